From an optimization exercise on the open Yosys and OpenROAD flow, aimed at small area; shortcuts taken in it are not production practice.
At most, simulation tests tie the RTL to the original design; equivalence was not proved.
The runs stand in the order in which they began. Some may have run side by side, so a run need not build on the results above it, and the first need not be the original design.
Some runs may be left out. An edit can pass the tests and still lose a function that they never use.
Only the layout flow was run in run 12; the RTL was not checked for function there.
Power figures rest on the tool's default switching activity, not on a simulated workload.

$ cat run.sh
#!/bin/bash
# synth_recipe.tcl (not shown) runs the flow's synth.tcl, then flattens the netlist and writes it again
# the make line also repeats each setting of config.mk as NAME=value (left out here)
make -C /OpenROAD-flow-scripts/flow DESIGN_CONFIG=/design/flow/config.mk WORK_HOME=/design/flow/orfs CLKGATE_MAP_FILE= SYNTH_SCRIPT=/design/flow/synth_recipe.tcl finish
$ cat config.mk
export PLATFORM = sky130hd
export DESIGN_NAME = dp_mod
export DESIGN_NICKNAME = dp_mod
export VERILOG_FILES = /design/flow/design.v
export SDC_FILE = /design/flow/constraint.sdc
export NUM_CORES = 4
export LEC_CHECK = 0
export ABC_AREA = 1
export CAP_MARGIN = 20
export CORE_MARGIN = 2
export CORE_UTILIZATION = 25
export PLACE_DENSITY = 0.35
export SLEW_MARGIN = 20
export SYNTH_MEMORY_MAX_BITS = 131072
$ cat constraint.sdc
create_clock -name core_clock -period 12.0 [get_ports {clk}]
set_input_delay 2.4000 -clock core_clock [delete_from_list [all_inputs] [get_ports {clk}]]
set_output_delay 2.4000 -clock core_clock [all_outputs]
set_load 0.01 [all_outputs]
$ cat design.v
module dds_mod_dds (
	input clk,
	input ic_rst,			 
	input ic_rh1,			 
	input ic_rh2,			 
	input [23:0] id_inc,	 
	input [23:0] id_frec,	 
	output signed [15:0] od_sin_wave
);
logic [23:0] acc;
logic [14:0] x_ph;			 
logic [14:0] z0, z;		 
logic [15:0] sin_r;
wire ac1, ac2, ac3, ac4, ac5, ac6, ac7, ac8, ac9, ac10, ac11, ac12, ac13, ac14, ac15, ac16;
wire ac17, ac18, ac19, ac20, ac21, ac22, ac23, ac24, ac25, ac26, ac27, ac28, ac29, ac30, ac31, ac32;
wire ac33, ac34, ac35, ac36, ac37, ac38, ac39, ac40, ac41, ac42, ac43, ac44, ac45, ac46, ac47, ac48;
wire ac49, ac50, ac51, ac52, ac53, ac54, ac55, ac56, ac57, ac58, ac59, ac60, ac61, ac62, ac63, ac64;
wire ac65, ac66, ac67, ac68, ac69, ac70, ac71, ac72, ac73, ac74, ac75, ac76, ac77, ac78, ac79, ac80;
wire ac81, ac82, ac83, ac84, ac85, ac86, ac87, ac88, ac89, ac90, ac91, ac92, ac93, ac94, ac95, ac96;
assign ac1 = acc[0] ^ id_inc[0];
assign ac2 = acc[0] & id_inc[0];
assign ac3 = acc[1] ^ id_inc[1] ^ id_frec[1];
assign ac4 = (acc[1] & id_inc[1]) | (acc[1] & id_frec[1]) | (id_inc[1] & id_frec[1]);
assign ac5 = acc[2] ^ id_inc[2] ^ id_frec[2];
assign ac6 = (acc[2] & id_inc[2]) | (acc[2] & id_frec[2]) | (id_inc[2] & id_frec[2]);
assign ac7 = acc[3] ^ id_inc[3] ^ id_frec[3];
assign ac8 = (acc[3] & id_inc[3]) | (acc[3] & id_frec[3]) | (id_inc[3] & id_frec[3]);
assign ac9 = acc[4] ^ id_inc[4] ^ id_frec[4];
assign ac10 = (acc[4] & id_inc[4]) | (acc[4] & id_frec[4]) | (id_inc[4] & id_frec[4]);
assign ac11 = acc[5] ^ id_inc[5] ^ id_frec[5];
assign ac12 = (acc[5] & id_inc[5]) | (acc[5] & id_frec[5]) | (id_inc[5] & id_frec[5]);
assign ac13 = acc[6] ^ id_inc[6] ^ id_frec[6];
assign ac14 = (acc[6] & id_inc[6]) | (acc[6] & id_frec[6]) | (id_inc[6] & id_frec[6]);
assign ac15 = acc[7] ^ id_inc[7] ^ id_frec[7];
assign ac16 = (acc[7] & id_inc[7]) | (acc[7] & id_frec[7]) | (id_inc[7] & id_frec[7]);
assign ac17 = acc[8] ^ id_inc[8] ^ id_frec[8];
assign ac18 = (acc[8] & id_inc[8]) | (acc[8] & id_frec[8]) | (id_inc[8] & id_frec[8]);
assign ac19 = acc[9] ^ id_inc[9] ^ id_frec[9];
assign ac20 = (acc[9] & id_inc[9]) | (acc[9] & id_frec[9]) | (id_inc[9] & id_frec[9]);
assign ac21 = acc[10] ^ id_inc[10] ^ id_frec[10];
assign ac22 = (acc[10] & id_inc[10]) | (acc[10] & id_frec[10]) | (id_inc[10] & id_frec[10]);
assign ac23 = acc[11] ^ id_inc[11] ^ id_frec[11];
assign ac24 = (acc[11] & id_inc[11]) | (acc[11] & id_frec[11]) | (id_inc[11] & id_frec[11]);
assign ac25 = acc[12] ^ id_inc[12] ^ id_frec[12];
assign ac26 = (acc[12] & id_inc[12]) | (acc[12] & id_frec[12]) | (id_inc[12] & id_frec[12]);
assign ac27 = acc[13] ^ id_inc[13] ^ id_frec[13];
assign ac28 = (acc[13] & id_inc[13]) | (acc[13] & id_frec[13]) | (id_inc[13] & id_frec[13]);
assign ac29 = acc[14] ^ id_inc[14] ^ id_frec[14];
assign ac30 = (acc[14] & id_inc[14]) | (acc[14] & id_frec[14]) | (id_inc[14] & id_frec[14]);
assign ac31 = acc[15] ^ id_inc[15] ^ id_frec[15];
assign ac32 = (acc[15] & id_inc[15]) | (acc[15] & id_frec[15]) | (id_inc[15] & id_frec[15]);
assign ac33 = acc[16] ^ id_inc[16] ^ id_frec[16];
assign ac34 = (acc[16] & id_inc[16]) | (acc[16] & id_frec[16]) | (id_inc[16] & id_frec[16]);
assign ac35 = acc[17] ^ id_inc[17] ^ id_frec[17];
assign ac36 = (acc[17] & id_inc[17]) | (acc[17] & id_frec[17]) | (id_inc[17] & id_frec[17]);
assign ac37 = acc[18] ^ id_inc[18] ^ id_frec[18];
assign ac38 = (acc[18] & id_inc[18]) | (acc[18] & id_frec[18]) | (id_inc[18] & id_frec[18]);
assign ac39 = acc[19] ^ id_inc[19] ^ id_frec[19];
assign ac40 = (acc[19] & id_inc[19]) | (acc[19] & id_frec[19]) | (id_inc[19] & id_frec[19]);
assign ac41 = acc[20] ^ id_inc[20] ^ id_frec[20];
assign ac42 = (acc[20] & id_inc[20]) | (acc[20] & id_frec[20]) | (id_inc[20] & id_frec[20]);
assign ac43 = acc[21] ^ id_inc[21] ^ id_frec[21];
assign ac44 = (acc[21] & id_inc[21]) | (acc[21] & id_frec[21]) | (id_inc[21] & id_frec[21]);
assign ac45 = acc[22] ^ id_inc[22] ^ id_frec[22];
assign ac46 = (acc[22] & id_inc[22]) | (acc[22] & id_frec[22]) | (id_inc[22] & id_frec[22]);
assign ac47 = acc[23] ^ id_inc[23] ^ id_frec[23];
assign ac48 = (acc[23] & id_inc[23]) | (acc[23] & id_frec[23]) | (id_inc[23] & id_frec[23]);
assign ac49 = ac1 ^ id_frec[0];
assign ac50 = ac1 & id_frec[0];
assign ac51 = ac2 ^ ac3 ^ ac50;
assign ac52 = (ac2 & ac3) | (ac2 & ac50) | (ac3 & ac50);
assign ac53 = ac4 ^ ac5 ^ ac52;
assign ac54 = (ac4 & ac5) | (ac4 & ac52) | (ac5 & ac52);
assign ac55 = ac6 ^ ac7 ^ ac54;
assign ac56 = (ac6 & ac7) | (ac6 & ac54) | (ac7 & ac54);
assign ac57 = ac8 ^ ac9 ^ ac56;
assign ac58 = (ac8 & ac9) | (ac8 & ac56) | (ac9 & ac56);
assign ac59 = ac10 ^ ac11 ^ ac58;
assign ac60 = (ac10 & ac11) | (ac10 & ac58) | (ac11 & ac58);
assign ac61 = ac12 ^ ac13 ^ ac60;
assign ac62 = (ac12 & ac13) | (ac12 & ac60) | (ac13 & ac60);
assign ac63 = ac14 ^ ac15 ^ ac62;
assign ac64 = (ac14 & ac15) | (ac14 & ac62) | (ac15 & ac62);
assign ac65 = ac16 ^ ac17 ^ ac64;
assign ac66 = (ac16 & ac17) | (ac16 & ac64) | (ac17 & ac64);
assign ac67 = ac18 ^ ac19 ^ ac66;
assign ac68 = (ac18 & ac19) | (ac18 & ac66) | (ac19 & ac66);
assign ac69 = ac20 ^ ac21 ^ ac68;
assign ac70 = (ac20 & ac21) | (ac20 & ac68) | (ac21 & ac68);
assign ac71 = ac22 ^ ac23 ^ ac70;
assign ac72 = (ac22 & ac23) | (ac22 & ac70) | (ac23 & ac70);
assign ac73 = ac24 ^ ac25 ^ ac72;
assign ac74 = (ac24 & ac25) | (ac24 & ac72) | (ac25 & ac72);
assign ac75 = ac26 ^ ac27 ^ ac74;
assign ac76 = (ac26 & ac27) | (ac26 & ac74) | (ac27 & ac74);
assign ac77 = ac28 ^ ac29 ^ ac76;
assign ac78 = (ac28 & ac29) | (ac28 & ac76) | (ac29 & ac76);
assign ac79 = ac30 ^ ac31 ^ ac78;
assign ac80 = (ac30 & ac31) | (ac30 & ac78) | (ac31 & ac78);
assign ac81 = ac32 ^ ac33 ^ ac80;
assign ac82 = (ac32 & ac33) | (ac32 & ac80) | (ac33 & ac80);
assign ac83 = ac34 ^ ac35 ^ ac82;
assign ac84 = (ac34 & ac35) | (ac34 & ac82) | (ac35 & ac82);
assign ac85 = ac36 ^ ac37 ^ ac84;
assign ac86 = (ac36 & ac37) | (ac36 & ac84) | (ac37 & ac84);
assign ac87 = ac38 ^ ac39 ^ ac86;
assign ac88 = (ac38 & ac39) | (ac38 & ac86) | (ac39 & ac86);
assign ac89 = ac40 ^ ac41 ^ ac88;
assign ac90 = (ac40 & ac41) | (ac40 & ac88) | (ac41 & ac88);
assign ac91 = ac42 ^ ac43 ^ ac90;
assign ac92 = (ac42 & ac43) | (ac42 & ac90) | (ac43 & ac90);
assign ac93 = ac44 ^ ac45 ^ ac92;
assign ac94 = (ac44 & ac45) | (ac44 & ac92) | (ac45 & ac92);
assign ac95 = ac46 ^ ac47 ^ ac94;
assign ac96 = (ac46 & ac47) | (ac46 & ac94) | (ac47 & ac94);
wire [23:0] acc_n = {ac95, ac93, ac91, ac89, ac87, ac85, ac83, ac81, ac79, ac77, ac75, ac73, ac71, ac69, ac67, ac65, ac63, ac61, ac59, ac57, ac55, ac53, ac51, ac49};
wire [14:0] y;
wire z_s = z[14];
wire [12:0] z_a = z[12:0] ^ {13{z[13]}};
dds_mod_dds_sine rom (.a(z_a), .y(y));
wire [15:0] yx = {1'b0, y} ^ {16{z_s}};
wire ng1, ng2, ng3, ng4, ng5, ng6, ng7, ng8, ng9, ng10, ng11, ng12, ng13, ng14, ng15, ng16;
wire ng17, ng18, ng19, ng20, ng21, ng22, ng23, ng24, ng25, ng26, ng27, ng28, ng29, ng30, ng31, ng32;
assign ng1 = yx[0] ^ z_s;
assign ng2 = yx[0] & z_s;
assign ng3 = yx[1] ^ ng2;
assign ng4 = yx[1] & ng2;
assign ng5 = yx[2] ^ ng4;
assign ng6 = yx[2] & ng4;
assign ng7 = yx[3] ^ ng6;
assign ng8 = yx[3] & ng6;
assign ng9 = yx[4] ^ ng8;
assign ng10 = yx[4] & ng8;
assign ng11 = yx[5] ^ ng10;
assign ng12 = yx[5] & ng10;
assign ng13 = yx[6] ^ ng12;
assign ng14 = yx[6] & ng12;
assign ng15 = yx[7] ^ ng14;
assign ng16 = yx[7] & ng14;
assign ng17 = yx[8] ^ ng16;
assign ng18 = yx[8] & ng16;
assign ng19 = yx[9] ^ ng18;
assign ng20 = yx[9] & ng18;
assign ng21 = yx[10] ^ ng20;
assign ng22 = yx[10] & ng20;
assign ng23 = yx[11] ^ ng22;
assign ng24 = yx[11] & ng22;
assign ng25 = yx[12] ^ ng24;
assign ng26 = yx[12] & ng24;
assign ng27 = yx[13] ^ ng26;
assign ng28 = yx[13] & ng26;
assign ng29 = yx[14] ^ ng28;
assign ng30 = yx[14] & ng28;
assign ng31 = yx[15] ^ ng30;
assign ng32 = yx[15] & ng30;
wire [15:0] sv = {ng31, ng29, ng27, ng25, ng23, ng21, ng19, ng17, ng15, ng13, ng11, ng9, ng7, ng5, ng3, ng1};
wire hold = ic_rh1 | ic_rh2;
always_ff @(posedge clk) begin
	acc <= (ic_rst | ic_rh1) ? 24'd0 : acc_n;
	x_ph <= acc[23:9];
	z0 <= hold ? 15'd0 : x_ph;
	z <= z0;
	sin_r <= hold ? 16'd0 : sv;
end
assign od_sin_wave = sin_r;
endmodule
module dds_mod_dds_sine (
  input  [12:0] a,
  output [14:0] y
);
wire [6:0] j = a[12:6];
wire [5:0] m = a[5:0];
wire [4:0] w = m[4:0] ^ {5{~m[5]}};
reg [22:0] ta;
reg [12:0] tb;
reg [4:0] tc;
reg [8:0] tt;
always @* begin
  case(j)
    7'd0: ta = 23'd698;
    7'd1: ta = 23'd103624;
    7'd2: ta = 23'd206568;
    7'd3: ta = 23'd309449;
    7'd4: ta = 23'd412304;
    7'd5: ta = 23'd515087;
    7'd6: ta = 23'd617798;
    7'd7: ta = 23'd720452;
    7'd8: ta = 23'd822921;
    7'd9: ta = 23'd925326;
    7'd10: ta = 23'd1027550;
    7'd11: ta = 23'd1129649;
    7'd12: ta = 23'd1231557;
    7'd13: ta = 23'd1333312;
    7'd14: ta = 23'd1434839;
    7'd15: ta = 23'd1536150;
    7'd16: ta = 23'd1637227;
    7'd17: ta = 23'd1738076;
    7'd18: ta = 23'd1838659;
    7'd19: ta = 23'd1938947;
    7'd20: ta = 23'd2038967;
    7'd21: ta = 23'd2138670;
    7'd22: ta = 23'd2238049;
    7'd23: ta = 23'd2337142;
    7'd24: ta = 23'd2435689;
    7'd25: ta = 23'd2534159;
    7'd26: ta = 23'd2632043;
    7'd27: ta = 23'd2729599;
    7'd28: ta = 23'd2826719;
    7'd29: ta = 23'd2923434;
    7'd30: ta = 23'd3019699;
    7'd31: ta = 23'd3115529;
    7'd32: ta = 23'd3210852;
    7'd33: ta = 23'd3305712;
    7'd34: ta = 23'd3400074;
    7'd35: ta = 23'd3493939;
    7'd36: ta = 23'd3587276;
    7'd37: ta = 23'd3680044;
    7'd38: ta = 23'd3772307;
    7'd39: ta = 23'd3863934;
    7'd40: ta = 23'd3955018;
    7'd41: ta = 23'd4045493;
    7'd42: ta = 23'd4135385;
    7'd43: ta = 23'd4224636;
    7'd44: ta = 23'd4313265;
    7'd45: ta = 23'd4401196;
    7'd46: ta = 23'd4488517;
    7'd47: ta = 23'd4575157;
    7'd48: ta = 23'd4661097;
    7'd49: ta = 23'd4746302;
    7'd50: ta = 23'd4830840;
    7'd51: ta = 23'd4914647;
    7'd52: ta = 23'd4997682;
    7'd53: ta = 23'd5080043;
    7'd54: ta = 23'd5161550;
    7'd55: ta = 23'd5242300;
    7'd56: ta = 23'd5322282;
    7'd57: ta = 23'd5401436;
    7'd58: ta = 23'd5479818;
    7'd59: ta = 23'd5557325;
    7'd60: ta = 23'd5634018;
    7'd61: ta = 23'd5709870;
    7'd62: ta = 23'd5784854;
    7'd63: ta = 23'd5858970;
    7'd64: ta = 23'd5932197;
    7'd65: ta = 23'd6004539;
    7'd66: ta = 23'd6075963;
    7'd67: ta = 23'd6146488;
    7'd68: ta = 23'd6216081;
    7'd69: ta = 23'd6284736;
    7'd70: ta = 23'd6352434;
    7'd71: ta = 23'd6419206;
    7'd72: ta = 23'd6484987;
    7'd73: ta = 23'd6549797;
    7'd74: ta = 23'd6613619;
    7'd75: ta = 23'd6676434;
    7'd76: ta = 23'd6738277;
    7'd77: ta = 23'd6799119;
    7'd78: ta = 23'd6858870;
    7'd79: ta = 23'd6917603;
    7'd80: ta = 23'd6975330;
    7'd81: ta = 23'd7031985;
    7'd82: ta = 23'd7087583;
    7'd83: ta = 23'd7142118;
    7'd84: ta = 23'd7195569;
    7'd85: ta = 23'd7247942;
    7'd86: ta = 23'd7299233;
    7'd87: ta = 23'd7349466;
    7'd88: ta = 23'd7398493;
    7'd89: ta = 23'd7446446;
    7'd90: ta = 23'd7493285;
    7'd91: ta = 23'd7538995;
    7'd92: ta = 23'd7583594;
    7'd93: ta = 23'd7627011;
    7'd94: ta = 23'd7669296;
    7'd95: ta = 23'd7710427;
    7'd96: ta = 23'd7750391;
    7'd97: ta = 23'd7789186;
    7'd98: ta = 23'd7826816;
    7'd99: ta = 23'd7863267;
    7'd100: ta = 23'd7898539;
    7'd101: ta = 23'd7932614;
    7'd102: ta = 23'd7965516;
    7'd103: ta = 23'd7997173;
    7'd104: ta = 23'd8027650;
    7'd105: ta = 23'd8056927;
    7'd106: ta = 23'd8084991;
    7'd107: ta = 23'd8111793;
    7'd108: ta = 23'd8137435;
    7'd109: ta = 23'd8161820;
    7'd110: ta = 23'd8184977;
    7'd111: ta = 23'd8206898;
    7'd112: ta = 23'd8227605;
    7'd113: ta = 23'd8247073;
    7'd114: ta = 23'd8265267;
    7'd115: ta = 23'd8282238;
    7'd116: ta = 23'd8297959;
    7'd117: ta = 23'd8312448;
    7'd118: ta = 23'd8325635;
    7'd119: ta = 23'd8337612;
    7'd120: ta = 23'd8348335;
    7'd121: ta = 23'd8357775;
    7'd122: ta = 23'd8365952;
    7'd123: ta = 23'd8372900;
    7'd124: ta = 23'd8378587;
    7'd125: ta = 23'd8382983;
    7'd126: ta = 23'd8386154;
    7'd127: ta = 23'd8388029;
    default: ta = 23'd0;
  endcase
end
always @* begin
  case(j)
    7'd0: tb = 13'd6432;
    7'd1: tb = 13'd6433;
    7'd2: tb = 13'd6429;
    7'd3: tb = 13'd6428;
    7'd4: tb = 13'd6424;
    7'd5: tb = 13'd6419;
    7'd6: tb = 13'd6413;
    7'd7: tb = 13'd6401;
    7'd8: tb = 13'd6396;
    7'd9: tb = 13'd6388;
    7'd10: tb = 13'd6381;
    7'd11: tb = 13'd6369;
    7'd12: tb = 13'd6358;
    7'd13: tb = 13'd6344;
    7'd14: tb = 13'd6331;
    7'd15: tb = 13'd6318;
    7'd16: tb = 13'd6302;
    7'd17: tb = 13'd6286;
    7'd18: tb = 13'd6268;
    7'd19: tb = 13'd6251;
    7'd20: tb = 13'd6231;
    7'd21: tb = 13'd6211;
    7'd22: tb = 13'd6190;
    7'd23: tb = 13'd6162;
    7'd24: tb = 13'd6139;
    7'd25: tb = 13'd6115;
    7'd26: tb = 13'd6097;
    7'd27: tb = 13'd6070;
    7'd28: tb = 13'd6044;
    7'd29: tb = 13'd6017;
    7'd30: tb = 13'd5988;
    7'd31: tb = 13'd5958;
    7'd32: tb = 13'd5929;
    7'd33: tb = 13'd5899;
    7'd34: tb = 13'd5867;
    7'd35: tb = 13'd5833;
    7'd36: tb = 13'd5797;
    7'd37: tb = 13'd5764;
    7'd38: tb = 13'd5726;
    7'd39: tb = 13'd5693;
    7'd40: tb = 13'd5656;
    7'd41: tb = 13'd5618;
    7'd42: tb = 13'd5579;
    7'd43: tb = 13'd5539;
    7'd44: tb = 13'd5497;
    7'd45: tb = 13'd5459;
    7'd46: tb = 13'd5415;
    7'd47: tb = 13'd5371;
    7'd48: tb = 13'd5327;
    7'd49: tb = 13'd5285;
    7'd50: tb = 13'd5238;
    7'd51: tb = 13'd5191;
    7'd52: tb = 13'd5147;
    7'd53: tb = 13'd5092;
    7'd54: tb = 13'd5047;
    7'd55: tb = 13'd4998;
    7'd56: tb = 13'd4947;
    7'd57: tb = 13'd4898;
    7'd58: tb = 13'd4843;
    7'd59: tb = 13'd4793;
    7'd60: tb = 13'd4741;
    7'd61: tb = 13'd4686;
    7'd62: tb = 13'd4632;
    7'd63: tb = 13'd4577;
    7'd64: tb = 13'd4521;
    7'd65: tb = 13'd4465;
    7'd66: tb = 13'd4408;
    7'd67: tb = 13'd4350;
    7'd68: tb = 13'd4291;
    7'd69: tb = 13'd4232;
    7'd70: tb = 13'd4173;
    7'd71: tb = 13'd4106;
    7'd72: tb = 13'd4051;
    7'd73: tb = 13'd3990;
    7'd74: tb = 13'd3927;
    7'd75: tb = 13'd3866;
    7'd76: tb = 13'd3801;
    7'd77: tb = 13'd3733;
    7'd78: tb = 13'd3672;
    7'd79: tb = 13'd3609;
    7'd80: tb = 13'd3541;
    7'd81: tb = 13'd3474;
    7'd82: tb = 13'd3409;
    7'd83: tb = 13'd3341;
    7'd84: tb = 13'd3272;
    7'd85: tb = 13'd3205;
    7'd86: tb = 13'd3136;
    7'd87: tb = 13'd3062;
    7'd88: tb = 13'd2996;
    7'd89: tb = 13'd2928;
    7'd90: tb = 13'd2856;
    7'd91: tb = 13'd2785;
    7'd92: tb = 13'd2712;
    7'd93: tb = 13'd2642;
    7'd94: tb = 13'd2571;
    7'd95: tb = 13'd2498;
    7'd96: tb = 13'd2426;
    7'd97: tb = 13'd2353;
    7'd98: tb = 13'd2279;
    7'd99: tb = 13'd2204;
    7'd100: tb = 13'd2130;
    7'd101: tb = 13'd2056;
    7'd102: tb = 13'd1978;
    7'd103: tb = 13'd1905;
    7'd104: tb = 13'd1830;
    7'd105: tb = 13'd1754;
    7'd106: tb = 13'd1677;
    7'd107: tb = 13'd1603;
    7'd108: tb = 13'd1525;
    7'd109: tb = 13'd1449;
    7'd110: tb = 13'd1372;
    7'd111: tb = 13'd1295;
    7'd112: tb = 13'd1217;
    7'd113: tb = 13'd1138;
    7'd114: tb = 13'd1061;
    7'd115: tb = 13'd983;
    7'd116: tb = 13'd905;
    7'd117: tb = 13'd825;
    7'd118: tb = 13'd750;
    7'd119: tb = 13'd670;
    7'd120: tb = 13'd589;
    7'd121: tb = 13'd513;
    7'd122: tb = 13'd435;
    7'd123: tb = 13'd355;
    7'd124: tb = 13'd275;
    7'd125: tb = 13'd198;
    7'd126: tb = 13'd116;
    7'd127: tb = 13'd33;
    default: tb = 13'd0;
  endcase
end
always @* begin
  case(j)
    7'd0: tc = 5'd0;
    7'd1: tc = 5'd0;
    7'd2: tc = 5'd0;
    7'd3: tc = 5'd0;
    7'd4: tc = 5'd0;
    7'd5: tc = 5'd1;
    7'd6: tc = 5'd1;
    7'd7: tc = 5'd0;
    7'd8: tc = 5'd0;
    7'd9: tc = 5'd0;
    7'd10: tc = 5'd2;
    7'd11: tc = 5'd0;
    7'd12: tc = 5'd0;
    7'd13: tc = 5'd0;
    7'd14: tc = 5'd0;
    7'd15: tc = 5'd4;
    7'd16: tc = 5'd0;
    7'd17: tc = 5'd2;
    7'd18: tc = 5'd4;
    7'd19: tc = 5'd3;
    7'd20: tc = 5'd5;
    7'd21: tc = 5'd5;
    7'd22: tc = 5'd5;
    7'd23: tc = 5'd2;
    7'd24: tc = 5'd2;
    7'd25: tc = 5'd2;
    7'd26: tc = 5'd6;
    7'd27: tc = 5'd6;
    7'd28: tc = 5'd4;
    7'd29: tc = 5'd6;
    7'd30: tc = 5'd3;
    7'd31: tc = 5'd5;
    7'd32: tc = 5'd6;
    7'd33: tc = 5'd4;
    7'd34: tc = 5'd5;
    7'd35: tc = 5'd6;
    7'd36: tc = 5'd5;
    7'd37: tc = 5'd5;
    7'd38: tc = 5'd5;
    7'd39: tc = 5'd6;
    7'd40: tc = 5'd9;
    7'd41: tc = 5'd6;
    7'd42: tc = 5'd10;
    7'd43: tc = 5'd10;
    7'd44: tc = 5'd7;
    7'd45: tc = 5'd6;
    7'd46: tc = 5'd8;
    7'd47: tc = 5'd9;
    7'd48: tc = 5'd8;
    7'd49: tc = 5'd7;
    7'd50: tc = 5'd7;
    7'd51: tc = 5'd8;
    7'd52: tc = 5'd8;
    7'd53: tc = 5'd8;
    7'd54: tc = 5'd11;
    7'd55: tc = 5'd10;
    7'd56: tc = 5'd9;
    7'd57: tc = 5'd11;
    7'd58: tc = 5'd9;
    7'd59: tc = 5'd9;
    7'd60: tc = 5'd11;
    7'd61: tc = 5'd12;
    7'd62: tc = 5'd10;
    7'd63: tc = 5'd13;
    7'd64: tc = 5'd12;
    7'd65: tc = 5'd13;
    7'd66: tc = 5'd13;
    7'd67: tc = 5'd14;
    7'd68: tc = 5'd13;
    7'd69: tc = 5'd11;
    7'd70: tc = 5'd12;
    7'd71: tc = 5'd11;
    7'd72: tc = 5'd13;
    7'd73: tc = 5'd12;
    7'd74: tc = 5'd14;
    7'd75: tc = 5'd13;
    7'd76: tc = 5'd16;
    7'd77: tc = 5'd12;
    7'd78: tc = 5'd15;
    7'd79: tc = 5'd14;
    7'd80: tc = 5'd13;
    7'd81: tc = 5'd13;
    7'd82: tc = 5'd15;
    7'd83: tc = 5'd15;
    7'd84: tc = 5'd13;
    7'd85: tc = 5'd14;
    7'd86: tc = 5'd16;
    7'd87: tc = 5'd13;
    7'd88: tc = 5'd13;
    7'd89: tc = 5'd17;
    7'd90: tc = 5'd14;
    7'd91: tc = 5'd14;
    7'd92: tc = 5'd14;
    7'd93: tc = 5'd14;
    7'd94: tc = 5'd19;
    7'd95: tc = 5'd17;
    7'd96: tc = 5'd18;
    7'd97: tc = 5'd16;
    7'd98: tc = 5'd17;
    7'd99: tc = 5'd15;
    7'd100: tc = 5'd18;
    7'd101: tc = 5'd18;
    7'd102: tc = 5'd16;
    7'd103: tc = 5'd16;
    7'd104: tc = 5'd16;
    7'd105: tc = 5'd19;
    7'd106: tc = 5'd18;
    7'd107: tc = 5'd15;
    7'd108: tc = 5'd18;
    7'd109: tc = 5'd18;
    7'd110: tc = 5'd18;
    7'd111: tc = 5'd15;
    7'd112: tc = 5'd16;
    7'd113: tc = 5'd18;
    7'd114: tc = 5'd16;
    7'd115: tc = 5'd16;
    7'd116: tc = 5'd18;
    7'd117: tc = 5'd16;
    7'd118: tc = 5'd17;
    7'd119: tc = 5'd17;
    7'd120: tc = 5'd16;
    7'd121: tc = 5'd18;
    7'd122: tc = 5'd16;
    7'd123: tc = 5'd17;
    7'd124: tc = 5'd17;
    7'd125: tc = 5'd19;
    7'd126: tc = 5'd18;
    7'd127: tc = 5'd16;
    default: tc = 5'd0;
  endcase
end
always @* begin
  case(w)
    5'd0: tt = 9'd0;
    5'd1: tt = 9'd1;
    5'd2: tt = 9'd3;
    5'd3: tt = 9'd6;
    5'd4: tt = 9'd10;
    5'd5: tt = 9'd15;
    5'd6: tt = 9'd21;
    5'd7: tt = 9'd28;
    5'd8: tt = 9'd36;
    5'd9: tt = 9'd45;
    5'd10: tt = 9'd55;
    5'd11: tt = 9'd66;
    5'd12: tt = 9'd78;
    5'd13: tt = 9'd91;
    5'd14: tt = 9'd105;
    5'd15: tt = 9'd120;
    5'd16: tt = 9'd136;
    5'd17: tt = 9'd153;
    5'd18: tt = 9'd171;
    5'd19: tt = 9'd190;
    5'd20: tt = 9'd210;
    5'd21: tt = 9'd231;
    5'd22: tt = 9'd253;
    5'd23: tt = 9'd276;
    5'd24: tt = 9'd300;
    5'd25: tt = 9'd325;
    5'd26: tt = 9'd351;
    5'd27: tt = 9'd378;
    5'd28: tt = 9'd406;
    5'd29: tt = 9'd435;
    5'd30: tt = 9'd465;
    5'd31: tt = 9'd496;
    default: tt = 9'd0;
  endcase
end
wire sn1, sn2, sn3, sn4, sn5, sn6, sn7, sn8, sn9, sn10, sn11, sn12, sn13, sn14, sn15, sn16;
wire sn17, sn18, sn19, sn20, sn21, sn22, sn23, sn24, sn25, sn26, sn27, sn28, sn29, sn30, sn31, sn32;
wire sn33, sn34, sn35, sn36, sn37, sn38, sn39, sn40, sn41, sn42, sn43, sn44, sn45, sn46, sn47, sn48;
wire sn49, sn50, sn51, sn52, sn53, sn54, sn55, sn56, sn57, sn58, sn59, sn60, sn61, sn62, sn63, sn64;
wire sn65, sn66, sn67, sn68, sn69, sn70, sn71, sn72, sn73, sn74, sn75, sn76, sn77, sn78, sn79, sn80;
wire sn81, sn82, sn83, sn84, sn85, sn86, sn87, sn88, sn89, sn90, sn91, sn92, sn93, sn94, sn95, sn96;
wire sn97, sn98, sn99, sn100, sn101, sn102, sn103, sn104, sn105, sn106, sn107, sn108, sn109, sn110, sn111, sn112;
wire sn113, sn114, sn115, sn116, sn117, sn118, sn119, sn120, sn121, sn122, sn123, sn124, sn125, sn126, sn127, sn128;
wire sn129, sn130, sn131, sn132, sn133, sn134, sn135, sn136, sn137, sn138, sn139, sn140, sn141, sn142, sn143, sn144;
wire sn145, sn146, sn147, sn148, sn149, sn150, sn151, sn152, sn153, sn154, sn155, sn156, sn157, sn158, sn159, sn160;
wire sn161, sn162, sn163, sn164, sn165, sn166, sn167, sn168, sn169, sn170, sn171, sn172, sn173, sn174, sn175, sn176;
wire sn177, sn178, sn179, sn180, sn181, sn182, sn183, sn184, sn185, sn186, sn187, sn188, sn189, sn190, sn191, sn192;
wire sn193, sn194, sn195, sn196, sn197, sn198, sn199, sn200, sn201, sn202, sn203, sn204, sn205, sn206, sn207, sn208;
wire sn209, sn210, sn211, sn212, sn213, sn214, sn215, sn216, sn217, sn218, sn219, sn220, sn221, sn222, sn223, sn224;
wire sn225, sn226, sn227, sn228, sn229, sn230, sn231, sn232, sn233, sn234, sn235, sn236, sn237, sn238, sn239, sn240;
wire sn241, sn242, sn243, sn244, sn245, sn246, sn247, sn248, sn249, sn250, sn251, sn252, sn253, sn254, sn255, sn256;
wire sn257, sn258, sn259, sn260, sn261, sn262, sn263, sn264, sn265, sn266, sn267, sn268, sn269, sn270, sn271, sn272;
wire sn273, sn274, sn275, sn276, sn277, sn278, sn279, sn280, sn281, sn282, sn283, sn284, sn285, sn286, sn287, sn288;
wire sn289, sn290, sn291, sn292, sn293, sn294, sn295, sn296, sn297, sn298, sn299, sn300, sn301, sn302, sn303, sn304;
wire sn305, sn306, sn307, sn308, sn309, sn310, sn311, sn312, sn313, sn314, sn315, sn316, sn317, sn318, sn319, sn320;
wire sn321, sn322, sn323, sn324, sn325, sn326, sn327, sn328, sn329, sn330, sn331, sn332, sn333, sn334, sn335, sn336;
wire sn337, sn338, sn339, sn340, sn341, sn342, sn343, sn344, sn345, sn346, sn347, sn348, sn349, sn350, sn351, sn352;
wire sn353;
assign sn1 = tb[0] & m[1];
assign sn2 = tb[0] & m[2];
assign sn3 = tb[0] & m[3];
assign sn4 = tb[0] & m[4];
assign sn5 = tb[0] & m[5];
assign sn6 = tb[1] & m[0];
assign sn7 = tb[1] & m[1];
assign sn8 = tb[1] & m[2];
assign sn9 = tb[1] & m[3];
assign sn10 = tb[1] & m[4];
assign sn11 = tb[1] & m[5];
assign sn12 = tb[2] & m[0];
assign sn13 = tb[2] & m[1];
assign sn14 = tb[2] & m[2];
assign sn15 = tb[2] & m[3];
assign sn16 = tb[2] & m[4];
assign sn17 = tb[2] & m[5];
assign sn18 = tb[3] & m[0];
assign sn19 = tb[3] & m[1];
assign sn20 = tb[3] & m[2];
assign sn21 = tb[3] & m[3];
assign sn22 = tb[3] & m[4];
assign sn23 = tb[3] & m[5];
assign sn24 = tb[4] & m[0];
assign sn25 = tb[4] & m[1];
assign sn26 = tb[4] & m[2];
assign sn27 = tb[4] & m[3];
assign sn28 = tb[4] & m[4];
assign sn29 = tb[4] & m[5];
assign sn30 = tb[5] & m[0];
assign sn31 = tb[5] & m[1];
assign sn32 = tb[5] & m[2];
assign sn33 = tb[5] & m[3];
assign sn34 = tb[5] & m[4];
assign sn35 = tb[5] & m[5];
assign sn36 = tb[6] & m[0];
assign sn37 = tb[6] & m[1];
assign sn38 = tb[6] & m[2];
assign sn39 = tb[6] & m[3];
assign sn40 = tb[6] & m[4];
assign sn41 = tb[6] & m[5];
assign sn42 = tb[7] & m[0];
assign sn43 = tb[7] & m[1];
assign sn44 = tb[7] & m[2];
assign sn45 = tb[7] & m[3];
assign sn46 = tb[7] & m[4];
assign sn47 = tb[7] & m[5];
assign sn48 = tb[8] & m[0];
assign sn49 = tb[8] & m[1];
assign sn50 = tb[8] & m[2];
assign sn51 = tb[8] & m[3];
assign sn52 = tb[8] & m[4];
assign sn53 = tb[8] & m[5];
assign sn54 = tb[9] & m[0];
assign sn55 = tb[9] & m[1];
assign sn56 = tb[9] & m[2];
assign sn57 = tb[9] & m[3];
assign sn58 = tb[9] & m[4];
assign sn59 = tb[9] & m[5];
assign sn60 = tb[10] & m[0];
assign sn61 = tb[10] & m[1];
assign sn62 = tb[10] & m[2];
assign sn63 = tb[10] & m[3];
assign sn64 = tb[10] & m[4];
assign sn65 = tb[10] & m[5];
assign sn66 = tb[11] & m[0];
assign sn67 = tb[11] & m[1];
assign sn68 = tb[11] & m[2];
assign sn69 = tb[11] & m[3];
assign sn70 = tb[11] & m[4];
assign sn71 = tb[11] & m[5];
assign sn72 = tb[12] & m[0];
assign sn73 = tb[12] & m[1];
assign sn74 = tb[12] & m[2];
assign sn75 = tb[12] & m[3];
assign sn76 = tb[12] & m[4];
assign sn77 = tb[12] & m[5];
assign sn78 = ~(tc[0] & tt[5]);
assign sn79 = ~(tc[0] & tt[6]);
assign sn80 = ~(tc[0] & tt[7]);
assign sn81 = ~(tc[0] & tt[8]);
assign sn82 = ~(tc[1] & tt[4]);
assign sn83 = ~(tc[1] & tt[5]);
assign sn84 = ~(tc[1] & tt[6]);
assign sn85 = ~(tc[1] & tt[7]);
assign sn86 = ~(tc[1] & tt[8]);
assign sn87 = ~(tc[2] & tt[3]);
assign sn88 = ~(tc[2] & tt[4]);
assign sn89 = ~(tc[2] & tt[5]);
assign sn90 = ~(tc[2] & tt[6]);
assign sn91 = ~(tc[2] & tt[7]);
assign sn92 = ~(tc[2] & tt[8]);
assign sn93 = ~(tc[3] & tt[2]);
assign sn94 = ~(tc[3] & tt[3]);
assign sn95 = ~(tc[3] & tt[4]);
assign sn96 = ~(tc[3] & tt[5]);
assign sn97 = ~(tc[3] & tt[6]);
assign sn98 = ~(tc[3] & tt[7]);
assign sn99 = ~(tc[3] & tt[8]);
assign sn100 = ~(tc[4] & tt[1]);
assign sn101 = ~(tc[4] & tt[2]);
assign sn102 = ~(tc[4] & tt[3]);
assign sn103 = ~(tc[4] & tt[4]);
assign sn104 = ~(tc[4] & tt[5]);
assign sn105 = ~(tc[4] & tt[6]);
assign sn106 = ~(tc[4] & tt[7]);
assign sn107 = ~(tc[4] & tt[8]);
assign sn108 = ta[1] ^ sn3;
assign sn109 = ta[1] & sn3;
assign sn110 = ta[2] ^ sn4 ^ sn9;
assign sn111 = (ta[2] & sn4) | (ta[2] & sn9) | (sn4 & sn9);
assign sn112 = sn14 ^ sn19;
assign sn113 = sn14 & sn19;
assign sn114 = ta[3] ^ sn5 ^ sn10;
assign sn115 = (ta[3] & sn5) | (ta[3] & sn10) | (sn5 & sn10);
assign sn116 = sn15 ^ sn20 ^ sn25;
assign sn117 = (sn15 & sn20) | (sn15 & sn25) | (sn20 & sn25);
assign sn118 = ta[4] ^ sn11 ^ sn16;
assign sn119 = (ta[4] & sn11) | (ta[4] & sn16) | (sn11 & sn16);
assign sn120 = sn21 ^ sn26;
assign sn121 = sn21 & sn26;
assign sn122 = ta[5] ^ sn17 ^ sn22;
assign sn123 = (ta[5] & sn17) | (ta[5] & sn22) | (sn17 & sn22);
assign sn124 = sn1 ^ sn6 ^ sn78;
assign sn125 = (sn1 & sn6) | (sn1 & sn78) | (sn6 & sn78);
assign sn126 = ta[0] ^ sn2 ^ sn7;
assign sn127 = (ta[0] & sn2) | (ta[0] & sn7) | (sn2 & sn7);
assign sn128 = sn12 ^ sn79 ^ sn83;
assign sn129 = (sn12 & sn79) | (sn12 & sn83) | (sn79 & sn83);
assign sn130 = sn108 ^ sn8 ^ sn13;
assign sn131 = (sn108 & sn8) | (sn108 & sn13) | (sn8 & sn13);
assign sn132 = sn18 ^ sn80 ^ sn84;
assign sn133 = (sn18 & sn80) | (sn18 & sn84) | (sn80 & sn84);
assign sn134 = sn89 ^ sn95;
assign sn135 = sn89 & sn95;
assign sn136 = sn109 ^ sn110 ^ sn112;
assign sn137 = (sn109 & sn110) | (sn109 & sn112) | (sn110 & sn112);
assign sn138 = sn24 ^ sn81 ^ sn85;
assign sn139 = (sn24 & sn81) | (sn24 & sn85) | (sn81 & sn85);
assign sn140 = sn90 ^ sn96 ^ sn103;
assign sn141 = (sn90 & sn96) | (sn90 & sn103) | (sn96 & sn103);
assign sn142 = sn111 ^ sn113 ^ sn114;
assign sn143 = (sn111 & sn113) | (sn111 & sn114) | (sn113 & sn114);
assign sn144 = sn116 ^ sn30 ^ sn86;
assign sn145 = (sn116 & sn30) | (sn116 & sn86) | (sn30 & sn86);
assign sn146 = sn91 ^ sn97 ^ sn104;
assign sn147 = (sn91 & sn97) | (sn91 & sn104) | (sn97 & sn104);
assign sn148 = sn115 ^ sn117 ^ sn118;
assign sn149 = (sn115 & sn117) | (sn115 & sn118) | (sn117 & sn118);
assign sn150 = sn120 ^ sn31 ^ sn36;
assign sn151 = (sn120 & sn31) | (sn120 & sn36) | (sn31 & sn36);
assign sn152 = sn92 ^ sn98 ^ sn105;
assign sn153 = (sn92 & sn98) | (sn92 & sn105) | (sn98 & sn105);
assign sn154 = sn119 ^ sn121 ^ sn122;
assign sn155 = (sn119 & sn121) | (sn119 & sn122) | (sn121 & sn122);
assign sn156 = sn27 ^ sn32 ^ sn37;
assign sn157 = (sn27 & sn32) | (sn27 & sn37) | (sn32 & sn37);
assign sn158 = sn42 ^ sn99 ^ sn106;
assign sn159 = (sn42 & sn99) | (sn42 & sn106) | (sn99 & sn106);
assign sn160 = sn123 ^ ta[6] ^ sn23;
assign sn161 = (sn123 & ta[6]) | (sn123 & sn23) | (ta[6] & sn23);
assign sn162 = sn28 ^ sn33 ^ sn38;
assign sn163 = (sn28 & sn33) | (sn28 & sn38) | (sn33 & sn38);
assign sn164 = sn43 ^ sn48 ^ sn107;
assign sn165 = (sn43 & sn48) | (sn43 & sn107) | (sn48 & sn107);
assign sn166 = ta[7] ^ sn29 ^ sn34;
assign sn167 = (ta[7] & sn29) | (ta[7] & sn34) | (sn29 & sn34);
assign sn168 = sn39 ^ sn44 ^ sn49;
assign sn169 = (sn39 & sn44) | (sn39 & sn49) | (sn44 & sn49);
assign sn170 = ta[8] ^ sn35 ^ sn40;
assign sn171 = (ta[8] & sn35) | (ta[8] & sn40) | (sn35 & sn40);
assign sn172 = sn45 ^ sn50;
assign sn173 = sn45 & sn50;
assign sn174 = ta[9] ^ sn41 ^ sn46;
assign sn175 = (ta[9] & sn41) | (ta[9] & sn46) | (sn41 & sn46);
assign sn176 = sn51 ^ sn56;
assign sn177 = sn51 & sn56;
assign sn178 = ta[10] ^ sn47 ^ sn52;
assign sn179 = (ta[10] & sn47) | (ta[10] & sn52) | (sn47 & sn52);
assign sn180 = sn57 ^ sn62;
assign sn181 = sn57 & sn62;
assign sn182 = ta[11] ^ sn53 ^ sn58;
assign sn183 = (ta[11] & sn53) | (ta[11] & sn58) | (sn53 & sn58);
assign sn184 = sn124 ^ sn82 ^ sn87;
assign sn185 = (sn124 & sn82) | (sn124 & sn87) | (sn82 & sn87);
assign sn186 = sn125 ^ sn126 ^ sn128;
assign sn187 = (sn125 & sn126) | (sn125 & sn128) | (sn126 & sn128);
assign sn188 = sn88 ^ sn94;
assign sn189 = sn88 & sn94;
assign sn190 = sn127 ^ sn129 ^ sn130;
assign sn191 = (sn127 & sn129) | (sn127 & sn130) | (sn129 & sn130);
assign sn192 = sn132 ^ sn134 ^ sn102;
assign sn193 = (sn132 & sn134) | (sn132 & sn102) | (sn134 & sn102);
assign sn194 = sn131 ^ sn133 ^ sn135;
assign sn195 = (sn131 & sn133) | (sn131 & sn135) | (sn133 & sn135);
assign sn196 = sn136 ^ sn138 ^ sn140;
assign sn197 = (sn136 & sn138) | (sn136 & sn140) | (sn138 & sn140);
assign sn198 = sn137 ^ sn139 ^ sn141;
assign sn199 = (sn137 & sn139) | (sn137 & sn141) | (sn139 & sn141);
assign sn200 = sn142 ^ sn144 ^ sn146;
assign sn201 = (sn142 & sn144) | (sn142 & sn146) | (sn144 & sn146);
assign sn202 = sn143 ^ sn145 ^ sn147;
assign sn203 = (sn143 & sn145) | (sn143 & sn147) | (sn145 & sn147);
assign sn204 = sn148 ^ sn150 ^ sn152;
assign sn205 = (sn148 & sn150) | (sn148 & sn152) | (sn150 & sn152);
assign sn206 = sn149 ^ sn151 ^ sn153;
assign sn207 = (sn149 & sn151) | (sn149 & sn153) | (sn151 & sn153);
assign sn208 = sn154 ^ sn156 ^ sn158;
assign sn209 = (sn154 & sn156) | (sn154 & sn158) | (sn156 & sn158);
assign sn210 = sn155 ^ sn157 ^ sn159;
assign sn211 = (sn155 & sn157) | (sn155 & sn159) | (sn157 & sn159);
assign sn212 = sn160 ^ sn162 ^ sn164;
assign sn213 = (sn160 & sn162) | (sn160 & sn164) | (sn162 & sn164);
assign sn214 = sn161 ^ sn163 ^ sn165;
assign sn215 = (sn161 & sn163) | (sn161 & sn165) | (sn163 & sn165);
assign sn216 = sn166 ^ sn168 ^ sn54;
assign sn217 = (sn166 & sn168) | (sn166 & sn54) | (sn168 & sn54);
assign sn218 = sn167 ^ sn169 ^ sn170;
assign sn219 = (sn167 & sn169) | (sn167 & sn170) | (sn169 & sn170);
assign sn220 = sn172 ^ sn55 ^ sn60;
assign sn221 = (sn172 & sn55) | (sn172 & sn60) | (sn55 & sn60);
assign sn222 = sn171 ^ sn173 ^ sn174;
assign sn223 = (sn171 & sn173) | (sn171 & sn174) | (sn173 & sn174);
assign sn224 = sn176 ^ sn61 ^ sn66;
assign sn225 = (sn176 & sn61) | (sn176 & sn66) | (sn61 & sn66);
assign sn226 = sn175 ^ sn177 ^ sn178;
assign sn227 = (sn175 & sn177) | (sn175 & sn178) | (sn177 & sn178);
assign sn228 = sn180 ^ sn67 ^ sn72;
assign sn229 = (sn180 & sn67) | (sn180 & sn72) | (sn67 & sn72);
assign sn230 = sn179 ^ sn181 ^ sn182;
assign sn231 = (sn179 & sn181) | (sn179 & sn182) | (sn181 & sn182);
assign sn232 = sn63 ^ sn68 ^ sn73;
assign sn233 = (sn63 & sn68) | (sn63 & sn73) | (sn68 & sn73);
assign sn234 = sn183 ^ ta[12] ^ sn59;
assign sn235 = (sn183 & ta[12]) | (sn183 & sn59) | (ta[12] & sn59);
assign sn236 = sn64 ^ sn69 ^ sn74;
assign sn237 = (sn64 & sn69) | (sn64 & sn74) | (sn69 & sn74);
assign sn238 = ta[13] ^ sn65 ^ sn70;
assign sn239 = (ta[13] & sn65) | (ta[13] & sn70) | (sn65 & sn70);
assign sn240 = sn184 ^ sn93;
assign sn241 = sn184 & sn93;
assign sn242 = sn185 ^ sn186 ^ sn188;
assign sn243 = (sn185 & sn186) | (sn185 & sn188) | (sn186 & sn188);
assign sn244 = sn187 ^ sn189 ^ sn190;
assign sn245 = (sn187 & sn189) | (sn187 & sn190) | (sn189 & sn190);
assign sn246 = sn191 ^ sn193 ^ sn194;
assign sn247 = (sn191 & sn193) | (sn191 & sn194) | (sn193 & sn194);
assign sn248 = sn195 ^ sn197 ^ sn198;
assign sn249 = (sn195 & sn197) | (sn195 & sn198) | (sn197 & sn198);
assign sn250 = sn199 ^ sn201 ^ sn202;
assign sn251 = (sn199 & sn201) | (sn199 & sn202) | (sn201 & sn202);
assign sn252 = sn203 ^ sn205 ^ sn206;
assign sn253 = (sn203 & sn205) | (sn203 & sn206) | (sn205 & sn206);
assign sn254 = sn207 ^ sn209 ^ sn210;
assign sn255 = (sn207 & sn209) | (sn207 & sn210) | (sn209 & sn210);
assign sn256 = sn211 ^ sn213 ^ sn214;
assign sn257 = (sn211 & sn213) | (sn211 & sn214) | (sn213 & sn214);
assign sn258 = sn215 ^ sn217 ^ sn218;
assign sn259 = (sn215 & sn217) | (sn215 & sn218) | (sn217 & sn218);
assign sn260 = sn219 ^ sn221 ^ sn222;
assign sn261 = (sn219 & sn221) | (sn219 & sn222) | (sn221 & sn222);
assign sn262 = sn223 ^ sn225 ^ sn226;
assign sn263 = (sn223 & sn225) | (sn223 & sn226) | (sn225 & sn226);
assign sn264 = sn227 ^ sn229 ^ sn230;
assign sn265 = (sn227 & sn229) | (sn227 & sn230) | (sn229 & sn230);
assign sn266 = sn231 ^ sn233 ^ sn234;
assign sn267 = (sn231 & sn233) | (sn231 & sn234) | (sn233 & sn234);
assign sn268 = sn235 ^ sn237 ^ sn238;
assign sn269 = (sn235 & sn237) | (sn235 & sn238) | (sn237 & sn238);
assign sn270 = sn239 ^ ta[14] ^ sn71;
assign sn271 = (sn239 & ta[14]) | (sn239 & sn71) | (ta[14] & sn71);
assign sn272 = sn240 ^ sn100;
assign sn273 = sn240 & sn100;
assign sn274 = sn241 ^ sn242 ^ sn101;
assign sn275 = (sn241 & sn242) | (sn241 & sn101) | (sn242 & sn101);
assign sn276 = sn243 ^ sn244 ^ sn192;
assign sn277 = (sn243 & sn244) | (sn243 & sn192) | (sn244 & sn192);
assign sn278 = sn245 ^ sn246 ^ sn196;
assign sn279 = (sn245 & sn246) | (sn245 & sn196) | (sn246 & sn196);
assign sn280 = sn247 ^ sn248 ^ sn200;
assign sn281 = (sn247 & sn248) | (sn247 & sn200) | (sn248 & sn200);
assign sn282 = sn249 ^ sn250 ^ sn204;
assign sn283 = (sn249 & sn250) | (sn249 & sn204) | (sn250 & sn204);
assign sn284 = sn251 ^ sn252 ^ sn208;
assign sn285 = (sn251 & sn252) | (sn251 & sn208) | (sn252 & sn208);
assign sn286 = sn253 ^ sn254 ^ sn212;
assign sn287 = (sn253 & sn254) | (sn253 & sn212) | (sn254 & sn212);
assign sn288 = sn255 ^ sn256 ^ sn216;
assign sn289 = (sn255 & sn256) | (sn255 & sn216) | (sn256 & sn216);
assign sn290 = sn257 ^ sn258 ^ sn220;
assign sn291 = (sn257 & sn258) | (sn257 & sn220) | (sn258 & sn220);
assign sn292 = sn259 ^ sn260 ^ sn224;
assign sn293 = (sn259 & sn260) | (sn259 & sn224) | (sn260 & sn224);
assign sn294 = sn261 ^ sn262 ^ sn228;
assign sn295 = (sn261 & sn262) | (sn261 & sn228) | (sn262 & sn228);
assign sn296 = sn263 ^ sn264 ^ sn232;
assign sn297 = (sn263 & sn264) | (sn263 & sn232) | (sn264 & sn232);
assign sn298 = sn265 ^ sn266 ^ sn236;
assign sn299 = (sn265 & sn266) | (sn265 & sn236) | (sn266 & sn236);
assign sn300 = sn267 ^ sn268 ^ sn75;
assign sn301 = (sn267 & sn268) | (sn267 & sn75) | (sn268 & sn75);
assign sn302 = sn269 ^ sn270 ^ sn76;
assign sn303 = (sn269 & sn270) | (sn269 & sn76) | (sn270 & sn76);
assign sn304 = sn271 ^ ta[15] ^ sn77;
assign sn305 = (sn271 & ta[15]) | (sn271 & sn77) | (ta[15] & sn77);
assign sn306 = sn272 ^ 1'b1;
assign sn307 = sn272 & 1'b1;
assign sn308 = sn273 ^ sn274 ^ sn307;
assign sn309 = (sn273 & sn274) | (sn273 & sn307) | (sn274 & sn307);
assign sn310 = sn275 ^ sn276 ^ sn309;
assign sn311 = (sn275 & sn276) | (sn275 & sn309) | (sn276 & sn309);
assign sn312 = sn277 ^ sn278 ^ sn311;
assign sn313 = (sn277 & sn278) | (sn277 & sn311) | (sn278 & sn311);
assign sn314 = sn279 ^ sn280 ^ sn313;
assign sn315 = (sn279 & sn280) | (sn279 & sn313) | (sn280 & sn313);
assign sn316 = sn281 ^ sn282 ^ sn315;
assign sn317 = (sn281 & sn282) | (sn281 & sn315) | (sn282 & sn315);
assign sn318 = sn283 ^ sn284 ^ sn317;
assign sn319 = (sn283 & sn284) | (sn283 & sn317) | (sn284 & sn317);
assign sn320 = sn285 ^ sn286 ^ sn319;
assign sn321 = (sn285 & sn286) | (sn285 & sn319) | (sn286 & sn319);
assign sn322 = sn287 ^ sn288 ^ sn321;
assign sn323 = (sn287 & sn288) | (sn287 & sn321) | (sn288 & sn321);
assign sn324 = sn289 ^ sn290 ^ sn323;
assign sn325 = (sn289 & sn290) | (sn289 & sn323) | (sn290 & sn323);
assign sn326 = sn291 ^ sn292 ^ sn325;
assign sn327 = (sn291 & sn292) | (sn291 & sn325) | (sn292 & sn325);
assign sn328 = sn293 ^ sn294 ^ sn327;
assign sn329 = (sn293 & sn294) | (sn293 & sn327) | (sn294 & sn327);
assign sn330 = sn295 ^ sn296 ^ sn329;
assign sn331 = (sn295 & sn296) | (sn295 & sn329) | (sn296 & sn329);
assign sn332 = sn297 ^ sn298 ^ sn331;
assign sn333 = (sn297 & sn298) | (sn297 & sn331) | (sn298 & sn331);
assign sn334 = sn299 ^ sn300 ^ sn333;
assign sn335 = (sn299 & sn300) | (sn299 & sn333) | (sn300 & sn333);
assign sn336 = sn301 ^ sn302 ^ sn335;
assign sn337 = (sn301 & sn302) | (sn301 & sn335) | (sn302 & sn335);
assign sn338 = sn303 ^ sn304 ^ sn337;
assign sn339 = (sn303 & sn304) | (sn303 & sn337) | (sn304 & sn337);
assign sn340 = sn305 ^ ta[16] ^ sn339;
assign sn341 = (sn305 & ta[16]) | (sn305 & sn339) | (ta[16] & sn339);
assign sn342 = ta[17] ^ sn341;
assign sn343 = ta[17] & sn341;
assign sn344 = ta[18] ^ sn343;
assign sn345 = ta[18] & sn343;
assign sn346 = ta[19] ^ sn345;
assign sn347 = ta[19] & sn345;
assign sn348 = ta[20] ^ sn347;
assign sn349 = ta[20] & sn347;
assign sn350 = ta[21] ^ sn349;
assign sn351 = ta[21] & sn349;
assign sn352 = ta[22] ^ sn351;
assign sn353 = ta[22] & sn351;
wire [29:0] g = {sn353,sn352,sn350,sn348,sn346,sn344,sn342,sn340,sn338,sn336,sn334,sn332,sn330,sn328,sn326,sn324,sn322,sn320,sn318,sn316,sn314,sn312,sn310,sn308,sn306,1'b0,1'b0,1'b0,1'b0,1'b0};
assign y = g[29] ? 15'h7fff : g[28:14];
endmodule
module dp_mod
	(
	input signed [15:0] id_data,	 
	input [23:0] id_frec_por,		 
	input [15:0] id_im_am,			 
	input [15:0] id_im_fm,			 
	input ic_fm_am, 				 
	input ic_rst,					 
	input ic_val_data,
	input clk,
	output signed [15:0] od_data,	 
	output oc_val_data
	);
logic rh1, rh2, rh3;
logic fmq;
logic [15:0] yq;
logic [15:0] d0, d1, d2;
logic [14:0] mr, ma;
logic [23:0] b0res;
logic signed [15:0] sine;
logic [15:0] od_r;
logic [6:0] vd;
wire [15:0] mx = fmq ? id_data : sine;
wire ms1, ms2, ms3, ms4, ms5, ms6, ms7, ms8, ms9, ms10, ms11, ms12, ms13, ms14, ms15, ms16;
wire ms17, ms18, ms19, ms20, ms21, ms22, ms23, ms24, ms25, ms26, ms27, ms28, ms29, ms30, ms31, ms32;
wire ms33, ms34, ms35, ms36, ms37, ms38, ms39, ms40, ms41, ms42, ms43, ms44, ms45, ms46, ms47, ms48;
wire ms49, ms50, ms51, ms52, ms53, ms54, ms55, ms56, ms57, ms58, ms59, ms60, ms61, ms62, ms63, ms64;
wire ms65, ms66, ms67, ms68, ms69, ms70, ms71, ms72, ms73, ms74, ms75, ms76, ms77, ms78, ms79, ms80;
wire ms81, ms82, ms83, ms84, ms85, ms86, ms87, ms88, ms89, ms90, ms91, ms92, ms93, ms94, ms95, ms96;
wire ms97, ms98, ms99, ms100, ms101, ms102, ms103, ms104, ms105, ms106, ms107, ms108, ms109, ms110, ms111, ms112;
wire ms113, ms114, ms115, ms116, ms117, ms118, ms119, ms120, ms121, ms122, ms123, ms124, ms125, ms126, ms127, ms128;
wire ms129, ms130, ms131, ms132, ms133, ms134, ms135, ms136, ms137, ms138, ms139, ms140, ms141, ms142, ms143, ms144;
wire ms145, ms146, ms147, ms148, ms149, ms150, ms151, ms152, ms153, ms154, ms155, ms156, ms157, ms158, ms159, ms160;
wire ms161, ms162, ms163, ms164, ms165, ms166, ms167, ms168, ms169, ms170, ms171, ms172, ms173, ms174, ms175, ms176;
wire ms177, ms178, ms179, ms180, ms181, ms182, ms183, ms184, ms185, ms186, ms187, ms188, ms189, ms190, ms191, ms192;
wire ms193, ms194, ms195, ms196, ms197, ms198, ms199, ms200, ms201, ms202, ms203, ms204, ms205, ms206, ms207, ms208;
wire ms209, ms210, ms211, ms212, ms213, ms214, ms215, ms216, ms217, ms218, ms219, ms220, ms221, ms222, ms223, ms224;
wire ms225, ms226, ms227, ms228, ms229, ms230, ms231, ms232, ms233, ms234, ms235, ms236, ms237, ms238, ms239, ms240;
wire ms241, ms242, ms243, ms244, ms245, ms246, ms247, ms248, ms249, ms250, ms251, ms252, ms253, ms254, ms255, ms256;
wire ms257, ms258, ms259, ms260, ms261, ms262, ms263, ms264, ms265, ms266, ms267, ms268, ms269, ms270, ms271, ms272;
wire ms273, ms274, ms275, ms276, ms277, ms278, ms279, ms280, ms281, ms282, ms283, ms284, ms285, ms286, ms287, ms288;
wire ms289, ms290, ms291, ms292, ms293, ms294, ms295, ms296, ms297, ms298, ms299, ms300, ms301, ms302, ms303, ms304;
wire ms305, ms306, ms307, ms308, ms309, ms310, ms311, ms312, ms313, ms314, ms315, ms316, ms317, ms318, ms319, ms320;
wire ms321, ms322, ms323, ms324, ms325, ms326, ms327, ms328, ms329, ms330, ms331, ms332, ms333, ms334, ms335, ms336;
wire ms337, ms338, ms339, ms340, ms341, ms342, ms343, ms344, ms345, ms346, ms347, ms348, ms349, ms350, ms351, ms352;
wire ms353, ms354, ms355, ms356, ms357, ms358, ms359, ms360, ms361, ms362, ms363, ms364, ms365, ms366, ms367, ms368;
wire ms369, ms370, ms371, ms372, ms373, ms374, ms375, ms376, ms377, ms378, ms379, ms380, ms381, ms382, ms383, ms384;
wire ms385, ms386, ms387, ms388, ms389, ms390, ms391, ms392, ms393, ms394, ms395, ms396, ms397, ms398, ms399, ms400;
wire ms401, ms402, ms403, ms404, ms405, ms406, ms407, ms408, ms409, ms410, ms411, ms412, ms413, ms414, ms415, ms416;
wire ms417, ms418, ms419, ms420, ms421, ms422, ms423, ms424, ms425, ms426, ms427, ms428, ms429, ms430, ms431, ms432;
wire ms433, ms434, ms435, ms436, ms437, ms438, ms439, ms440, ms441, ms442, ms443, ms444, ms445, ms446, ms447, ms448;
wire ms449, ms450, ms451, ms452, ms453, ms454, ms455, ms456, ms457, ms458, ms459, ms460, ms461, ms462, ms463, ms464;
wire ms465, ms466, ms467, ms468, ms469, ms470, ms471, ms472, ms473, ms474, ms475, ms476, ms477, ms478, ms479, ms480;
wire ms481, ms482, ms483, ms484, ms485, ms486, ms487, ms488, ms489, ms490, ms491, ms492, ms493, ms494, ms495, ms496;
wire ms497, ms498, ms499, ms500, ms501, ms502, ms503, ms504, ms505, ms506, ms507, ms508, ms509, ms510, ms511, ms512;
wire ms513, ms514, ms515, ms516, ms517, ms518, ms519, ms520, ms521, ms522, ms523, ms524, ms525, ms526, ms527, ms528;
wire ms529, ms530, ms531, ms532, ms533, ms534, ms535, ms536, ms537, ms538, ms539, ms540, ms541, ms542, ms543, ms544;
wire ms545, ms546, ms547, ms548, ms549, ms550, ms551, ms552, ms553, ms554, ms555, ms556, ms557, ms558, ms559, ms560;
wire ms561, ms562, ms563, ms564, ms565, ms566, ms567, ms568, ms569, ms570, ms571, ms572, ms573, ms574, ms575, ms576;
wire ms577, ms578, ms579, ms580, ms581, ms582, ms583, ms584, ms585, ms586, ms587, ms588, ms589, ms590, ms591, ms592;
wire ms593, ms594, ms595, ms596, ms597, ms598, ms599, ms600, ms601, ms602, ms603, ms604, ms605, ms606, ms607, ms608;
wire ms609, ms610, ms611, ms612, ms613, ms614, ms615, ms616, ms617, ms618, ms619, ms620, ms621, ms622, ms623, ms624;
wire ms625, ms626, ms627, ms628, ms629, ms630, ms631, ms632, ms633, ms634, ms635, ms636, ms637, ms638, ms639, ms640;
wire ms641, ms642, ms643, ms644, ms645, ms646, ms647, ms648, ms649, ms650, ms651, ms652, ms653, ms654, ms655, ms656;
wire ms657, ms658, ms659, ms660, ms661, ms662, ms663, ms664, ms665, ms666, ms667, ms668, ms669, ms670, ms671, ms672;
wire ms673, ms674, ms675, ms676, ms677, ms678, ms679, ms680, ms681, ms682, ms683, ms684, ms685, ms686, ms687, ms688;
wire ms689, ms690, ms691, ms692, ms693, ms694, ms695, ms696, ms697, ms698, ms699, ms700, ms701, ms702, ms703, ms704;
wire ms705, ms706, ms707, ms708, ms709, ms710, ms711, ms712, ms713, ms714, ms715, ms716, ms717, ms718, ms719, ms720;
wire ms721, ms722, ms723, ms724, ms725, ms726, ms727, ms728, ms729, ms730, ms731, ms732, ms733, ms734, ms735, ms736;
assign ms1 = mx[0] & yq[0];
assign ms2 = mx[0] & yq[1];
assign ms3 = mx[0] & yq[2];
assign ms4 = mx[0] & yq[3];
assign ms5 = mx[0] & yq[4];
assign ms6 = mx[0] & yq[5];
assign ms7 = mx[0] & yq[6];
assign ms8 = mx[0] & yq[7];
assign ms9 = mx[0] & yq[8];
assign ms10 = mx[0] & yq[9];
assign ms11 = mx[0] & yq[10];
assign ms12 = mx[0] & yq[11];
assign ms13 = mx[0] & yq[12];
assign ms14 = mx[0] & yq[13];
assign ms15 = mx[0] & yq[14];
assign ms16 = mx[0] & yq[15];
assign ms17 = mx[1] & yq[0];
assign ms18 = mx[1] & yq[1];
assign ms19 = mx[1] & yq[2];
assign ms20 = mx[1] & yq[3];
assign ms21 = mx[1] & yq[4];
assign ms22 = mx[1] & yq[5];
assign ms23 = mx[1] & yq[6];
assign ms24 = mx[1] & yq[7];
assign ms25 = mx[1] & yq[8];
assign ms26 = mx[1] & yq[9];
assign ms27 = mx[1] & yq[10];
assign ms28 = mx[1] & yq[11];
assign ms29 = mx[1] & yq[12];
assign ms30 = mx[1] & yq[13];
assign ms31 = mx[1] & yq[14];
assign ms32 = mx[1] & yq[15];
assign ms33 = mx[2] & yq[0];
assign ms34 = mx[2] & yq[1];
assign ms35 = mx[2] & yq[2];
assign ms36 = mx[2] & yq[3];
assign ms37 = mx[2] & yq[4];
assign ms38 = mx[2] & yq[5];
assign ms39 = mx[2] & yq[6];
assign ms40 = mx[2] & yq[7];
assign ms41 = mx[2] & yq[8];
assign ms42 = mx[2] & yq[9];
assign ms43 = mx[2] & yq[10];
assign ms44 = mx[2] & yq[11];
assign ms45 = mx[2] & yq[12];
assign ms46 = mx[2] & yq[13];
assign ms47 = mx[2] & yq[14];
assign ms48 = mx[2] & yq[15];
assign ms49 = mx[3] & yq[0];
assign ms50 = mx[3] & yq[1];
assign ms51 = mx[3] & yq[2];
assign ms52 = mx[3] & yq[3];
assign ms53 = mx[3] & yq[4];
assign ms54 = mx[3] & yq[5];
assign ms55 = mx[3] & yq[6];
assign ms56 = mx[3] & yq[7];
assign ms57 = mx[3] & yq[8];
assign ms58 = mx[3] & yq[9];
assign ms59 = mx[3] & yq[10];
assign ms60 = mx[3] & yq[11];
assign ms61 = mx[3] & yq[12];
assign ms62 = mx[3] & yq[13];
assign ms63 = mx[3] & yq[14];
assign ms64 = mx[3] & yq[15];
assign ms65 = mx[4] & yq[0];
assign ms66 = mx[4] & yq[1];
assign ms67 = mx[4] & yq[2];
assign ms68 = mx[4] & yq[3];
assign ms69 = mx[4] & yq[4];
assign ms70 = mx[4] & yq[5];
assign ms71 = mx[4] & yq[6];
assign ms72 = mx[4] & yq[7];
assign ms73 = mx[4] & yq[8];
assign ms74 = mx[4] & yq[9];
assign ms75 = mx[4] & yq[10];
assign ms76 = mx[4] & yq[11];
assign ms77 = mx[4] & yq[12];
assign ms78 = mx[4] & yq[13];
assign ms79 = mx[4] & yq[14];
assign ms80 = mx[4] & yq[15];
assign ms81 = mx[5] & yq[0];
assign ms82 = mx[5] & yq[1];
assign ms83 = mx[5] & yq[2];
assign ms84 = mx[5] & yq[3];
assign ms85 = mx[5] & yq[4];
assign ms86 = mx[5] & yq[5];
assign ms87 = mx[5] & yq[6];
assign ms88 = mx[5] & yq[7];
assign ms89 = mx[5] & yq[8];
assign ms90 = mx[5] & yq[9];
assign ms91 = mx[5] & yq[10];
assign ms92 = mx[5] & yq[11];
assign ms93 = mx[5] & yq[12];
assign ms94 = mx[5] & yq[13];
assign ms95 = mx[5] & yq[14];
assign ms96 = mx[5] & yq[15];
assign ms97 = mx[6] & yq[0];
assign ms98 = mx[6] & yq[1];
assign ms99 = mx[6] & yq[2];
assign ms100 = mx[6] & yq[3];
assign ms101 = mx[6] & yq[4];
assign ms102 = mx[6] & yq[5];
assign ms103 = mx[6] & yq[6];
assign ms104 = mx[6] & yq[7];
assign ms105 = mx[6] & yq[8];
assign ms106 = mx[6] & yq[9];
assign ms107 = mx[6] & yq[10];
assign ms108 = mx[6] & yq[11];
assign ms109 = mx[6] & yq[12];
assign ms110 = mx[6] & yq[13];
assign ms111 = mx[6] & yq[14];
assign ms112 = mx[6] & yq[15];
assign ms113 = mx[7] & yq[0];
assign ms114 = mx[7] & yq[1];
assign ms115 = mx[7] & yq[2];
assign ms116 = mx[7] & yq[3];
assign ms117 = mx[7] & yq[4];
assign ms118 = mx[7] & yq[5];
assign ms119 = mx[7] & yq[6];
assign ms120 = mx[7] & yq[7];
assign ms121 = mx[7] & yq[8];
assign ms122 = mx[7] & yq[9];
assign ms123 = mx[7] & yq[10];
assign ms124 = mx[7] & yq[11];
assign ms125 = mx[7] & yq[12];
assign ms126 = mx[7] & yq[13];
assign ms127 = mx[7] & yq[14];
assign ms128 = mx[7] & yq[15];
assign ms129 = mx[8] & yq[0];
assign ms130 = mx[8] & yq[1];
assign ms131 = mx[8] & yq[2];
assign ms132 = mx[8] & yq[3];
assign ms133 = mx[8] & yq[4];
assign ms134 = mx[8] & yq[5];
assign ms135 = mx[8] & yq[6];
assign ms136 = mx[8] & yq[7];
assign ms137 = mx[8] & yq[8];
assign ms138 = mx[8] & yq[9];
assign ms139 = mx[8] & yq[10];
assign ms140 = mx[8] & yq[11];
assign ms141 = mx[8] & yq[12];
assign ms142 = mx[8] & yq[13];
assign ms143 = mx[8] & yq[14];
assign ms144 = mx[8] & yq[15];
assign ms145 = mx[9] & yq[0];
assign ms146 = mx[9] & yq[1];
assign ms147 = mx[9] & yq[2];
assign ms148 = mx[9] & yq[3];
assign ms149 = mx[9] & yq[4];
assign ms150 = mx[9] & yq[5];
assign ms151 = mx[9] & yq[6];
assign ms152 = mx[9] & yq[7];
assign ms153 = mx[9] & yq[8];
assign ms154 = mx[9] & yq[9];
assign ms155 = mx[9] & yq[10];
assign ms156 = mx[9] & yq[11];
assign ms157 = mx[9] & yq[12];
assign ms158 = mx[9] & yq[13];
assign ms159 = mx[9] & yq[14];
assign ms160 = mx[9] & yq[15];
assign ms161 = mx[10] & yq[0];
assign ms162 = mx[10] & yq[1];
assign ms163 = mx[10] & yq[2];
assign ms164 = mx[10] & yq[3];
assign ms165 = mx[10] & yq[4];
assign ms166 = mx[10] & yq[5];
assign ms167 = mx[10] & yq[6];
assign ms168 = mx[10] & yq[7];
assign ms169 = mx[10] & yq[8];
assign ms170 = mx[10] & yq[9];
assign ms171 = mx[10] & yq[10];
assign ms172 = mx[10] & yq[11];
assign ms173 = mx[10] & yq[12];
assign ms174 = mx[10] & yq[13];
assign ms175 = mx[10] & yq[14];
assign ms176 = mx[10] & yq[15];
assign ms177 = mx[11] & yq[0];
assign ms178 = mx[11] & yq[1];
assign ms179 = mx[11] & yq[2];
assign ms180 = mx[11] & yq[3];
assign ms181 = mx[11] & yq[4];
assign ms182 = mx[11] & yq[5];
assign ms183 = mx[11] & yq[6];
assign ms184 = mx[11] & yq[7];
assign ms185 = mx[11] & yq[8];
assign ms186 = mx[11] & yq[9];
assign ms187 = mx[11] & yq[10];
assign ms188 = mx[11] & yq[11];
assign ms189 = mx[11] & yq[12];
assign ms190 = mx[11] & yq[13];
assign ms191 = mx[11] & yq[14];
assign ms192 = mx[11] & yq[15];
assign ms193 = mx[12] & yq[0];
assign ms194 = mx[12] & yq[1];
assign ms195 = mx[12] & yq[2];
assign ms196 = mx[12] & yq[3];
assign ms197 = mx[12] & yq[4];
assign ms198 = mx[12] & yq[5];
assign ms199 = mx[12] & yq[6];
assign ms200 = mx[12] & yq[7];
assign ms201 = mx[12] & yq[8];
assign ms202 = mx[12] & yq[9];
assign ms203 = mx[12] & yq[10];
assign ms204 = mx[12] & yq[11];
assign ms205 = mx[12] & yq[12];
assign ms206 = mx[12] & yq[13];
assign ms207 = mx[12] & yq[14];
assign ms208 = mx[12] & yq[15];
assign ms209 = mx[13] & yq[0];
assign ms210 = mx[13] & yq[1];
assign ms211 = mx[13] & yq[2];
assign ms212 = mx[13] & yq[3];
assign ms213 = mx[13] & yq[4];
assign ms214 = mx[13] & yq[5];
assign ms215 = mx[13] & yq[6];
assign ms216 = mx[13] & yq[7];
assign ms217 = mx[13] & yq[8];
assign ms218 = mx[13] & yq[9];
assign ms219 = mx[13] & yq[10];
assign ms220 = mx[13] & yq[11];
assign ms221 = mx[13] & yq[12];
assign ms222 = mx[13] & yq[13];
assign ms223 = mx[13] & yq[14];
assign ms224 = mx[13] & yq[15];
assign ms225 = mx[14] & yq[0];
assign ms226 = mx[14] & yq[1];
assign ms227 = mx[14] & yq[2];
assign ms228 = mx[14] & yq[3];
assign ms229 = mx[14] & yq[4];
assign ms230 = mx[14] & yq[5];
assign ms231 = mx[14] & yq[6];
assign ms232 = mx[14] & yq[7];
assign ms233 = mx[14] & yq[8];
assign ms234 = mx[14] & yq[9];
assign ms235 = mx[14] & yq[10];
assign ms236 = mx[14] & yq[11];
assign ms237 = mx[14] & yq[12];
assign ms238 = mx[14] & yq[13];
assign ms239 = mx[14] & yq[14];
assign ms240 = mx[14] & yq[15];
assign ms241 = ~(mx[15] & yq[0]);
assign ms242 = ~(mx[15] & yq[1]);
assign ms243 = ~(mx[15] & yq[2]);
assign ms244 = ~(mx[15] & yq[3]);
assign ms245 = ~(mx[15] & yq[4]);
assign ms246 = ~(mx[15] & yq[5]);
assign ms247 = ~(mx[15] & yq[6]);
assign ms248 = ~(mx[15] & yq[7]);
assign ms249 = ~(mx[15] & yq[8]);
assign ms250 = ~(mx[15] & yq[9]);
assign ms251 = ~(mx[15] & yq[10]);
assign ms252 = ~(mx[15] & yq[11]);
assign ms253 = ~(mx[15] & yq[12]);
assign ms254 = ~(mx[15] & yq[13]);
assign ms255 = ~(mx[15] & yq[14]);
assign ms256 = ~(mx[15] & yq[15]);
assign ms257 = ms14 ^ ms29;
assign ms258 = ms14 & ms29;
assign ms259 = ms15 ^ ms30 ^ ms45;
assign ms260 = (ms15 & ms30) | (ms15 & ms45) | (ms30 & ms45);
assign ms261 = ms60 ^ ms75;
assign ms262 = ms60 & ms75;
assign ms263 = ms16 ^ ms31 ^ ms46;
assign ms264 = (ms16 & ms31) | (ms16 & ms46) | (ms31 & ms46);
assign ms265 = ms61 ^ ms76 ^ ms91;
assign ms266 = (ms61 & ms76) | (ms61 & ms91) | (ms76 & ms91);
assign ms267 = ms106 ^ ms121 ^ ms136;
assign ms268 = (ms106 & ms121) | (ms106 & ms136) | (ms121 & ms136);
assign ms269 = ms32 ^ ms47 ^ ms62;
assign ms270 = (ms32 & ms47) | (ms32 & ms62) | (ms47 & ms62);
assign ms271 = ms77 ^ ms92 ^ ms107;
assign ms272 = (ms77 & ms92) | (ms77 & ms107) | (ms92 & ms107);
assign ms273 = ms122 ^ ms137;
assign ms274 = ms122 & ms137;
assign ms275 = ms48 ^ ms63 ^ ms78;
assign ms276 = (ms48 & ms63) | (ms48 & ms78) | (ms63 & ms78);
assign ms277 = ms93 ^ ms108 ^ ms123;
assign ms278 = (ms93 & ms108) | (ms93 & ms123) | (ms108 & ms123);
assign ms279 = ms64 ^ ms79 ^ ms94;
assign ms280 = (ms64 & ms79) | (ms64 & ms94) | (ms79 & ms94);
assign ms281 = ms10 ^ ms25;
assign ms282 = ms10 & ms25;
assign ms283 = ms11 ^ ms26 ^ ms41;
assign ms284 = (ms11 & ms26) | (ms11 & ms41) | (ms26 & ms41);
assign ms285 = ms56 ^ ms71;
assign ms286 = ms56 & ms71;
assign ms287 = ms12 ^ ms27 ^ ms42;
assign ms288 = (ms12 & ms27) | (ms12 & ms42) | (ms27 & ms42);
assign ms289 = ms57 ^ ms72 ^ ms87;
assign ms290 = (ms57 & ms72) | (ms57 & ms87) | (ms72 & ms87);
assign ms291 = ms102 ^ ms117;
assign ms292 = ms102 & ms117;
assign ms293 = ms13 ^ ms28 ^ ms43;
assign ms294 = (ms13 & ms28) | (ms13 & ms43) | (ms28 & ms43);
assign ms295 = ms58 ^ ms73 ^ ms88;
assign ms296 = (ms58 & ms73) | (ms58 & ms88) | (ms73 & ms88);
assign ms297 = ms103 ^ ms118 ^ ms133;
assign ms298 = (ms103 & ms118) | (ms103 & ms133) | (ms118 & ms133);
assign ms299 = ms148 ^ ms163;
assign ms300 = ms148 & ms163;
assign ms301 = ms257 ^ ms44 ^ ms59;
assign ms302 = (ms257 & ms44) | (ms257 & ms59) | (ms44 & ms59);
assign ms303 = ms74 ^ ms89 ^ ms104;
assign ms304 = (ms74 & ms89) | (ms74 & ms104) | (ms89 & ms104);
assign ms305 = ms119 ^ ms134 ^ ms149;
assign ms306 = (ms119 & ms134) | (ms119 & ms149) | (ms134 & ms149);
assign ms307 = ms164 ^ ms179 ^ ms194;
assign ms308 = (ms164 & ms179) | (ms164 & ms194) | (ms179 & ms194);
assign ms309 = ms258 ^ ms259 ^ ms261;
assign ms310 = (ms258 & ms259) | (ms258 & ms261) | (ms259 & ms261);
assign ms311 = ms90 ^ ms105 ^ ms120;
assign ms312 = (ms90 & ms105) | (ms90 & ms120) | (ms105 & ms120);
assign ms313 = ms135 ^ ms150 ^ ms165;
assign ms314 = (ms135 & ms150) | (ms135 & ms165) | (ms150 & ms165);
assign ms315 = ms180 ^ ms195 ^ ms210;
assign ms316 = (ms180 & ms195) | (ms180 & ms210) | (ms195 & ms210);
assign ms317 = ms260 ^ ms262 ^ ms263;
assign ms318 = (ms260 & ms262) | (ms260 & ms263) | (ms262 & ms263);
assign ms319 = ms265 ^ ms267 ^ ms151;
assign ms320 = (ms265 & ms267) | (ms265 & ms151) | (ms267 & ms151);
assign ms321 = ms166 ^ ms181 ^ ms196;
assign ms322 = (ms166 & ms181) | (ms166 & ms196) | (ms181 & ms196);
assign ms323 = ms211 ^ ms226 ^ ms241;
assign ms324 = (ms211 & ms226) | (ms211 & ms241) | (ms226 & ms241);
assign ms325 = ms264 ^ ms266 ^ ms268;
assign ms326 = (ms264 & ms266) | (ms264 & ms268) | (ms266 & ms268);
assign ms327 = ms269 ^ ms271 ^ ms273;
assign ms328 = (ms269 & ms271) | (ms269 & ms273) | (ms271 & ms273);
assign ms329 = ms152 ^ ms167 ^ ms182;
assign ms330 = (ms152 & ms167) | (ms152 & ms182) | (ms167 & ms182);
assign ms331 = ms197 ^ ms212 ^ ms227;
assign ms332 = (ms197 & ms212) | (ms197 & ms227) | (ms212 & ms227);
assign ms333 = ms270 ^ ms272 ^ ms274;
assign ms334 = (ms270 & ms272) | (ms270 & ms274) | (ms272 & ms274);
assign ms335 = ms275 ^ ms277 ^ ms138;
assign ms336 = (ms275 & ms277) | (ms275 & ms138) | (ms277 & ms138);
assign ms337 = ms153 ^ ms168 ^ ms183;
assign ms338 = (ms153 & ms168) | (ms153 & ms183) | (ms168 & ms183);
assign ms339 = ms198 ^ ms213 ^ ms228;
assign ms340 = (ms198 & ms213) | (ms198 & ms228) | (ms213 & ms228);
assign ms341 = ms276 ^ ms278 ^ ms279;
assign ms342 = (ms276 & ms278) | (ms276 & ms279) | (ms278 & ms279);
assign ms343 = ms109 ^ ms124 ^ ms139;
assign ms344 = (ms109 & ms124) | (ms109 & ms139) | (ms124 & ms139);
assign ms345 = ms154 ^ ms169 ^ ms184;
assign ms346 = (ms154 & ms169) | (ms154 & ms184) | (ms169 & ms184);
assign ms347 = ms199 ^ ms214 ^ ms229;
assign ms348 = (ms199 & ms214) | (ms199 & ms229) | (ms214 & ms229);
assign ms349 = ms280 ^ ms80 ^ ms95;
assign ms350 = (ms280 & ms80) | (ms280 & ms95) | (ms80 & ms95);
assign ms351 = ms110 ^ ms125 ^ ms140;
assign ms352 = (ms110 & ms125) | (ms110 & ms140) | (ms125 & ms140);
assign ms353 = ms155 ^ ms170 ^ ms185;
assign ms354 = (ms155 & ms170) | (ms155 & ms185) | (ms170 & ms185);
assign ms355 = ms200 ^ ms215 ^ ms230;
assign ms356 = (ms200 & ms215) | (ms200 & ms230) | (ms215 & ms230);
assign ms357 = ms96 ^ ms111 ^ ms126;
assign ms358 = (ms96 & ms111) | (ms96 & ms126) | (ms111 & ms126);
assign ms359 = ms141 ^ ms156 ^ ms171;
assign ms360 = (ms141 & ms156) | (ms141 & ms171) | (ms156 & ms171);
assign ms361 = ms186 ^ ms201 ^ ms216;
assign ms362 = (ms186 & ms201) | (ms186 & ms216) | (ms201 & ms216);
assign ms363 = ms112 ^ ms127 ^ ms142;
assign ms364 = (ms112 & ms127) | (ms112 & ms142) | (ms127 & ms142);
assign ms365 = ms157 ^ ms172 ^ ms187;
assign ms366 = (ms157 & ms172) | (ms157 & ms187) | (ms172 & ms187);
assign ms367 = ms128 ^ ms143 ^ ms158;
assign ms368 = (ms128 & ms143) | (ms128 & ms158) | (ms143 & ms158);
assign ms369 = ms7 ^ ms22;
assign ms370 = ms7 & ms22;
assign ms371 = ms8 ^ ms23 ^ ms38;
assign ms372 = (ms8 & ms23) | (ms8 & ms38) | (ms23 & ms38);
assign ms373 = ms53 ^ ms68;
assign ms374 = ms53 & ms68;
assign ms375 = ms9 ^ ms24 ^ ms39;
assign ms376 = (ms9 & ms24) | (ms9 & ms39) | (ms24 & ms39);
assign ms377 = ms54 ^ ms69 ^ ms84;
assign ms378 = (ms54 & ms69) | (ms54 & ms84) | (ms69 & ms84);
assign ms379 = ms99 ^ ms114;
assign ms380 = ms99 & ms114;
assign ms381 = ms281 ^ ms40 ^ ms55;
assign ms382 = (ms281 & ms40) | (ms281 & ms55) | (ms40 & ms55);
assign ms383 = ms70 ^ ms85 ^ ms100;
assign ms384 = (ms70 & ms85) | (ms70 & ms100) | (ms85 & ms100);
assign ms385 = ms115 ^ ms130 ^ ms145;
assign ms386 = (ms115 & ms130) | (ms115 & ms145) | (ms130 & ms145);
assign ms387 = ms282 ^ ms283 ^ ms285;
assign ms388 = (ms282 & ms283) | (ms282 & ms285) | (ms283 & ms285);
assign ms389 = ms86 ^ ms101 ^ ms116;
assign ms390 = (ms86 & ms101) | (ms86 & ms116) | (ms101 & ms116);
assign ms391 = ms131 ^ ms146 ^ ms161;
assign ms392 = (ms131 & ms146) | (ms131 & ms161) | (ms146 & ms161);
assign ms393 = ms284 ^ ms286 ^ ms287;
assign ms394 = (ms284 & ms286) | (ms284 & ms287) | (ms286 & ms287);
assign ms395 = ms289 ^ ms291 ^ ms132;
assign ms396 = (ms289 & ms291) | (ms289 & ms132) | (ms291 & ms132);
assign ms397 = ms147 ^ ms162 ^ ms177;
assign ms398 = (ms147 & ms162) | (ms147 & ms177) | (ms162 & ms177);
assign ms399 = ms288 ^ ms290 ^ ms292;
assign ms400 = (ms288 & ms290) | (ms288 & ms292) | (ms290 & ms292);
assign ms401 = ms293 ^ ms295 ^ ms297;
assign ms402 = (ms293 & ms295) | (ms293 & ms297) | (ms295 & ms297);
assign ms403 = ms299 ^ ms178 ^ ms193;
assign ms404 = (ms299 & ms178) | (ms299 & ms193) | (ms178 & ms193);
assign ms405 = ms294 ^ ms296 ^ ms298;
assign ms406 = (ms294 & ms296) | (ms294 & ms298) | (ms296 & ms298);
assign ms407 = ms300 ^ ms301 ^ ms303;
assign ms408 = (ms300 & ms301) | (ms300 & ms303) | (ms301 & ms303);
assign ms409 = ms305 ^ ms307 ^ ms209;
assign ms410 = (ms305 & ms307) | (ms305 & ms209) | (ms307 & ms209);
assign ms411 = ms302 ^ ms304 ^ ms306;
assign ms412 = (ms302 & ms304) | (ms302 & ms306) | (ms304 & ms306);
assign ms413 = ms308 ^ ms309 ^ ms311;
assign ms414 = (ms308 & ms309) | (ms308 & ms311) | (ms309 & ms311);
assign ms415 = ms313 ^ ms315 ^ ms225;
assign ms416 = (ms313 & ms315) | (ms313 & ms225) | (ms315 & ms225);
assign ms417 = ms310 ^ ms312 ^ ms314;
assign ms418 = (ms310 & ms312) | (ms310 & ms314) | (ms312 & ms314);
assign ms419 = ms316 ^ ms317 ^ ms319;
assign ms420 = (ms316 & ms317) | (ms316 & ms319) | (ms317 & ms319);
assign ms421 = ms321 ^ ms323 ^ 1'b1;
assign ms422 = (ms321 & ms323) | (ms321 & 1'b1) | (ms323 & 1'b1);
assign ms423 = ms318 ^ ms320 ^ ms322;
assign ms424 = (ms318 & ms320) | (ms318 & ms322) | (ms320 & ms322);
assign ms425 = ms324 ^ ms325 ^ ms327;
assign ms426 = (ms324 & ms325) | (ms324 & ms327) | (ms325 & ms327);
assign ms427 = ms329 ^ ms331 ^ ms242;
assign ms428 = (ms329 & ms331) | (ms329 & ms242) | (ms331 & ms242);
assign ms429 = ms326 ^ ms328 ^ ms330;
assign ms430 = (ms326 & ms328) | (ms326 & ms330) | (ms328 & ms330);
assign ms431 = ms332 ^ ms333 ^ ms335;
assign ms432 = (ms332 & ms333) | (ms332 & ms335) | (ms333 & ms335);
assign ms433 = ms337 ^ ms339 ^ ms243;
assign ms434 = (ms337 & ms339) | (ms337 & ms243) | (ms339 & ms243);
assign ms435 = ms334 ^ ms336 ^ ms338;
assign ms436 = (ms334 & ms336) | (ms334 & ms338) | (ms336 & ms338);
assign ms437 = ms340 ^ ms341 ^ ms343;
assign ms438 = (ms340 & ms341) | (ms340 & ms343) | (ms341 & ms343);
assign ms439 = ms345 ^ ms347 ^ ms244;
assign ms440 = (ms345 & ms347) | (ms345 & ms244) | (ms347 & ms244);
assign ms441 = ms342 ^ ms344 ^ ms346;
assign ms442 = (ms342 & ms344) | (ms342 & ms346) | (ms344 & ms346);
assign ms443 = ms348 ^ ms349 ^ ms351;
assign ms444 = (ms348 & ms349) | (ms348 & ms351) | (ms349 & ms351);
assign ms445 = ms353 ^ ms355 ^ ms245;
assign ms446 = (ms353 & ms355) | (ms353 & ms245) | (ms355 & ms245);
assign ms447 = ms350 ^ ms352 ^ ms354;
assign ms448 = (ms350 & ms352) | (ms350 & ms354) | (ms352 & ms354);
assign ms449 = ms356 ^ ms357 ^ ms359;
assign ms450 = (ms356 & ms357) | (ms356 & ms359) | (ms357 & ms359);
assign ms451 = ms361 ^ ms231 ^ ms246;
assign ms452 = (ms361 & ms231) | (ms361 & ms246) | (ms231 & ms246);
assign ms453 = ms358 ^ ms360 ^ ms362;
assign ms454 = (ms358 & ms360) | (ms358 & ms362) | (ms360 & ms362);
assign ms455 = ms363 ^ ms365 ^ ms202;
assign ms456 = (ms363 & ms365) | (ms363 & ms202) | (ms365 & ms202);
assign ms457 = ms217 ^ ms232 ^ ms247;
assign ms458 = (ms217 & ms232) | (ms217 & ms247) | (ms232 & ms247);
assign ms459 = ms364 ^ ms366 ^ ms367;
assign ms460 = (ms364 & ms366) | (ms364 & ms367) | (ms366 & ms367);
assign ms461 = ms173 ^ ms188 ^ ms203;
assign ms462 = (ms173 & ms188) | (ms173 & ms203) | (ms188 & ms203);
assign ms463 = ms218 ^ ms233 ^ ms248;
assign ms464 = (ms218 & ms233) | (ms218 & ms248) | (ms233 & ms248);
assign ms465 = ms368 ^ ms144 ^ ms159;
assign ms466 = (ms368 & ms144) | (ms368 & ms159) | (ms144 & ms159);
assign ms467 = ms174 ^ ms189 ^ ms204;
assign ms468 = (ms174 & ms189) | (ms174 & ms204) | (ms189 & ms204);
assign ms469 = ms219 ^ ms234 ^ ms249;
assign ms470 = (ms219 & ms234) | (ms219 & ms249) | (ms234 & ms249);
assign ms471 = ms160 ^ ms175 ^ ms190;
assign ms472 = (ms160 & ms175) | (ms160 & ms190) | (ms175 & ms190);
assign ms473 = ms205 ^ ms220 ^ ms235;
assign ms474 = (ms205 & ms220) | (ms205 & ms235) | (ms220 & ms235);
assign ms475 = ms176 ^ ms191 ^ ms206;
assign ms476 = (ms176 & ms191) | (ms176 & ms206) | (ms191 & ms206);
assign ms477 = ms5 ^ ms20;
assign ms478 = ms5 & ms20;
assign ms479 = ms6 ^ ms21 ^ ms36;
assign ms480 = (ms6 & ms21) | (ms6 & ms36) | (ms21 & ms36);
assign ms481 = ms51 ^ ms66;
assign ms482 = ms51 & ms66;
assign ms483 = ms369 ^ ms37 ^ ms52;
assign ms484 = (ms369 & ms37) | (ms369 & ms52) | (ms37 & ms52);
assign ms485 = ms67 ^ ms82 ^ ms97;
assign ms486 = (ms67 & ms82) | (ms67 & ms97) | (ms82 & ms97);
assign ms487 = ms370 ^ ms371 ^ ms373;
assign ms488 = (ms370 & ms371) | (ms370 & ms373) | (ms371 & ms373);
assign ms489 = ms83 ^ ms98 ^ ms113;
assign ms490 = (ms83 & ms98) | (ms83 & ms113) | (ms98 & ms113);
assign ms491 = ms372 ^ ms374 ^ ms375;
assign ms492 = (ms372 & ms374) | (ms372 & ms375) | (ms374 & ms375);
assign ms493 = ms377 ^ ms379 ^ ms129;
assign ms494 = (ms377 & ms379) | (ms377 & ms129) | (ms379 & ms129);
assign ms495 = ms376 ^ ms378 ^ ms380;
assign ms496 = (ms376 & ms378) | (ms376 & ms380) | (ms378 & ms380);
assign ms497 = ms381 ^ ms383 ^ ms385;
assign ms498 = (ms381 & ms383) | (ms381 & ms385) | (ms383 & ms385);
assign ms499 = ms382 ^ ms384 ^ ms386;
assign ms500 = (ms382 & ms384) | (ms382 & ms386) | (ms384 & ms386);
assign ms501 = ms387 ^ ms389 ^ ms391;
assign ms502 = (ms387 & ms389) | (ms387 & ms391) | (ms389 & ms391);
assign ms503 = ms388 ^ ms390 ^ ms392;
assign ms504 = (ms388 & ms390) | (ms388 & ms392) | (ms390 & ms392);
assign ms505 = ms393 ^ ms395 ^ ms397;
assign ms506 = (ms393 & ms395) | (ms393 & ms397) | (ms395 & ms397);
assign ms507 = ms394 ^ ms396 ^ ms398;
assign ms508 = (ms394 & ms396) | (ms394 & ms398) | (ms396 & ms398);
assign ms509 = ms399 ^ ms401 ^ ms403;
assign ms510 = (ms399 & ms401) | (ms399 & ms403) | (ms401 & ms403);
assign ms511 = ms400 ^ ms402 ^ ms404;
assign ms512 = (ms400 & ms402) | (ms400 & ms404) | (ms402 & ms404);
assign ms513 = ms405 ^ ms407 ^ ms409;
assign ms514 = (ms405 & ms407) | (ms405 & ms409) | (ms407 & ms409);
assign ms515 = ms406 ^ ms408 ^ ms410;
assign ms516 = (ms406 & ms408) | (ms406 & ms410) | (ms408 & ms410);
assign ms517 = ms411 ^ ms413 ^ ms415;
assign ms518 = (ms411 & ms413) | (ms411 & ms415) | (ms413 & ms415);
assign ms519 = ms412 ^ ms414 ^ ms416;
assign ms520 = (ms412 & ms414) | (ms412 & ms416) | (ms414 & ms416);
assign ms521 = ms417 ^ ms419 ^ ms421;
assign ms522 = (ms417 & ms419) | (ms417 & ms421) | (ms419 & ms421);
assign ms523 = ms418 ^ ms420 ^ ms422;
assign ms524 = (ms418 & ms420) | (ms418 & ms422) | (ms420 & ms422);
assign ms525 = ms423 ^ ms425 ^ ms427;
assign ms526 = (ms423 & ms425) | (ms423 & ms427) | (ms425 & ms427);
assign ms527 = ms424 ^ ms426 ^ ms428;
assign ms528 = (ms424 & ms426) | (ms424 & ms428) | (ms426 & ms428);
assign ms529 = ms429 ^ ms431 ^ ms433;
assign ms530 = (ms429 & ms431) | (ms429 & ms433) | (ms431 & ms433);
assign ms531 = ms430 ^ ms432 ^ ms434;
assign ms532 = (ms430 & ms432) | (ms430 & ms434) | (ms432 & ms434);
assign ms533 = ms435 ^ ms437 ^ ms439;
assign ms534 = (ms435 & ms437) | (ms435 & ms439) | (ms437 & ms439);
assign ms535 = ms436 ^ ms438 ^ ms440;
assign ms536 = (ms436 & ms438) | (ms436 & ms440) | (ms438 & ms440);
assign ms537 = ms441 ^ ms443 ^ ms445;
assign ms538 = (ms441 & ms443) | (ms441 & ms445) | (ms443 & ms445);
assign ms539 = ms442 ^ ms444 ^ ms446;
assign ms540 = (ms442 & ms444) | (ms442 & ms446) | (ms444 & ms446);
assign ms541 = ms447 ^ ms449 ^ ms451;
assign ms542 = (ms447 & ms449) | (ms447 & ms451) | (ms449 & ms451);
assign ms543 = ms448 ^ ms450 ^ ms452;
assign ms544 = (ms448 & ms450) | (ms448 & ms452) | (ms450 & ms452);
assign ms545 = ms453 ^ ms455 ^ ms457;
assign ms546 = (ms453 & ms455) | (ms453 & ms457) | (ms455 & ms457);
assign ms547 = ms454 ^ ms456 ^ ms458;
assign ms548 = (ms454 & ms456) | (ms454 & ms458) | (ms456 & ms458);
assign ms549 = ms459 ^ ms461 ^ ms463;
assign ms550 = (ms459 & ms461) | (ms459 & ms463) | (ms461 & ms463);
assign ms551 = ms460 ^ ms462 ^ ms464;
assign ms552 = (ms460 & ms462) | (ms460 & ms464) | (ms462 & ms464);
assign ms553 = ms465 ^ ms467 ^ ms469;
assign ms554 = (ms465 & ms467) | (ms465 & ms469) | (ms467 & ms469);
assign ms555 = ms466 ^ ms468 ^ ms470;
assign ms556 = (ms466 & ms468) | (ms466 & ms470) | (ms468 & ms470);
assign ms557 = ms471 ^ ms473 ^ ms250;
assign ms558 = (ms471 & ms473) | (ms471 & ms250) | (ms473 & ms250);
assign ms559 = ms472 ^ ms474 ^ ms475;
assign ms560 = (ms472 & ms474) | (ms472 & ms475) | (ms474 & ms475);
assign ms561 = ms221 ^ ms236 ^ ms251;
assign ms562 = (ms221 & ms236) | (ms221 & ms251) | (ms236 & ms251);
assign ms563 = ms476 ^ ms192 ^ ms207;
assign ms564 = (ms476 & ms192) | (ms476 & ms207) | (ms192 & ms207);
assign ms565 = ms222 ^ ms237 ^ ms252;
assign ms566 = (ms222 & ms237) | (ms222 & ms252) | (ms237 & ms252);
assign ms567 = ms208 ^ ms223 ^ ms238;
assign ms568 = (ms208 & ms223) | (ms208 & ms238) | (ms223 & ms238);
assign ms569 = ms4 ^ ms19;
assign ms570 = ms4 & ms19;
assign ms571 = ms477 ^ ms35 ^ ms50;
assign ms572 = (ms477 & ms35) | (ms477 & ms50) | (ms35 & ms50);
assign ms573 = ms478 ^ ms479 ^ ms481;
assign ms574 = (ms478 & ms479) | (ms478 & ms481) | (ms479 & ms481);
assign ms575 = ms480 ^ ms482 ^ ms483;
assign ms576 = (ms480 & ms482) | (ms480 & ms483) | (ms482 & ms483);
assign ms577 = ms484 ^ ms486 ^ ms487;
assign ms578 = (ms484 & ms486) | (ms484 & ms487) | (ms486 & ms487);
assign ms579 = ms488 ^ ms490 ^ ms491;
assign ms580 = (ms488 & ms490) | (ms488 & ms491) | (ms490 & ms491);
assign ms581 = ms492 ^ ms494 ^ ms495;
assign ms582 = (ms492 & ms494) | (ms492 & ms495) | (ms494 & ms495);
assign ms583 = ms496 ^ ms498 ^ ms499;
assign ms584 = (ms496 & ms498) | (ms496 & ms499) | (ms498 & ms499);
assign ms585 = ms500 ^ ms502 ^ ms503;
assign ms586 = (ms500 & ms502) | (ms500 & ms503) | (ms502 & ms503);
assign ms587 = ms504 ^ ms506 ^ ms507;
assign ms588 = (ms504 & ms506) | (ms504 & ms507) | (ms506 & ms507);
assign ms589 = ms508 ^ ms510 ^ ms511;
assign ms590 = (ms508 & ms510) | (ms508 & ms511) | (ms510 & ms511);
assign ms591 = ms512 ^ ms514 ^ ms515;
assign ms592 = (ms512 & ms514) | (ms512 & ms515) | (ms514 & ms515);
assign ms593 = ms516 ^ ms518 ^ ms519;
assign ms594 = (ms516 & ms518) | (ms516 & ms519) | (ms518 & ms519);
assign ms595 = ms520 ^ ms522 ^ ms523;
assign ms596 = (ms520 & ms522) | (ms520 & ms523) | (ms522 & ms523);
assign ms597 = ms524 ^ ms526 ^ ms527;
assign ms598 = (ms524 & ms526) | (ms524 & ms527) | (ms526 & ms527);
assign ms599 = ms528 ^ ms530 ^ ms531;
assign ms600 = (ms528 & ms530) | (ms528 & ms531) | (ms530 & ms531);
assign ms601 = ms532 ^ ms534 ^ ms535;
assign ms602 = (ms532 & ms534) | (ms532 & ms535) | (ms534 & ms535);
assign ms603 = ms536 ^ ms538 ^ ms539;
assign ms604 = (ms536 & ms538) | (ms536 & ms539) | (ms538 & ms539);
assign ms605 = ms540 ^ ms542 ^ ms543;
assign ms606 = (ms540 & ms542) | (ms540 & ms543) | (ms542 & ms543);
assign ms607 = ms544 ^ ms546 ^ ms547;
assign ms608 = (ms544 & ms546) | (ms544 & ms547) | (ms546 & ms547);
assign ms609 = ms548 ^ ms550 ^ ms551;
assign ms610 = (ms548 & ms550) | (ms548 & ms551) | (ms550 & ms551);
assign ms611 = ms552 ^ ms554 ^ ms555;
assign ms612 = (ms552 & ms554) | (ms552 & ms555) | (ms554 & ms555);
assign ms613 = ms556 ^ ms558 ^ ms559;
assign ms614 = (ms556 & ms558) | (ms556 & ms559) | (ms558 & ms559);
assign ms615 = ms560 ^ ms562 ^ ms563;
assign ms616 = (ms560 & ms562) | (ms560 & ms563) | (ms562 & ms563);
assign ms617 = ms564 ^ ms566 ^ ms567;
assign ms618 = (ms564 & ms566) | (ms564 & ms567) | (ms566 & ms567);
assign ms619 = ms568 ^ ms224 ^ ms239;
assign ms620 = (ms568 & ms224) | (ms568 & ms239) | (ms224 & ms239);
assign ms621 = ms3 ^ ms18;
assign ms622 = ms3 & ms18;
assign ms623 = ms569 ^ ms34 ^ ms49;
assign ms624 = (ms569 & ms34) | (ms569 & ms49) | (ms34 & ms49);
assign ms625 = ms570 ^ ms571 ^ ms65;
assign ms626 = (ms570 & ms571) | (ms570 & ms65) | (ms571 & ms65);
assign ms627 = ms572 ^ ms573 ^ ms81;
assign ms628 = (ms572 & ms573) | (ms572 & ms81) | (ms573 & ms81);
assign ms629 = ms574 ^ ms575 ^ ms485;
assign ms630 = (ms574 & ms575) | (ms574 & ms485) | (ms575 & ms485);
assign ms631 = ms576 ^ ms577 ^ ms489;
assign ms632 = (ms576 & ms577) | (ms576 & ms489) | (ms577 & ms489);
assign ms633 = ms578 ^ ms579 ^ ms493;
assign ms634 = (ms578 & ms579) | (ms578 & ms493) | (ms579 & ms493);
assign ms635 = ms580 ^ ms581 ^ ms497;
assign ms636 = (ms580 & ms581) | (ms580 & ms497) | (ms581 & ms497);
assign ms637 = ms582 ^ ms583 ^ ms501;
assign ms638 = (ms582 & ms583) | (ms582 & ms501) | (ms583 & ms501);
assign ms639 = ms584 ^ ms585 ^ ms505;
assign ms640 = (ms584 & ms585) | (ms584 & ms505) | (ms585 & ms505);
assign ms641 = ms586 ^ ms587 ^ ms509;
assign ms642 = (ms586 & ms587) | (ms586 & ms509) | (ms587 & ms509);
assign ms643 = ms588 ^ ms589 ^ ms513;
assign ms644 = (ms588 & ms589) | (ms588 & ms513) | (ms589 & ms513);
assign ms645 = ms590 ^ ms591 ^ ms517;
assign ms646 = (ms590 & ms591) | (ms590 & ms517) | (ms591 & ms517);
assign ms647 = ms592 ^ ms593 ^ ms521;
assign ms648 = (ms592 & ms593) | (ms592 & ms521) | (ms593 & ms521);
assign ms649 = ms594 ^ ms595 ^ ms525;
assign ms650 = (ms594 & ms595) | (ms594 & ms525) | (ms595 & ms525);
assign ms651 = ms596 ^ ms597 ^ ms529;
assign ms652 = (ms596 & ms597) | (ms596 & ms529) | (ms597 & ms529);
assign ms653 = ms598 ^ ms599 ^ ms533;
assign ms654 = (ms598 & ms599) | (ms598 & ms533) | (ms599 & ms533);
assign ms655 = ms600 ^ ms601 ^ ms537;
assign ms656 = (ms600 & ms601) | (ms600 & ms537) | (ms601 & ms537);
assign ms657 = ms602 ^ ms603 ^ ms541;
assign ms658 = (ms602 & ms603) | (ms602 & ms541) | (ms603 & ms541);
assign ms659 = ms604 ^ ms605 ^ ms545;
assign ms660 = (ms604 & ms605) | (ms604 & ms545) | (ms605 & ms545);
assign ms661 = ms606 ^ ms607 ^ ms549;
assign ms662 = (ms606 & ms607) | (ms606 & ms549) | (ms607 & ms549);
assign ms663 = ms608 ^ ms609 ^ ms553;
assign ms664 = (ms608 & ms609) | (ms608 & ms553) | (ms609 & ms553);
assign ms665 = ms610 ^ ms611 ^ ms557;
assign ms666 = (ms610 & ms611) | (ms610 & ms557) | (ms611 & ms557);
assign ms667 = ms612 ^ ms613 ^ ms561;
assign ms668 = (ms612 & ms613) | (ms612 & ms561) | (ms613 & ms561);
assign ms669 = ms614 ^ ms615 ^ ms565;
assign ms670 = (ms614 & ms615) | (ms614 & ms565) | (ms615 & ms565);
assign ms671 = ms616 ^ ms617 ^ ms253;
assign ms672 = (ms616 & ms617) | (ms616 & ms253) | (ms617 & ms253);
assign ms673 = ms618 ^ ms619 ^ ms254;
assign ms674 = (ms618 & ms619) | (ms618 & ms254) | (ms619 & ms254);
assign ms675 = ms620 ^ ms240 ^ ms255;
assign ms676 = (ms620 & ms240) | (ms620 & ms255) | (ms240 & ms255);
assign ms677 = ms2 ^ ms17;
assign ms678 = ms2 & ms17;
assign ms679 = ms621 ^ ms33 ^ ms678;
assign ms680 = (ms621 & ms33) | (ms621 & ms678) | (ms33 & ms678);
assign ms681 = ms622 ^ ms623 ^ ms680;
assign ms682 = (ms622 & ms623) | (ms622 & ms680) | (ms623 & ms680);
assign ms683 = ms624 ^ ms625 ^ ms682;
assign ms684 = (ms624 & ms625) | (ms624 & ms682) | (ms625 & ms682);
assign ms685 = ms626 ^ ms627 ^ ms684;
assign ms686 = (ms626 & ms627) | (ms626 & ms684) | (ms627 & ms684);
assign ms687 = ms628 ^ ms629 ^ ms686;
assign ms688 = (ms628 & ms629) | (ms628 & ms686) | (ms629 & ms686);
assign ms689 = ms630 ^ ms631 ^ ms688;
assign ms690 = (ms630 & ms631) | (ms630 & ms688) | (ms631 & ms688);
assign ms691 = ms632 ^ ms633 ^ ms690;
assign ms692 = (ms632 & ms633) | (ms632 & ms690) | (ms633 & ms690);
assign ms693 = ms634 ^ ms635 ^ ms692;
assign ms694 = (ms634 & ms635) | (ms634 & ms692) | (ms635 & ms692);
assign ms695 = ms636 ^ ms637 ^ ms694;
assign ms696 = (ms636 & ms637) | (ms636 & ms694) | (ms637 & ms694);
assign ms697 = ms638 ^ ms639 ^ ms696;
assign ms698 = (ms638 & ms639) | (ms638 & ms696) | (ms639 & ms696);
assign ms699 = ms640 ^ ms641 ^ ms698;
assign ms700 = (ms640 & ms641) | (ms640 & ms698) | (ms641 & ms698);
assign ms701 = ms642 ^ ms643 ^ ms700;
assign ms702 = (ms642 & ms643) | (ms642 & ms700) | (ms643 & ms700);
assign ms703 = ms644 ^ ms645 ^ ms702;
assign ms704 = (ms644 & ms645) | (ms644 & ms702) | (ms645 & ms702);
assign ms705 = ms646 ^ ms647 ^ ms704;
assign ms706 = (ms646 & ms647) | (ms646 & ms704) | (ms647 & ms704);
assign ms707 = ms648 ^ ms649 ^ ms706;
assign ms708 = (ms648 & ms649) | (ms648 & ms706) | (ms649 & ms706);
assign ms709 = ms650 ^ ms651 ^ ms708;
assign ms710 = (ms650 & ms651) | (ms650 & ms708) | (ms651 & ms708);
assign ms711 = ms652 ^ ms653 ^ ms710;
assign ms712 = (ms652 & ms653) | (ms652 & ms710) | (ms653 & ms710);
assign ms713 = ms654 ^ ms655 ^ ms712;
assign ms714 = (ms654 & ms655) | (ms654 & ms712) | (ms655 & ms712);
assign ms715 = ms656 ^ ms657 ^ ms714;
assign ms716 = (ms656 & ms657) | (ms656 & ms714) | (ms657 & ms714);
assign ms717 = ms658 ^ ms659 ^ ms716;
assign ms718 = (ms658 & ms659) | (ms658 & ms716) | (ms659 & ms716);
assign ms719 = ms660 ^ ms661 ^ ms718;
assign ms720 = (ms660 & ms661) | (ms660 & ms718) | (ms661 & ms718);
assign ms721 = ms662 ^ ms663 ^ ms720;
assign ms722 = (ms662 & ms663) | (ms662 & ms720) | (ms663 & ms720);
assign ms723 = ms664 ^ ms665 ^ ms722;
assign ms724 = (ms664 & ms665) | (ms664 & ms722) | (ms665 & ms722);
assign ms725 = ms666 ^ ms667 ^ ms724;
assign ms726 = (ms666 & ms667) | (ms666 & ms724) | (ms667 & ms724);
assign ms727 = ms668 ^ ms669 ^ ms726;
assign ms728 = (ms668 & ms669) | (ms668 & ms726) | (ms669 & ms726);
assign ms729 = ms670 ^ ms671 ^ ms728;
assign ms730 = (ms670 & ms671) | (ms670 & ms728) | (ms671 & ms728);
assign ms731 = ms672 ^ ms673 ^ ms730;
assign ms732 = (ms672 & ms673) | (ms672 & ms730) | (ms673 & ms730);
assign ms733 = ms674 ^ ms675 ^ ms732;
assign ms734 = (ms674 & ms675) | (ms674 & ms732) | (ms675 & ms732);
assign ms735 = ms676 ^ ms256 ^ ms734;
assign ms736 = (ms676 & ms256) | (ms676 & ms734) | (ms256 & ms734);
wire [30:0] pm = {ms735, ms733, ms731, ms729, ms727, ms725, ms723, ms721, ms719, ms717, ms715, ms713, ms711, ms709, ms707, ms705, ms703, ms701, ms699, ms697, ms695, ms693, ms691, ms689, ms687, ms685, ms683, ms681, ms679, ms677, ms1};
wire ma1, ma2, ma3, ma4, ma5, ma6, ma7, ma8, ma9, ma10, ma11, ma12, ma13, ma14, ma15, ma16;
wire ma17, ma18, ma19, ma20, ma21, ma22, ma23, ma24, ma25, ma26, ma27, ma28, ma29, ma30, ma31, ma32;
wire ma33, ma34, ma35, ma36, ma37, ma38, ma39, ma40, ma41, ma42, ma43, ma44, ma45, ma46, ma47, ma48;
wire ma49, ma50, ma51, ma52, ma53, ma54, ma55, ma56, ma57, ma58, ma59, ma60, ma61, ma62, ma63, ma64;
wire ma65, ma66, ma67, ma68, ma69, ma70, ma71, ma72, ma73, ma74, ma75, ma76, ma77, ma78, ma79, ma80;
wire ma81, ma82, ma83, ma84, ma85, ma86, ma87, ma88, ma89, ma90, ma91, ma92, ma93, ma94, ma95, ma96;
wire ma97, ma98, ma99, ma100, ma101, ma102, ma103, ma104, ma105, ma106, ma107, ma108, ma109, ma110, ma111, ma112;
wire ma113, ma114, ma115, ma116, ma117, ma118, ma119, ma120, ma121, ma122, ma123, ma124, ma125, ma126, ma127, ma128;
wire ma129, ma130, ma131, ma132, ma133, ma134, ma135, ma136, ma137, ma138, ma139, ma140, ma141, ma142, ma143, ma144;
wire ma145, ma146, ma147, ma148, ma149, ma150, ma151, ma152, ma153, ma154, ma155, ma156, ma157, ma158, ma159, ma160;
wire ma161, ma162, ma163, ma164, ma165, ma166, ma167, ma168, ma169, ma170, ma171, ma172, ma173, ma174, ma175, ma176;
wire ma177, ma178, ma179, ma180, ma181, ma182, ma183, ma184, ma185, ma186, ma187, ma188, ma189, ma190, ma191, ma192;
wire ma193, ma194, ma195, ma196, ma197, ma198, ma199, ma200, ma201, ma202, ma203, ma204, ma205, ma206, ma207, ma208;
wire ma209, ma210, ma211, ma212, ma213, ma214, ma215, ma216, ma217, ma218, ma219, ma220, ma221, ma222, ma223, ma224;
wire ma225, ma226, ma227, ma228, ma229, ma230, ma231, ma232, ma233, ma234, ma235, ma236, ma237, ma238, ma239, ma240;
wire ma241, ma242, ma243, ma244, ma245, ma246, ma247, ma248, ma249, ma250, ma251, ma252, ma253, ma254, ma255, ma256;
wire ma257, ma258, ma259, ma260, ma261, ma262, ma263, ma264, ma265, ma266, ma267, ma268, ma269, ma270, ma271, ma272;
wire ma273, ma274, ma275, ma276, ma277, ma278, ma279, ma280, ma281, ma282, ma283, ma284, ma285, ma286, ma287, ma288;
wire ma289, ma290, ma291, ma292, ma293, ma294, ma295, ma296, ma297, ma298, ma299, ma300, ma301, ma302, ma303, ma304;
wire ma305, ma306, ma307, ma308, ma309, ma310, ma311, ma312, ma313, ma314, ma315, ma316, ma317, ma318, ma319, ma320;
wire ma321, ma322, ma323, ma324, ma325, ma326, ma327, ma328, ma329, ma330, ma331, ma332, ma333, ma334, ma335, ma336;
wire ma337, ma338, ma339, ma340, ma341, ma342, ma343, ma344, ma345, ma346, ma347, ma348, ma349, ma350, ma351, ma352;
wire ma353, ma354, ma355, ma356, ma357, ma358, ma359, ma360, ma361, ma362, ma363, ma364, ma365, ma366, ma367, ma368;
wire ma369, ma370, ma371, ma372, ma373, ma374, ma375, ma376, ma377, ma378, ma379, ma380, ma381, ma382, ma383, ma384;
wire ma385, ma386, ma387, ma388, ma389, ma390, ma391, ma392, ma393, ma394, ma395, ma396, ma397, ma398, ma399, ma400;
wire ma401, ma402, ma403, ma404, ma405, ma406, ma407, ma408, ma409, ma410, ma411, ma412, ma413, ma414, ma415, ma416;
wire ma417, ma418, ma419, ma420, ma421, ma422, ma423, ma424, ma425, ma426, ma427, ma428, ma429, ma430, ma431, ma432;
wire ma433, ma434, ma435, ma436, ma437, ma438, ma439, ma440, ma441, ma442, ma443, ma444, ma445, ma446, ma447, ma448;
wire ma449, ma450, ma451, ma452, ma453, ma454, ma455, ma456, ma457, ma458, ma459, ma460, ma461, ma462, ma463, ma464;
wire ma465, ma466, ma467, ma468, ma469, ma470, ma471, ma472, ma473, ma474, ma475, ma476, ma477, ma478, ma479, ma480;
wire ma481, ma482, ma483, ma484, ma485, ma486, ma487, ma488, ma489, ma490, ma491, ma492, ma493, ma494, ma495, ma496;
wire ma497, ma498, ma499, ma500, ma501, ma502, ma503, ma504, ma505, ma506, ma507, ma508, ma509, ma510, ma511, ma512;
wire ma513, ma514, ma515, ma516, ma517, ma518, ma519, ma520, ma521, ma522, ma523, ma524, ma525, ma526, ma527, ma528;
wire ma529, ma530, ma531, ma532, ma533, ma534, ma535, ma536, ma537, ma538, ma539, ma540, ma541, ma542, ma543, ma544;
wire ma545, ma546, ma547, ma548, ma549, ma550, ma551, ma552, ma553, ma554, ma555, ma556, ma557, ma558, ma559, ma560;
wire ma561, ma562, ma563, ma564, ma565, ma566, ma567, ma568, ma569, ma570, ma571, ma572, ma573, ma574, ma575, ma576;
wire ma577, ma578, ma579, ma580, ma581, ma582, ma583, ma584, ma585, ma586, ma587, ma588, ma589, ma590, ma591, ma592;
wire ma593, ma594, ma595, ma596, ma597, ma598, ma599, ma600, ma601, ma602, ma603, ma604, ma605, ma606, ma607, ma608;
wire ma609, ma610, ma611, ma612, ma613, ma614, ma615, ma616, ma617, ma618, ma619, ma620, ma621, ma622, ma623, ma624;
wire ma625, ma626, ma627, ma628, ma629, ma630, ma631, ma632, ma633, ma634, ma635, ma636, ma637, ma638, ma639, ma640;
wire ma641, ma642, ma643, ma644, ma645, ma646, ma647, ma648, ma649, ma650, ma651, ma652, ma653, ma654, ma655, ma656;
wire ma657, ma658, ma659, ma660, ma661, ma662, ma663, ma664, ma665, ma666, ma667, ma668, ma669, ma670, ma671, ma672;
wire ma673, ma674, ma675, ma676, ma677, ma678, ma679, ma680, ma681, ma682, ma683, ma684, ma685, ma686, ma687, ma688;
wire ma689, ma690, ma691, ma692, ma693, ma694, ma695, ma696, ma697, ma698, ma699, ma700, ma701, ma702, ma703, ma704;
wire ma705, ma706, ma707, ma708, ma709, ma710, ma711, ma712, ma713, ma714, ma715, ma716, ma717, ma718, ma719, ma720;
wire ma721, ma722, ma723, ma724, ma725, ma726, ma727, ma728, ma729, ma730, ma731, ma732, ma733, ma734, ma735, ma736;
assign ma1 = d2[0] & id_im_am[0];
assign ma2 = d2[0] & id_im_am[1];
assign ma3 = d2[0] & id_im_am[2];
assign ma4 = d2[0] & id_im_am[3];
assign ma5 = d2[0] & id_im_am[4];
assign ma6 = d2[0] & id_im_am[5];
assign ma7 = d2[0] & id_im_am[6];
assign ma8 = d2[0] & id_im_am[7];
assign ma9 = d2[0] & id_im_am[8];
assign ma10 = d2[0] & id_im_am[9];
assign ma11 = d2[0] & id_im_am[10];
assign ma12 = d2[0] & id_im_am[11];
assign ma13 = d2[0] & id_im_am[12];
assign ma14 = d2[0] & id_im_am[13];
assign ma15 = d2[0] & id_im_am[14];
assign ma16 = d2[0] & id_im_am[15];
assign ma17 = d2[1] & id_im_am[0];
assign ma18 = d2[1] & id_im_am[1];
assign ma19 = d2[1] & id_im_am[2];
assign ma20 = d2[1] & id_im_am[3];
assign ma21 = d2[1] & id_im_am[4];
assign ma22 = d2[1] & id_im_am[5];
assign ma23 = d2[1] & id_im_am[6];
assign ma24 = d2[1] & id_im_am[7];
assign ma25 = d2[1] & id_im_am[8];
assign ma26 = d2[1] & id_im_am[9];
assign ma27 = d2[1] & id_im_am[10];
assign ma28 = d2[1] & id_im_am[11];
assign ma29 = d2[1] & id_im_am[12];
assign ma30 = d2[1] & id_im_am[13];
assign ma31 = d2[1] & id_im_am[14];
assign ma32 = d2[1] & id_im_am[15];
assign ma33 = d2[2] & id_im_am[0];
assign ma34 = d2[2] & id_im_am[1];
assign ma35 = d2[2] & id_im_am[2];
assign ma36 = d2[2] & id_im_am[3];
assign ma37 = d2[2] & id_im_am[4];
assign ma38 = d2[2] & id_im_am[5];
assign ma39 = d2[2] & id_im_am[6];
assign ma40 = d2[2] & id_im_am[7];
assign ma41 = d2[2] & id_im_am[8];
assign ma42 = d2[2] & id_im_am[9];
assign ma43 = d2[2] & id_im_am[10];
assign ma44 = d2[2] & id_im_am[11];
assign ma45 = d2[2] & id_im_am[12];
assign ma46 = d2[2] & id_im_am[13];
assign ma47 = d2[2] & id_im_am[14];
assign ma48 = d2[2] & id_im_am[15];
assign ma49 = d2[3] & id_im_am[0];
assign ma50 = d2[3] & id_im_am[1];
assign ma51 = d2[3] & id_im_am[2];
assign ma52 = d2[3] & id_im_am[3];
assign ma53 = d2[3] & id_im_am[4];
assign ma54 = d2[3] & id_im_am[5];
assign ma55 = d2[3] & id_im_am[6];
assign ma56 = d2[3] & id_im_am[7];
assign ma57 = d2[3] & id_im_am[8];
assign ma58 = d2[3] & id_im_am[9];
assign ma59 = d2[3] & id_im_am[10];
assign ma60 = d2[3] & id_im_am[11];
assign ma61 = d2[3] & id_im_am[12];
assign ma62 = d2[3] & id_im_am[13];
assign ma63 = d2[3] & id_im_am[14];
assign ma64 = d2[3] & id_im_am[15];
assign ma65 = d2[4] & id_im_am[0];
assign ma66 = d2[4] & id_im_am[1];
assign ma67 = d2[4] & id_im_am[2];
assign ma68 = d2[4] & id_im_am[3];
assign ma69 = d2[4] & id_im_am[4];
assign ma70 = d2[4] & id_im_am[5];
assign ma71 = d2[4] & id_im_am[6];
assign ma72 = d2[4] & id_im_am[7];
assign ma73 = d2[4] & id_im_am[8];
assign ma74 = d2[4] & id_im_am[9];
assign ma75 = d2[4] & id_im_am[10];
assign ma76 = d2[4] & id_im_am[11];
assign ma77 = d2[4] & id_im_am[12];
assign ma78 = d2[4] & id_im_am[13];
assign ma79 = d2[4] & id_im_am[14];
assign ma80 = d2[4] & id_im_am[15];
assign ma81 = d2[5] & id_im_am[0];
assign ma82 = d2[5] & id_im_am[1];
assign ma83 = d2[5] & id_im_am[2];
assign ma84 = d2[5] & id_im_am[3];
assign ma85 = d2[5] & id_im_am[4];
assign ma86 = d2[5] & id_im_am[5];
assign ma87 = d2[5] & id_im_am[6];
assign ma88 = d2[5] & id_im_am[7];
assign ma89 = d2[5] & id_im_am[8];
assign ma90 = d2[5] & id_im_am[9];
assign ma91 = d2[5] & id_im_am[10];
assign ma92 = d2[5] & id_im_am[11];
assign ma93 = d2[5] & id_im_am[12];
assign ma94 = d2[5] & id_im_am[13];
assign ma95 = d2[5] & id_im_am[14];
assign ma96 = d2[5] & id_im_am[15];
assign ma97 = d2[6] & id_im_am[0];
assign ma98 = d2[6] & id_im_am[1];
assign ma99 = d2[6] & id_im_am[2];
assign ma100 = d2[6] & id_im_am[3];
assign ma101 = d2[6] & id_im_am[4];
assign ma102 = d2[6] & id_im_am[5];
assign ma103 = d2[6] & id_im_am[6];
assign ma104 = d2[6] & id_im_am[7];
assign ma105 = d2[6] & id_im_am[8];
assign ma106 = d2[6] & id_im_am[9];
assign ma107 = d2[6] & id_im_am[10];
assign ma108 = d2[6] & id_im_am[11];
assign ma109 = d2[6] & id_im_am[12];
assign ma110 = d2[6] & id_im_am[13];
assign ma111 = d2[6] & id_im_am[14];
assign ma112 = d2[6] & id_im_am[15];
assign ma113 = d2[7] & id_im_am[0];
assign ma114 = d2[7] & id_im_am[1];
assign ma115 = d2[7] & id_im_am[2];
assign ma116 = d2[7] & id_im_am[3];
assign ma117 = d2[7] & id_im_am[4];
assign ma118 = d2[7] & id_im_am[5];
assign ma119 = d2[7] & id_im_am[6];
assign ma120 = d2[7] & id_im_am[7];
assign ma121 = d2[7] & id_im_am[8];
assign ma122 = d2[7] & id_im_am[9];
assign ma123 = d2[7] & id_im_am[10];
assign ma124 = d2[7] & id_im_am[11];
assign ma125 = d2[7] & id_im_am[12];
assign ma126 = d2[7] & id_im_am[13];
assign ma127 = d2[7] & id_im_am[14];
assign ma128 = d2[7] & id_im_am[15];
assign ma129 = d2[8] & id_im_am[0];
assign ma130 = d2[8] & id_im_am[1];
assign ma131 = d2[8] & id_im_am[2];
assign ma132 = d2[8] & id_im_am[3];
assign ma133 = d2[8] & id_im_am[4];
assign ma134 = d2[8] & id_im_am[5];
assign ma135 = d2[8] & id_im_am[6];
assign ma136 = d2[8] & id_im_am[7];
assign ma137 = d2[8] & id_im_am[8];
assign ma138 = d2[8] & id_im_am[9];
assign ma139 = d2[8] & id_im_am[10];
assign ma140 = d2[8] & id_im_am[11];
assign ma141 = d2[8] & id_im_am[12];
assign ma142 = d2[8] & id_im_am[13];
assign ma143 = d2[8] & id_im_am[14];
assign ma144 = d2[8] & id_im_am[15];
assign ma145 = d2[9] & id_im_am[0];
assign ma146 = d2[9] & id_im_am[1];
assign ma147 = d2[9] & id_im_am[2];
assign ma148 = d2[9] & id_im_am[3];
assign ma149 = d2[9] & id_im_am[4];
assign ma150 = d2[9] & id_im_am[5];
assign ma151 = d2[9] & id_im_am[6];
assign ma152 = d2[9] & id_im_am[7];
assign ma153 = d2[9] & id_im_am[8];
assign ma154 = d2[9] & id_im_am[9];
assign ma155 = d2[9] & id_im_am[10];
assign ma156 = d2[9] & id_im_am[11];
assign ma157 = d2[9] & id_im_am[12];
assign ma158 = d2[9] & id_im_am[13];
assign ma159 = d2[9] & id_im_am[14];
assign ma160 = d2[9] & id_im_am[15];
assign ma161 = d2[10] & id_im_am[0];
assign ma162 = d2[10] & id_im_am[1];
assign ma163 = d2[10] & id_im_am[2];
assign ma164 = d2[10] & id_im_am[3];
assign ma165 = d2[10] & id_im_am[4];
assign ma166 = d2[10] & id_im_am[5];
assign ma167 = d2[10] & id_im_am[6];
assign ma168 = d2[10] & id_im_am[7];
assign ma169 = d2[10] & id_im_am[8];
assign ma170 = d2[10] & id_im_am[9];
assign ma171 = d2[10] & id_im_am[10];
assign ma172 = d2[10] & id_im_am[11];
assign ma173 = d2[10] & id_im_am[12];
assign ma174 = d2[10] & id_im_am[13];
assign ma175 = d2[10] & id_im_am[14];
assign ma176 = d2[10] & id_im_am[15];
assign ma177 = d2[11] & id_im_am[0];
assign ma178 = d2[11] & id_im_am[1];
assign ma179 = d2[11] & id_im_am[2];
assign ma180 = d2[11] & id_im_am[3];
assign ma181 = d2[11] & id_im_am[4];
assign ma182 = d2[11] & id_im_am[5];
assign ma183 = d2[11] & id_im_am[6];
assign ma184 = d2[11] & id_im_am[7];
assign ma185 = d2[11] & id_im_am[8];
assign ma186 = d2[11] & id_im_am[9];
assign ma187 = d2[11] & id_im_am[10];
assign ma188 = d2[11] & id_im_am[11];
assign ma189 = d2[11] & id_im_am[12];
assign ma190 = d2[11] & id_im_am[13];
assign ma191 = d2[11] & id_im_am[14];
assign ma192 = d2[11] & id_im_am[15];
assign ma193 = d2[12] & id_im_am[0];
assign ma194 = d2[12] & id_im_am[1];
assign ma195 = d2[12] & id_im_am[2];
assign ma196 = d2[12] & id_im_am[3];
assign ma197 = d2[12] & id_im_am[4];
assign ma198 = d2[12] & id_im_am[5];
assign ma199 = d2[12] & id_im_am[6];
assign ma200 = d2[12] & id_im_am[7];
assign ma201 = d2[12] & id_im_am[8];
assign ma202 = d2[12] & id_im_am[9];
assign ma203 = d2[12] & id_im_am[10];
assign ma204 = d2[12] & id_im_am[11];
assign ma205 = d2[12] & id_im_am[12];
assign ma206 = d2[12] & id_im_am[13];
assign ma207 = d2[12] & id_im_am[14];
assign ma208 = d2[12] & id_im_am[15];
assign ma209 = d2[13] & id_im_am[0];
assign ma210 = d2[13] & id_im_am[1];
assign ma211 = d2[13] & id_im_am[2];
assign ma212 = d2[13] & id_im_am[3];
assign ma213 = d2[13] & id_im_am[4];
assign ma214 = d2[13] & id_im_am[5];
assign ma215 = d2[13] & id_im_am[6];
assign ma216 = d2[13] & id_im_am[7];
assign ma217 = d2[13] & id_im_am[8];
assign ma218 = d2[13] & id_im_am[9];
assign ma219 = d2[13] & id_im_am[10];
assign ma220 = d2[13] & id_im_am[11];
assign ma221 = d2[13] & id_im_am[12];
assign ma222 = d2[13] & id_im_am[13];
assign ma223 = d2[13] & id_im_am[14];
assign ma224 = d2[13] & id_im_am[15];
assign ma225 = d2[14] & id_im_am[0];
assign ma226 = d2[14] & id_im_am[1];
assign ma227 = d2[14] & id_im_am[2];
assign ma228 = d2[14] & id_im_am[3];
assign ma229 = d2[14] & id_im_am[4];
assign ma230 = d2[14] & id_im_am[5];
assign ma231 = d2[14] & id_im_am[6];
assign ma232 = d2[14] & id_im_am[7];
assign ma233 = d2[14] & id_im_am[8];
assign ma234 = d2[14] & id_im_am[9];
assign ma235 = d2[14] & id_im_am[10];
assign ma236 = d2[14] & id_im_am[11];
assign ma237 = d2[14] & id_im_am[12];
assign ma238 = d2[14] & id_im_am[13];
assign ma239 = d2[14] & id_im_am[14];
assign ma240 = d2[14] & id_im_am[15];
assign ma241 = ~(d2[15] & id_im_am[0]);
assign ma242 = ~(d2[15] & id_im_am[1]);
assign ma243 = ~(d2[15] & id_im_am[2]);
assign ma244 = ~(d2[15] & id_im_am[3]);
assign ma245 = ~(d2[15] & id_im_am[4]);
assign ma246 = ~(d2[15] & id_im_am[5]);
assign ma247 = ~(d2[15] & id_im_am[6]);
assign ma248 = ~(d2[15] & id_im_am[7]);
assign ma249 = ~(d2[15] & id_im_am[8]);
assign ma250 = ~(d2[15] & id_im_am[9]);
assign ma251 = ~(d2[15] & id_im_am[10]);
assign ma252 = ~(d2[15] & id_im_am[11]);
assign ma253 = ~(d2[15] & id_im_am[12]);
assign ma254 = ~(d2[15] & id_im_am[13]);
assign ma255 = ~(d2[15] & id_im_am[14]);
assign ma256 = ~(d2[15] & id_im_am[15]);
assign ma257 = ma14 ^ ma29;
assign ma258 = ma14 & ma29;
assign ma259 = ma15 ^ ma30 ^ ma45;
assign ma260 = (ma15 & ma30) | (ma15 & ma45) | (ma30 & ma45);
assign ma261 = ma60 ^ ma75;
assign ma262 = ma60 & ma75;
assign ma263 = ma16 ^ ma31 ^ ma46;
assign ma264 = (ma16 & ma31) | (ma16 & ma46) | (ma31 & ma46);
assign ma265 = ma61 ^ ma76 ^ ma91;
assign ma266 = (ma61 & ma76) | (ma61 & ma91) | (ma76 & ma91);
assign ma267 = ma106 ^ ma121 ^ ma136;
assign ma268 = (ma106 & ma121) | (ma106 & ma136) | (ma121 & ma136);
assign ma269 = ma32 ^ ma47 ^ ma62;
assign ma270 = (ma32 & ma47) | (ma32 & ma62) | (ma47 & ma62);
assign ma271 = ma77 ^ ma92 ^ ma107;
assign ma272 = (ma77 & ma92) | (ma77 & ma107) | (ma92 & ma107);
assign ma273 = ma122 ^ ma137;
assign ma274 = ma122 & ma137;
assign ma275 = ma48 ^ ma63 ^ ma78;
assign ma276 = (ma48 & ma63) | (ma48 & ma78) | (ma63 & ma78);
assign ma277 = ma93 ^ ma108 ^ ma123;
assign ma278 = (ma93 & ma108) | (ma93 & ma123) | (ma108 & ma123);
assign ma279 = ma64 ^ ma79 ^ ma94;
assign ma280 = (ma64 & ma79) | (ma64 & ma94) | (ma79 & ma94);
assign ma281 = ma10 ^ ma25;
assign ma282 = ma10 & ma25;
assign ma283 = ma11 ^ ma26 ^ ma41;
assign ma284 = (ma11 & ma26) | (ma11 & ma41) | (ma26 & ma41);
assign ma285 = ma56 ^ ma71;
assign ma286 = ma56 & ma71;
assign ma287 = ma12 ^ ma27 ^ ma42;
assign ma288 = (ma12 & ma27) | (ma12 & ma42) | (ma27 & ma42);
assign ma289 = ma57 ^ ma72 ^ ma87;
assign ma290 = (ma57 & ma72) | (ma57 & ma87) | (ma72 & ma87);
assign ma291 = ma102 ^ ma117;
assign ma292 = ma102 & ma117;
assign ma293 = ma13 ^ ma28 ^ ma43;
assign ma294 = (ma13 & ma28) | (ma13 & ma43) | (ma28 & ma43);
assign ma295 = ma58 ^ ma73 ^ ma88;
assign ma296 = (ma58 & ma73) | (ma58 & ma88) | (ma73 & ma88);
assign ma297 = ma103 ^ ma118 ^ ma133;
assign ma298 = (ma103 & ma118) | (ma103 & ma133) | (ma118 & ma133);
assign ma299 = ma148 ^ ma163;
assign ma300 = ma148 & ma163;
assign ma301 = ma257 ^ ma44 ^ ma59;
assign ma302 = (ma257 & ma44) | (ma257 & ma59) | (ma44 & ma59);
assign ma303 = ma74 ^ ma89 ^ ma104;
assign ma304 = (ma74 & ma89) | (ma74 & ma104) | (ma89 & ma104);
assign ma305 = ma119 ^ ma134 ^ ma149;
assign ma306 = (ma119 & ma134) | (ma119 & ma149) | (ma134 & ma149);
assign ma307 = ma164 ^ ma179 ^ ma194;
assign ma308 = (ma164 & ma179) | (ma164 & ma194) | (ma179 & ma194);
assign ma309 = ma258 ^ ma259 ^ ma261;
assign ma310 = (ma258 & ma259) | (ma258 & ma261) | (ma259 & ma261);
assign ma311 = ma90 ^ ma105 ^ ma120;
assign ma312 = (ma90 & ma105) | (ma90 & ma120) | (ma105 & ma120);
assign ma313 = ma135 ^ ma150 ^ ma165;
assign ma314 = (ma135 & ma150) | (ma135 & ma165) | (ma150 & ma165);
assign ma315 = ma180 ^ ma195 ^ ma210;
assign ma316 = (ma180 & ma195) | (ma180 & ma210) | (ma195 & ma210);
assign ma317 = ma260 ^ ma262 ^ ma263;
assign ma318 = (ma260 & ma262) | (ma260 & ma263) | (ma262 & ma263);
assign ma319 = ma265 ^ ma267 ^ ma151;
assign ma320 = (ma265 & ma267) | (ma265 & ma151) | (ma267 & ma151);
assign ma321 = ma166 ^ ma181 ^ ma196;
assign ma322 = (ma166 & ma181) | (ma166 & ma196) | (ma181 & ma196);
assign ma323 = ma211 ^ ma226 ^ ma241;
assign ma324 = (ma211 & ma226) | (ma211 & ma241) | (ma226 & ma241);
assign ma325 = ma264 ^ ma266 ^ ma268;
assign ma326 = (ma264 & ma266) | (ma264 & ma268) | (ma266 & ma268);
assign ma327 = ma269 ^ ma271 ^ ma273;
assign ma328 = (ma269 & ma271) | (ma269 & ma273) | (ma271 & ma273);
assign ma329 = ma152 ^ ma167 ^ ma182;
assign ma330 = (ma152 & ma167) | (ma152 & ma182) | (ma167 & ma182);
assign ma331 = ma197 ^ ma212 ^ ma227;
assign ma332 = (ma197 & ma212) | (ma197 & ma227) | (ma212 & ma227);
assign ma333 = ma270 ^ ma272 ^ ma274;
assign ma334 = (ma270 & ma272) | (ma270 & ma274) | (ma272 & ma274);
assign ma335 = ma275 ^ ma277 ^ ma138;
assign ma336 = (ma275 & ma277) | (ma275 & ma138) | (ma277 & ma138);
assign ma337 = ma153 ^ ma168 ^ ma183;
assign ma338 = (ma153 & ma168) | (ma153 & ma183) | (ma168 & ma183);
assign ma339 = ma198 ^ ma213 ^ ma228;
assign ma340 = (ma198 & ma213) | (ma198 & ma228) | (ma213 & ma228);
assign ma341 = ma276 ^ ma278 ^ ma279;
assign ma342 = (ma276 & ma278) | (ma276 & ma279) | (ma278 & ma279);
assign ma343 = ma109 ^ ma124 ^ ma139;
assign ma344 = (ma109 & ma124) | (ma109 & ma139) | (ma124 & ma139);
assign ma345 = ma154 ^ ma169 ^ ma184;
assign ma346 = (ma154 & ma169) | (ma154 & ma184) | (ma169 & ma184);
assign ma347 = ma199 ^ ma214 ^ ma229;
assign ma348 = (ma199 & ma214) | (ma199 & ma229) | (ma214 & ma229);
assign ma349 = ma280 ^ ma80 ^ ma95;
assign ma350 = (ma280 & ma80) | (ma280 & ma95) | (ma80 & ma95);
assign ma351 = ma110 ^ ma125 ^ ma140;
assign ma352 = (ma110 & ma125) | (ma110 & ma140) | (ma125 & ma140);
assign ma353 = ma155 ^ ma170 ^ ma185;
assign ma354 = (ma155 & ma170) | (ma155 & ma185) | (ma170 & ma185);
assign ma355 = ma200 ^ ma215 ^ ma230;
assign ma356 = (ma200 & ma215) | (ma200 & ma230) | (ma215 & ma230);
assign ma357 = ma96 ^ ma111 ^ ma126;
assign ma358 = (ma96 & ma111) | (ma96 & ma126) | (ma111 & ma126);
assign ma359 = ma141 ^ ma156 ^ ma171;
assign ma360 = (ma141 & ma156) | (ma141 & ma171) | (ma156 & ma171);
assign ma361 = ma186 ^ ma201 ^ ma216;
assign ma362 = (ma186 & ma201) | (ma186 & ma216) | (ma201 & ma216);
assign ma363 = ma112 ^ ma127 ^ ma142;
assign ma364 = (ma112 & ma127) | (ma112 & ma142) | (ma127 & ma142);
assign ma365 = ma157 ^ ma172 ^ ma187;
assign ma366 = (ma157 & ma172) | (ma157 & ma187) | (ma172 & ma187);
assign ma367 = ma128 ^ ma143 ^ ma158;
assign ma368 = (ma128 & ma143) | (ma128 & ma158) | (ma143 & ma158);
assign ma369 = ma7 ^ ma22;
assign ma370 = ma7 & ma22;
assign ma371 = ma8 ^ ma23 ^ ma38;
assign ma372 = (ma8 & ma23) | (ma8 & ma38) | (ma23 & ma38);
assign ma373 = ma53 ^ ma68;
assign ma374 = ma53 & ma68;
assign ma375 = ma9 ^ ma24 ^ ma39;
assign ma376 = (ma9 & ma24) | (ma9 & ma39) | (ma24 & ma39);
assign ma377 = ma54 ^ ma69 ^ ma84;
assign ma378 = (ma54 & ma69) | (ma54 & ma84) | (ma69 & ma84);
assign ma379 = ma99 ^ ma114;
assign ma380 = ma99 & ma114;
assign ma381 = ma281 ^ ma40 ^ ma55;
assign ma382 = (ma281 & ma40) | (ma281 & ma55) | (ma40 & ma55);
assign ma383 = ma70 ^ ma85 ^ ma100;
assign ma384 = (ma70 & ma85) | (ma70 & ma100) | (ma85 & ma100);
assign ma385 = ma115 ^ ma130 ^ ma145;
assign ma386 = (ma115 & ma130) | (ma115 & ma145) | (ma130 & ma145);
assign ma387 = ma282 ^ ma283 ^ ma285;
assign ma388 = (ma282 & ma283) | (ma282 & ma285) | (ma283 & ma285);
assign ma389 = ma86 ^ ma101 ^ ma116;
assign ma390 = (ma86 & ma101) | (ma86 & ma116) | (ma101 & ma116);
assign ma391 = ma131 ^ ma146 ^ ma161;
assign ma392 = (ma131 & ma146) | (ma131 & ma161) | (ma146 & ma161);
assign ma393 = ma284 ^ ma286 ^ ma287;
assign ma394 = (ma284 & ma286) | (ma284 & ma287) | (ma286 & ma287);
assign ma395 = ma289 ^ ma291 ^ ma132;
assign ma396 = (ma289 & ma291) | (ma289 & ma132) | (ma291 & ma132);
assign ma397 = ma147 ^ ma162 ^ ma177;
assign ma398 = (ma147 & ma162) | (ma147 & ma177) | (ma162 & ma177);
assign ma399 = ma288 ^ ma290 ^ ma292;
assign ma400 = (ma288 & ma290) | (ma288 & ma292) | (ma290 & ma292);
assign ma401 = ma293 ^ ma295 ^ ma297;
assign ma402 = (ma293 & ma295) | (ma293 & ma297) | (ma295 & ma297);
assign ma403 = ma299 ^ ma178 ^ ma193;
assign ma404 = (ma299 & ma178) | (ma299 & ma193) | (ma178 & ma193);
assign ma405 = ma294 ^ ma296 ^ ma298;
assign ma406 = (ma294 & ma296) | (ma294 & ma298) | (ma296 & ma298);
assign ma407 = ma300 ^ ma301 ^ ma303;
assign ma408 = (ma300 & ma301) | (ma300 & ma303) | (ma301 & ma303);
assign ma409 = ma305 ^ ma307 ^ ma209;
assign ma410 = (ma305 & ma307) | (ma305 & ma209) | (ma307 & ma209);
assign ma411 = ma302 ^ ma304 ^ ma306;
assign ma412 = (ma302 & ma304) | (ma302 & ma306) | (ma304 & ma306);
assign ma413 = ma308 ^ ma309 ^ ma311;
assign ma414 = (ma308 & ma309) | (ma308 & ma311) | (ma309 & ma311);
assign ma415 = ma313 ^ ma315 ^ ma225;
assign ma416 = (ma313 & ma315) | (ma313 & ma225) | (ma315 & ma225);
assign ma417 = ma310 ^ ma312 ^ ma314;
assign ma418 = (ma310 & ma312) | (ma310 & ma314) | (ma312 & ma314);
assign ma419 = ma316 ^ ma317 ^ ma319;
assign ma420 = (ma316 & ma317) | (ma316 & ma319) | (ma317 & ma319);
assign ma421 = ma321 ^ ma323 ^ 1'b1;
assign ma422 = (ma321 & ma323) | (ma321 & 1'b1) | (ma323 & 1'b1);
assign ma423 = ma318 ^ ma320 ^ ma322;
assign ma424 = (ma318 & ma320) | (ma318 & ma322) | (ma320 & ma322);
assign ma425 = ma324 ^ ma325 ^ ma327;
assign ma426 = (ma324 & ma325) | (ma324 & ma327) | (ma325 & ma327);
assign ma427 = ma329 ^ ma331 ^ ma242;
assign ma428 = (ma329 & ma331) | (ma329 & ma242) | (ma331 & ma242);
assign ma429 = ma326 ^ ma328 ^ ma330;
assign ma430 = (ma326 & ma328) | (ma326 & ma330) | (ma328 & ma330);
assign ma431 = ma332 ^ ma333 ^ ma335;
assign ma432 = (ma332 & ma333) | (ma332 & ma335) | (ma333 & ma335);
assign ma433 = ma337 ^ ma339 ^ ma243;
assign ma434 = (ma337 & ma339) | (ma337 & ma243) | (ma339 & ma243);
assign ma435 = ma334 ^ ma336 ^ ma338;
assign ma436 = (ma334 & ma336) | (ma334 & ma338) | (ma336 & ma338);
assign ma437 = ma340 ^ ma341 ^ ma343;
assign ma438 = (ma340 & ma341) | (ma340 & ma343) | (ma341 & ma343);
assign ma439 = ma345 ^ ma347 ^ ma244;
assign ma440 = (ma345 & ma347) | (ma345 & ma244) | (ma347 & ma244);
assign ma441 = ma342 ^ ma344 ^ ma346;
assign ma442 = (ma342 & ma344) | (ma342 & ma346) | (ma344 & ma346);
assign ma443 = ma348 ^ ma349 ^ ma351;
assign ma444 = (ma348 & ma349) | (ma348 & ma351) | (ma349 & ma351);
assign ma445 = ma353 ^ ma355 ^ ma245;
assign ma446 = (ma353 & ma355) | (ma353 & ma245) | (ma355 & ma245);
assign ma447 = ma350 ^ ma352 ^ ma354;
assign ma448 = (ma350 & ma352) | (ma350 & ma354) | (ma352 & ma354);
assign ma449 = ma356 ^ ma357 ^ ma359;
assign ma450 = (ma356 & ma357) | (ma356 & ma359) | (ma357 & ma359);
assign ma451 = ma361 ^ ma231 ^ ma246;
assign ma452 = (ma361 & ma231) | (ma361 & ma246) | (ma231 & ma246);
assign ma453 = ma358 ^ ma360 ^ ma362;
assign ma454 = (ma358 & ma360) | (ma358 & ma362) | (ma360 & ma362);
assign ma455 = ma363 ^ ma365 ^ ma202;
assign ma456 = (ma363 & ma365) | (ma363 & ma202) | (ma365 & ma202);
assign ma457 = ma217 ^ ma232 ^ ma247;
assign ma458 = (ma217 & ma232) | (ma217 & ma247) | (ma232 & ma247);
assign ma459 = ma364 ^ ma366 ^ ma367;
assign ma460 = (ma364 & ma366) | (ma364 & ma367) | (ma366 & ma367);
assign ma461 = ma173 ^ ma188 ^ ma203;
assign ma462 = (ma173 & ma188) | (ma173 & ma203) | (ma188 & ma203);
assign ma463 = ma218 ^ ma233 ^ ma248;
assign ma464 = (ma218 & ma233) | (ma218 & ma248) | (ma233 & ma248);
assign ma465 = ma368 ^ ma144 ^ ma159;
assign ma466 = (ma368 & ma144) | (ma368 & ma159) | (ma144 & ma159);
assign ma467 = ma174 ^ ma189 ^ ma204;
assign ma468 = (ma174 & ma189) | (ma174 & ma204) | (ma189 & ma204);
assign ma469 = ma219 ^ ma234 ^ ma249;
assign ma470 = (ma219 & ma234) | (ma219 & ma249) | (ma234 & ma249);
assign ma471 = ma160 ^ ma175 ^ ma190;
assign ma472 = (ma160 & ma175) | (ma160 & ma190) | (ma175 & ma190);
assign ma473 = ma205 ^ ma220 ^ ma235;
assign ma474 = (ma205 & ma220) | (ma205 & ma235) | (ma220 & ma235);
assign ma475 = ma176 ^ ma191 ^ ma206;
assign ma476 = (ma176 & ma191) | (ma176 & ma206) | (ma191 & ma206);
assign ma477 = ma5 ^ ma20;
assign ma478 = ma5 & ma20;
assign ma479 = ma6 ^ ma21 ^ ma36;
assign ma480 = (ma6 & ma21) | (ma6 & ma36) | (ma21 & ma36);
assign ma481 = ma51 ^ ma66;
assign ma482 = ma51 & ma66;
assign ma483 = ma369 ^ ma37 ^ ma52;
assign ma484 = (ma369 & ma37) | (ma369 & ma52) | (ma37 & ma52);
assign ma485 = ma67 ^ ma82 ^ ma97;
assign ma486 = (ma67 & ma82) | (ma67 & ma97) | (ma82 & ma97);
assign ma487 = ma370 ^ ma371 ^ ma373;
assign ma488 = (ma370 & ma371) | (ma370 & ma373) | (ma371 & ma373);
assign ma489 = ma83 ^ ma98 ^ ma113;
assign ma490 = (ma83 & ma98) | (ma83 & ma113) | (ma98 & ma113);
assign ma491 = ma372 ^ ma374 ^ ma375;
assign ma492 = (ma372 & ma374) | (ma372 & ma375) | (ma374 & ma375);
assign ma493 = ma377 ^ ma379 ^ ma129;
assign ma494 = (ma377 & ma379) | (ma377 & ma129) | (ma379 & ma129);
assign ma495 = ma376 ^ ma378 ^ ma380;
assign ma496 = (ma376 & ma378) | (ma376 & ma380) | (ma378 & ma380);
assign ma497 = ma381 ^ ma383 ^ ma385;
assign ma498 = (ma381 & ma383) | (ma381 & ma385) | (ma383 & ma385);
assign ma499 = ma382 ^ ma384 ^ ma386;
assign ma500 = (ma382 & ma384) | (ma382 & ma386) | (ma384 & ma386);
assign ma501 = ma387 ^ ma389 ^ ma391;
assign ma502 = (ma387 & ma389) | (ma387 & ma391) | (ma389 & ma391);
assign ma503 = ma388 ^ ma390 ^ ma392;
assign ma504 = (ma388 & ma390) | (ma388 & ma392) | (ma390 & ma392);
assign ma505 = ma393 ^ ma395 ^ ma397;
assign ma506 = (ma393 & ma395) | (ma393 & ma397) | (ma395 & ma397);
assign ma507 = ma394 ^ ma396 ^ ma398;
assign ma508 = (ma394 & ma396) | (ma394 & ma398) | (ma396 & ma398);
assign ma509 = ma399 ^ ma401 ^ ma403;
assign ma510 = (ma399 & ma401) | (ma399 & ma403) | (ma401 & ma403);
assign ma511 = ma400 ^ ma402 ^ ma404;
assign ma512 = (ma400 & ma402) | (ma400 & ma404) | (ma402 & ma404);
assign ma513 = ma405 ^ ma407 ^ ma409;
assign ma514 = (ma405 & ma407) | (ma405 & ma409) | (ma407 & ma409);
assign ma515 = ma406 ^ ma408 ^ ma410;
assign ma516 = (ma406 & ma408) | (ma406 & ma410) | (ma408 & ma410);
assign ma517 = ma411 ^ ma413 ^ ma415;
assign ma518 = (ma411 & ma413) | (ma411 & ma415) | (ma413 & ma415);
assign ma519 = ma412 ^ ma414 ^ ma416;
assign ma520 = (ma412 & ma414) | (ma412 & ma416) | (ma414 & ma416);
assign ma521 = ma417 ^ ma419 ^ ma421;
assign ma522 = (ma417 & ma419) | (ma417 & ma421) | (ma419 & ma421);
assign ma523 = ma418 ^ ma420 ^ ma422;
assign ma524 = (ma418 & ma420) | (ma418 & ma422) | (ma420 & ma422);
assign ma525 = ma423 ^ ma425 ^ ma427;
assign ma526 = (ma423 & ma425) | (ma423 & ma427) | (ma425 & ma427);
assign ma527 = ma424 ^ ma426 ^ ma428;
assign ma528 = (ma424 & ma426) | (ma424 & ma428) | (ma426 & ma428);
assign ma529 = ma429 ^ ma431 ^ ma433;
assign ma530 = (ma429 & ma431) | (ma429 & ma433) | (ma431 & ma433);
assign ma531 = ma430 ^ ma432 ^ ma434;
assign ma532 = (ma430 & ma432) | (ma430 & ma434) | (ma432 & ma434);
assign ma533 = ma435 ^ ma437 ^ ma439;
assign ma534 = (ma435 & ma437) | (ma435 & ma439) | (ma437 & ma439);
assign ma535 = ma436 ^ ma438 ^ ma440;
assign ma536 = (ma436 & ma438) | (ma436 & ma440) | (ma438 & ma440);
assign ma537 = ma441 ^ ma443 ^ ma445;
assign ma538 = (ma441 & ma443) | (ma441 & ma445) | (ma443 & ma445);
assign ma539 = ma442 ^ ma444 ^ ma446;
assign ma540 = (ma442 & ma444) | (ma442 & ma446) | (ma444 & ma446);
assign ma541 = ma447 ^ ma449 ^ ma451;
assign ma542 = (ma447 & ma449) | (ma447 & ma451) | (ma449 & ma451);
assign ma543 = ma448 ^ ma450 ^ ma452;
assign ma544 = (ma448 & ma450) | (ma448 & ma452) | (ma450 & ma452);
assign ma545 = ma453 ^ ma455 ^ ma457;
assign ma546 = (ma453 & ma455) | (ma453 & ma457) | (ma455 & ma457);
assign ma547 = ma454 ^ ma456 ^ ma458;
assign ma548 = (ma454 & ma456) | (ma454 & ma458) | (ma456 & ma458);
assign ma549 = ma459 ^ ma461 ^ ma463;
assign ma550 = (ma459 & ma461) | (ma459 & ma463) | (ma461 & ma463);
assign ma551 = ma460 ^ ma462 ^ ma464;
assign ma552 = (ma460 & ma462) | (ma460 & ma464) | (ma462 & ma464);
assign ma553 = ma465 ^ ma467 ^ ma469;
assign ma554 = (ma465 & ma467) | (ma465 & ma469) | (ma467 & ma469);
assign ma555 = ma466 ^ ma468 ^ ma470;
assign ma556 = (ma466 & ma468) | (ma466 & ma470) | (ma468 & ma470);
assign ma557 = ma471 ^ ma473 ^ ma250;
assign ma558 = (ma471 & ma473) | (ma471 & ma250) | (ma473 & ma250);
assign ma559 = ma472 ^ ma474 ^ ma475;
assign ma560 = (ma472 & ma474) | (ma472 & ma475) | (ma474 & ma475);
assign ma561 = ma221 ^ ma236 ^ ma251;
assign ma562 = (ma221 & ma236) | (ma221 & ma251) | (ma236 & ma251);
assign ma563 = ma476 ^ ma192 ^ ma207;
assign ma564 = (ma476 & ma192) | (ma476 & ma207) | (ma192 & ma207);
assign ma565 = ma222 ^ ma237 ^ ma252;
assign ma566 = (ma222 & ma237) | (ma222 & ma252) | (ma237 & ma252);
assign ma567 = ma208 ^ ma223 ^ ma238;
assign ma568 = (ma208 & ma223) | (ma208 & ma238) | (ma223 & ma238);
assign ma569 = ma4 ^ ma19;
assign ma570 = ma4 & ma19;
assign ma571 = ma477 ^ ma35 ^ ma50;
assign ma572 = (ma477 & ma35) | (ma477 & ma50) | (ma35 & ma50);
assign ma573 = ma478 ^ ma479 ^ ma481;
assign ma574 = (ma478 & ma479) | (ma478 & ma481) | (ma479 & ma481);
assign ma575 = ma480 ^ ma482 ^ ma483;
assign ma576 = (ma480 & ma482) | (ma480 & ma483) | (ma482 & ma483);
assign ma577 = ma484 ^ ma486 ^ ma487;
assign ma578 = (ma484 & ma486) | (ma484 & ma487) | (ma486 & ma487);
assign ma579 = ma488 ^ ma490 ^ ma491;
assign ma580 = (ma488 & ma490) | (ma488 & ma491) | (ma490 & ma491);
assign ma581 = ma492 ^ ma494 ^ ma495;
assign ma582 = (ma492 & ma494) | (ma492 & ma495) | (ma494 & ma495);
assign ma583 = ma496 ^ ma498 ^ ma499;
assign ma584 = (ma496 & ma498) | (ma496 & ma499) | (ma498 & ma499);
assign ma585 = ma500 ^ ma502 ^ ma503;
assign ma586 = (ma500 & ma502) | (ma500 & ma503) | (ma502 & ma503);
assign ma587 = ma504 ^ ma506 ^ ma507;
assign ma588 = (ma504 & ma506) | (ma504 & ma507) | (ma506 & ma507);
assign ma589 = ma508 ^ ma510 ^ ma511;
assign ma590 = (ma508 & ma510) | (ma508 & ma511) | (ma510 & ma511);
assign ma591 = ma512 ^ ma514 ^ ma515;
assign ma592 = (ma512 & ma514) | (ma512 & ma515) | (ma514 & ma515);
assign ma593 = ma516 ^ ma518 ^ ma519;
assign ma594 = (ma516 & ma518) | (ma516 & ma519) | (ma518 & ma519);
assign ma595 = ma520 ^ ma522 ^ ma523;
assign ma596 = (ma520 & ma522) | (ma520 & ma523) | (ma522 & ma523);
assign ma597 = ma524 ^ ma526 ^ ma527;
assign ma598 = (ma524 & ma526) | (ma524 & ma527) | (ma526 & ma527);
assign ma599 = ma528 ^ ma530 ^ ma531;
assign ma600 = (ma528 & ma530) | (ma528 & ma531) | (ma530 & ma531);
assign ma601 = ma532 ^ ma534 ^ ma535;
assign ma602 = (ma532 & ma534) | (ma532 & ma535) | (ma534 & ma535);
assign ma603 = ma536 ^ ma538 ^ ma539;
assign ma604 = (ma536 & ma538) | (ma536 & ma539) | (ma538 & ma539);
assign ma605 = ma540 ^ ma542 ^ ma543;
assign ma606 = (ma540 & ma542) | (ma540 & ma543) | (ma542 & ma543);
assign ma607 = ma544 ^ ma546 ^ ma547;
assign ma608 = (ma544 & ma546) | (ma544 & ma547) | (ma546 & ma547);
assign ma609 = ma548 ^ ma550 ^ ma551;
assign ma610 = (ma548 & ma550) | (ma548 & ma551) | (ma550 & ma551);
assign ma611 = ma552 ^ ma554 ^ ma555;
assign ma612 = (ma552 & ma554) | (ma552 & ma555) | (ma554 & ma555);
assign ma613 = ma556 ^ ma558 ^ ma559;
assign ma614 = (ma556 & ma558) | (ma556 & ma559) | (ma558 & ma559);
assign ma615 = ma560 ^ ma562 ^ ma563;
assign ma616 = (ma560 & ma562) | (ma560 & ma563) | (ma562 & ma563);
assign ma617 = ma564 ^ ma566 ^ ma567;
assign ma618 = (ma564 & ma566) | (ma564 & ma567) | (ma566 & ma567);
assign ma619 = ma568 ^ ma224 ^ ma239;
assign ma620 = (ma568 & ma224) | (ma568 & ma239) | (ma224 & ma239);
assign ma621 = ma3 ^ ma18;
assign ma622 = ma3 & ma18;
assign ma623 = ma569 ^ ma34 ^ ma49;
assign ma624 = (ma569 & ma34) | (ma569 & ma49) | (ma34 & ma49);
assign ma625 = ma570 ^ ma571 ^ ma65;
assign ma626 = (ma570 & ma571) | (ma570 & ma65) | (ma571 & ma65);
assign ma627 = ma572 ^ ma573 ^ ma81;
assign ma628 = (ma572 & ma573) | (ma572 & ma81) | (ma573 & ma81);
assign ma629 = ma574 ^ ma575 ^ ma485;
assign ma630 = (ma574 & ma575) | (ma574 & ma485) | (ma575 & ma485);
assign ma631 = ma576 ^ ma577 ^ ma489;
assign ma632 = (ma576 & ma577) | (ma576 & ma489) | (ma577 & ma489);
assign ma633 = ma578 ^ ma579 ^ ma493;
assign ma634 = (ma578 & ma579) | (ma578 & ma493) | (ma579 & ma493);
assign ma635 = ma580 ^ ma581 ^ ma497;
assign ma636 = (ma580 & ma581) | (ma580 & ma497) | (ma581 & ma497);
assign ma637 = ma582 ^ ma583 ^ ma501;
assign ma638 = (ma582 & ma583) | (ma582 & ma501) | (ma583 & ma501);
assign ma639 = ma584 ^ ma585 ^ ma505;
assign ma640 = (ma584 & ma585) | (ma584 & ma505) | (ma585 & ma505);
assign ma641 = ma586 ^ ma587 ^ ma509;
assign ma642 = (ma586 & ma587) | (ma586 & ma509) | (ma587 & ma509);
assign ma643 = ma588 ^ ma589 ^ ma513;
assign ma644 = (ma588 & ma589) | (ma588 & ma513) | (ma589 & ma513);
assign ma645 = ma590 ^ ma591 ^ ma517;
assign ma646 = (ma590 & ma591) | (ma590 & ma517) | (ma591 & ma517);
assign ma647 = ma592 ^ ma593 ^ ma521;
assign ma648 = (ma592 & ma593) | (ma592 & ma521) | (ma593 & ma521);
assign ma649 = ma594 ^ ma595 ^ ma525;
assign ma650 = (ma594 & ma595) | (ma594 & ma525) | (ma595 & ma525);
assign ma651 = ma596 ^ ma597 ^ ma529;
assign ma652 = (ma596 & ma597) | (ma596 & ma529) | (ma597 & ma529);
assign ma653 = ma598 ^ ma599 ^ ma533;
assign ma654 = (ma598 & ma599) | (ma598 & ma533) | (ma599 & ma533);
assign ma655 = ma600 ^ ma601 ^ ma537;
assign ma656 = (ma600 & ma601) | (ma600 & ma537) | (ma601 & ma537);
assign ma657 = ma602 ^ ma603 ^ ma541;
assign ma658 = (ma602 & ma603) | (ma602 & ma541) | (ma603 & ma541);
assign ma659 = ma604 ^ ma605 ^ ma545;
assign ma660 = (ma604 & ma605) | (ma604 & ma545) | (ma605 & ma545);
assign ma661 = ma606 ^ ma607 ^ ma549;
assign ma662 = (ma606 & ma607) | (ma606 & ma549) | (ma607 & ma549);
assign ma663 = ma608 ^ ma609 ^ ma553;
assign ma664 = (ma608 & ma609) | (ma608 & ma553) | (ma609 & ma553);
assign ma665 = ma610 ^ ma611 ^ ma557;
assign ma666 = (ma610 & ma611) | (ma610 & ma557) | (ma611 & ma557);
assign ma667 = ma612 ^ ma613 ^ ma561;
assign ma668 = (ma612 & ma613) | (ma612 & ma561) | (ma613 & ma561);
assign ma669 = ma614 ^ ma615 ^ ma565;
assign ma670 = (ma614 & ma615) | (ma614 & ma565) | (ma615 & ma565);
assign ma671 = ma616 ^ ma617 ^ ma253;
assign ma672 = (ma616 & ma617) | (ma616 & ma253) | (ma617 & ma253);
assign ma673 = ma618 ^ ma619 ^ ma254;
assign ma674 = (ma618 & ma619) | (ma618 & ma254) | (ma619 & ma254);
assign ma675 = ma620 ^ ma240 ^ ma255;
assign ma676 = (ma620 & ma240) | (ma620 & ma255) | (ma240 & ma255);
assign ma677 = ma2 ^ ma17;
assign ma678 = ma2 & ma17;
assign ma679 = ma621 ^ ma33 ^ ma678;
assign ma680 = (ma621 & ma33) | (ma621 & ma678) | (ma33 & ma678);
assign ma681 = ma622 ^ ma623 ^ ma680;
assign ma682 = (ma622 & ma623) | (ma622 & ma680) | (ma623 & ma680);
assign ma683 = ma624 ^ ma625 ^ ma682;
assign ma684 = (ma624 & ma625) | (ma624 & ma682) | (ma625 & ma682);
assign ma685 = ma626 ^ ma627 ^ ma684;
assign ma686 = (ma626 & ma627) | (ma626 & ma684) | (ma627 & ma684);
assign ma687 = ma628 ^ ma629 ^ ma686;
assign ma688 = (ma628 & ma629) | (ma628 & ma686) | (ma629 & ma686);
assign ma689 = ma630 ^ ma631 ^ ma688;
assign ma690 = (ma630 & ma631) | (ma630 & ma688) | (ma631 & ma688);
assign ma691 = ma632 ^ ma633 ^ ma690;
assign ma692 = (ma632 & ma633) | (ma632 & ma690) | (ma633 & ma690);
assign ma693 = ma634 ^ ma635 ^ ma692;
assign ma694 = (ma634 & ma635) | (ma634 & ma692) | (ma635 & ma692);
assign ma695 = ma636 ^ ma637 ^ ma694;
assign ma696 = (ma636 & ma637) | (ma636 & ma694) | (ma637 & ma694);
assign ma697 = ma638 ^ ma639 ^ ma696;
assign ma698 = (ma638 & ma639) | (ma638 & ma696) | (ma639 & ma696);
assign ma699 = ma640 ^ ma641 ^ ma698;
assign ma700 = (ma640 & ma641) | (ma640 & ma698) | (ma641 & ma698);
assign ma701 = ma642 ^ ma643 ^ ma700;
assign ma702 = (ma642 & ma643) | (ma642 & ma700) | (ma643 & ma700);
assign ma703 = ma644 ^ ma645 ^ ma702;
assign ma704 = (ma644 & ma645) | (ma644 & ma702) | (ma645 & ma702);
assign ma705 = ma646 ^ ma647 ^ ma704;
assign ma706 = (ma646 & ma647) | (ma646 & ma704) | (ma647 & ma704);
assign ma707 = ma648 ^ ma649 ^ ma706;
assign ma708 = (ma648 & ma649) | (ma648 & ma706) | (ma649 & ma706);
assign ma709 = ma650 ^ ma651 ^ ma708;
assign ma710 = (ma650 & ma651) | (ma650 & ma708) | (ma651 & ma708);
assign ma711 = ma652 ^ ma653 ^ ma710;
assign ma712 = (ma652 & ma653) | (ma652 & ma710) | (ma653 & ma710);
assign ma713 = ma654 ^ ma655 ^ ma712;
assign ma714 = (ma654 & ma655) | (ma654 & ma712) | (ma655 & ma712);
assign ma715 = ma656 ^ ma657 ^ ma714;
assign ma716 = (ma656 & ma657) | (ma656 & ma714) | (ma657 & ma714);
assign ma717 = ma658 ^ ma659 ^ ma716;
assign ma718 = (ma658 & ma659) | (ma658 & ma716) | (ma659 & ma716);
assign ma719 = ma660 ^ ma661 ^ ma718;
assign ma720 = (ma660 & ma661) | (ma660 & ma718) | (ma661 & ma718);
assign ma721 = ma662 ^ ma663 ^ ma720;
assign ma722 = (ma662 & ma663) | (ma662 & ma720) | (ma663 & ma720);
assign ma723 = ma664 ^ ma665 ^ ma722;
assign ma724 = (ma664 & ma665) | (ma664 & ma722) | (ma665 & ma722);
assign ma725 = ma666 ^ ma667 ^ ma724;
assign ma726 = (ma666 & ma667) | (ma666 & ma724) | (ma667 & ma724);
assign ma727 = ma668 ^ ma669 ^ ma726;
assign ma728 = (ma668 & ma669) | (ma668 & ma726) | (ma669 & ma726);
assign ma729 = ma670 ^ ma671 ^ ma728;
assign ma730 = (ma670 & ma671) | (ma670 & ma728) | (ma671 & ma728);
assign ma731 = ma672 ^ ma673 ^ ma730;
assign ma732 = (ma672 & ma673) | (ma672 & ma730) | (ma673 & ma730);
assign ma733 = ma674 ^ ma675 ^ ma732;
assign ma734 = (ma674 & ma675) | (ma674 & ma732) | (ma675 & ma732);
assign ma735 = ma676 ^ ma256 ^ ma734;
assign ma736 = (ma676 & ma256) | (ma676 & ma734) | (ma256 & ma734);
wire [30:0] pa = {ma735, ma733, ma731, ma729, ma727, ma725, ma723, ma721, ma719, ma717, ma715, ma713, ma711, ma709, ma707, ma705, ma703, ma701, ma699, ma697, ma695, ma693, ma691, ma689, ma687, ma685, ma683, ma681, ma679, ma677, ma1};
wire rst_any = ic_rst | rh1 | rh2 | rh3;
always_ff @(posedge clk) begin
	rh1 <= ic_rst;
	rh2 <= rh1;
	rh3 <= rh2;
	fmq <= ic_fm_am;
	d0 <= id_data;
	d1 <= d0;
	d2 <= d1;
	mr <= rst_any ? 15'd0 : pa[30:16];
	ma <= mr;
	if (ic_fm_am)
		yq <= id_im_fm;
	else if (ic_rst | rh1)
		yq <= 16'd0;
	else
		yq <= {1'b0, ~ma[14], ma[13:0]};
	b0res <= fmq ? pm[30:7] : 24'd0;
	if (ic_rst)
		od_r <= 16'd0;
	else if (fmq)
		od_r <= rh1 ? 16'd0 : sine;
	else
		od_r <= pm[30:15];
	vd <= ic_rst ? 7'd0 : {vd[5:0], ic_val_data};
end
dds_mod_dds dds (
	.clk(clk),
	.ic_rst(ic_rst),
	.ic_rh1(rh1),
	.ic_rh2(rh2),
	.id_inc(b0res),
	.id_frec(id_frec_por),
	.od_sin_wave(sine)
);
assign od_data = od_r;
assign oc_val_data = vd[6];
endmodule
==> results of run 1 <==
-- critical path: cells and delay by family --
kind            cells  cell delay, ps
buf+inv             4             350
xor+xnor            2             320
simple gates        3             520
compound gates      2             200
fa+ha+maj          27           10040
-- cell type report --
cell class,instances,area [um^2]
Tap cell,1536,1920
Clock buffer,34,731
Antenna cell,4,10.0
Timing Repair Buffer,735,6120
Sequential cell,230,4610
Fill cell,12700,78900
Clock inverter,12,110
Inverter,951,3600
Multi-Input combinational cell,2432,21800
-- layout by cell type, fill, tap and decap left out, types with 6 or more instances in the layout --
cell type	Yosys	routed
dfxtp_1	230	227
clkinv_1	7	7
nor2_1	379	359
or2_2	21	16
a21oi_2	0	11
o21ai_1	27	38
a21oi_1	92	80
nand2_1	790	750
o221ai_1	10	9
clkbuf_16	0	26
inv_4	0	6
or2_4	0	6
o2111ai_1	8	8
xor2_1	18	17
clkdlybuf4s50_1	0	86
nand3_1	127	119
xnor2_2	9	8
buf_12	1	22
fa_1	569	524
nor2_2	7	12
a22oi_1	10	10
fa_2	0	45
inv_2	23	44
nor2_4	0	15
ha_4	0	24
o22ai_1	19	19
o211ai_1	36	36
o21ai_2	3	7
a31oi_1	14	13
buf_6	4	15
buf_4	4	602
ha_1	87	60
nor3_1	15	14
o21ai_0	112	92
inv_1	921	891
nand3_2	0	7
nand2_4	1	25
nand2_2	15	31
-- kinds of logic (layout without fill, tap and decap cells) --
family,after synthesis,in the layout,synth area share
AOI/OAI and AO/OA,367,367,0.0746
xor gates and xnor gates,38,38,0.0176
adders and majority gates,656,656,0.422
buffers and inverters,1122,1732,0.146
DFF,230,230,0.156
muxes,2,2,0.000676
other,0,4,0
and+or+nand+nor,1368,1369,0.185
-- where the power goes --
group	switching, mW	leakage (nW)	internal, mW
Clock	0.357	0.407	0.435
Combinational	3.72	17.0	2.84
Sequential	0.113	1.90	0.944
-- through the flow --
step	total power, mW	std cells	area (um^2)	utilization	hold slack [ps]
global route	9.44	5930	38900	0.330	321
CTS	8.42	5925	38600	0.328	310
global placement	7.48	5848	37000	0.314	310
finish	8.40	5934	38900	0.330	313
floorplan	4.89	3783	30100	-	310
detailed placement	7.43	5848	37000	0.314	312
-- worst max-delay path by stage --
stage | slack [ps] | to | from | cells past startpoint
after floorplan | -1500 | od_r[15] | id_data[0] | 37
after global placement | -2570 | od_r[15] | id_data[0] | 39
after detailed placement | -2600 | od_r[15] | id_data[1] | 38
after CTS | -1470 | od_r[15] | id_data[1] | 38
after global routing | -1620 | od_r[15] | id_data[1] | 38
final | -1350 | od_r[15] | id_data[1] | 38
-- layer usage --
metal  wire [um]  part of all wire  vias up
met1       54200              0.44    12900
met2       57700              0.46      836
met3        6550             0.053      246
met5          13           0.00010        -
li1            -                 -    12300
met4        5880             0.047        2
-- sequential cells by signal (all words and copies together) (netlist names) --
name / cells
mr: 15
rh1: 1
yq: 16
dds.acc: 24
rh2: 1
rh3: 1
d1: 16
fmq: 1
vd: 7
dds.z: 15
ma: 15
b0res: 24
dds.sin_r: 16
dds.x_ph: 15
d2: 16
dds.z0: 15
od_r: 16
d0: 16
-- what timing repair did --
action	CTS	global route
setup endpoints to repair	23	21
gates cloned	2	0
resized for setup	152	86
buffers inserted	31	5
pin swaps	58	36
==> flow_summary.toml, run 1 <==
[run_status]
status = "finished with violations"
violations = "setup timing"

[timing]
fin_worst_skew_ps = 19.2
slew_violations = 0
rsz0062_at_grt = "true"
fin_crit_ps = 13350
hold_viol = 0
worst_slack_ps = -1350
setup_viol = 11
setup_tns_ps = -7320
max_freq_mhz = 74.9
slew_headroom = 0.441
tightest_slew_ps = 833
fin_crit_sh = 1.11

[cts]
clockBufferDepth = 3
clock_latency_ps = 580
cts_tree = "yes"
cts_buffers = 26
cts_hold_buf = 0
root_buffer = "clkbuf_16"
h-tree-depth = 1
numClockSinks = 230
clk_pin_slew_ps = 70

[global_routing]
grtUsageMet2 = 0.350
grt_pass1_vias = 29000
grtUsageMet3 = 0.0208
grt_pass1_wl_mm = 190
grt_start_max_net_pins = 32
grt_usage = 0.211
grt-ovfl-total = 0
gr-usage-met1 = 0.281
antenna_found_initial = 4
grt.busiest_layer = "met2"

[power_and_ir_drop]
max-vdd-ir-drop_mv = 0.172
power_leakage_nw = 19.3
p_per_area_mw_per_mm2 = 216

[synthesis]
async_reset_ff_frac = 0
synth_flop_cell = "dfxtp_1"
synth_most_common_cell = "inv_1"
ys_ff_latch = 230
yosys_warnings = 3
synth_cells = 3783
synth_fp_nets = 4515
ys_seq_area_frac = 0.156
synth_top_cell_area_share = 0.385
synth_area_leaders = "fa_1 (38%), dfxtp_1 (16%), inv_1 (12%), nand2_1 (10%), nor2_1 (4.8%)"
synth_edf_count = 0
avgSynthCellArea_um2 = 7.83
ys_top_cells_by_count = "inv_1 (921), nand2_1 (790), fa_1 (569)"
syn_area_mm2 = 0.0296
yosys.area.top_type = "fa_1"
ys_types = 64

[drt]
dr.pass1.iters = 6
avgRoutedWirePerCell_um = 20.9
drtAntennaViolNets = 0
vias = 26300
drc_errors = 0
first_iter_violations = 1952
via_per_inst = 4.42
wl_mm = 124

[hold_path]
min_to = "d2[13]"
hold_start = "d1[13]"
hold_class = "reg2reg"
hold_path_depth = 0

[floorplanning]
pin_count = 93
die_area_mm2 = 0.121
start_util = 0.251
rows = 126
fp.coreArea_mm2 = 0.118
die_y_um = 348
die_w_um = 348

[setup_path]
r2r_cells = 67
crit_type = "in2reg"
timing.rr.end = "dds.sin_r[14]"
critPathSlowestCell = "fa_1"
cp_common_cell = "fa_2"
critPathMaxFanout = 3
worst_ep_arrival_time_ps = 13860
cp.required_ps = 12500
cp_slowest_stage_delay_ps = 510
regToRegSetupSlack_ps = -340
crit_path_end_kind = "register"
cp-start-kind = "primary input"
r2r-start = "dds.z[13]"

[placed_design]
dp_slack_ps = -2600
portBuffers = 92
gp_congestion = 1.02
dp_hpwl_mm = 106

[flow_run]
maxCapViolations = 0

[final_layout]
drive_gt1_frac = 0.224
area_delta_synth_final_pct = 31.3
nNetsFinal = 5108
==> run 2: too many edits to list; what changed since run 1 <==
design.v: 2619 -> 2164 lines; modules unchanged: 0
  dds_mod_dds: edited, 166 -> 170 lines
  dds_mod_dds_sine: edited, 826 -> 826 lines, not shown
  dp_mod: edited, 1627 -> 1168 lines, shown in part
==> module dds_mod_dds as of run 2 <==
module dds_mod_dds (
	input clk,
	input ic_rst,			 
	input ic_rh1,			 
	input ic_rh2,			 
	input [23:0] id_inc,	 
	input [23:0] id_frec,	 
	output [14:0] od_sin_mag,
	output od_sin_neg
);
logic [23:0] acc;
logic [14:0] x_ph;			 
logic [14:0] z0, z;		 
logic [15:0] sin_r;		 
wire ac1, ac2, ac3, ac4, ac5, ac6, ac7, ac8, ac9, ac10, ac11, ac12, ac13, ac14, ac15, ac16;
wire ac17, ac18, ac19, ac20, ac21, ac22, ac23, ac24, ac25, ac26, ac27, ac28, ac29, ac30, ac31, ac32;
wire ac33, ac34, ac35, ac36, ac37, ac38, ac39, ac40, ac41, ac42, ac43, ac44, ac45, ac46, ac47, ac48;
wire ac49, ac50, ac51, ac52, ac53, ac54, ac55, ac56, ac57, ac58, ac59, ac60, ac61, ac62, ac63, ac64;
wire ac65, ac66, ac67, ac68, ac69, ac70, ac71, ac72, ac73, ac74, ac75, ac76, ac77, ac78, ac79, ac80;
wire ac81, ac82, ac83, ac84, ac85, ac86, ac87, ac88, ac89, ac90, ac91, ac92, ac93, ac94, ac95, ac96;
wire ac97, ac98, ac99, ac100, ac101, ac102, ac103, ac104, ac105, ac106, ac107, ac108, ac109, ac110, ac111, ac112;
wire ac113, ac114, ac115, ac116, ac117, ac118, ac119, ac120, ac121, ac122, ac123, ac124, ac125, ac126, ac127, ac128;
wire ac129, ac130, ac131, ac132;
assign ac1 = acc[0] ^ id_inc[0];
assign ac2 = acc[0] & id_inc[0];
assign ac3 = acc[1] ^ id_inc[1] ^ id_frec[1];
assign ac4 = (acc[1] & id_inc[1]) | (acc[1] & id_frec[1]) | (id_inc[1] & id_frec[1]);
assign ac5 = acc[2] ^ id_inc[2] ^ id_frec[2];
assign ac6 = (acc[2] & id_inc[2]) | (acc[2] & id_frec[2]) | (id_inc[2] & id_frec[2]);
assign ac7 = acc[3] ^ id_inc[3] ^ id_frec[3];
assign ac8 = (acc[3] & id_inc[3]) | (acc[3] & id_frec[3]) | (id_inc[3] & id_frec[3]);
assign ac9 = acc[4] ^ id_inc[4] ^ id_frec[4];
assign ac10 = (acc[4] & id_inc[4]) | (acc[4] & id_frec[4]) | (id_inc[4] & id_frec[4]);
assign ac11 = acc[5] ^ id_inc[5] ^ id_frec[5];
assign ac12 = (acc[5] & id_inc[5]) | (acc[5] & id_frec[5]) | (id_inc[5] & id_frec[5]);
assign ac13 = acc[6] ^ id_inc[6] ^ id_frec[6];
assign ac14 = (acc[6] & id_inc[6]) | (acc[6] & id_frec[6]) | (id_inc[6] & id_frec[6]);
assign ac15 = acc[7] ^ id_inc[7] ^ id_frec[7];
assign ac16 = (acc[7] & id_inc[7]) | (acc[7] & id_frec[7]) | (id_inc[7] & id_frec[7]);
assign ac17 = acc[8] ^ id_inc[8] ^ id_frec[8];
assign ac18 = (acc[8] & id_inc[8]) | (acc[8] & id_frec[8]) | (id_inc[8] & id_frec[8]);
assign ac19 = acc[9] ^ id_inc[9] ^ id_frec[9];
assign ac20 = (acc[9] & id_inc[9]) | (acc[9] & id_frec[9]) | (id_inc[9] & id_frec[9]);
assign ac21 = acc[10] ^ id_inc[10] ^ id_frec[10];
assign ac22 = (acc[10] & id_inc[10]) | (acc[10] & id_frec[10]) | (id_inc[10] & id_frec[10]);
assign ac23 = acc[11] ^ id_inc[11] ^ id_frec[11];
assign ac24 = (acc[11] & id_inc[11]) | (acc[11] & id_frec[11]) | (id_inc[11] & id_frec[11]);
assign ac25 = acc[12] ^ id_inc[12] ^ id_frec[12];
assign ac26 = (acc[12] & id_inc[12]) | (acc[12] & id_frec[12]) | (id_inc[12] & id_frec[12]);
assign ac27 = acc[13] ^ id_inc[13] ^ id_frec[13];
assign ac28 = (acc[13] & id_inc[13]) | (acc[13] & id_frec[13]) | (id_inc[13] & id_frec[13]);
assign ac29 = acc[14] ^ id_inc[14] ^ id_frec[14];
assign ac30 = (acc[14] & id_inc[14]) | (acc[14] & id_frec[14]) | (id_inc[14] & id_frec[14]);
assign ac31 = acc[15] ^ id_inc[15] ^ id_frec[15];
assign ac32 = (acc[15] & id_inc[15]) | (acc[15] & id_frec[15]) | (id_inc[15] & id_frec[15]);
assign ac33 = acc[16] ^ id_inc[16] ^ id_frec[16];
assign ac34 = (acc[16] & id_inc[16]) | (acc[16] & id_frec[16]) | (id_inc[16] & id_frec[16]);
assign ac35 = acc[17] ^ id_inc[17] ^ id_frec[17];
assign ac36 = (acc[17] & id_inc[17]) | (acc[17] & id_frec[17]) | (id_inc[17] & id_frec[17]);
assign ac37 = acc[18] ^ id_inc[18] ^ id_frec[18];
assign ac38 = (acc[18] & id_inc[18]) | (acc[18] & id_frec[18]) | (id_inc[18] & id_frec[18]);
assign ac39 = acc[19] ^ id_inc[19] ^ id_frec[19];
assign ac40 = (acc[19] & id_inc[19]) | (acc[19] & id_frec[19]) | (id_inc[19] & id_frec[19]);
assign ac41 = acc[20] ^ id_inc[20] ^ id_frec[20];
assign ac42 = (acc[20] & id_inc[20]) | (acc[20] & id_frec[20]) | (id_inc[20] & id_frec[20]);
assign ac43 = acc[21] ^ id_inc[21] ^ id_frec[21];
assign ac44 = (acc[21] & id_inc[21]) | (acc[21] & id_frec[21]) | (id_inc[21] & id_frec[21]);
assign ac45 = acc[22] ^ id_inc[22] ^ id_frec[22];
assign ac46 = (acc[22] & id_inc[22]) | (acc[22] & id_frec[22]) | (id_inc[22] & id_frec[22]);
assign ac47 = acc[23] ^ id_inc[23] ^ id_frec[23];
assign ac48 = (acc[23] & id_inc[23]) | (acc[23] & id_frec[23]) | (id_inc[23] & id_frec[23]);
assign ac49 = ac1 ^ id_frec[0];
assign ac50 = ac1 & id_frec[0];
assign ac51 = ac2 ^ ac3 ^ ac50;
assign ac52 = (ac2 & ac3) | (ac2 & ac50) | (ac3 & ac50);
assign ac53 = ac4 ^ ac5 ^ ac52;
assign ac54 = (ac4 & ac5) | (ac4 & ac52) | (ac5 & ac52);
assign ac55 = ac6 ^ ac7 ^ ac54;
assign ac56 = (ac6 & ac7) | (ac6 & ac54) | (ac7 & ac54);
assign ac57 = ac8 ^ ac9 ^ ac56;
assign ac58 = (ac8 & ac9) | (ac8 & ac56) | (ac9 & ac56);
assign ac59 = ac10 ^ ac11 ^ ac58;
assign ac60 = (ac10 & ac11) | (ac10 & ac58) | (ac11 & ac58);
assign ac61 = ac12 ^ ac13 ^ ac60;
assign ac62 = (ac12 & ac13) | (ac12 & ac60) | (ac13 & ac60);
assign ac63 = ac14 ^ ac15 ^ ac62;
assign ac64 = (ac14 & ac15) | (ac14 & ac62) | (ac15 & ac62);
assign ac65 = ac16 ^ ac17 ^ ac64;
assign ac66 = (ac16 & ac17) | (ac16 & ac64) | (ac17 & ac64);
assign ac67 = ac18 ^ ac19 ^ ac66;
assign ac68 = (ac18 & ac19) | (ac18 & ac66) | (ac19 & ac66);
assign ac69 = ac20 ^ ac21 ^ ac68;
assign ac70 = (ac20 & ac21) | (ac20 & ac68) | (ac21 & ac68);
assign ac71 = ac22 ^ ac23 ^ ac70;
assign ac72 = (ac22 & ac23) | (ac22 & ac70) | (ac23 & ac70);
assign ac73 = ac24 ^ ac25;
assign ac74 = ac24 & ac25;
assign ac75 = ~(ac24 ^ ac25);
assign ac76 = ac24 | ac25;
assign ac77 = ac26 ^ ac27 ^ ac74;
assign ac78 = (ac26 & ac27) | (ac26 & ac74) | (ac27 & ac74);
assign ac79 = ac26 ^ ac27 ^ ac76;
assign ac80 = (ac26 & ac27) | (ac26 & ac76) | (ac27 & ac76);
assign ac81 = ac28 ^ ac29 ^ ac78;
assign ac82 = (ac28 & ac29) | (ac28 & ac78) | (ac29 & ac78);
assign ac83 = ac28 ^ ac29 ^ ac80;
assign ac84 = (ac28 & ac29) | (ac28 & ac80) | (ac29 & ac80);
assign ac85 = ac30 ^ ac31 ^ ac82;
assign ac86 = (ac30 & ac31) | (ac30 & ac82) | (ac31 & ac82);
assign ac87 = ac30 ^ ac31 ^ ac84;
assign ac88 = (ac30 & ac31) | (ac30 & ac84) | (ac31 & ac84);
assign ac89 = ac32 ^ ac33 ^ ac86;
assign ac90 = (ac32 & ac33) | (ac32 & ac86) | (ac33 & ac86);
assign ac91 = ac32 ^ ac33 ^ ac88;
assign ac92 = (ac32 & ac33) | (ac32 & ac88) | (ac33 & ac88);
assign ac93 = ac34 ^ ac35 ^ ac90;
assign ac94 = (ac34 & ac35) | (ac34 & ac90) | (ac35 & ac90);
assign ac95 = ac34 ^ ac35 ^ ac92;
assign ac96 = (ac34 & ac35) | (ac34 & ac92) | (ac35 & ac92);
assign ac97 = ac36 ^ ac37 ^ ac94;
assign ac98 = (ac36 & ac37) | (ac36 & ac94) | (ac37 & ac94);
assign ac99 = ac36 ^ ac37 ^ ac96;
assign ac100 = (ac36 & ac37) | (ac36 & ac96) | (ac37 & ac96);
assign ac101 = ac38 ^ ac39 ^ ac98;
assign ac102 = (ac38 & ac39) | (ac38 & ac98) | (ac39 & ac98);
assign ac103 = ac38 ^ ac39 ^ ac100;
assign ac104 = (ac38 & ac39) | (ac38 & ac100) | (ac39 & ac100);
assign ac105 = ac40 ^ ac41 ^ ac102;
assign ac106 = (ac40 & ac41) | (ac40 & ac102) | (ac41 & ac102);
assign ac107 = ac40 ^ ac41 ^ ac104;
assign ac108 = (ac40 & ac41) | (ac40 & ac104) | (ac41 & ac104);
assign ac109 = ac42 ^ ac43 ^ ac106;
assign ac110 = (ac42 & ac43) | (ac42 & ac106) | (ac43 & ac106);
assign ac111 = ac42 ^ ac43 ^ ac108;
assign ac112 = (ac42 & ac43) | (ac42 & ac108) | (ac43 & ac108);
assign ac113 = ac44 ^ ac45 ^ ac110;
assign ac114 = (ac44 & ac45) | (ac44 & ac110) | (ac45 & ac110);
assign ac115 = ac44 ^ ac45 ^ ac112;
assign ac116 = (ac44 & ac45) | (ac44 & ac112) | (ac45 & ac112);
assign ac117 = ac46 ^ ac47 ^ ac114;
assign ac118 = (ac46 & ac47) | (ac46 & ac114) | (ac47 & ac114);
assign ac119 = ac46 ^ ac47 ^ ac116;
assign ac120 = (ac46 & ac47) | (ac46 & ac116) | (ac47 & ac116);
assign ac121 = ac72 ? ac75 : ac73;
assign ac122 = ac72 ? ac79 : ac77;
assign ac123 = ac72 ? ac83 : ac81;
assign ac124 = ac72 ? ac87 : ac85;
assign ac125 = ac72 ? ac91 : ac89;
assign ac126 = ac72 ? ac95 : ac93;
assign ac127 = ac72 ? ac99 : ac97;
assign ac128 = ac72 ? ac103 : ac101;
assign ac129 = ac72 ? ac107 : ac105;
assign ac130 = ac72 ? ac111 : ac109;
assign ac131 = ac72 ? ac115 : ac113;
assign ac132 = ac72 ? ac119 : ac117;
wire [23:0] acc_n = {ac132, ac131, ac130, ac129, ac128, ac127, ac126, ac125, ac124, ac123, ac122, ac121, ac71, ac69, ac67, ac65, ac63, ac61, ac59, ac57, ac55, ac53, ac51, ac49};
wire [14:0] y;
wire [12:0] z_a = z[12:0] ^ {13{z[13]}};
dds_mod_dds_sine rom (.a(z_a), .y(y));
wire hold = ic_rh1 | ic_rh2;
always_ff @(posedge clk) begin
	acc <= (ic_rst | ic_rh1) ? 24'd0 : acc_n;
	x_ph <= acc[23:9];
	z0 <= hold ? 15'd0 : x_ph;
	z <= z0;
	sin_r <= hold ? 16'd0 : {z[14], y};
end
assign od_sin_mag = sin_r[14:0];
assign od_sin_neg = sin_r[15];
endmodule
==> module dp_mod, changes in run 2, first 25 of 2586 lines <==
@@ -18,8 +18,10 @@
 logic [14:0] mr, ma;
 logic [23:0] b0res;
-logic signed [15:0] sine;
+wire [14:0] sin_y;
+wire sin_s;
 logic [15:0] od_r;
 logic [6:0] vd;
-wire [15:0] mx = fmq ? id_data : sine;
+wire [15:0] mx = fmq ? id_data : {1'b0, sin_y};
+wire sneg = sin_s & ~fmq;
 wire ms1, ms2, ms3, ms4, ms5, ms6, ms7, ms8, ms9, ms10, ms11, ms12, ms13, ms14, ms15, ms16;
 wire ms17, ms18, ms19, ms20, ms21, ms22, ms23, ms24, ms25, ms26, ms27, ms28, ms29, ms30, ms31, ms32;
@@ -55,754 +57,587 @@
 wire ms497, ms498, ms499, ms500, ms501, ms502, ms503, ms504, ms505, ms506, ms507, ms508, ms509, ms510, ms511, ms512;
 wire ms513, ms514, ms515, ms516, ms517, ms518, ms519, ms520, ms521, ms522, ms523, ms524, ms525, ms526, ms527, ms528;
-wire ms529, ms530, ms531, ms532, ms533, ms534, ms535, ms536, ms537, ms538, ms539, ms540, ms541, ms542, ms543, ms544;
-wire ms545, ms546, ms547, ms548, ms549, ms550, ms551, ms552, ms553, ms554, ms555, ms556, ms557, ms558, ms559, ms560;
-wire ms561, ms562, ms563, ms564, ms565, ms566, ms567, ms568, ms569, ms570, ms571, ms572, ms573, ms574, ms575, ms576;
-wire ms577, ms578, ms579, ms580, ms581, ms582, ms583, ms584, ms585, ms586, ms587, ms588, ms589, ms590, ms591, ms592;
-wire ms593, ms594, ms595, ms596, ms597, ms598, ms599, ms600, ms601, ms602, ms603, ms604, ms605, ms606, ms607, ms608;
-wire ms609, ms610, ms611, ms612, ms613, ms614, ms615, ms616, ms617, ms618, ms619, ms620, ms621, ms622, ms623, ms624;
-wire ms625, ms626, ms627, ms628, ms629, ms630, ms631, ms632, ms633, ms634, ms635, ms636, ms637, ms638, ms639, ms640;
-wire ms641, ms642, ms643, ms644, ms645, ms646, ms647, ms648, ms649, ms650, ms651, ms652, ms653, ms654, ms655, ms656;
-wire ms657, ms658, ms659, ms660, ms661, ms662, ms663, ms664, ms665, ms666, ms667, ms668, ms669, ms670, ms671, ms672;
==> flow_summary.toml, run 2 <==
[synthesis]
async_reset_ff_frac = 0
ys_ff_latch = 230
ys_types = 59
yosys.area.top_type = "fa_1"
ys_seq_area_frac = 0.169
synth_top_family_by_area = "adder cells"
synth_most_common_cell = "inv_1"
synth_area_leaders = "fa_1 (25%), dfxtp_1 (17%), xor2_1 (9.1%), inv_1 (7.9%), ha_1 (7.1%)"
synth_mux_area_frac = 0.00331
synth-xor-area-share = 0.107
synthAdderAreaFrac = 0.319
yosys.area_share.simple = 0.136
synth_cells = 3413
synth_edf_count = 0
avgSynthCellArea_um2 = 7.96
synth-compound-area-share = 0.154
synth_fp_nets = 3979
ys_top_cells_by_count = "inv_1 (575), nand2_1 (408), fa_1 (336)"
yosys_warnings = 3
synth_top_cell_area_share = 0.247
syn_area_mm2 = 0.0272
synth_flop_cell = "dfxtp_1"

[global_routing]
grt_start_max_net_pins = 81
grt-ovfl-total = 0
gr-usage-met1 = 0.275
grt_usage = 0.193
grt_pass1_vias = 24400
antenna_found_initial = 1
grtUsageMet3 = 0.0217
grtUsageMet2 = 0.311
grt.busiest_layer = "met2"
grt_pass1_wl_mm = 164

[final_layout]
seq_area_mm2 = 0.00460
post-route-util = 0.290
mostFrequentLayoutCells = "inv_1 (575), nand2_1 (408), fa_1 (336)"
nNetsFinal = 4066
multi_input_comb_area_mm2 = 0.0196
num-fill-cells = 11900
drive_gt1_frac = 0.0892
reg.largest.list = "b0res (24), dds.acc (24)"
instances_no_fill = 4924
area_delta_synth_final_pct = 14.6
layout_commonest_cell = "inv_1"

[timing]
fin_crit_sh = 0.949
rsz0062_at_grt = "false"
worst_slack_ps = 610
fin_worst_skew_ps = 35.8
slew_headroom = 0.272
fin_crit_ps = 11390
tightest_slew_ps = 1060
max_freq_mhz = 87.8
hold_viol = 0
setup_viol = 0
slew_violations = 0
setup_tns_ps = 0

[floorplanning]
pin_count = 93
fp.coreArea_mm2 = 0.108
rows = 120
start_util = 0.253
die_area_mm2 = 0.111
die_y_um = 334
die_w_um = 334

[cts]
root_buffer = "clkbuf_16"
numClockSinks = 230
cts_tree = "yes"
clk_pin_slew_ps = 60
cts_setup_buffers = 0
h-tree-depth = 1
clockBufferDepth = 3
cts-resized-gates = 0
clock_latency_ps = 580
cts_buffers = 27
cts_hold_buf = 0

[setup_path]
r2r-start = "dds.z[13]"
r2r_cells = 47
cp_common_cell = "fa_1"
crit_path_end_kind = "register"
critPathMaxFanout = 8
critPathSlowestCell = "a2111oi_0"
timing.rr.end = "dds.sin_r[10]"
cp-start-kind = "register"
worst_ep_arrival_time_ps = 11850
cp_slowest_stage_delay_ps = 900
regToRegSetupSlack_ps = 610
crit_type = "reg2reg"
cp.required_ps = 12460

[drt]
dr.pass1.iters = 7
drtAntennaViolNets = 0
via_per_inst = 4.77
avgRoutedWirePerCell_um = 21.9
drc_errors = 0
first_iter_violations = 1930
vias = 23500
wl_mm = 108

[flow_run]
maxCapViolations = 0

[placed_design]
dp.cells = 4874
gp_congestion = 0.985
dp_slack_ps = 230
dp_hpwl_mm = 86.3
portBuffers = 92

[hold_path]
min_to = "d2[8]"
hold_start = "d1[8]"
hold_class = "reg2reg"
hold_path_depth = 0

[run_status]
status = "no timing/DRC/antenna violations"
-- run 2: cell count changes in the layout (fill, tap and decap cells not counted), sizes merged, moves of 23 or more --
cell / delta
nand2: -370
a21oi: +46
o22ai: +237
xor2: +266
inv: -339
buf: -506
fa: -233
ha: +67
nor2: -73
or2: +23
nand3: -54
-- run 2: logic make-up after synthesis --
group,Yosys count
XOR/XNOR,324
flip-flops,230
AO/OA/AOI/OAI,676
adder cells (fa/ha/maj),493
buffers and inverters,791
multiplexers,9
AND/OR/NAND/NOR,890
-- run 2: critical path, delay by kind of cell, from the launching register on --
kind / cells / cell delay, ps
compound gates: 7 / 1720
xor+xnor: 1 / 480
fa+ha+maj: 20 / 6610
buf+inv: 12 / 1390
flops: 1 / 410
simple gates: 7 / 650
-- run 2: final cells by class --
cell class	count	area share
repair buffers	231	0.0643
clock inverters	13	0.00289
diodes	1	0.0000804
inverters	618	0.0745
clock buffers	36	0.0247
flip-flops and latches	230	0.148
well taps	1403	0.0564
multi-input cells	2392	0.629
-- run 2: how the worst max path moves through the flow --
stage,cells after the start,end,slack (ps),from
6_report,47,dds.sin_r[10],610,dds.z[13]
5_1_grt,47,dds.sin_r[10],100,dds.z[13]
4_1_cts,47,dds.sin_r[10],750,dds.z[13]
3_5_place_dp,36,mr[14],230,id_im_am[8]
3_3_place_gp,36,mr[14],290,id_im_am[8]
2_1_floorplan,36,mr[14],1010,id_im_am[12]
-- run 2: layer usage --
layer | part of all wire | up-vias
li1 | - | 11100
met1 | 0.47 | 11600
met2 | 0.45 | 752
met3 | 0.055 | 141
met4 | 0.027 | 2
met5 | 0.00012 | -
-- run 2: through the flow --
stage	hold WS (ps)	cell area [um^2]
after detailed placement	312	30300
after CTS	323	31100
after global placement	310	30300
final	323	31100
after floorplan	310	27200
after global routing	325	31100
Power of run 2 is not shown: the default activity estimate is doubtful for this run.
==> run 3: changes to the inputs <==
--- a/config.mk
+++ b/config.mk
@@ -9,6 +9,6 @@
 export CAP_MARGIN = 20
 export CORE_MARGIN = 2
-export CORE_UTILIZATION = 25
-export PLACE_DENSITY = 0.35
+export CORE_UTILIZATION = 55
+export PLACE_DENSITY = 0.65
 export SLEW_MARGIN = 20
 export SYNTH_MEMORY_MAX_BITS = 131072
==> flow_summary.toml, run 3 <==
[setup_path]
timing.rr.end = "dds.sin_r[11]"
crit_type = "reg2reg"
cp_slowest_stage_delay_ps = 560
regToRegSetupSlack_ps = 620
cp.required_ps = 12420
path_depth = 48
worst_ep_arrival_time_ps = 11800
crit_path_end_kind = "register"
critPathLaunch = "dds.z[13]"
cp-start-kind = "register"
critPathMaxFanout = 14
critPathSlowestCell = "fa_1"
crit_buf_inv = 11
cp_top_family = "adder cells"
cp_common_cell = "fa_1"
endpoint = "dds.sin_r[11]"
r2r_cells = 48
r2r-start = "dds.z[13]"

[placed_design]
dp_slack_ps = 268
gp_congestion = 1.04
placed_area_mm2 = 0.0292
dp_hpwl_mm = 76.2
portBuffers = 92

[drt]
vias = 25100
drc_errors = 0
first_iter_violations = 3038
dr.pass1.iters = 6
via_per_inst = 6.04
drtAntennaViolNets = 0
avgRoutedWirePerCell_um = 23.7
wl_mm = 98.5

[synthesis]
avgSynthCellArea_um2 = 7.96
synth_edf_count = 0
ys_types = 59
async_reset_ff_frac = 0
syn_area_mm2 = 0.0272
yosys_warnings = 3
synth_cells = 3413
ys_ff_latch = 230
synth_fp_nets = 3979
synth_flop_cell = "dfxtp_1"
yosys.area.top_type = "fa_1"
ys_top_cells_by_count = "inv_1 (575), nand2_1 (408), fa_1 (336)"
synth_top_cell_area_share = 0.247
ys_seq_area_frac = 0.169
synth_area_leaders = "fa_1 (25%), dfxtp_1 (17%), xor2_1 (9.1%), inv_1 (7.9%), ha_1 (7.1%)"
synth_most_common_cell = "inv_1"

[floorplanning]
die_area_mm2 = 0.0512
die_w_um = 226
start_util = 0.556
pin_count = 93
rows = 81
fp.coreArea_mm2 = 0.0488
die_y_um = 226

[timing]
tightest_slew_ps = 1050
hold_viol = 0
fin_crit_sh = 0.948
setup_tns_ps = 0
fin_worst_skew_ps = 37.0
slew_headroom = 0.297
rsz0062_at_grt = "false"
worst_slack_ps = 625
fin_crit_ps = 11380
setup_viol = 0
max_freq_mhz = 87.9
slew_violations = 0

[cts]
cts_tree = "yes"
h-tree-depth = 1
clk_pin_slew_ps = 60
clock_latency_ps = 540
root_buffer = "clkbuf_16"
cts_buffers = 23
clockBufferDepth = 3
numClockSinks = 230

[hold_path]
hold_class = "reg2reg"

[run_status]
status = "no timing/DRC/antenna violations"

[global_routing]
grt_pass1_wl_mm = 151
grt-ovfl-total = 0
grt_pass1_vias = 25800
antenna_found_initial = 2
grt_usage = 0.389
grt_start_max_net_pins = 41

[final_layout]
num-fill-cells = 4364
multi_input_comb_area_mm2 = 0.0196
mostFrequentLayoutCells = "inv_1 (575), nand2_1 (408), fa_1 (336)"
nNetsFinal = 4044
drive_gt1_frac = 0.0799
seq_area_mm2 = 0.00460
area_delta_synth_final_pct = 10.3
final_area_mm2 = 0.0300
reg.largest.list = "b0res (24), dds.acc (24)"
layout_commonest_cell = "inv_1"

[flow_run]
maxCapViolations = 0
-- run 3: cell types whose count changed in the layout (fill, tap and decap cells not counted), moves of 4 or more --
cell / change
buf_4: -17
bufinv_16: +5
clkbuf_16: -4
clkbuf_8: -6
-- run 3: how the worst min path moves through the flow --
stage                   start       end  slack, ps  depth (start not counted)
floorplan               d0[0]     d1[0]        310                          0
global placement    dds.z0[9]  dds.z[9]        310                          0
detailed placement      d0[0]     d1[0]        310                          0
CTS                     d0[0]     d1[0]        330                          0
global route            d0[9]     d1[9]        330                          0
finish              dds.z0[2]  dds.z[2]        330                          0
-- run 3: cell families after synthesis --
family,Yosys count,synth area share
AO/OA/AOI/OAI,676,0.154
XOR/XNOR,324,0.107
multiplexers,9,0.00331
adder cells (fa/ha/maj),493,0.319
flip-flops,230,0.169
buffers and inverters,791,0.111
AND/OR/NAND/NOR,890,0.136
-- run 3: stage by stage --
stage,hold slack [ps],utilization,instances
after floorplan,310,-,3413
after global placement,310,0.597,4117
after detailed placement,312,0.597,4117
after CTS,326,0.614,4158
after global routing,332,0.614,4158
final,326,0.614,4159
-- run 3: routing by layer --
metal,up-vias,track usage,share of wire
met5,-,0,0.000091
met2,1594,0.601,0.44
met4,2,0.160,0.047
met1,12200,0.520,0.40
li1,11000,-,-
met3,336,0.101,0.11
-- run 3: final cells by class --
type	count	area share
clock buffers	28	0.0198
multi-input cells	2392	0.652
repair buffers	213	0.0618
well taps	664	0.0277
clock inverters	13	0.00726
inverters	618	0.0774
flip-flops and latches	230	0.154
diodes	1	0.0000834
-- run 3: what timing repair did --
item                       CTS  global route
setup buffers                0             0
hold buffers                 0             0
setup endpoints to repair    0             1
gates resized for setup      0             1
-- run 3: worst register-to-register path: cells and delay by family, from the launching register on --
family                     cells  cell delay, ps
buffers and inverters         11            1430
and+or+nand+nor                5             790
adders and majority gates     21            6840
xor gates and xnor gates       1             120
AOI/OAI and AO/OA             10            1660
DFF                            1             470
Power of run 3 is not shown: the default activity estimate is doubtful for this run.
==> run 4: changes to the inputs <==
==> flow/run.sh (new file) <==
#!/bin/bash
# Own flow: the standard layout, unchanged (probe).
set -o pipefail
cd "$(dirname "$0")/.." 2>/dev/null || true
ls -la > ls.log 2>&1
bash standard.sh > standard.log 2>&1
==> standard.sh (new file) <==
#!/bin/bash
# synth_recipe.tcl (not shown) runs the flow's synth.tcl, then flattens the netlist and writes it again
# the make line also repeats each setting of config.mk as NAME=value (left out here)
make -C /OpenROAD-flow-scripts/flow DESIGN_CONFIG=/design/flow/config.mk WORK_HOME=/design/flow/orfs CLKGATE_MAP_FILE= SYNTH_SCRIPT=/design/flow/synth_recipe.tcl "${@:-finish}"
removed: run.sh
==> flow_summary.toml, run 4 <==
[run_status]
status = "no timing/DRC/antenna violations"

[timing]
worst_slack_ps = 625
max_freq_mhz = 87.9
fin_crit_ps = 11380
rsz0062_at_grt = "false"
slew_violations = 0
tightest_slew_ps = 1050
fin_crit_sh = 0.948
setup_tns_ps = 0
hold_viol = 0
fin_worst_skew_ps = 37.0
slew_headroom = 0.297
setup_viol = 0

[final_layout]
final_area_mm2 = 0.0300
post-route-util = 0.614
drive_gt1_frac = 0.0799
mostFrequentLayoutCells = "inv_1 (575), nand2_1 (408), fa_1 (336)"
layout_commonest_cell = "inv_1"
area_delta_synth_final_pct = 10.3
nNetsFinal = 4044
reg.largest.list = "b0res (24), dds.acc (24)"

[synthesis]
ys_top_cells_by_count = "inv_1 (575), nand2_1 (408), fa_1 (336)"
synth_most_common_cell = "inv_1"
yosys_warnings = 3
synth_fp_nets = 3979
ys_ff_latch = 230
async_reset_ff_frac = 0
synth_flop_cell = "dfxtp_1"
synth_area_leaders = "fa_1 (25%), dfxtp_1 (17%), xor2_1 (9.1%), inv_1 (7.9%), ha_1 (7.1%)"
ys_types = 59
ys_seq_area_frac = 0.169
synth_cells = 3413
synth_top_cell_area_share = 0.247
syn_area_mm2 = 0.0272
synth_edf_count = 0
avgSynthCellArea_um2 = 7.96
yosys.area.top_type = "fa_1"

[global_routing]
grt_pass1_wl_mm = 151
grt_usage = 0.389
antenna_found_initial = 2
grt_start_max_net_pins = 41
grt-ovfl-total = 0
grt_pass1_vias = 25800

[cts]
h-tree-depth = 1
clockBufferDepth = 3
numClockSinks = 230
clk_pin_slew_ps = 60
cts_tree = "yes"
cts_buffers = 23
clock_latency_ps = 540
cts_setup_buffers = 0
root_buffer = "clkbuf_16"

[setup_path]
cp_common_cell = "fa_1"
r2r_cells = 48
worst_ep_arrival_time_ps = 11800
critPathMaxFanout = 14
critPathSlowestCell = "fa_1"
cp.required_ps = 12420
crit_path_end_kind = "register"
path_depth = 48
cp-start-kind = "register"
cp_slowest_stage_delay_ps = 560
crit_buf_inv = 11
crit_type = "reg2reg"
cp_top_family = "adder cells"

[floorplanning]
die_y_um = 226
fp.coreArea_mm2 = 0.0488
pin_count = 93
die_area_mm2 = 0.0512
start_util = 0.556
rows = 81
die_w_um = 226

[drt]
drtAntennaViolNets = 0
via_per_inst = 6.04
avgRoutedWirePerCell_um = 23.7
dr.pass1.iters = 6
first_iter_violations = 3038
drc_errors = 0
vias = 25100
wl_mm = 98.5

[placed_design]
placed_area_mm2 = 0.0292
portBuffers = 92
dp_hpwl_mm = 76.2
gp_congestion = 1.04
dp_slack_ps = 268

[hold_path]
hold_path_depth = 0
hold_class = "reg2reg"

[flow_run]
maxCapViolations = 0
## run 4: metrics by stage
stage                     hold WS (ps)  cells
final                              326   4159
after global routing               332   4158
after detailed placement           312   4117
after CTS                          326   4158
after global placement             310   4117
after floorplan                    310   3413
## run 4: final cells by class
cell class	instances	area [um^2]
Clock buffer	28	594
Multi-Input combinational cell	2392	19600
Inverter	618	2320
Sequential cell	230	4600
Fill cell	4364	18900
Clock inverter	13	218
Timing Repair Buffer	213	1850
Antenna cell	1	2.50
Tap cell	664	831
## run 4: path summary, 6_finish.rpt
check | startpoint | end | slack [ps]
worst max-delay path | dds.z[13] | dds.sin_r[11] | 620
worst min-delay path | dds.z0[2] | dds.z[2] | 330
worst max register to register | dds.z[13] | dds.sin_r[11] | 620
worst min register to register | dds.z0[2] | dds.z[2] | 330
## run 4: logic make-up (layout without fill, tap and decap cells)
kind of cell | count (synthesis) | count (layout) | share of synthesized area
mux | 9 | 9 | 0.00331
fa+ha+maj | 493 | 493 | 0.319
simple gates | 890 | 890 | 0.136
flops | 230 | 230 | 0.169
buf+inv | 791 | 872 | 0.111
other cells | 0 | 1 | 0
xor+xnor | 324 | 324 | 0.107
compound gates | 676 | 676 | 0.154
## run 4: what timing repair did
item	CTS	global route
setup endpoints to repair	0	1
resized for setup	0	1
hold buffers	0	0
## run 4: per-layer routing
metal,vias up,GRT usage,part of all wire
met2,1594,0.601,0.44
met5,-,0,0.000091
met1,12200,0.520,0.40
met4,2,0.160,0.047
met3,336,0.101,0.11
li1,11000,-,-
Power of run 4 is not shown: the default activity estimate is doubtful for this run.
==> run 5: changes to the inputs <==
==> run.sh (new file) <==
#!/bin/bash
# synth_recipe.tcl (not shown) runs the flow's synth.tcl, then flattens the netlist and writes it again
# the make line also repeats each setting of config.mk as NAME=value (left out here)
make -C /OpenROAD-flow-scripts/flow DESIGN_CONFIG=/design/flow/config.mk WORK_HOME=/design/flow/orfs CLKGATE_MAP_FILE= SYNTH_SCRIPT=/design/flow/synth_recipe.tcl finish
--- a/config.mk
+++ b/config.mk
@@ -10,4 +10,6 @@
 export CORE_MARGIN = 2
 export CORE_UTILIZATION = 55
+export CTS_CLUSTER_DIAMETER = 70
+export CTS_CLUSTER_SIZE = 30
 export PLACE_DENSITY = 0.65
 export SLEW_MARGIN = 20
removed: flow/run.sh
removed: standard.sh
==> flow_summary.toml, run 5 <==
[hold_path]
hold_class = "reg2reg"
hold_path_depth = 0
min_to = "d1[9]"
hold_start = "d0[9]"

[cts]
cts_tree = "yes"
clockBufferDepth = 3
clk_pin_slew_ps = 110
root_buffer = "clkbuf_16"
h-tree-depth = 1
clock_latency_ps = 510
cts_buffers = 14
numClockSinks = 230
cts_setup_buffers = 0

[final_layout]
instances_no_fill = 4141
layout_commonest_cell = "inv_1"
drive_gt1_frac = 0.0763
mostFrequentLayoutCells = "inv_1 (575), nand2_1 (408), fa_1 (336)"
seq_area_mm2 = 0.00460
reg.largest.list = "b0res (24), dds.acc (24)"
multi_input_comb_area_mm2 = 0.0196
num-fill-cells = 4410
nNetsFinal = 4035
area_delta_synth_final_pct = 9.22
final_area_mm2 = 0.0297

[drt]
drtAntennaViolNets = 0
via_per_inst = 6.07
wl_mm = 98.2
drc_errors = 0
dr.pass1.iters = 8
vias = 25100
avgRoutedWirePerCell_um = 23.7
first_iter_violations = 3179

[global_routing]
grt_pass1_vias = 25700
grt_start_max_net_pins = 41
grt_usage = 0.388
grt-ovfl-total = 0
grt_pass1_wl_mm = 151
antenna_found_initial = 2

[timing]
tightest_slew_ps = 1030
worst_slack_ps = 601
slew_headroom = 0.315
rsz0062_at_grt = "false"
fin_crit_sh = 0.950
setup_viol = 0
hold_viol = 0
fin_crit_ps = 11400
max_freq_mhz = 87.7
slew_violations = 0
setup_tns_ps = 0
fin_worst_skew_ps = 23.1

[synthesis]
ys_ff_latch = 230
ys_top_cells_by_count = "inv_1 (575), nand2_1 (408), fa_1 (336)"
synth-xor-area-share = 0.107
ys_seq_area_frac = 0.169
avgSynthCellArea_um2 = 7.96
synth_flop_cell = "dfxtp_1"
yosys.area.top_type = "fa_1"
synth_area_leaders = "fa_1 (25%), dfxtp_1 (17%), xor2_1 (9.1%), inv_1 (7.9%), ha_1 (7.1%)"
synthAdderAreaFrac = 0.319
synth_top_family_by_area = "adder cells"
async_reset_ff_frac = 0
synth_most_common_cell = "inv_1"
yosys_warnings = 3
synth-compound-area-share = 0.154
synth_edf_count = 0
synth_top_cell_area_share = 0.247
ys_types = 59
synth_fp_nets = 3979
synth_cells = 3413
yosys.area_share.simple = 0.136
syn_area_mm2 = 0.0272
synth_mux_area_frac = 0.00331

[placed_design]
dp.cells = 4117
portBuffers = 92
dp_hpwl_mm = 76.2
gp_congestion = 1.04
placed_area_mm2 = 0.0292
dp_slack_ps = 268

[setup_path]
cp_slowest_stage_delay_ps = 560
worst_ep_arrival_time_ps = 11820
r2r-start = "dds.z[13]"
regToRegSetupSlack_ps = 600
timing.rr.end = "dds.sin_r[11]"
r2r_cells = 48
crit_path_end_kind = "register"
critPathSlowestCell = "fa_1"
cp-start-kind = "register"
critPathMaxFanout = 14
crit_type = "reg2reg"
cp.required_ps = 12420
cp_common_cell = "fa_1"

[floorplanning]
die_y_um = 226
die_w_um = 226
die_area_mm2 = 0.0512
start_util = 0.556
pin_count = 93
rows = 81
fp.coreArea_mm2 = 0.0488

[flow_run]
maxCapViolations = 0

[run_status]
status = "no timing/DRC/antenna violations"
## run 5: timing repair
item / in CTS / in global routing
gates resized for setup: 0 / 2
hold buffers: 0 / 0
endpoints found under the setup margin: 0 / 6
## run 5: cells by family after synthesis
logic type / after synthesis
simple gates: 890
compound gates: 676
fa+ha+maj: 493
flops: 230
xor+xnor: 324
mux: 9
buf+inv: 791
## run 5: per-layer routing
layer,up-vias,GRT usage,share of wire
li1,11000,-,-
met1,12200,0.525,0.40
met2,1650,0.597,0.44
met3,335,0.0945,0.11
met4,0,0.159,0.046
met5,-,0,0
## run 5: final cells by class
class                           instances  share of cell area
Clock inverter                          7             0.00434
Antenna cell                            2            0.000169
Timing Repair Buffer                  213              0.0625
Clock buffer                           15              0.0126
Inverter                              618              0.0782
Sequential cell                       230               0.155
Multi-Input combinational cell       2392               0.659
Tap cell                              664              0.0280
## run 5: through the flow
stage,hold slack (ps),utilization
2_1_floorplan,310,-
4_1_cts,328,0.608
3_3_place_gp,310,0.597
6_report,335,0.608
3_5_place_dp,312,0.597
5_1_grt,321,0.608
## run 5: worst max-delay path by stage
stage / startpoint / slack [ps] / endpoint
3_5_place_dp: id_im_am[7] / 270 / mr[14]
6_report: dds.z[13] / 600 / dds.sin_r[11]
2_1_floorplan: id_im_am[12] / 1010 / mr[14]
5_1_grt: dds.z[13] / 50 / dds.sin_r[11]
3_3_place_gp: id_im_am[8] / 400 / mr[14]
4_1_cts: dds.z[13] / 690 / dds.sin_r[11]
## run 5: critical path, delay by kind of cell (launching register included)
kind                       cells  cell delay (ps)
AOI/OAI and AO/OA             10             1630
xor gates and xnor gates       1              120
adders and majority gates     21             6860
buffers and inverters         11             1420
DFF                            1              490
and+or+nand+nor                5              800
Power of run 5 is not shown: the default activity estimate is doubtful for this run.
==> run 6: changes to the inputs <==
==> flow/run.sh (new file) <==
#!/bin/bash
set -euo pipefail
R=orfs/results/sky130hd/dp_mod/base
bash standard.sh synth > standard_synth.log 2>&1
cp "$R/1_2_yosys.v" 1_2_yosys.std.v
python3 flow/invopt.py 1_2_yosys.std.v "$R/1_2_yosys.v" > invopt.log 2>&1
rm -f "$R/1_synth.odb"
bash standard.sh > standard.log 2>&1
==> flow/invopt.py (new file) <==
#!/usr/bin/env python3
"""Inverter minimisation on a yosys gate-level netlist (sky130hd cells).
Full adders are self-dual: complementing all three inputs complements both outputs, so
each FA may be flipped. XOR2/XNOR2 absorb input inversions and may flip their output by
swapping xor2<->xnor2 (same footprint family). Inverter chains are collapsed and rebuilt
so that each signal needs at most one inverter. Registers and all other cells are kept.
usage: invopt.py in.v out.v"""
import re, sys, random
src=open(sys.argv[1]).read()
m=re.search(r'(module\s+\w+\s*\(.*?\);)(.*?)(endmodule)',src,re.S)
head,body,tail=m.group(1),m.group(2),m.group(3)
# split body into statements
stmts=[s.strip() for s in re.split(r';\s*\n',body) if s.strip()]
decls=[]; cells=[]
cellre=re.compile(r'^(\S+)\s+(\S+|\\\S+\s)\s*\((.*)\)$',re.S)
portnets=set(); outports=set(); inports=set()
for s in stmts:
    if re.match(r'^(input|output|wire|inout)\b',s):
        decls.append(s)
        mm=re.match(r'^(input|output)\s*(\[(\d+):(\d+)\])?\s*(\S+)$',s)
        if mm:
            nm=mm.group(5)
            if mm.group(2):
                hi,lo=int(mm.group(3)),int(mm.group(4))
                bits=[f"{nm}[{i}]" for i in range(min(hi,lo),max(hi,lo)+1)]
            else: bits=[nm]
            (outports if mm.group(1)=='output' else inports).update(bits)
        continue
    if s.startswith('assign'): raise SystemExit('assign not supported')
    mm=cellre.match(s)
    if not mm: raise SystemExit('cannot parse: '+s[:200])
    typ,name,pins=mm.group(1),mm.group(2).strip(),mm.group(3)
    pd={}
    for p,n in re.findall(r'\.(\w+)\(\s*((?:\\\S+\s)|[^()]*?)\s*\)',pins):
        pd[p]=n.strip()
    cells.append([typ,name,pd])
def short(t): return t.replace('sky130_fd_sc_hd__','')
OUTP={'X','Y','Q','Q_N','SUM','COUT','HI','LO'}
def is_inv(t): return re.match(r'(clk)?inv_\d+$',short(t)) is not None
def is_fa(t): return re.match(r'fa_\d+$',short(t)) is not None
def is_xor(t): return re.match(r'x(n)?or2_\d+$',short(t)) is not None
def netkey(n): return n
drv={}
for i,(t,nm,pd) in enumerate(cells):
    for p,n in pd.items():
        if p in OUTP: drv[n]=(i,p)
# inverters to collapse: those whose output is not a port
collapse=set()
for i,(t,nm,pd) in enumerate(cells):
    if is_inv(t) and pd['Y'] not in outports: collapse.add(i)
def root(n):
    par=0; seen=0
    while n in drv and drv[n][0] in collapse:
        i=drv[n][0]; n=cells[i][2]['A']; par^=1; seen+=1
        if seen>1000: raise SystemExit('loop')
    return n,par
# loads: list of (cell idx, pin, root, parity)
loads=[]
for i,(t,nm,pd) in enumerate(cells):
    if i in collapse: continue
    for p,n in pd.items():
        if p in OUTP: continue
        if n.startswith("1'") or n=='' : continue
        r,par=root(n)
        loads.append((i,p,r,par))
# output ports driven by collapsed inverters? (excluded from collapse) ; output ports driven directly are fine
# variables
var={}  # cell idx -> 0/1 flip
for i,(t,nm,pd) in enumerate(cells):
    if i in collapse: continue
    if is_fa(t) or is_xor(t): var[i]=0
def drvflip(r):
    if r in drv:
        i,p=drv[r]
        if i in var: return var[i]
    return 0
loads_by_root={}
for L in loads: loads_by_root.setdefault(L[2],[]).append(L)
def needs(L):
    i,p,r,par=L
    t=cells[i][0]
    if is_xor(t) and i in var: return 0
    lf=var.get(i,0) if is_fa(t) else 0
    return par ^ lf ^ drvflip(r)
def rootcost(r):
    return 1 if any(needs(L) for L in loads_by_root.get(r,[])) else 0
# roots affected by a var: its output nets and its input roots
aff={}
for i in var:
    rs=set()
    for p,n in cells[i][2].items():
        if p in OUTP: rs.add(n)
    for L in loads:
        pass
    aff[i]=rs
for L in loads:
    if L[0] in var: aff[L[0]].add(L[2])
allroots=set(loads_by_root)
def total(): return sum(rootcost(r) for r in allroots)
c0=total(); print('inverters before (roots needing complement):',c0,'original inverter cells:',len(collapse),file=sys.stderr)
random.seed(1)
import math
order=list(var)
cur=total(); best=cur; bestvar=dict(var)
T=1.0
for step in range(200000):
    i=random.choice(order)
    before=sum(rootcost(r) for r in aff[i])
    var[i]^=1
    after=sum(rootcost(r) for r in aff[i])
    d=after-before
    if d<=0 or random.random()<math.exp(-d/T):
        cur+=d
        if cur<best: best=cur; bestvar=dict(var)
    else: var[i]^=1
    T=max(0.02,1.0*(1-step/150000))
var.update(bestvar)
c1=total(); print('after:',c1,file=sys.stderr)
# emit
newcells=[]; newwires=[]; invnet={}
def inv_of(r):
    if r not in invnet:
        k=len(invnet); n=f"_invopt_{k}_"; invnet[r]=n; newwires.append(n)
        newcells.append(('sky130_fd_sc_hd__inv_1',f"_invopt_c{k}_",{'A':r,'Y':n}))
    return invnet[r]
load_map={}
for L in loads:
    i,p,r,par=L
    t=cells[i][0]
    if is_xor(t) and i in var:
        load_map[(i,p)]=(r, par ^ drvflip(r))  # connect root directly; record delivered inversion
    else:
        load_map[(i,p)]=(inv_of(r) if needs(L) else r, 0)
out=[]
for i,(t,nm,pd) in enumerate(cells):
    if i in collapse: continue
    pd=dict(pd)
    if is_xor(t) and i in var:
        d=0
        for p in list(pd):
            if p in OUTP: continue
            if (i,p) in load_map:
                n,dv=load_map[(i,p)]; pd[p]=n; d^=dv
        orig_xnor = 'xnor' in short(t)
        new_xnor = orig_xnor ^ var[i] ^ d
        drive=short(t).split('_')[-1]
        t=f"sky130_fd_sc_hd__{'xnor2' if new_xnor else 'xor2'}_{drive}"
        onet=pd.pop('X',None) or pd.pop('Y')
        pd['Y' if new_xnor else 'X']=onet
    else:
        for p in list(pd):
            if (i,p) in load_map: pd[p]=load_map[(i,p)][0]
    out.append((t,nm,pd))
out+=newcells
def emit(t,nm,pd):
    ps=",\n".join(f"    .{p}({n} )" for p,n in pd.items())
    return f"  {t} {nm} (\n{ps}\n  );"
# FA flips: output nets unchanged names; their loads were computed with flips. Note an FA output that
# feeds a port directly (not through inverter) with flip=1 would be wrong: guard
for i in var:
    if var[i] and is_fa(cells[i][0]):
        for p,n in cells[i][2].items():
            if p in OUTP and n in outports: raise SystemExit('flipped FA drives port')
    if var[i] and is_xor(cells[i][0]):
        for p,n in cells[i][2].items():
            if p in OUTP and n in outports: raise SystemExit('flipped XOR drives port')
res=head+"\n"+"\n".join("  "+d+" ;" for d in decls)+"\n"+"\n".join(f"  wire {w} ;" for w in newwires)+"\n"+"\n".join(emit(*c) for c in out)+"\n"+tail+"\n"
open(sys.argv[2],'w').write(res)
print('inverter cells after:',len(newcells),file=sys.stderr)
==> standard.sh (new file) <==
#!/bin/bash
# synth_recipe.tcl (not shown) runs the flow's synth.tcl, then flattens the netlist and writes it again
# the make line also repeats each setting of config.mk as NAME=value (left out here)
make -C /OpenROAD-flow-scripts/flow DESIGN_CONFIG=/design/flow/config.mk WORK_HOME=/design/flow/orfs CLKGATE_MAP_FILE= SYNTH_SCRIPT=/design/flow/synth_recipe.tcl "${@:-finish}"
removed: run.sh
==> flow_summary.toml, run 6 <==
[run_status]
status = "no timing/DRC/antenna violations"

[timing]
fin_crit_ps = 11470
slew_violations = 0
setup_tns_ps = 0
fin_worst_skew_ps = 38.9
rsz0062_at_grt = "false"
slew_headroom = 0.204
hold_viol = 0
tightest_slew_ps = 1190
fin_crit_sh = 0.956
max_freq_mhz = 87.2
setup_viol = 0

[global_routing]
grt_pass1_vias = 25000
grtUsageMet3 = 0.0803
grt_usage = 0.394
grt.busiest_layer = "met2"
grt_start_max_net_pins = 64
grt-ovfl-total = 0
gr-usage-met1 = 0.524
grt_pass1_wl_mm = 149
grtUsageMet2 = 0.619
antenna_found_initial = 3

[setup_path]
cp.required_ps = 12390
crit_buf_inv = 3
cp_common_cell = "fa_1"
cp_top_family = "adder cells"
crit_path_end_kind = "register"
crit_type = "in2reg"
worst_ep_arrival_time_ps = 11860
critPathMaxFanout = 7
cp_slowest_stage_delay_ps = 560
critPathSlowestCell = "fa_1"
cp-start-kind = "primary input"

[cts]
cts_setup_buffers = 0
root_buffer = "clkbuf_16"
cts_tree = "yes"
clockBufferDepth = 3
h-tree-depth = 1
numClockSinks = 230
clk_pin_slew_ps = 100
cts_hold_buf = 0
clock_latency_ps = 520
cts_buffers = 14
cts-resized-gates = 0

[floorplanning]
rows = 80
start_util = 0.553
die_y_um = 222
fp.coreArea_mm2 = 0.0474
pin_count = 93
die_area_mm2 = 0.0495
die_w_um = 222

[synthesis]
synth_fp_nets = 3733
yosys_warnings = 3
syn_area_mm2 = 0.0263
synth_cells = 3167
avgSynthCellArea_um2 = 8.29

[final_layout]
area_delta_synth_final_pct = 11.7
mostFrequentLayoutCells = "nand2_1 (408), inv_1 (371), fa_1 (336)"
drive_gt1_frac = 0.0967
reg.largest.list = "b0res (24), dds.acc (24)"
n_antenna_cell = 0
nNetsFinal = 3870
layout_commonest_cell = "nand2_1"

[drt]
drc_errors = 0
vias = 24400
wl_mm = 97.1
dr.pass1.iters = 8
drtAntennaViolNets = 0
via_per_inst = 6.22
avgRoutedWirePerCell_um = 24.7
first_iter_violations = 3350

[flow_run]
maxCapViolations = 0

[placed_design]
portBuffers = 92
dp_hpwl_mm = 75.4
gp_congestion = 1.08

[hold_path]
hold_class = "reg2reg"
[run 6: worst paths after layout]
kind | end | slack [ps] | from | cells past startpoint
worst max-delay path | mr[14] | 530 | id_im_am[8] | 32
worst min-delay path | d1[6] | 330 | d0[6] | 0
worst max register to register | dds.sin_r[10] | 720 | dds.z[13] | 39
worst min register to register | d1[6] | 330 | d0[6] | 0
[run 6: area by class of cell]
class | instances | area [um^2]
inverter | 372 | 1400
timing repair buffer | 294 | 2470
clock buffer | 16 | 389
tap | 615 | 769
sequential | 230 | 4600
multi-input combinational | 2392 | 19600
clock inverter | 5 | 119
fill | 4107 | 18100
[run 6: through the flow]
step / hold WS, ps / cell area (um^2) / setup slack [ps] / util / cells
2_1_floorplan: 310 / 26300 / 651 / - / 3167
3_3_place_gp: 310 / 28800 / 56.7 / 0.607 / 3903
3_5_place_dp: 312 / 28800 / -84.5 / 0.607 / 3903
4_1_cts: 327 / 29300 / 524 / 0.618 / 3924
5_1_grt: 331 / 29300 / 246 / 0.618 / 3924
6_report: 327 / 29300 / 530 / 0.618 / 3924
[run 6: worst reg2reg max path: cells and delay by family (launching register included)]
family | cells | cell delay [ps]
compound gates | 8 | 1260
buf+inv | 6 | 1340
simple gates | 6 | 1440
flops | 1 | 450
fa+ha+maj | 19 | 6750
[run 6: per-layer routing]
metal	vias to the layer above	wire, um
met2	1538	43600
met3	370	10300
li1	10600	-
met4	6	5520
met1	11900	37600
met5	-	56
Power of run 6 is not shown: the default activity estimate is doubtful for this run.
==> run 7: changes to the inputs <==
--- a/design.v
+++ b/design.v
@@ -164,5 +164,5 @@
 	z0 <= hold ? 15'd0 : x_ph;
 	z <= z0;
-	sin_r <= hold ? 16'd0 : {z[14], y};
+	sin_r <= {z[14], y};
 end
 assign od_sin_mag = sin_r[14:0];
@@ -2142,8 +2142,8 @@
 		yq <= {1'b0, ~ma[14], ma[13:0]};
 	b0res <= fmq ? pm[30:7] : 24'd0;
-	if (ic_rst)
+	if (ic_rst | rh2 | rh3 | (fmq & rh1))
 		od_r <= 16'd0;
 	else if (fmq)
-		od_r <= rh1 ? 16'd0 : pos;
+		od_r <= pos;
 	else
 		od_r <= pm[30:15];
--- a/flow/invopt.py
+++ b/flow/invopt.py
@@ -40,4 +40,5 @@
 def is_fa(t): return re.match(r'fa_\d+$',short(t)) is not None
 def is_xor(t): return re.match(r'x(n)?or2_\d+$',short(t)) is not None
+def is_ha(t): return re.match(r'ha_\d+$',short(t)) is not None
 def netkey(n): return n
 drv={}
@@ -69,9 +70,11 @@
 for i,(t,nm,pd) in enumerate(cells):
     if i in collapse: continue
-    if is_fa(t) or is_xor(t): var[i]=0
+    if is_fa(t) or is_xor(t) or is_ha(t): var[i]=0
 def drvflip(r):
     if r in drv:
         i,p=drv[r]
-        if i in var: return var[i]
+        if i in var:
+            if is_ha(cells[i][0]): return (var[i]>>(1 if p=='COUT' else 0))&1
+            return var[i]
     return 0
 loads_by_root={}
@@ -84,5 +87,9 @@
     return par ^ lf ^ drvflip(r)
 def rootcost(r):
-    return 1 if any(needs(L) for L in loads_by_root.get(r,[])) else 0
+    c=4*(1 if any(needs(L) for L in loads_by_root.get(r,[])) else 0)
+    if r in drv:
+        i,p=drv[r]
+        if i in var and is_ha(cells[i][0]) and p=='SUM' and var[i]==1: c+=3
+    return c
 # roots affected by a var: its output nets and its input roots
 aff={}
@@ -98,5 +105,5 @@
 allroots=set(loads_by_root)
 def total(): return sum(rootcost(r) for r in allroots)
-c0=total(); print('inverters before (roots needing complement):',c0,'original inverter cells:',len(collapse),file=sys.stderr)
+c0=total(); print('cost before:',c0,'original inverter cells:',len(collapse),file=sys.stderr)
 random.seed(1)
 import math
@@ -107,11 +114,13 @@
     i=random.choice(order)
     before=sum(rootcost(r) for r in aff[i])
-    var[i]^=1
+    old=var[i]
+    if is_ha(cells[i][0]): var[i]=random.choice([x for x in range(4) if x!=old])
+    else: var[i]^=1
     after=sum(rootcost(r) for r in aff[i])
     d=after-before
-    if d<=0 or random.random()<math.exp(-d/T):
+    if d<=0 or random.random()<math.exp(-d/(4*T)):
         cur+=d
         if cur<best: best=cur; bestvar=dict(var)
-    else: var[i]^=1
+    else: var[i]=old
     T=max(0.02,1.0*(1-step/150000))
 var.update(bestvar)
@@ -148,8 +157,19 @@
         onet=pd.pop('X',None) or pd.pop('Y')
         pd['Y' if new_xnor else 'X']=onet
+    elif is_ha(t) and i in var and var[i]!=0:
+        for p in list(pd):
+            if (i,p) in load_map: pd[p]=load_map[(i,p)][0]
+        sf=var[i]&1; cf=(var[i]>>1)&1
+        out.append(('sky130_fd_sc_hd__xnor2_1' if sf else 'sky130_fd_sc_hd__xor2_1', nm+'_s' if not nm.startswith('\\') else nm+'_s', {'A':pd['A'],'B':pd['B'],('Y' if sf else 'X'):pd['SUM']}))
+        out.append(('sky130_fd_sc_hd__nand2_1' if cf else 'sky130_fd_sc_hd__and2_1', nm+'_c', {'A':pd['A'],'B':pd['B'],('Y' if cf else 'X'):pd['COUT']}))
+        continue
     else:
         for p in list(pd):
             if (i,p) in load_map: pd[p]=load_map[(i,p)][0]
     out.append((t,nm,pd))
+# size new inverters by fanout (inv_2 has the same area as inv_1 in sky130hd)
+fo={}
+for (i,p),(n,_) in load_map.items(): fo[n]=fo.get(n,0)+1
+newcells=[(('sky130_fd_sc_hd__inv_2' if fo.get(pd['Y'],0)>3 else t),nm,pd) for (t,nm,pd) in newcells]
 out+=newcells
 def emit(t,nm,pd):
@@ -162,4 +182,7 @@
         for p,n in cells[i][2].items():
             if p in OUTP and n in outports: raise SystemExit('flipped FA drives port')
+    if var[i] and is_ha(cells[i][0]):
+        for p,n in cells[i][2].items():
+            if p in OUTP and n in outports: raise SystemExit('flipped HA drives port')
     if var[i] and is_xor(cells[i][0]):
         for p,n in cells[i][2].items():
==> flow_summary.toml, run 7 <==
[run_status]
status = "no timing/DRC/antenna violations"

[setup_path]
cp-start-kind = "register"
cp_top_family = "adder cells"
path_depth = 43
regToRegSetupSlack_ps = 600
crit_buf_inv = 5
crit_type = "reg2reg"
r2r_cells = 43
cp.required_ps = 12400
critPathSlowestCell = "nor2_1"
timing.rr.end = "dds.sin_r[14]"
critPathMaxFanout = 7
cp_slowest_stage_delay_ps = 760
cp_common_cell = "fa_1"
worst_ep_arrival_time_ps = 11800
crit_path_end_kind = "register"
r2r-start = "dds.z[13]"

[global_routing]
grt_start_max_net_pins = 76
grt_pass1_vias = 24900
grt_pass1_wl_mm = 150
grt-ovfl-total = 0
antenna_found_initial = 2
grt_usage = 0.411

[floorplanning]
pin_count = 93
die_area_mm2 = 0.0486
start_util = 0.555
die_w_um = 221
rows = 79
fp.coreArea_mm2 = 0.0465
die_y_um = 221

[cts]
cts_tree = "yes"
cts_setup_buffers = 0
root_buffer = "clkbuf_16"
clk_pin_slew_ps = 110
cts_buffers = 12
numClockSinks = 230
clock_latency_ps = 500
clockBufferDepth = 3
cts_hold_buf = 0
h-tree-depth = 1
cts-resized-gates = 0

[final_layout]
layout_commonest_cell = "nand2_1"
multi_input_comb_area_mm2 = 0.0193
mostFrequentLayoutCells = "nand2_1 (504), fa_1 (336), nor2_1 (303)"
area_delta_synth_final_pct = 10.8
n_antenna_cell = 0
nNetsFinal = 3780
seq_area_mm2 = 0.00461
num-fill-cells = 3965
post-route-util = 0.615
reg.largest.list = "b0res (24), dds.acc (24)"
drive_gt1_frac = 0.101
instances_no_fill = 3881

[hold_path]
hold_start = "dds.z0[5]"
hold_path_depth = 0
hold_class = "reg2reg"
min_to = "dds.z[5]"

[timing]
slew_headroom = 0.252
fin_worst_skew_ps = 30.8
fin_crit_sh = 0.950
worst_slack_ps = 603
max_freq_mhz = 87.7
setup_tns_ps = 0
fin_crit_ps = 11400
setup_viol = 0
hold_viol = 0
tightest_slew_ps = 1110
rsz0062_at_grt = "false"
slew_violations = 0

[placed_design]
gp_congestion = 1.05
dp_hpwl_mm = 75.7
portBuffers = 92
dp_slack_ps = 10.1
dp.cells = 3864

[drt]
via_per_inst = 6.30
avgRoutedWirePerCell_um = 25.4
wl_mm = 98.5
drc_errors = 0
dr.pass1.iters = 8
first_iter_violations = 3054
drtAntennaViolNets = 0
vias = 24400

[synthesis]
synth_fp_nets = 3672
syn_area_mm2 = 0.0258
avgSynthCellArea_um2 = 8.15
synth_cells = 3163
yosys_warnings = 3

[flow_run]
maxCapViolations = 0
==> run 7: area by class of cell <==
type	instances	area share
inverters	336	0.0441
multi-input cells	2429	0.676
clock inverters	4	0.00171
clock buffers	13	0.0114
flip-flops and latches	230	0.161
repair buffers	262	0.0790
well taps	607	0.0266
==> run 7: how the worst max path moves through the flow <==
stage               slack [ps]             to          from
floorplan                  940         mr[14]  id_im_am[12]
global placement           310         mr[14]  id_im_am[10]
detailed placement          10         mr[14]  id_im_am[10]
CTS                        610         mr[14]  id_im_am[10]
global route               120         mr[14]  id_im_am[10]
finish                     600  dds.sin_r[14]     dds.z[13]
==> run 7: metrics by stage <==
stage | cell area, um^2 | hold slack [ps]
floorplan | 25800 | 310
global placement | 28200 | 311
detailed placement | 28200 | 312
CTS | 28600 | 329
global route | 28600 | 336
finish | 28600 | 329
==> run 7: layer usage <==
| layer | wire [um] | up-vias | track usage |
|---|---|---|---|
| met3 | 11600 | 343 | 0.0981 |
| met5 | 24 | - | 0 |
| met2 | 43800 | 1629 | 0.643 |
| met4 | 4860 | 4 | 0.167 |
| li1 | - | 10500 | - |
| met1 | 38200 | 11900 | 0.551 |
Power of run 7 is not shown: default switching activity piles up to over one toggle a cycle in this logic, so the estimate is an artifact.
==> run 8: changes to the inputs <==
--- a/design.v
+++ b/design.v
@@ -638,5 +638,7 @@
 wire sn321, sn322, sn323, sn324, sn325, sn326, sn327, sn328, sn329, sn330, sn331, sn332, sn333, sn334, sn335, sn336;
 wire sn337, sn338, sn339, sn340, sn341, sn342, sn343, sn344, sn345, sn346, sn347, sn348, sn349, sn350, sn351, sn352;
-wire sn353;
+wire sn353, sn354, sn355, sn356, sn357, sn358, sn359, sn360, sn361, sn362, sn363, sn364, sn365, sn366, sn367, sn368;
+wire sn369, sn370, sn371, sn372, sn373, sn374, sn375, sn376, sn377, sn378, sn379, sn380, sn381, sn382, sn383, sn384;
+wire sn385, sn386, sn387;
 assign sn1 = tb[0] & m[1];
 assign sn2 = tb[0] & m[2];
@@ -970,27 +972,61 @@
 assign sn330 = sn295 ^ sn296 ^ sn329;
 assign sn331 = (sn295 & sn296) | (sn295 & sn329) | (sn296 & sn329);
-assign sn332 = sn297 ^ sn298 ^ sn331;
-assign sn333 = (sn297 & sn298) | (sn297 & sn331) | (sn298 & sn331);
-assign sn334 = sn299 ^ sn300 ^ sn333;
-assign sn335 = (sn299 & sn300) | (sn299 & sn333) | (sn300 & sn333);
-assign sn336 = sn301 ^ sn302 ^ sn335;
-assign sn337 = (sn301 & sn302) | (sn301 & sn335) | (sn302 & sn335);
-assign sn338 = sn303 ^ sn304 ^ sn337;
-assign sn339 = (sn303 & sn304) | (sn303 & sn337) | (sn304 & sn337);
-assign sn340 = sn305 ^ ta[16] ^ sn339;
-assign sn341 = (sn305 & ta[16]) | (sn305 & sn339) | (ta[16] & sn339);
-assign sn342 = ta[17] ^ sn341;
-assign sn343 = ta[17] & sn341;
-assign sn344 = ta[18] ^ sn343;
-assign sn345 = ta[18] & sn343;
-assign sn346 = ta[19] ^ sn345;
-assign sn347 = ta[19] & sn345;
-assign sn348 = ta[20] ^ sn347;
-assign sn349 = ta[20] & sn347;
-assign sn350 = ta[21] ^ sn349;
-assign sn351 = ta[21] & sn349;
-assign sn352 = ta[22] ^ sn351;
-assign sn353 = ta[22] & sn351;
-wire [29:0] g = {sn353,sn352,sn350,sn348,sn346,sn344,sn342,sn340,sn338,sn336,sn334,sn332,sn330,sn328,sn326,sn324,sn322,sn320,sn318,sn316,sn314,sn312,sn310,sn308,sn306,1'b0,1'b0,1'b0,1'b0,1'b0};
+assign sn332 = sn297 ^ sn298;
+assign sn333 = sn297 & sn298;
+assign sn334 = ~(sn297 ^ sn298);
+assign sn335 = sn297 | sn298;
+assign sn336 = sn299 ^ sn300 ^ sn333;
+assign sn337 = (sn299 & sn300) | (sn299 & sn333) | (sn300 & sn333);
+assign sn338 = sn299 ^ sn300 ^ sn335;
+assign sn339 = (sn299 & sn300) | (sn299 & sn335) | (sn300 & sn335);
+assign sn340 = sn301 ^ sn302 ^ sn337;
+assign sn341 = (sn301 & sn302) | (sn301 & sn337) | (sn302 & sn337);
+assign sn342 = sn301 ^ sn302 ^ sn339;
+assign sn343 = (sn301 & sn302) | (sn301 & sn339) | (sn302 & sn339);
+assign sn344 = sn303 ^ sn304 ^ sn341;
+assign sn345 = (sn303 & sn304) | (sn303 & sn341) | (sn304 & sn341);
+assign sn346 = sn303 ^ sn304 ^ sn343;
+assign sn347 = (sn303 & sn304) | (sn303 & sn343) | (sn304 & sn343);
+assign sn348 = sn305 ^ ta[16] ^ sn345;
+assign sn349 = (sn305 & ta[16]) | (sn305 & sn345) | (ta[16] & sn345);
+assign sn350 = sn305 ^ ta[16] ^ sn347;
+assign sn351 = (sn305 & ta[16]) | (sn305 & sn347) | (ta[16] & sn347);
+assign sn352 = ta[17] ^ sn349;
+assign sn353 = ta[17] & sn349;
+assign sn354 = ta[17] ^ sn351;
+assign sn355 = ta[17] & sn351;
+assign sn356 = ta[18] ^ sn353;
+assign sn357 = ta[18] & sn353;
+assign sn358 = ta[18] ^ sn355;
+assign sn359 = ta[18] & sn355;
+assign sn360 = ta[19] ^ sn357;
+assign sn361 = ta[19] & sn357;
+assign sn362 = ta[19] ^ sn359;
+assign sn363 = ta[19] & sn359;
+assign sn364 = ta[20] ^ sn361;
+assign sn365 = ta[20] & sn361;
+assign sn366 = ta[20] ^ sn363;
+assign sn367 = ta[20] & sn363;
+assign sn368 = ta[21] ^ sn365;
+assign sn369 = ta[21] & sn365;
+assign sn370 = ta[21] ^ sn367;
+assign sn371 = ta[21] & sn367;
+assign sn372 = ta[22] ^ sn369;
+assign sn373 = ta[22] & sn369;
+assign sn374 = ta[22] ^ sn371;
+assign sn375 = ta[22] & sn371;
+assign sn376 = sn331 ? sn334 : sn332;
+assign sn377 = sn331 ? sn338 : sn336;
+assign sn378 = sn331 ? sn342 : sn340;
+assign sn379 = sn331 ? sn346 : sn344;
+assign sn380 = sn331 ? sn350 : sn348;
+assign sn381 = sn331 ? sn354 : sn352;
+assign sn382 = sn331 ? sn358 : sn356;
+assign sn383 = sn331 ? sn362 : sn360;
+assign sn384 = sn331 ? sn366 : sn364;
+assign sn385 = sn331 ? sn370 : sn368;
+assign sn386 = sn331 ? sn374 : sn372;
+assign sn387 = sn331 ? sn375 : sn373;
+wire [29:0] g = {sn387,sn386,sn385,sn384,sn383,sn382,sn381,sn380,sn379,sn378,sn377,sn376,sn330,sn328,sn326,sn324,sn322,sn320,sn318,sn316,sn314,sn312,sn310,sn308,sn306,1'b0,1'b0,1'b0,1'b0,1'b0};
 assign y = g[29] ? 15'h7fff : g[28:14];
 endmodule
--- a/config.mk
+++ b/config.mk
@@ -12,4 +12,5 @@
 export CTS_CLUSTER_DIAMETER = 70
 export CTS_CLUSTER_SIZE = 30
+export GPL_TIMING_DRIVEN = 0
 export PLACE_DENSITY = 0.65
 export SLEW_MARGIN = 20
==> flow_summary.toml, run 8 <==
[placed_design]
dp_slack_ps = -837
gp_congestion = 1.14
portBuffers = 92
dp_hpwl_mm = 86.1
dp.cells = 3903
placed_area_mm2 = 0.0277

[setup_path]
crit_buf_inv = 10
cp_slowest_stage_delay_ps = 670
crit_path_end_kind = "register"
worst_ep_arrival_time_ps = 12050
crit_type = "reg2reg"
r2r-start = "dds.z[13]"
cp.required_ps = 12370
cp_common_cell = "fa_1"
cp_top_family = "adder cells"
critPathSlowestCell = "clkbuf_1"
critPathLaunch = "dds.z[13]"
cp-start-kind = "register"
critPathMaxFanout = 10

[drt]
drc_errors = 0
dr.pass1.iters = 10
drtAntennaViolNets = 0
via_per_inst = 6.69
avgRoutedWirePerCell_um = 28.8
vias = 26300
first_iter_violations = 3726
wl_mm = 113

[global_routing]
grt-ovfl-total = 0
grt_usage = 0.458
grt_start_max_net_pins = 31
antenna_found_initial = 3
grt_pass1_wl_mm = 168
grt_pass1_vias = 26700

[synthesis]
syn_area_mm2 = 0.0259
synth_cells = 3202
synth_fp_nets = 3708
yosys_warnings = 3
avgSynthCellArea_um2 = 8.09

[timing]
slew_headroom = 0.156
fin_worst_skew_ps = 32.7
tightest_slew_ps = 1230
rsz0062_at_grt = "false"
slew_violations = 0
fin_crit_ps = 11680
holdWs_ps = 334
setup_viol = 0
max_freq_mhz = 85.6
hold_viol = 0
worst_slack_ps = 320
fin_crit_sh = 0.973

[floorplanning]
start_util = 0.556
pin_count = 93
die_y_um = 221
die_w_um = 221
fp.coreArea_mm2 = 0.0466
die_area_mm2 = 0.0489
rows = 79

[final_layout]
reg.largest.list = "b0res (24), dds.acc (24)"
instances_no_fill = 3934
num-fill-cells = 3779
nNetsFinal = 3829
mostFrequentLayoutCells = "nand2_1 (492), fa_1 (330), nor2_1 (308)"
final_area_mm2 = 0.0285
layout_commonest_cell = "nand2_1"
n_antenna_cell = 0
drive_gt1_frac = 0.0736
area_delta_synth_final_pct = 10.0
multi_input_comb_area_mm2 = 0.0196
seq_area_mm2 = 0.00460

[hold_path]
hold_start = "dds.z0[7]"
hold_class = "reg2reg"

[cts]
clockBufferDepth = 3
numClockSinks = 230
h-tree-depth = 1
cts_buffers = 13
clock_latency_ps = 510
cts_tree = "yes"
clk_pin_slew_ps = 120
root_buffer = "clkbuf_16"
cts_hold_buf = 0

[flow_run]
maxCapViolations = 0

[run_status]
status = "no timing/DRC/antenna violations"
==> run 8: changes by cell type in the layout (fill, tap and decap cells not counted), sizes merged, moves of 12 or more <==
cell / previous run / this run
nor2: 305 / 319
nand3: 75 / 63
o21ai: 148 / 167
clkbuf: 13 / 140
buf: 170 / 50
inv: 338 / 374
==> run 8: layer usage <==
layer / track usage / vias up / share of wire / wire length (um)
met4: 0.311 / 6 / 0.091 / 10300
li1: - / 10700 / - / -
met3: 0.131 / 734 / 0.13 / 14400
met5: 0 / - / 0.00059 / 67
met2: 0.699 / 2324 / 0.43 / 48500
met1: 0.564 / 12500 / 0.35 / 39800
==> run 8: final timing paths <==
path,end,slack [ps],depth (start not counted)
max,dds.sin_r[13],320,44
max reg2reg,dds.sin_r[13],320,44
min,dds.z[7],330,0
min reg2reg,dds.z[7],330,0
==> run 8: per-stage QoR <==
step	setup TNS [ps]	utilization
after detailed placement	-9180	0.595
after global routing	0	0.612
final	0	0.612
after CTS	0	0.606
after global placement	-5750	0.593
after floorplan	0	-
==> run 8: area by class of cell <==
type | instances | share of cell area
Buffer | 161 | 0.0234
Clock buffer | 15 | 0.0124
Clock inverter | 4 | 0.00277
Inverter | 373 | 0.0491
Multi-Input combinational cell | 2438 | 0.687
Sequential cell | 230 | 0.162
Tap cell | 607 | 0.0266
Timing Repair Buffer | 106 | 0.0374
==> run 8: worst reg2reg max path, delay by kind of cell (launching register included) <==
kind,cells,cell delay (ps)
AO/OA/AOI/OAI,10,2060
adder cells (fa/ha/maj),14,5210
buffers and inverters,10,2480
flip-flops,1,380
AND/OR/NAND/NOR,10,1390
==> run 8: timing repair <==
item | 4_1_cts | 5_1_grt
setup endpoints to repair | 24 | 24
pin swaps | 1 | 1
setup buffers | 1 | 10
gates resized for setup | 12 | 71
Power of run 8 is left out for the same reason.
==> run 9: changes to the inputs <==
--- a/design.v
+++ b/design.v
@@ -1089,5 +1089,6 @@
 wire ms497, ms498, ms499, ms500, ms501, ms502, ms503, ms504, ms505, ms506, ms507, ms508, ms509, ms510, ms511, ms512;
 wire ms513, ms514, ms515, ms516, ms517, ms518, ms519, ms520, ms521, ms522, ms523, ms524, ms525, ms526, ms527, ms528;
-wire ms529, ms530, ms531, ms532, ms533, ms534, ms535, ms536, ms537;
+wire ms529, ms530, ms531, ms532, ms533, ms534, ms535, ms536, ms537, ms538, ms539, ms540, ms541, ms542, ms543, ms544;
+wire ms545, ms546, ms547, ms548, ms549, ms550, ms551, ms552, ms553;
 assign ms1 = (yq[1] & ~yq[0] & ~1'b0) | (~yq[1] & yq[0] & 1'b0);
 assign ms2 = yq[1] ^ sneg;
@@ -1542,90 +1543,106 @@
 assign ms451 = ms388 ^ ms389 ^ ms450;
 assign ms452 = (ms388 & ms389) | (ms388 & ms450) | (ms389 & ms450);
-assign ms453 = ms390 ^ ms391 ^ ms452;
-assign ms454 = (ms390 & ms391) | (ms390 & ms452) | (ms391 & ms452);
-assign ms455 = ms392 ^ ms393 ^ ms454;
-assign ms456 = (ms392 & ms393) | (ms392 & ms454) | (ms393 & ms454);
-assign ms457 = ms394 ^ ms395 ^ ms456;
-assign ms458 = (ms394 & ms395) | (ms394 & ms456) | (ms395 & ms456);
-assign ms459 = ms396 ^ ms397 ^ ms458;
-assign ms460 = (ms396 & ms397) | (ms396 & ms458) | (ms397 & ms458);
-assign ms461 = ms398 ^ ms399 ^ ms460;
-assign ms462 = (ms398 & ms399) | (ms398 & ms460) | (ms399 & ms460);
-assign ms463 = ms400 ^ ms401;
-assign ms464 = ms400 & ms401;
-assign ms465 = ~(ms400 ^ ms401);
-assign ms466 = ms400 | ms401;
-assign ms467 = ms402 ^ ms403 ^ ms464;
-assign ms468 = (ms402 & ms403) | (ms402 & ms464) | (ms403 & ms464);
-assign ms469 = ms402 ^ ms403 ^ ms466;
-assign ms470 = (ms402 & ms403) | (ms402 & ms466) | (ms403 & ms466);
-assign ms471 = ms404 ^ ms405 ^ ms468;
-assign ms472 = (ms404 & ms405) | (ms404 & ms468) | (ms405 & ms468);
-assign ms473 = ms404 ^ ms405 ^ ms470;
-assign ms474 = (ms404 & ms405) | (ms404 & ms470) | (ms405 & ms470);
-assign ms475 = ms406 ^ ms407 ^ ms472;
-assign ms476 = (ms406 & ms407) | (ms406 & ms472) | (ms407 & ms472);
-assign ms477 = ms406 ^ ms407 ^ ms474;
-assign ms478 = (ms406 & ms407) | (ms406 & ms474) | (ms407 & ms474);
-assign ms479 = ms408 ^ ms409 ^ ms476;
-assign ms480 = (ms408 & ms409) | (ms408 & ms476) | (ms409 & ms476);
-assign ms481 = ms408 ^ ms409 ^ ms478;
-assign ms482 = (ms408 & ms409) | (ms408 & ms478) | (ms409 & ms478);
-assign ms483 = ms410 ^ ms411 ^ ms480;
-assign ms484 = (ms410 & ms411) | (ms410 & ms480) | (ms411 & ms480);
-assign ms485 = ms410 ^ ms411 ^ ms482;
-assign ms486 = (ms410 & ms411) | (ms410 & ms482) | (ms411 & ms482);
-assign ms487 = ms412 ^ ms413 ^ ms484;
-assign ms488 = (ms412 & ms413) | (ms412 & ms484) | (ms413 & ms484);
-assign ms489 = ms412 ^ ms413 ^ ms486;
-assign ms490 = (ms412 & ms413) | (ms412 & ms486) | (ms413 & ms486);
-assign ms491 = ms414 ^ ms415 ^ ms488;
-assign ms492 = (ms414 & ms415) | (ms414 & ms488) | (ms415 & ms488);
-assign ms493 = ms414 ^ ms415 ^ ms490;
-assign ms494 = (ms414 & ms415) | (ms414 & ms490) | (ms415 & ms490);
-assign ms495 = ms416 ^ ms417 ^ ms492;
-assign ms496 = (ms416 & ms417) | (ms416 & ms492) | (ms417 & ms492);
-assign ms497 = ms416 ^ ms417 ^ ms494;
-assign ms498 = (ms416 & ms417) | (ms416 & ms494) | (ms417 & ms494);
-assign ms499 = ms418 ^ ms419 ^ ms496;
-assign ms500 = (ms418 & ms419) | (ms418 & ms496) | (ms419 & ms496);
-assign ms501 = ms418 ^ ms419 ^ ms498;
-assign ms502 = (ms418 & ms419) | (ms418 & ms498) | (ms419 & ms498);
-assign ms503 = ms420 ^ ms421 ^ ms500;
-assign ms504 = (ms420 & ms421) | (ms420 & ms500) | (ms421 & ms500);
-assign ms505 = ms420 ^ ms421 ^ ms502;
-assign ms506 = (ms420 & ms421) | (ms420 & ms502) | (ms421 & ms502);
-assign ms507 = ms422 ^ ms423 ^ ms504;
-assign ms508 = (ms422 & ms423) | (ms422 & ms504) | (ms423 & ms504);
-assign ms509 = ms422 ^ ms423 ^ ms506;
-assign ms510 = (ms422 & ms423) | (ms422 & ms506) | (ms423 & ms506);
-assign ms511 = ms424 ^ ms425 ^ ms508;
-assign ms512 = (ms424 & ms425) | (ms424 & ms508) | (ms425 & ms508);
-assign ms513 = ms424 ^ ms425 ^ ms510;
-assign ms514 = (ms424 & ms425) | (ms424 & ms510) | (ms425 & ms510);
-assign ms515 = ms426 ^ ms427 ^ ms512;
-assign ms516 = (ms426 & ms427) | (ms426 & ms512) | (ms427 & ms512);
-assign ms517 = ms426 ^ ms427 ^ ms514;
-assign ms518 = (ms426 & ms427) | (ms426 & ms514) | (ms427 & ms514);
-assign ms519 = ms428 ^ ms429 ^ ms516;
-assign ms520 = (ms428 & ms429) | (ms428 & ms516) | (ms429 & ms516);
-assign ms521 = ms428 ^ ms429 ^ ms518;
-assign ms522 = (ms428 & ms429) | (ms428 & ms518) | (ms429 & ms518);
-assign ms523 = ms462 ? ms465 : ms463;
-assign ms524 = ms462 ? ms469 : ms467;
-assign ms525 = ms462 ? ms473 : ms471;
-assign ms526 = ms462 ? ms477 : ms475;
-assign ms527 = ms462 ? ms481 : ms479;
-assign ms528 = ms462 ? ms485 : ms483;
-assign ms529 = ms462 ? ms489 : ms487;
-assign ms530 = ms462 ? ms493 : ms491;
-assign ms531 = ms462 ? ms497 : ms495;
-assign ms532 = ms462 ? ms501 : ms499;
-assign ms533 = ms462 ? ms505 : ms503;
-assign ms534 = ms462 ? ms509 : ms507;
-assign ms535 = ms462 ? ms513 : ms511;
-assign ms536 = ms462 ? ms517 : ms515;
-assign ms537 = ms462 ? ms521 : ms519;
-wire [30:0] pm = {ms537, ms536, ms535, ms534, ms533, ms532, ms531, ms530, ms529, ms528, ms527, ms526, ms525, ms524, ms523, ms461, ms459, ms457, ms455, ms453, ms451, ms449, ms447, ms445, ms443, ms441, ms439, ms437, ms435, ms433, ms431};
+assign ms453 = ms390 ^ ms391;
+assign ms454 = ms390 & ms391;
+assign ms455 = ~(ms390 ^ ms391);
+assign ms456 = ms390 | ms391;
+assign ms457 = ms392 ^ ms393 ^ ms454;
+assign ms458 = (ms392 & ms393) | (ms392 & ms454) | (ms393 & ms454);
+assign ms459 = ms392 ^ ms393 ^ ms456;
+assign ms460 = (ms392 & ms393) | (ms392 & ms456) | (ms393 & ms456);
+assign ms461 = ms394 ^ ms395 ^ ms458;
+assign ms462 = (ms394 & ms395) | (ms394 & ms458) | (ms395 & ms458);
+assign ms463 = ms394 ^ ms395 ^ ms460;
+assign ms464 = (ms394 & ms395) | (ms394 & ms460) | (ms395 & ms460);
+assign ms465 = ms396 ^ ms397 ^ ms462;
+assign ms466 = (ms396 & ms397) | (ms396 & ms462) | (ms397 & ms462);
+assign ms467 = ms396 ^ ms397 ^ ms464;
+assign ms468 = (ms396 & ms397) | (ms396 & ms464) | (ms397 & ms464);
+assign ms469 = ms398 ^ ms399 ^ ms466;
+assign ms470 = (ms398 & ms399) | (ms398 & ms466) | (ms399 & ms466);
+assign ms471 = ms398 ^ ms399 ^ ms468;
+assign ms472 = (ms398 & ms399) | (ms398 & ms468) | (ms399 & ms468);
+assign ms473 = ms400 ^ ms401 ^ ms470;
+assign ms474 = (ms400 & ms401) | (ms400 & ms470) | (ms401 & ms470);
+assign ms475 = ms400 ^ ms401 ^ ms472;
+assign ms476 = (ms400 & ms401) | (ms400 & ms472) | (ms401 & ms472);
+assign ms477 = ms402 ^ ms403 ^ ms474;
+assign ms478 = (ms402 & ms403) | (ms402 & ms474) | (ms403 & ms474);
+assign ms479 = ms402 ^ ms403 ^ ms476;
+assign ms480 = (ms402 & ms403) | (ms402 & ms476) | (ms403 & ms476);
+assign ms481 = ms404 ^ ms405 ^ ms478;
+assign ms482 = (ms404 & ms405) | (ms404 & ms478) | (ms405 & ms478);
+assign ms483 = ms404 ^ ms405 ^ ms480;
+assign ms484 = (ms404 & ms405) | (ms404 & ms480) | (ms405 & ms480);
+assign ms485 = ms406 ^ ms407 ^ ms482;
+assign ms486 = (ms406 & ms407) | (ms406 & ms482) | (ms407 & ms482);
+assign ms487 = ms406 ^ ms407 ^ ms484;
+assign ms488 = (ms406 & ms407) | (ms406 & ms484) | (ms407 & ms484);
+assign ms489 = ms408 ^ ms409 ^ ms486;
+assign ms490 = (ms408 & ms409) | (ms408 & ms486) | (ms409 & ms486);
+assign ms491 = ms408 ^ ms409 ^ ms488;
+assign ms492 = (ms408 & ms409) | (ms408 & ms488) | (ms409 & ms488);
+assign ms493 = ms452 ? ms455 : ms453;
+assign ms494 = ms452 ? ms459 : ms457;
+assign ms495 = ms452 ? ms463 : ms461;
+assign ms496 = ms452 ? ms467 : ms465;
+assign ms497 = ms452 ? ms471 : ms469;
+assign ms498 = ms452 ? ms475 : ms473;
+assign ms499 = ms452 ? ms479 : ms477;
+assign ms500 = ms452 ? ms483 : ms481;
+assign ms501 = ms452 ? ms487 : ms485;
+assign ms502 = ms452 ? ms491 : ms489;
+assign ms503 = ms452 ? ms492 : ms490;
+assign ms504 = ms410 ^ ms411;
+assign ms505 = ms410 & ms411;
+assign ms506 = ~(ms410 ^ ms411);
+assign ms507 = ms410 | ms411;
+assign ms508 = ms412 ^ ms413 ^ ms505;
+assign ms509 = (ms412 & ms413) | (ms412 & ms505) | (ms413 & ms505);
+assign ms510 = ms412 ^ ms413 ^ ms507;
+assign ms511 = (ms412 & ms413) | (ms412 & ms507) | (ms413 & ms507);
+assign ms512 = ms414 ^ ms415 ^ ms509;
+assign ms513 = (ms414 & ms415) | (ms414 & ms509) | (ms415 & ms509);
+assign ms514 = ms414 ^ ms415 ^ ms511;
+assign ms515 = (ms414 & ms415) | (ms414 & ms511) | (ms415 & ms511);
+assign ms516 = ms416 ^ ms417 ^ ms513;
+assign ms517 = (ms416 & ms417) | (ms416 & ms513) | (ms417 & ms513);
+assign ms518 = ms416 ^ ms417 ^ ms515;
+assign ms519 = (ms416 & ms417) | (ms416 & ms515) | (ms417 & ms515);
+assign ms520 = ms418 ^ ms419 ^ ms517;
+assign ms521 = (ms418 & ms419) | (ms418 & ms517) | (ms419 & ms517);
+assign ms522 = ms418 ^ ms419 ^ ms519;
+assign ms523 = (ms418 & ms419) | (ms418 & ms519) | (ms419 & ms519);
+assign ms524 = ms420 ^ ms421 ^ ms521;
+assign ms525 = (ms420 & ms421) | (ms420 & ms521) | (ms421 & ms521);
+assign ms526 = ms420 ^ ms421 ^ ms523;
+assign ms527 = (ms420 & ms421) | (ms420 & ms523) | (ms421 & ms523);
+assign ms528 = ms422 ^ ms423 ^ ms525;
+assign ms529 = (ms422 & ms423) | (ms422 & ms525) | (ms423 & ms525);
+assign ms530 = ms422 ^ ms423 ^ ms527;
+assign ms531 = (ms422 & ms423) | (ms422 & ms527) | (ms423 & ms527);
+assign ms532 = ms424 ^ ms425 ^ ms529;
+assign ms533 = (ms424 & ms425) | (ms424 & ms529) | (ms425 & ms529);
+assign ms534 = ms424 ^ ms425 ^ ms531;
+assign ms535 = (ms424 & ms425) | (ms424 & ms531) | (ms425 & ms531);
+assign ms536 = ms426 ^ ms427 ^ ms533;
+assign ms537 = (ms426 & ms427) | (ms426 & ms533) | (ms427 & ms533);
+assign ms538 = ms426 ^ ms427 ^ ms535;
+assign ms539 = (ms426 & ms427) | (ms426 & ms535) | (ms427 & ms535);
+assign ms540 = ms428 ^ ms429 ^ ms537;
+assign ms541 = (ms428 & ms429) | (ms428 & ms537) | (ms429 & ms537);
+assign ms542 = ms428 ^ ms429 ^ ms539;
+assign ms543 = (ms428 & ms429) | (ms428 & ms539) | (ms429 & ms539);
+assign ms544 = ms503 ? ms506 : ms504;
+assign ms545 = ms503 ? ms510 : ms508;
+assign ms546 = ms503 ? ms514 : ms512;
+assign ms547 = ms503 ? ms518 : ms516;
+assign ms548 = ms503 ? ms522 : ms520;
+assign ms549 = ms503 ? ms526 : ms524;
+assign ms550 = ms503 ? ms530 : ms528;
+assign ms551 = ms503 ? ms534 : ms532;
+assign ms552 = ms503 ? ms538 : ms536;
+assign ms553 = ms503 ? ms542 : ms540;
+wire [30:0] pm = {ms553, ms552, ms551, ms550, ms549, ms548, ms547, ms546, ms545, ms544, ms502, ms501, ms500, ms499, ms498, ms497, ms496, ms495, ms494, ms493, ms451, ms449, ms447, ms445, ms443, ms441, ms439, ms437, ms435, ms433, ms431};
 wire [15:0] pxs = {1'b0, sin_y} ^ {16{sin_s}};
 wire ng1, ng2, ng3, ng4, ng5, ng6, ng7, ng8, ng9, ng10, ng11, ng12, ng13, ng14, ng15, ng16;
--- a/flow/run.sh
+++ b/flow/run.sh
@@ -6,3 +6,3 @@
 python3 flow/invopt.py 1_2_yosys.std.v "$R/1_2_yosys.v" > invopt.log 2>&1
 rm -f "$R/1_synth.odb"
-bash standard.sh > standard.log 2>&1
+bash standard.sh "BUFFER_PORTS_ARGS=-buffer_cell sky130_fd_sc_hd__buf_1" finish > standard.log 2>&1
==> flow_summary.toml, run 9 <==
[run_status]
status = "no timing/DRC/antenna violations"

[cts]
clock_latency_ps = 510
clk_pin_slew_ps = 110
numClockSinks = 230
h-tree-depth = 1
cts_hold_buf = 0
root_buffer = "clkbuf_16"
clockBufferDepth = 3
cts_buffers = 13
cts_tree = "yes"

[synthesis]
synth_cells = 3292
syn_area_mm2 = 0.0265
synth_fp_nets = 3779
avgSynthCellArea_um2 = 8.06
yosys_warnings = 3

[timing]
slew_violations = 0
fin_crit_sh = 0.974
fin_worst_skew_ps = 31.4
rsz0062_at_grt = "false"
setup_viol = 0
tightest_slew_ps = 1320
slew_headroom = 0.0930
max_freq_mhz = 85.6
hold_viol = 0
fin_crit_ps = 11680

[global_routing]
grt_usage = 0.466
grt-ovfl-total = 0
grt_pass1_wl_mm = 173
grt_pass1_vias = 27600
antenna_found_initial = 3
grt_start_max_net_pins = 31

[setup_path]
cp-start-kind = "primary input"
regToRegSetupSlack_ps = 340
r2r-start = "dds.z[13]"
cp_common_cell = "fa_1"
timing.rr.end = "dds.sin_r[8]"
r2r_cells = 47
cp_slowest_stage_delay_ps = 670
crit_path_end_kind = "register"
critPathSlowestCell = "clkbuf_1"
cp.required_ps = 12390
crit_type = "in2reg"
critPathMaxFanout = 10
worst_ep_arrival_time_ps = 12070

[drt]
dr.pass1.iters = 9
first_iter_violations = 4113
via_per_inst = 6.66
vias = 26800
drc_errors = 0
avgRoutedWirePerCell_um = 28.8
wl_mm = 116
drtAntennaViolNets = 0

[hold_path]
hold_start = "d0[0]"
hold_class = "reg2reg"
hold_path_depth = 0
min_to = "d1[0]"

[final_layout]
post-route-util = 0.593
reg.largest.list = "b0res (24), dds.acc (24)"
layout_commonest_cell = "nand2_1"
area_delta_synth_final_pct = 6.48
final_area_mm2 = 0.0283
mostFrequentLayoutCells = "nand2_1 (534), fa_1 (326), nor2_1 (286)"
drive_gt1_frac = 0.0889
nNetsFinal = 3892

[floorplanning]
pin_count = 93
die_w_um = 224
start_util = 0.557
die_y_um = 224
rows = 80
die_area_mm2 = 0.0500
fp.coreArea_mm2 = 0.0476

[placed_design]
dp_hpwl_mm = 89.7
placed_area_mm2 = 0.0277
gp_congestion = 1.14
portBuffers = 92

[flow_run]
maxCapViolations = 0
-- run 9: routing by layer --
layer,routed length (um),global-route usage,part of all wire,up-vias
li1,-,-,-,11000
met1,40400,0.563,0.35,12800
met2,50700,0.726,0.44,2265
met3,13600,0.117,0.12,729
met4,11300,0.341,0.097,0
met5,0,0,0,-
-- run 9: how the worst max path moves through the flow --
| stage | start | endpoint | slack [ps] | depth (start not counted) |
|---|---|---|---|---|
| floorplan | id_im_am[12] | mr[14] | 960 | 32 |
| global placement | dds.z[13] | dds.sin_r[8] | 5 | 49 |
| detailed placement | dds.z[13] | dds.sin_r[6] | -190 | 49 |
| CTS | dds.z[13] | dds.sin_r[8] | 50 | 47 |
| global route | dds.z[13] | dds.sin_r[8] | 20 | 48 |
| finish | id_im_am[8] | mr[14] | 320 | 32 |
-- run 9: through the flow --
| step | hold WS [ps] | std cells | setup WS (ps) | setup TNS (ps) |
|---|---|---|---|---|
| detailed placement | 312 | 3999 | -187 | -1430 |
| finish | 332 | 4025 | 318 | 0 |
| floorplan | 310 | 3292 | 959 | 0 |
| CTS | 333 | 4016 | 48.2 | 0 |
| global route | 336 | 4023 | 23.7 | 0 |
| global placement | 310 | 3999 | 5.41 | 0 |
-- run 9: cell type report --
class / instances / area [um^2]
antenna: 2 / 5.00
tap: 615 / 769
inverter: 363 / 1370
clock inverter: 5 / 80.1
fill: 4038 / 19400
buffer: 165 / 795
multi-input combinational: 2533 / 19900
sequential: 230 / 4600
clock buffer: 13 / 325
timing repair buffer: 99 / 410
-- run 9: critical path: cells and delay by family --
| family | cells | cell delay [ps] |
|---|---|---|
| buffers and inverters | 5 | 1050 |
| AOI/OAI and AO/OA | 3 | 470 |
| adders and majority gates | 18 | 7480 |
| xor gates and xnor gates | 1 | 280 |
| and+or+nand+nor | 5 | 370 |
-- run 9: what timing repair did --
item	in CTS	in global routing
buffers inserted	0	7
resized for setup	1	15
setup endpoints to repair	15	15
pin swaps	0	2
Power of run 9 is left out for the same reason.
==> run 10: changes to the inputs <==
--- a/config.mk
+++ b/config.mk
@@ -12,5 +12,5 @@
 export CTS_CLUSTER_DIAMETER = 70
 export CTS_CLUSTER_SIZE = 30
-export GPL_TIMING_DRIVEN = 0
+export GPL_TIMING_DRIVEN = 1
 export PLACE_DENSITY = 0.65
 export SLEW_MARGIN = 20
==> flow_summary.toml, run 10 <==
[run_status]
status = "no timing/DRC/antenna violations"

[cts]
cts_buffers = 15
cts_setup_buffers = 0
clock_latency_ps = 510
numClockSinks = 230
clk_pin_slew_ps = 110
cts_tree = "yes"
cts-resized-gates = 0
root_buffer = "clkbuf_16"
cts_hold_buf = 0
h-tree-depth = 1
clockBufferDepth = 3

[timing]
fin_worst_skew_ps = 33.9
setup_tns_ps = 0
hold_viol = 0
fin_crit_sh = 0.955
tightest_slew_ps = 1060
fin_crit_ps = 11450
rsz0062_at_grt = "false"
setup_viol = 0
max_freq_mhz = 87.3
slew_headroom = 0.287
slew_violations = 0

[setup_path]
crit_buf_inv = 3
cp_common_cell = "fa_1"
worst_ep_arrival_time_ps = 11840
cp.required_ps = 12390
cp_top_family = "adder cells"
critPathMaxFanout = 11
crit_path_end_kind = "register"
crit_type = "reg2reg"
cp-start-kind = "register"
cp_slowest_stage_delay_ps = 790
critPathSlowestCell = "o21ai_0"

[floorplanning]
fp.coreArea_mm2 = 0.0476
die_w_um = 224
die_area_mm2 = 0.0500
die_y_um = 224
rows = 80
start_util = 0.557
pin_count = 93

[global_routing]
grt.busiest_layer = "met2"
grt_pass1_vias = 25900
grtUsageMet2 = 0.662
gr-usage-met1 = 0.523
grtUsageMet3 = 0.101
grt_start_max_net_pins = 54
grt_usage = 0.411
antenna_found_initial = 1
grt-ovfl-total = 0
grt_pass1_wl_mm = 156

[final_layout]
layout_commonest_cell = "nand2_1"
drive_gt1_frac = 0.0950
nNetsFinal = 3810
area_delta_synth_final_pct = 5.82
reg.largest.list = "b0res (24), dds.acc (24)"
mostFrequentLayoutCells = "nand2_1 (540), fa_1 (326), nor2_1 (286)"
instances_no_fill = 3945

[drt]
drtAntennaViolNets = 0
via_per_inst = 6.42
wl_mm = 103
drc_errors = 0
first_iter_violations = 3158
vias = 25300
dr.pass1.iters = 8
avgRoutedWirePerCell_um = 26.2

[flow_run]
maxCapViolations = 0

[placed_design]
dp_hpwl_mm = 78.5
gp_congestion = 1.03
dp.cells = 3921
portBuffers = 92

[synthesis]
avgSynthCellArea_um2 = 8.06
yosys_warnings = 3
synth_cells = 3292
syn_area_mm2 = 0.0265
synth_fp_nets = 3779

[hold_path]
hold_class = "reg2reg"
-- run 10: cell type report --
cell class | count | area (um^2)
sequential | 230 | 4600
fill | 4222 | 19600
multi-input combinational | 2533 | 19800
clock buffer | 15 | 375
antenna | 3 | 7.51
tap | 615 | 769
clock inverter | 6 | 160
inverter | 363 | 1360
timing repair buffer | 180 | 1010
-- run 10: through the flow --
step | utilization | worst slack (ps) | instance area, um^2 | hold slack, ps
floorplan | - | 959 | 26500 | 310
global placement | 0.578 | 606 | 27500 | 311
detailed placement | 0.578 | 329 | 27500 | 312
CTS | 0.589 | 776 | 28100 | 315
global route | 0.589 | 44.4 | 28100 | 315
finish | 0.589 | 546 | 28100 | 318
-- run 10: final timing paths --
check             from      endpoint  slack (ps)  cells after the start
max          dds.z[13]  dds.sin_r[7]         550                     38
min              d1[5]         d2[5]         320                      0
max reg2reg  dds.z[13]  dds.sin_r[7]         550                     38
min reg2reg      d1[5]         d2[5]         320                      0
-- run 10: layer usage --
| layer | part of all wire | vias to the layer above |
|---|---|---|
| met5 | 0 | - |
| met4 | 0.056 | 0 |
| met3 | 0.12 | 432 |
| met2 | 0.45 | 1798 |
| met1 | 0.37 | 12200 |
| li1 | - | 10900 |
-- run 10: worst reg2reg max path: cells and delay by family, from the launching register on --
family	cells	cell delay, ps
AO/OA/AOI/OAI	13	3170
XOR/XNOR	1	300
adder cells (fa/ha/maj)	16	5950
buffers and inverters	3	550
flip-flops	1	680
AND/OR/NAND/NOR	5	680
Power of run 10 is left out for the same reason.
==> run 11: changes to the inputs <==
==> design.v: back to that of run 8 <==
==> flow_summary.toml, run 11 <==
[run_status]
status = "no timing/DRC/antenna violations"

[synthesis]
yosys_warnings = 3
synth_cells = 3202
syn_area_mm2 = 0.0259
avgSynthCellArea_um2 = 8.09
synth_fp_nets = 3708

[final_layout]
mostFrequentLayoutCells = "nand2_1 (494), fa_1 (331), nor2_1 (317)"
reg.largest.list = "b0res (24), dds.acc (24)"
layout_commonest_cell = "nand2_1"
nNetsFinal = 3756
instances_no_fill = 3862
drive_gt1_frac = 0.0823
post-route-util = 0.594
area_delta_synth_final_pct = 6.79
n_antenna_cell = 0

[placed_design]
gp_congestion = 1.03
dp_slack_ps = 935
dp_hpwl_mm = 75.9
dp.cells = 3842
portBuffers = 92

[cts]
cts_buffers = 13
cts_setup_buffers = 0
numClockSinks = 230
clk_pin_slew_ps = 120
clockBufferDepth = 3
cts-resized-gates = 0
clock_latency_ps = 510
cts_tree = "yes"
root_buffer = "clkbuf_16"
cts_hold_buf = 0
h-tree-depth = 1

[timing]
setup_tns_ps = 0
slew_headroom = 0.259
fin_crit_ps = 10880
worst_slack_ps = 1120
fin_crit_sh = 0.906
fin_worst_skew_ps = 17.6
slew_violations = 0
tightest_slew_ps = 1100
rsz0062_at_grt = "false"
setup_viol = 0
hold_viol = 0
max_freq_mhz = 91.9

[setup_path]
cp.required_ps = 12390
r2r_cells = 46
critPathLaunch = "dds.z[13]"
r2r-start = "dds.z[13]"
timing.rr.end = "dds.sin_r[11]"
critPathMaxFanout = 12
cp_slowest_stage_delay_ps = 550
cp_common_cell = "fa_1"
crit_path_end_kind = "register"
crit_type = "reg2reg"
regToRegSetupSlack_ps = 1120
cp-start-kind = "register"
critPathSlowestCell = "fa_1"
worst_ep_arrival_time_ps = 11270

[drt]
via_per_inst = 6.32
vias = 24400
dr.pass1.iters = 6
drtAntennaViolNets = 0
first_iter_violations = 3700
wl_mm = 97.3
drc_errors = 0
avgRoutedWirePerCell_um = 25.2

[floorplanning]
rows = 79
die_area_mm2 = 0.0489
pin_count = 93
die_w_um = 221
fp.coreArea_mm2 = 0.0466
start_util = 0.556
die_y_um = 221

[hold_path]
hold_class = "reg2reg"
min_to = "d2[14]"
hold_start = "d1[14]"
hold_path_depth = 0

[global_routing]
grt_start_max_net_pins = 69
grt_usage = 0.395
antenna_found_initial = 1
grt_pass1_vias = 24600
grt_pass1_wl_mm = 149
grt-ovfl-total = 0

[flow_run]
maxCapViolations = 0
run 11: worst max path at each step:
stage,endpoint,depth (start not counted),slack [ps]
after CTS,dds.sin_r[11],50,1330
after global placement,od_r[15],52,1120
after detailed placement,od_r[15],52,930
after floorplan,od_r[15],50,1440
after global routing,dds.sin_r[11],50,560
final,dds.sin_r[11],46,1120
run 11: worst max-delay path, delay by kind of cell, from the launching register on:
family	cells	cell delay (ps)
XOR/XNOR	1	150
AO/OA/AOI/OAI	11	1930
flip-flops	1	540
buffers and inverters	8	900
AND/OR/NAND/NOR	11	1810
adder cells (fa/ha/maj)	15	5400
run 11: routing by layer:
| metal | part of all wire | vias to the layer above | global-route usage |
|---|---|---|---|
| met5 | 0 | - | 0 |
| met4 | 0.054 | 0 | 0.169 |
| met3 | 0.12 | 349 | 0.0944 |
| met2 | 0.44 | 1680 | 0.604 |
| met1 | 0.39 | 11900 | 0.537 |
| li1 | - | 10500 | - |
run 11: per-stage QoR:
stage,instance area (um^2),hold WS [ps]
global route,27700,337
global placement,27200,311
floorplan,25900,310
finish,27700,327
detailed placement,27200,312
CTS,27700,326
run 11: final cells by class:
cell class | count | area, um^2
multi-input cells | 2438 | 19300
fillers | 4135 | 18900
flip-flops and latches | 230 | 4600
inverters | 373 | 1400
repair buffers | 194 | 1140
well taps | 607 | 759
clock buffers | 14 | 329
clock inverters | 6 | 103
Power of run 11 is left out for the same reason.
==> run 12: changes to the inputs <==
--- a/design.v
+++ b/design.v
@@ -19,7 +19,4 @@
 wire ac65, ac66, ac67, ac68, ac69, ac70, ac71, ac72, ac73, ac74, ac75, ac76, ac77, ac78, ac79, ac80;
 wire ac81, ac82, ac83, ac84, ac85, ac86, ac87, ac88, ac89, ac90, ac91, ac92, ac93, ac94, ac95, ac96;
-wire ac97, ac98, ac99, ac100, ac101, ac102, ac103, ac104, ac105, ac106, ac107, ac108, ac109, ac110, ac111, ac112;
-wire ac113, ac114, ac115, ac116, ac117, ac118, ac119, ac120, ac121, ac122, ac123, ac124, ac125, ac126, ac127, ac128;
-wire ac129, ac130, ac131, ac132;
 assign ac1 = acc[0] ^ id_inc[0];
 assign ac2 = acc[0] & id_inc[0];
@@ -94,65 +91,29 @@
 assign ac71 = ac22 ^ ac23 ^ ac70;
 assign ac72 = (ac22 & ac23) | (ac22 & ac70) | (ac23 & ac70);
-assign ac73 = ac24 ^ ac25;
-assign ac74 = ac24 & ac25;
-assign ac75 = ~(ac24 ^ ac25);
-assign ac76 = ac24 | ac25;
-assign ac77 = ac26 ^ ac27 ^ ac74;
-assign ac78 = (ac26 & ac27) | (ac26 & ac74) | (ac27 & ac74);
-assign ac79 = ac26 ^ ac27 ^ ac76;
-assign ac80 = (ac26 & ac27) | (ac26 & ac76) | (ac27 & ac76);
-assign ac81 = ac28 ^ ac29 ^ ac78;
-assign ac82 = (ac28 & ac29) | (ac28 & ac78) | (ac29 & ac78);
-assign ac83 = ac28 ^ ac29 ^ ac80;
-assign ac84 = (ac28 & ac29) | (ac28 & ac80) | (ac29 & ac80);
-assign ac85 = ac30 ^ ac31 ^ ac82;
-assign ac86 = (ac30 & ac31) | (ac30 & ac82) | (ac31 & ac82);
-assign ac87 = ac30 ^ ac31 ^ ac84;
-assign ac88 = (ac30 & ac31) | (ac30 & ac84) | (ac31 & ac84);
-assign ac89 = ac32 ^ ac33 ^ ac86;
-assign ac90 = (ac32 & ac33) | (ac32 & ac86) | (ac33 & ac86);
-assign ac91 = ac32 ^ ac33 ^ ac88;
-assign ac92 = (ac32 & ac33) | (ac32 & ac88) | (ac33 & ac88);
-assign ac93 = ac34 ^ ac35 ^ ac90;
-assign ac94 = (ac34 & ac35) | (ac34 & ac90) | (ac35 & ac90);
-assign ac95 = ac34 ^ ac35 ^ ac92;
-assign ac96 = (ac34 & ac35) | (ac34 & ac92) | (ac35 & ac92);
-assign ac97 = ac36 ^ ac37 ^ ac94;
-assign ac98 = (ac36 & ac37) | (ac36 & ac94) | (ac37 & ac94);
-assign ac99 = ac36 ^ ac37 ^ ac96;
-assign ac100 = (ac36 & ac37) | (ac36 & ac96) | (ac37 & ac96);
-assign ac101 = ac38 ^ ac39 ^ ac98;
-assign ac102 = (ac38 & ac39) | (ac38 & ac98) | (ac39 & ac98);
-assign ac103 = ac38 ^ ac39 ^ ac100;
-assign ac104 = (ac38 & ac39) | (ac38 & ac100) | (ac39 & ac100);
-assign ac105 = ac40 ^ ac41 ^ ac102;
-assign ac106 = (ac40 & ac41) | (ac40 & ac102) | (ac41 & ac102);
-assign ac107 = ac40 ^ ac41 ^ ac104;
-assign ac108 = (ac40 & ac41) | (ac40 & ac104) | (ac41 & ac104);
-assign ac109 = ac42 ^ ac43 ^ ac106;
-assign ac110 = (ac42 & ac43) | (ac42 & ac106) | (ac43 & ac106);
-assign ac111 = ac42 ^ ac43 ^ ac108;
-assign ac112 = (ac42 & ac43) | (ac42 & ac108) | (ac43 & ac108);
-assign ac113 = ac44 ^ ac45 ^ ac110;
-assign ac114 = (ac44 & ac45) | (ac44 & ac110) | (ac45 & ac110);
-assign ac115 = ac44 ^ ac45 ^ ac112;
-assign ac116 = (ac44 & ac45) | (ac44 & ac112) | (ac45 & ac112);
-assign ac117 = ac46 ^ ac47 ^ ac114;
-assign ac118 = (ac46 & ac47) | (ac46 & ac114) | (ac47 & ac114);
-assign ac119 = ac46 ^ ac47 ^ ac116;
-assign ac120 = (ac46 & ac47) | (ac46 & ac116) | (ac47 & ac116);
-assign ac121 = ac72 ? ac75 : ac73;
-assign ac122 = ac72 ? ac79 : ac77;
-assign ac123 = ac72 ? ac83 : ac81;
-assign ac124 = ac72 ? ac87 : ac85;
-assign ac125 = ac72 ? ac91 : ac89;
-assign ac126 = ac72 ? ac95 : ac93;
-assign ac127 = ac72 ? ac99 : ac97;
-assign ac128 = ac72 ? ac103 : ac101;
-assign ac129 = ac72 ? ac107 : ac105;
-assign ac130 = ac72 ? ac111 : ac109;
-assign ac131 = ac72 ? ac115 : ac113;
-assign ac132 = ac72 ? ac119 : ac117;
-wire [23:0] acc_n = {ac132, ac131, ac130, ac129, ac128, ac127, ac126, ac125, ac124, ac123, ac122, ac121, ac71, ac69, ac67, ac65, ac63, ac61, ac59, ac57, ac55, ac53, ac51, ac49};
+assign ac73 = ac24 ^ ac25 ^ ac72;
+assign ac74 = (ac24 & ac25) | (ac24 & ac72) | (ac25 & ac72);
+assign ac75 = ac26 ^ ac27 ^ ac74;
+assign ac76 = (ac26 & ac27) | (ac26 & ac74) | (ac27 & ac74);
+assign ac77 = ac28 ^ ac29 ^ ac76;
+assign ac78 = (ac28 & ac29) | (ac28 & ac76) | (ac29 & ac76);
+assign ac79 = ac30 ^ ac31 ^ ac78;
+assign ac80 = (ac30 & ac31) | (ac30 & ac78) | (ac31 & ac78);
+assign ac81 = ac32 ^ ac33 ^ ac80;
+assign ac82 = (ac32 & ac33) | (ac32 & ac80) | (ac33 & ac80);
+assign ac83 = ac34 ^ ac35 ^ ac82;
+assign ac84 = (ac34 & ac35) | (ac34 & ac82) | (ac35 & ac82);
+assign ac85 = ac36 ^ ac37 ^ ac84;
+assign ac86 = (ac36 & ac37) | (ac36 & ac84) | (ac37 & ac84);
+assign ac87 = ac38 ^ ac39 ^ ac86;
+assign ac88 = (ac38 & ac39) | (ac38 & ac86) | (ac39 & ac86);
+assign ac89 = ac40 ^ ac41 ^ ac88;
+assign ac90 = (ac40 & ac41) | (ac40 & ac88) | (ac41 & ac88);
+assign ac91 = ac42 ^ ac43 ^ ac90;
+assign ac92 = (ac42 & ac43) | (ac42 & ac90) | (ac43 & ac90);
+assign ac93 = ac44 ^ ac45 ^ ac92;
+assign ac94 = (ac44 & ac45) | (ac44 & ac92) | (ac45 & ac92);
+assign ac95 = ac46 ^ ac47 ^ ac94;
+assign ac96 = (ac46 & ac47) | (ac46 & ac94) | (ac47 & ac94);
+wire [23:0] acc_n = {ac95, ac93, ac91, ac89, ac87, ac85, ac83, ac81, ac79, ac77, ac75, ac73, ac71, ac69, ac67, ac65, ac63, ac61, ac59, ac57, ac55, ac53, ac51, ac49};
 wire [14:0] y;
 wire [12:0] z_a = z[12:0] ^ {13{z[13]}};
@@ -638,7 +599,5 @@
 wire sn321, sn322, sn323, sn324, sn325, sn326, sn327, sn328, sn329, sn330, sn331, sn332, sn333, sn334, sn335, sn336;
 wire sn337, sn338, sn339, sn340, sn341, sn342, sn343, sn344, sn345, sn346, sn347, sn348, sn349, sn350, sn351, sn352;
-wire sn353, sn354, sn355, sn356, sn357, sn358, sn359, sn360, sn361, sn362, sn363, sn364, sn365, sn366, sn367, sn368;
-wire sn369, sn370, sn371, sn372, sn373, sn374, sn375, sn376, sn377, sn378, sn379, sn380, sn381, sn382, sn383, sn384;
-wire sn385, sn386, sn387;
+wire sn353;
 assign sn1 = tb[0] & m[1];
 assign sn2 = tb[0] & m[2];
@@ -972,61 +931,27 @@
 assign sn330 = sn295 ^ sn296 ^ sn329;
 assign sn331 = (sn295 & sn296) | (sn295 & sn329) | (sn296 & sn329);
-assign sn332 = sn297 ^ sn298;
-assign sn333 = sn297 & sn298;
-assign sn334 = ~(sn297 ^ sn298);
-assign sn335 = sn297 | sn298;
-assign sn336 = sn299 ^ sn300 ^ sn333;
-assign sn337 = (sn299 & sn300) | (sn299 & sn333) | (sn300 & sn333);
-assign sn338 = sn299 ^ sn300 ^ sn335;
-assign sn339 = (sn299 & sn300) | (sn299 & sn335) | (sn300 & sn335);
-assign sn340 = sn301 ^ sn302 ^ sn337;
-assign sn341 = (sn301 & sn302) | (sn301 & sn337) | (sn302 & sn337);
-assign sn342 = sn301 ^ sn302 ^ sn339;
-assign sn343 = (sn301 & sn302) | (sn301 & sn339) | (sn302 & sn339);
-assign sn344 = sn303 ^ sn304 ^ sn341;
-assign sn345 = (sn303 & sn304) | (sn303 & sn341) | (sn304 & sn341);
-assign sn346 = sn303 ^ sn304 ^ sn343;
-assign sn347 = (sn303 & sn304) | (sn303 & sn343) | (sn304 & sn343);
-assign sn348 = sn305 ^ ta[16] ^ sn345;
-assign sn349 = (sn305 & ta[16]) | (sn305 & sn345) | (ta[16] & sn345);
-assign sn350 = sn305 ^ ta[16] ^ sn347;
-assign sn351 = (sn305 & ta[16]) | (sn305 & sn347) | (ta[16] & sn347);
-assign sn352 = ta[17] ^ sn349;
-assign sn353 = ta[17] & sn349;
-assign sn354 = ta[17] ^ sn351;
-assign sn355 = ta[17] & sn351;
-assign sn356 = ta[18] ^ sn353;
-assign sn357 = ta[18] & sn353;
-assign sn358 = ta[18] ^ sn355;
-assign sn359 = ta[18] & sn355;
-assign sn360 = ta[19] ^ sn357;
-assign sn361 = ta[19] & sn357;
-assign sn362 = ta[19] ^ sn359;
-assign sn363 = ta[19] & sn359;
-assign sn364 = ta[20] ^ sn361;
-assign sn365 = ta[20] & sn361;
-assign sn366 = ta[20] ^ sn363;
-assign sn367 = ta[20] & sn363;
-assign sn368 = ta[21] ^ sn365;
-assign sn369 = ta[21] & sn365;
-assign sn370 = ta[21] ^ sn367;
-assign sn371 = ta[21] & sn367;
-assign sn372 = ta[22] ^ sn369;
-assign sn373 = ta[22] & sn369;
-assign sn374 = ta[22] ^ sn371;
-assign sn375 = ta[22] & sn371;
-assign sn376 = sn331 ? sn334 : sn332;
-assign sn377 = sn331 ? sn338 : sn336;
-assign sn378 = sn331 ? sn342 : sn340;
-assign sn379 = sn331 ? sn346 : sn344;
-assign sn380 = sn331 ? sn350 : sn348;
-assign sn381 = sn331 ? sn354 : sn352;
-assign sn382 = sn331 ? sn358 : sn356;
-assign sn383 = sn331 ? sn362 : sn360;
-assign sn384 = sn331 ? sn366 : sn364;
-assign sn385 = sn331 ? sn370 : sn368;
-assign sn386 = sn331 ? sn374 : sn372;
-assign sn387 = sn331 ? sn375 : sn373;
-wire [29:0] g = {sn387,sn386,sn385,sn384,sn383,sn382,sn381,sn380,sn379,sn378,sn377,sn376,sn330,sn328,sn326,sn324,sn322,sn320,sn318,sn316,sn314,sn312,sn310,sn308,sn306,1'b0,1'b0,1'b0,1'b0,1'b0};
+assign sn332 = sn297 ^ sn298 ^ sn331;
+assign sn333 = (sn297 & sn298) | (sn297 & sn331) | (sn298 & sn331);
+assign sn334 = sn299 ^ sn300 ^ sn333;
+assign sn335 = (sn299 & sn300) | (sn299 & sn333) | (sn300 & sn333);
+assign sn336 = sn301 ^ sn302 ^ sn335;
+assign sn337 = (sn301 & sn302) | (sn301 & sn335) | (sn302 & sn335);
+assign sn338 = sn303 ^ sn304 ^ sn337;
+assign sn339 = (sn303 & sn304) | (sn303 & sn337) | (sn304 & sn337);
+assign sn340 = sn305 ^ ta[16] ^ sn339;
+assign sn341 = (sn305 & ta[16]) | (sn305 & sn339) | (ta[16] & sn339);
+assign sn342 = ta[17] ^ sn341;
+assign sn343 = ta[17] & sn341;
+assign sn344 = ta[18] ^ sn343;
+assign sn345 = ta[18] & sn343;
+assign sn346 = ta[19] ^ sn345;
+assign sn347 = ta[19] & sn345;
+assign sn348 = ta[20] ^ sn347;
+assign sn349 = ta[20] & sn347;
+assign sn350 = ta[21] ^ sn349;
+assign sn351 = ta[21] & sn349;
+assign sn352 = ta[22] ^ sn351;
+assign sn353 = ta[22] & sn351;
+wire [29:0] g = {sn353,sn352,sn350,sn348,sn346,sn344,sn342,sn340,sn338,sn336,sn334,sn332,sn330,sn328,sn326,sn324,sn322,sn320,sn318,sn316,sn314,sn312,sn310,sn308,sn306,1'b0,1'b0,1'b0,1'b0,1'b0};
 assign y = g[29] ? 15'h7fff : g[28:14];
 endmodule
==> flow_summary.toml, run 12 <==
[timing]
setup_viol = 0
hold_viol = 0
fin_crit_sh = 0.972
fin_worst_skew_ps = 35.7
slew_headroom = 0.281
slew_violations = 0
fin_crit_ps = 11670
tightest_slew_ps = 1070
max_freq_mhz = 85.7
rsz0062_at_grt = "false"

[final_layout]
reg.largest.list = "b0res (24), dds.acc (24)"
layout_commonest_cell = "nand2_1"
drive_gt1_frac = 0.0919
area_delta_synth_final_pct = 7.10
num-fill-cells = 4156
nNetsFinal = 3701
instances_no_fill = 3808
mostFrequentLayoutCells = "nand2_1 (475), fa_1 (343), nor2_1 (301)"

[hold_path]
hold_class = "reg2reg"
hold_path_depth = 0

[floorplanning]
start_util = 0.556
rows = 79
die_y_um = 221
die_w_um = 221
pin_count = 93
die_area_mm2 = 0.0487
fp.coreArea_mm2 = 0.0465

[cts]
cts_setup_buffers = 0
clock_latency_ps = 510
root_buffer = "clkbuf_16"
cts-resized-gates = 1
numClockSinks = 230
clk_pin_slew_ps = 110
h-tree-depth = 1
clockBufferDepth = 3
cts_hold_buf = 0
cts_tree = "yes"
cts_buffers = 14

[synthesis]
syn_area_mm2 = 0.0258
avgSynthCellArea_um2 = 8.23
synth_fp_nets = 3645
synth_cells = 3139
yosys_warnings = 3

[drt]
drtAntennaViolNets = 0
first_iter_violations = 2953
vias = 23800
avgRoutedWirePerCell_um = 24.2
wl_mm = 92.1
via_per_inst = 6.25
drc_errors = 0
dr.pass1.iters = 7

[setup_path]
critPathMaxFanout = 2
cp.required_ps = 12390
crit_type = "in2reg"
r2r_cells = 40
crit_path_end_kind = "register"
worst_ep_arrival_time_ps = 12060
regToRegSetupSlack_ps = 650
cp-start-kind = "primary input"

[placed_design]
dp.cells = 3786
portBuffers = 92
gp_congestion = 1.10
dp_hpwl_mm = 72.0

[global_routing]
grt_usage = 0.382
antenna_found_initial = 5
grt_start_max_net_pins = 44
grt_pass1_vias = 23500
grt-ovfl-total = 0
grt_pass1_wl_mm = 141

[flow_run]
maxCapViolations = 0

[run_status]
status = "no timing/DRC/antenna violations"
==> run 12: metal layers <==
layer,vias up,GRT usage,part of all wire
met5,-,0,0.00037
met4,4,0.120,0.039
met3,290,0.112,0.13
met2,1548,0.576,0.43
met1,11600,0.530,0.40
li1,10300,-,-
==> run 12: final timing paths <==
kind             startpoint             to
max          id_frec_por[1]    dds.acc[23]
min               dds.z[14]  dds.sin_r[15]
max reg2reg       dds.z[13]  dds.sin_r[14]
min reg2reg       dds.z[14]  dds.sin_r[15]
==> run 12: metrics by stage <==
stage	hold slack, ps	setup WS, ps	instance area, um^2	util	setup TNS (ps)
finish	332	335	27700	0.596	0
global route	336	50.0	27700	0.596	0
CTS	331	10.5	27700	0.595	0
detailed placement	312	-542	27100	0.584	-782
global placement	310	-287	27100	0.584	-367
floorplan	310	282	25800	-	0
==> run 12: layout make-up <==
cell class | instances | area (um^2) | area share
Sequential cell | 230 | 4600 | 0.166
Antenna cell | 1 | 2.50 | 0.0000904
Multi-Input combinational cell | 2396 | 19300 | 0.697
Clock inverter | 5 | 123 | 0.00443
Inverter | 347 | 1300 | 0.0471
Clock buffer | 16 | 379 | 0.0137
Timing Repair Buffer | 206 | 1210 | 0.0439
Tap cell | 607 | 759 | 0.0274
==> run 12: worst max-delay path, stage by stage <==
cell	delay (ps)
buf_1	90
fa_1	510
fa_1	430
fa_1	400
fa_1	400
fa_1	390
fa_1	400
fa_2	390
fa_2	390
fa_1	400
fa_1	400
fa_1	390
fa_1	380
fa_1	380
fa_1	390
fa_1	410
fa_2	360
fa_1	390
fa_1	400
fa_1	390
fa_1	390
fa_1	400
fa_1	400
fa_2	370
xnor2_2	200
buf_4	140
a21oi_1	50
Power of run 12 is not shown: the default activity estimate is doubtful for this run.

==> what the ideal ports hide <==
No port has a modelled driver above. Below, the same layouts with a new extraction and two added sets of constraints. Step 1 sets driving cells, clkbuf_16 on the clock port and buf_2 on the other inputs (assumed; they add their load-dependent delay and slew). Step 2 also shifts input and output timing later by t, the mid clock arrival at the registers, as if the neighbouring blocks saw the same clock. Slacks: ideal / step 1 / step 2; pairs: ideal / step 1.
run | t, ns | setup WS [ns] | worst setup path at the end
run 1 | 0.631 | -1.355 / -1.335 / -1.966 | input to register
run 2 | 0.619 | 0.610 / 0.610 / 0.349 | input to register
run 3 | 0.579 | 0.625 / 0.625 / 0.363 | input to register
run 4 | 0.579 | 0.625 / 0.625 / 0.363 | input to register
run 5 | 0.561 | 0.601 / 0.601 / 0.398 | input to register
run 6 | 0.549 | 0.530 / 0.559 / 0.010 | input to register
run 7 | 0.541 | 0.603 / 0.603 / 0.099 | input to register
run 8 | 0.555 | 0.320 / 0.320 / -0.151 | input to register
run 9 | 0.549 | 0.318 / 0.340 / -0.196 | input to register
run 10 | 0.546 | 0.546 / 0.546 / 0.349 | input to register
run 11 | 0.548 | 1.124 / 1.124 / 0.880 | input to register
run 12 | 0.545 | 0.335 / 0.367 / -0.178 | input to register
With both steps, setup timing fails in run 8, run 9 and run 12, where it was met with ideal ports. The setup slack of run 1, which loses most, moves by +0.020 ns with the drivers and by -0.611 ns with both steps.
